Source: an optimization exercise on an open RTL-to-GDS flow (aim: small area, a short achievable clock period and few clock cycles). Production flows keep margins and buffers that such runs may drop.
Only simulation tests tie the RTL to the original design; equivalence was not proved.
Runs are listed by start time; runs that overlapped did not see each other's results, and the first one shown may already differ from the original design.
The series may have gaps, and a smaller design here may also do less where the tests do not look.

==> constraint.sdc <==
create_clock -name core_clock -period 17.0 [get_ports {clock}]
set_input_delay 3.4000 -clock core_clock [delete_from_list [all_inputs] [get_ports {clock}]]
set_output_delay 3.4000 -clock core_clock [all_outputs]
set_load 0.01 [all_outputs]
==> atanLUTd.hex <==
2d000000
1a90a732
0e094740
07200112
03938aa6
01ca3795
00e52a1b
007296d8
00394ba5
001ca5da
000e52ee
00072977
000394bc
0001ca5e
0000e52f
00007297
0000394c
00001ca6
00000e53
00000729
00000395
000001ca
000000e5
00000073
00000039
0000001d
0000000e
00000007
00000004
00000002
00000001
00000000
00000000
00000000
00000000
00000000
00000000
00000000
00000000
00000000
00000000
00000000
00000000
00000000
00000000
00000000
00000000
00000000
00000000
00000000
00000000
00000000
00000000
00000000
00000000
00000000
00000000
00000000
00000000
00000000
00000000
00000000
00000000
00000000
==> run.sh <==
#!/bin/bash
# synth_recipe.tcl (not shown) runs the flow's synth.tcl, then flattens the netlist and writes it again
# the make line also repeats each setting of config.mk as NAME=value (left out here)
make -C /OpenROAD-flow-scripts/flow DESIGN_CONFIG=/design/flow/config.mk WORK_HOME=/design/flow/orfs CLKGATE_MAP_FILE= SYNTH_SCRIPT=/design/flow/synth_recipe.tcl finish
==> config.mk <==
export PLATFORM = sky130hd
export DESIGN_NAME = ALU
export DESIGN_NICKNAME = ALU
export VERILOG_FILES = /design/flow/design.v
export SDC_FILE = /design/flow/constraint.sdc
export NUM_CORES = 4
export LEC_CHECK = 0
export CAP_MARGIN = 20
export CORE_MARGIN = 2
export CORE_UTILIZATION = 40
export PLACE_DENSITY = 0.6
export SLEW_MARGIN = 20
==> design.v <==
module fulladder(
        input inA, 
		input inB, 
        input Cin,
		output add,
		output Co
 	); 
    assign add = inA ^ inB ^ Cin;
	assign Co = (inA & inB) | ((inA | inB) & Cin);
 endmodule
module rc_adder(
		 input signed [31:0] inA, 
		 input signed [31:0] inB,
		 input Cin, 
		 output signed [31:0] add,
		 output Co
 	); 
	wire [31:0] c;
	genvar i;
	assign c[0] =Cin;
	generate
		for(i = 0; i <= 30; i = i + 1) 
			begin    
				fulladder u(
					.inA(inA[i]), 
					.inB(inB[i]),
					.Cin(c[i]),
					.add(add[i]), 
					.Co(c[i+1])
				); 
			end 
	endgenerate
	fulladder u32(inA[31], inB[31], c[31], add[31], Co);
 endmodule
module mult(
         input signed [31:0] inA, 
		 input signed [31:0] inB, 
		 output signed [31:0] mult
 	);
    assign mult = inA * inB;   
endmodule
module ITERCOUNTER(
                 input clock,
				 input reset,
				 input start,
				 output reg [5:0] count
			   );
always @(posedge clock)
if ( reset )
begin
  count <= 6'd0;
end
else
begin
   if ( start )
    begin
	  count <= 6'd0;
    end
    else
	begin
	  count <= count + 1;
    end
end		
endmodule	
module MODSCALE(
                 input  [33:0] XF,
				 output [31:0] MODUL
			   );
parameter CORDIC_SCALE_FACTOR = 50'd159188;
assign MODUL = ( $signed( { {16{XF[33]}},XF} ) * $signed( CORDIC_SCALE_FACTOR ) ) >>> 18;
endmodule	
module ATAN_ROM(
                 input  [ 5:0] addr,
				 output [31:0] data
			   );
parameter ROMSIZE = 64;
parameter ATANLUT_FILENAME = "atanLUTd.hex";	
reg [31:0] atanLUT[ 0 : ROMSIZE-1 ];	
initial
begin
  $readmemh( "atanLUTd.hex", atanLUT );
end		
assign data = atanLUT[ addr ];  
endmodule	
module rec2pol( 
                input clock,
				input reset,
				input start,                
				input  signed [31:0] x,     
				input  signed [31:0] y,     
				output signed [31:0] mod,   
				output signed [31:0] angle  
			  );
wire [5:0] rom_addr;
wire signed [31:0] data_out_rom;
reg signed [33:0] xr;
reg signed [31:0] zr;
reg signed [33:0] yr;
ITERCOUNTER counter(clock, reset, start, rom_addr);
ATAN_ROM atan(rom_addr, data_out_rom);
MODSCALE scale(xr, mod);
assign angle = zr;
always @(posedge clock) 
	if (reset)
		zr <= 32'd0;
	else 
    begin
        if(start)
            zr <= 32'd0;
        else
            if(yr[33])
                zr <= zr - data_out_rom;
            else
                zr <= zr + data_out_rom;
    end
always @(posedge clock) 
	if (reset)
		yr <= 34'd0;
	else 
    begin
        if(start)
            yr <= y;
        else
            if(yr[33])
                yr <= yr + (xr >>> rom_addr);
            else
                yr <= yr - (xr >>> rom_addr);
    end
always @(posedge clock) 
	if (reset)
		xr <= 34'd0;
	else 
    begin
        if(start)
            xr <= x;
        else
            if(yr[33])
                xr <= xr - (yr >>> rom_addr);
            else
                xr <= xr + (yr >>> rom_addr);
    end
endmodule
module ALU(
		 input clock,  
		 input reset,  
		 input start, 
		 input [63:0] inA, 
		 input [63:0] inB,
		 input [ 4:0] opr, 
		 output reg signed [63:0] outAB, 
		 output done 
 );
 reg regdone;
 reg [4:0] count;
 reg sig;
 reg pend;  
 wire [63:0] add;
 wire [63:0] sub;
 wire [63:0] mult;
 wire [63:0] mult_im;
 wire signed [31:0] modA;
 wire signed [31:0] modB;
 wire signed [31:0] angleA;
 wire signed [31:0] angleB;
 wire Co1;
 wire Co2;
 wire Co3;
 wire Co4;
 wire Co5;
 rc_adder adder1(inA[31:0], inB[31:0],1'b0, add[31:0], Co1);
 rc_adder adder2(inA[63:32], inB[63:32],1'b0, add[63:32], Co2);
 rc_adder sub1(inA[31:0], -inB[31:0],1'b0, sub[31:0], Co3);
 rc_adder sub2(inA[63:32], -inB[63:32],1'b0, sub[63:32], Co4);
 mult mult1(inA[31:0], inB[31:0], mult[31:0]);
 mult mult2(inA[63:32], inB[63:32], mult[63:32]);
 mult mult3(inA[63:32], inB[31:0] , mult_im[31:0]);
 mult mult4(inA[31:0], inB[63:32], mult_im[63:32]);
 rec2pol rec2pol1(clock, reset , start, inA[63:32], inA[31:0], modA, angleA);
 rec2pol rec2pol2(clock, reset , start, inB[63:32], inB[31:0], modB, angleB);
 assign done = regdone;
 always @(posedge clock)
	if (reset)
		pend <= 1'b0;
	else if (start)
		pend <= (opr == 5'b01001) || (opr == 5'b01010);
	else if (sig)
		pend <= 1'b0;
 always @(posedge clock)
	if (reset)
			begin
				count <= 5'd0;
				sig <= 1'b0;
			end
		else 
		begin
			if(start)
				begin
					count <= 5'd0;
					sig <= 1'b0;
				end
			else
			begin
				if (count[4:0]==5'b11111)
					begin
						sig <= 1'b1;
						count <= 5'd0;
					end
				else
					begin
						count <= count + 1;
						sig <= 1'b0;
					end
			end
		end
 always @(posedge clock)
	if(reset)
		begin
			outAB <= 64'h0;
			regdone <= 1'b0;
		end
	else 
	if(regdone)
			regdone <= 1'b0;
	else 
	if(start || (sig && pend))
		begin
			case(opr)
			5'b00000:
				begin
					outAB <= inA;
					regdone <= 1'b1;
				end
			5'b00001:
				begin
					outAB <= inB;
					regdone <= 1'b1;
				end
			5'b00010:
				begin
					outAB <= add;
					regdone <= 1'b1;
				end
			5'b00011:
				begin
					outAB <= sub;
					regdone <= 1'b1;
				end
			5'b00100:
				begin
					outAB[63:32] <= mult[63:32] - mult[31:0]; 
					outAB[31:0] <= mult_im[63:32] + mult_im[31:0];
					regdone <= 1'b1;
				end
			5'b00110:
				begin
					outAB <= mult;
					regdone <= 1'b1;
				end
			5'b01000:
				begin
					outAB <= inA == inB;
					regdone <= 1'b1;
				end
			5'b01001:
				begin
					if(sig && !start)
						begin
							outAB <= {modA,angleA};
							regdone <= 1'b1;
						end
				end
			5'b01010:
				begin
					if(sig && !start)	
						begin
							outAB <= {modB,angleB};
							regdone <= 1'b1;
						end
				end
			endcase
		end
endmodule			
==> results of run 1 <==
synthesized netlist by cell type, types with 25 or more instances:
cell	number
sky130_fd_sc_hd__o2111ai_1	26
sky130_fd_sc_hd__nor4_1	76
sky130_fd_sc_hd__inv_1	3017
sky130_fd_sc_hd__and2_1	145
sky130_fd_sc_hd__and3_1	52
sky130_fd_sc_hd__a22oi_1	28
sky130_fd_sc_hd__fa_1	2337
sky130_fd_sc_hd__clkinv_1	40
sky130_fd_sc_hd__or3_1	35
sky130_fd_sc_hd__a21oi_1	589
sky130_fd_sc_hd__nand4_1	43
sky130_fd_sc_hd__a221o_1	42
sky130_fd_sc_hd__nor3b_1	25
sky130_fd_sc_hd__nor2_1	1258
sky130_fd_sc_hd__a221oi_1	75
sky130_fd_sc_hd__buf_1	211
sky130_fd_sc_hd__ha_1	1364
sky130_fd_sc_hd__o22ai_1	54
sky130_fd_sc_hd__buf_2	32
sky130_fd_sc_hd__a31oi_1	76
sky130_fd_sc_hd__nand3_1	146
sky130_fd_sc_hd__nor3_1	174
sky130_fd_sc_hd__mux2i_1	176
sky130_fd_sc_hd__mux4_2	151
sky130_fd_sc_hd__nand2b_1	77
sky130_fd_sc_hd__o31ai_1	31
sky130_fd_sc_hd__o21bai_1	50
sky130_fd_sc_hd__a211oi_1	95
sky130_fd_sc_hd__nor2b_1	57
sky130_fd_sc_hd__xor2_1	206
sky130_fd_sc_hd__mux2_2	84
sky130_fd_sc_hd__xnor2_1	565
sky130_fd_sc_hd__nand2_1	1933
sky130_fd_sc_hd__clkbuf_1	517
sky130_fd_sc_hd__o211ai_1	63
sky130_fd_sc_hd__o21a_1	80
sky130_fd_sc_hd__a21o_1	177
sky130_fd_sc_hd__o21ai_0	417
sky130_fd_sc_hd__dfxtp_1	344
state kept, by name, indices dropped and copies added, names as in the netlist:
| register | count |
|---|---|
| count | 5 |
| outAB | 64 |
| pend | 1 |
| rec2pol1.counter.count | 6 |
| rec2pol1.data_out_rom | 30 |
| rec2pol1.xr | 34 |
| rec2pol1.yr | 34 |
| rec2pol1.zr | 32 |
| rec2pol2.counter.count | 6 |
| rec2pol2.data_out_rom | 30 |
| rec2pol2.xr | 34 |
| rec2pol2.yr | 34 |
| rec2pol2.zr | 32 |
| regdone | 1 |
| sig | 1 |
per-stage QoR:
stage,cell area [um^2],hold WS (ns)
floorplan,129000,0.433
global placement,136000,0.443
detailed placement,136000,0.453
CTS,138000,0.462
global route,138000,0.483
finish,138000,0.461
worst max-delay path: cells and delay by family:
| kind | cells | cell delay (ns) |
|---|---|---|
| compound gates | 5 | 1.00 |
| buf+inv | 8 | 1.01 |
| fa+ha+maj | 30 | 11.39 |
| mux | 1 | 0.27 |
per-layer routing:
metal  track usage  up-vias
li1              -    47900
met1         0.443    56900
met2         0.501     7156
met3         0.101     1719
met4         0.211       36
met5             0        -
final cells by class:
cell class / count / area, um^2
antenna: 43 / 108
clock buffer: 55 / 1170
clock inverter: 21 / 349
fill: 32400 / 183000
inverter: 3060 / 11500
multi-input combinational: 11100 / 108000
sequential: 344 / 6910
tap: 4305 / 5390
timing repair buffer: 583 / 4530
what timing repair did:
item	CTS	global route
hold buffers	0	0
resized for setup	0	17
endpoints found under the setup margin	0	6
cells by family (layout without fill, tap and decap cells):
| kind of cell | Yosys count | count (layout) | share of synthesized area |
|---|---|---|---|
| fa+ha+maj | 3702 | 3702 | 0.494 |
| other cells | 0 | 43 | 0 |
| xor+xnor | 773 | 773 | 0.0526 |
| compound gates | 2068 | 2068 | 0.104 |
| mux | 411 | 411 | 0.0473 |
| simple gates | 4123 | 4123 | 0.136 |
| buf+inv | 3831 | 3719 | 0.112 |
| flops | 344 | 344 | 0.0533 |
final timing paths:
check / startpoint / endpoint / slack (ns) / cells past startpoint
setup / recovery: inB[1] / outAB[29]$_SDFFE_PP0P_ / 0.47 / 44
hold / removal: outAB[32]$_SDFFE_PP0P_ / outAB[32]$_SDFFE_PP0P_ / 0.46 / 2
setup reg to reg: rec2pol1.counter.count[0]$_SDFF_PP0_ / rec2pol1.yr[33]$_SDFF_PP0_ / 8.25 / 25
hold reg to reg: outAB[32]$_SDFFE_PP0P_ / outAB[32]$_SDFFE_PP0P_ / 0.46 / 2
==> summary.txt, run 1 <==
most frequent cells in the layout=sky130_fd_sc_hd__inv_1, sky130_fd_sc_hd__fa_1, sky130_fd_sc_hd__nand2_1; Hold Vio Cnt, Final=0; top-level I/O count=201; Critical-path top delay cell=sky130_fd_sc_hd__clkdlybuf4s50_1; total number of clock tree sinks=344; number of distinct standard cells referenced by the synthesized netlist=98; HP Class=flop to flop; number of max-cap violations=0; number of synthesized flops with an enable pin=0; RD Place Congestion=1.05; cell types with the largest area share after synthesis=sky130_fd_sc_hd__fa_1, sky130_fd_sc_hd__ha_1, sky130_fd_sc_hd__inv_1; drt pass-1 iters=7; sum of routed wire segments on met1=217 mm; post-route worst setup slack=0.474 ns; Final Core Density=0.429; kind of start point of the critical path=input port; most frequent standard cell in the layout excluding fill and tap cells=sky130_fd_sc_hd__inv_1; highest signal layer in the routed design=met5; synthesized area divided by synthesized cell count=8.47 um^2; wire length of the first global-routing pass=804 mm; setup repair after global routing missed its margin=no; Slew @ Worst Pin=1.33 ns; post-synthesis instance area=129,000 um^2; critical path fanouts, max=2; via count of the first global-routing pass=112,000; global-route usage over all layers=0.342; FFs w/ async S/R, synth=0; number of CTS-inserted buffers=41; cell occurring most often along the worst timing path=sky130_fd_sc_hd__fa_1; Top FF cell, synth=sky130_fd_sc_hd__dfxtp_1; maximum number of pins on one net before global-route repair=108; max-slew headroom at the worst pin=0.111; initial core utilization=0.402; CTS tree=built; buffers added on ports=200; critical path endpoint category=flop; Synthesis Warnings=4; Die Wd=572 um; sequential fraction of the synthesis area=0.0533; critical path data required time=17.56 ns; Post-CTS Repair Setup Buffers=0; period utilization=0.972; max-slew violations=0; Placed Instances=19,400; Worst EP arrival=17.09 ns; Max Fclk=60.5 MHz; post-placement worst setup slack=-0.454 ns; H-tree depth=2; number of register bits inferred by synthesis=344; clock input transition at the sequential cells of the worst setup and hold paths=0.07 ns; number of antenna violations at the first check in global routing=69; DRC viols=0; clock buffer depth=3; final setup vio count=0; max incr delay on CP=0.46 ns; height of the die=572 um; die area=328,000 um^2; CTS root buffer=sky130_fd_sc_hd__clkbuf_16; Final Skew=0.0785 ns; Vias/cell=5.83; total length of routed wires=564 mm; number of standard-cell rows in the floorplan=208; latest clock arrival within the worst-skew pair=0.70 ns; net total in the final layout=18,900; met3 routed WL=69.3 mm; routed wl met2=233 mm; non-filler instance count after layout=19,500; total nets after synthesis=19,100; total half-perimeter wirelength after legalization and detailed placement=442 mm; via count=114,000; Yosys top cell by area=sky130_fd_sc_hd__fa_1; area added between synthesis and finish=6.75%; Fin Setup TNS=0 ns; post-detailed-route wirelength per cell=28.9 um; run status=complete, no violations; standard cell core area=321,000 um^2; post-route ant nets=0; top-area cell type share of the netlist area=0.362; final worst path period need=16.53 ns; WS Path Type=input port to flop; share of final-layout standard cells stronger than drive strength 1=0.0585; overflow left after global routing=0; number of standard cells after synthesis=15,300; initial DRC count=13,200
Testbench counts, summed over its fixed seeds: cycles 73,288.
Power of run 1 is not shown: default switching activity piles up to over one toggle a cycle in this logic, so the estimate is an artifact.
==> run 2, diff against run 1 <==
==> design.v (replaced) <==
module FA(input a, input b, input c, output s, output co);
  assign s = a ^ b ^ c;
  assign co = (a & b) | (c & (a ^ b));
endmodule
module MTREE(input [31:0] a, input [31:0] b, input neg, input kf, input [31:0] fs, input [31:0] fc,
             output [31:0] s, output [31:0] c);
  wire [32:0] bb = {b, 1'b0};
  wire [32:0] aa = {a, 1'b0};
  wire one0 = kf ? 1'b1 : (bb[1] ^ bb[0]);
  wire two0 = kf ? 1'b0 : ((bb[2] & ~bb[1] & ~bb[0]) | (~bb[2] & bb[1] & bb[0]));
  wire ng0 = kf ? 1'b0 : (bb[2] ^ neg);
  wire p0_0 = ((one0 & aa[1]) | (two0 & aa[0])) ^ ng0;
  wire p0_1 = ((one0 & aa[2]) | (two0 & aa[1])) ^ ng0;
  wire p0_2 = ((one0 & aa[3]) | (two0 & aa[2])) ^ ng0;
  wire p0_3 = ((one0 & aa[4]) | (two0 & aa[3])) ^ ng0;
  wire p0_4 = ((one0 & aa[5]) | (two0 & aa[4])) ^ ng0;
  wire p0_5 = ((one0 & aa[6]) | (two0 & aa[5])) ^ ng0;
  wire p0_6 = ((one0 & aa[7]) | (two0 & aa[6])) ^ ng0;
  wire p0_7 = ((one0 & aa[8]) | (two0 & aa[7])) ^ ng0;
  wire p0_8 = ((one0 & aa[9]) | (two0 & aa[8])) ^ ng0;
  wire p0_9 = ((one0 & aa[10]) | (two0 & aa[9])) ^ ng0;
  wire p0_10 = ((one0 & aa[11]) | (two0 & aa[10])) ^ ng0;
  wire p0_11 = ((one0 & aa[12]) | (two0 & aa[11])) ^ ng0;
  wire p0_12 = ((one0 & aa[13]) | (two0 & aa[12])) ^ ng0;
  wire p0_13 = ((one0 & aa[14]) | (two0 & aa[13])) ^ ng0;
  wire p0_14 = ((one0 & aa[15]) | (two0 & aa[14])) ^ ng0;
  wire p0_15 = ((one0 & aa[16]) | (two0 & aa[15])) ^ ng0;
  wire p0_16 = ((one0 & aa[17]) | (two0 & aa[16])) ^ ng0;
  wire p0_17 = ((one0 & aa[18]) | (two0 & aa[17])) ^ ng0;
  wire p0_18 = ((one0 & aa[19]) | (two0 & aa[18])) ^ ng0;
  wire p0_19 = ((one0 & aa[20]) | (two0 & aa[19])) ^ ng0;
  wire p0_20 = ((one0 & aa[21]) | (two0 & aa[20])) ^ ng0;
  wire p0_21 = ((one0 & aa[22]) | (two0 & aa[21])) ^ ng0;
  wire p0_22 = ((one0 & aa[23]) | (two0 & aa[22])) ^ ng0;
  wire p0_23 = ((one0 & aa[24]) | (two0 & aa[23])) ^ ng0;
  wire p0_24 = ((one0 & aa[25]) | (two0 & aa[24])) ^ ng0;
  wire p0_25 = ((one0 & aa[26]) | (two0 & aa[25])) ^ ng0;
  wire p0_26 = ((one0 & aa[27]) | (two0 & aa[26])) ^ ng0;
  wire p0_27 = ((one0 & aa[28]) | (two0 & aa[27])) ^ ng0;
  wire p0_28 = ((one0 & aa[29]) | (two0 & aa[28])) ^ ng0;
  wire p0_29 = ((one0 & aa[30]) | (two0 & aa[29])) ^ ng0;
  wire p0_30 = ((one0 & aa[31]) | (two0 & aa[30])) ^ ng0;
  wire p0_31 = ((one0 & aa[32]) | (two0 & aa[31])) ^ ng0;
  wire one1 = kf ? 1'b1 : (bb[3] ^ bb[2]);
  wire two1 = kf ? 1'b0 : ((bb[4] & ~bb[3] & ~bb[2]) | (~bb[4] & bb[3] & bb[2]));
  wire ng1 = kf ? 1'b0 : (bb[4] ^ neg);
  wire p1_0 = ((one1 & aa[1]) | (two1 & aa[0])) ^ ng1;
  wire p1_1 = ((one1 & aa[2]) | (two1 & aa[1])) ^ ng1;
  wire p1_2 = ((one1 & aa[3]) | (two1 & aa[2])) ^ ng1;
  wire p1_3 = ((one1 & aa[4]) | (two1 & aa[3])) ^ ng1;
  wire p1_4 = ((one1 & aa[5]) | (two1 & aa[4])) ^ ng1;
  wire p1_5 = ((one1 & aa[6]) | (two1 & aa[5])) ^ ng1;
  wire p1_6 = ((one1 & aa[7]) | (two1 & aa[6])) ^ ng1;
  wire p1_7 = ((one1 & aa[8]) | (two1 & aa[7])) ^ ng1;
  wire p1_8 = ((one1 & aa[9]) | (two1 & aa[8])) ^ ng1;
  wire p1_9 = ((one1 & aa[10]) | (two1 & aa[9])) ^ ng1;
  wire p1_10 = ((one1 & aa[11]) | (two1 & aa[10])) ^ ng1;
  wire p1_11 = ((one1 & aa[12]) | (two1 & aa[11])) ^ ng1;
  wire p1_12 = ((one1 & aa[13]) | (two1 & aa[12])) ^ ng1;
  wire p1_13 = ((one1 & aa[14]) | (two1 & aa[13])) ^ ng1;
  wire p1_14 = ((one1 & aa[15]) | (two1 & aa[14])) ^ ng1;
  wire p1_15 = ((one1 & aa[16]) | (two1 & aa[15])) ^ ng1;
  wire p1_16 = ((one1 & aa[17]) | (two1 & aa[16])) ^ ng1;
  wire p1_17 = ((one1 & aa[18]) | (two1 & aa[17])) ^ ng1;
  wire p1_18 = ((one1 & aa[19]) | (two1 & aa[18])) ^ ng1;
  wire p1_19 = ((one1 & aa[20]) | (two1 & aa[19])) ^ ng1;
  wire p1_20 = ((one1 & aa[21]) | (two1 & aa[20])) ^ ng1;
  wire p1_21 = ((one1 & aa[22]) | (two1 & aa[21])) ^ ng1;
  wire p1_22 = ((one1 & aa[23]) | (two1 & aa[22])) ^ ng1;
  wire p1_23 = ((one1 & aa[24]) | (two1 & aa[23])) ^ ng1;
  wire p1_24 = ((one1 & aa[25]) | (two1 & aa[24])) ^ ng1;
  wire p1_25 = ((one1 & aa[26]) | (two1 & aa[25])) ^ ng1;
  wire p1_26 = ((one1 & aa[27]) | (two1 & aa[26])) ^ ng1;
  wire p1_27 = ((one1 & aa[28]) | (two1 & aa[27])) ^ ng1;
  wire p1_28 = ((one1 & aa[29]) | (two1 & aa[28])) ^ ng1;
  wire p1_29 = ((one1 & aa[30]) | (two1 & aa[29])) ^ ng1;
  wire one2 = kf ? 1'b1 : (bb[5] ^ bb[4]);
  wire two2 = kf ? 1'b0 : ((bb[6] & ~bb[5] & ~bb[4]) | (~bb[6] & bb[5] & bb[4]));
  wire ng2 = kf ? 1'b1 : (bb[6] ^ neg);
  wire p2_0 = ((one2 & aa[1]) | (two2 & aa[0])) ^ ng2;
  wire p2_1 = ((one2 & aa[2]) | (two2 & aa[1])) ^ ng2;
  wire p2_2 = ((one2 & aa[3]) | (two2 & aa[2])) ^ ng2;
  wire p2_3 = ((one2 & aa[4]) | (two2 & aa[3])) ^ ng2;
  wire p2_4 = ((one2 & aa[5]) | (two2 & aa[4])) ^ ng2;
  wire p2_5 = ((one2 & aa[6]) | (two2 & aa[5])) ^ ng2;
  wire p2_6 = ((one2 & aa[7]) | (two2 & aa[6])) ^ ng2;
  wire p2_7 = ((one2 & aa[8]) | (two2 & aa[7])) ^ ng2;
  wire p2_8 = ((one2 & aa[9]) | (two2 & aa[8])) ^ ng2;
  wire p2_9 = ((one2 & aa[10]) | (two2 & aa[9])) ^ ng2;
  wire p2_10 = ((one2 & aa[11]) | (two2 & aa[10])) ^ ng2;
  wire p2_11 = ((one2 & aa[12]) | (two2 & aa[11])) ^ ng2;
  wire p2_12 = ((one2 & aa[13]) | (two2 & aa[12])) ^ ng2;
  wire p2_13 = ((one2 & aa[14]) | (two2 & aa[13])) ^ ng2;
  wire p2_14 = ((one2 & aa[15]) | (two2 & aa[14])) ^ ng2;
  wire p2_15 = ((one2 & aa[16]) | (two2 & aa[15])) ^ ng2;
  wire p2_16 = ((one2 & aa[17]) | (two2 & aa[16])) ^ ng2;
  wire p2_17 = ((one2 & aa[18]) | (two2 & aa[17])) ^ ng2;
  wire p2_18 = ((one2 & aa[19]) | (two2 & aa[18])) ^ ng2;
  wire p2_19 = ((one2 & aa[20]) | (two2 & aa[19])) ^ ng2;
  wire p2_20 = ((one2 & aa[21]) | (two2 & aa[20])) ^ ng2;
  wire p2_21 = ((one2 & aa[22]) | (two2 & aa[21])) ^ ng2;
  wire p2_22 = ((one2 & aa[23]) | (two2 & aa[22])) ^ ng2;
  wire p2_23 = ((one2 & aa[24]) | (two2 & aa[23])) ^ ng2;
  wire p2_24 = ((one2 & aa[25]) | (two2 & aa[24])) ^ ng2;
  wire p2_25 = ((one2 & aa[26]) | (two2 & aa[25])) ^ ng2;
  wire p2_26 = ((one2 & aa[27]) | (two2 & aa[26])) ^ ng2;
  wire p2_27 = ((one2 & aa[28]) | (two2 & aa[27])) ^ ng2;
  wire one3 = kf ? 1'b0 : (bb[7] ^ bb[6]);
  wire two3 = kf ? 1'b1 : ((bb[8] & ~bb[7] & ~bb[6]) | (~bb[8] & bb[7] & bb[6]));
  wire ng3 = kf ? 1'b0 : (bb[8] ^ neg);
  wire p3_0 = ((one3 & aa[1]) | (two3 & aa[0])) ^ ng3;
  wire p3_1 = ((one3 & aa[2]) | (two3 & aa[1])) ^ ng3;
  wire p3_2 = ((one3 & aa[3]) | (two3 & aa[2])) ^ ng3;
  wire p3_3 = ((one3 & aa[4]) | (two3 & aa[3])) ^ ng3;
  wire p3_4 = ((one3 & aa[5]) | (two3 & aa[4])) ^ ng3;
  wire p3_5 = ((one3 & aa[6]) | (two3 & aa[5])) ^ ng3;
  wire p3_6 = ((one3 & aa[7]) | (two3 & aa[6])) ^ ng3;
  wire p3_7 = ((one3 & aa[8]) | (two3 & aa[7])) ^ ng3;
  wire p3_8 = ((one3 & aa[9]) | (two3 & aa[8])) ^ ng3;
  wire p3_9 = ((one3 & aa[10]) | (two3 & aa[9])) ^ ng3;
  wire p3_10 = ((one3 & aa[11]) | (two3 & aa[10])) ^ ng3;
  wire p3_11 = ((one3 & aa[12]) | (two3 & aa[11])) ^ ng3;
  wire p3_12 = ((one3 & aa[13]) | (two3 & aa[12])) ^ ng3;
  wire p3_13 = ((one3 & aa[14]) | (two3 & aa[13])) ^ ng3;
  wire p3_14 = ((one3 & aa[15]) | (two3 & aa[14])) ^ ng3;
  wire p3_15 = ((one3 & aa[16]) | (two3 & aa[15])) ^ ng3;
  wire p3_16 = ((one3 & aa[17]) | (two3 & aa[16])) ^ ng3;
  wire p3_17 = ((one3 & aa[18]) | (two3 & aa[17])) ^ ng3;
  wire p3_18 = ((one3 & aa[19]) | (two3 & aa[18])) ^ ng3;
  wire p3_19 = ((one3 & aa[20]) | (two3 & aa[19])) ^ ng3;
  wire p3_20 = ((one3 & aa[21]) | (two3 & aa[20])) ^ ng3;
  wire p3_21 = ((one3 & aa[22]) | (two3 & aa[21])) ^ ng3;
  wire p3_22 = ((one3 & aa[23]) | (two3 & aa[22])) ^ ng3;
  wire p3_23 = ((one3 & aa[24]) | (two3 & aa[23])) ^ ng3;
  wire p3_24 = ((one3 & aa[25]) | (two3 & aa[24])) ^ ng3;
  wire p3_25 = ((one3 & aa[26]) | (two3 & aa[25])) ^ ng3;
  wire one4 = kf ? 1'b1 : (bb[9] ^ bb[8]);
  wire two4 = kf ? 1'b0 : ((bb[10] & ~bb[9] & ~bb[8]) | (~bb[10] & bb[9] & bb[8]));
  wire ng4 = kf ? 1'b1 : (bb[10] ^ neg);
  wire p4_0 = ((one4 & aa[1]) | (two4 & aa[0])) ^ ng4;
  wire p4_1 = ((one4 & aa[2]) | (two4 & aa[1])) ^ ng4;
  wire p4_2 = ((one4 & aa[3]) | (two4 & aa[2])) ^ ng4;
  wire p4_3 = ((one4 & aa[4]) | (two4 & aa[3])) ^ ng4;
  wire p4_4 = ((one4 & aa[5]) | (two4 & aa[4])) ^ ng4;
  wire p4_5 = ((one4 & aa[6]) | (two4 & aa[5])) ^ ng4;
  wire p4_6 = ((one4 & aa[7]) | (two4 & aa[6])) ^ ng4;
  wire p4_7 = ((one4 & aa[8]) | (two4 & aa[7])) ^ ng4;
  wire p4_8 = ((one4 & aa[9]) | (two4 & aa[8])) ^ ng4;
  wire p4_9 = ((one4 & aa[10]) | (two4 & aa[9])) ^ ng4;
  wire p4_10 = ((one4 & aa[11]) | (two4 & aa[10])) ^ ng4;
  wire p4_11 = ((one4 & aa[12]) | (two4 & aa[11])) ^ ng4;
  wire p4_12 = ((one4 & aa[13]) | (two4 & aa[12])) ^ ng4;
  wire p4_13 = ((one4 & aa[14]) | (two4 & aa[13])) ^ ng4;
  wire p4_14 = ((one4 & aa[15]) | (two4 & aa[14])) ^ ng4;
  wire p4_15 = ((one4 & aa[16]) | (two4 & aa[15])) ^ ng4;
  wire p4_16 = ((one4 & aa[17]) | (two4 & aa[16])) ^ ng4;
  wire p4_17 = ((one4 & aa[18]) | (two4 & aa[17])) ^ ng4;
  wire p4_18 = ((one4 & aa[19]) | (two4 & aa[18])) ^ ng4;
  wire p4_19 = ((one4 & aa[20]) | (two4 & aa[19])) ^ ng4;
  wire p4_20 = ((one4 & aa[21]) | (two4 & aa[20])) ^ ng4;
  wire p4_21 = ((one4 & aa[22]) | (two4 & aa[21])) ^ ng4;
  wire p4_22 = ((one4 & aa[23]) | (two4 & aa[22])) ^ ng4;
  wire p4_23 = ((one4 & aa[24]) | (two4 & aa[23])) ^ ng4;
  wire one5 = kf ? 1'b1 : (bb[11] ^ bb[10]);
  wire two5 = kf ? 1'b0 : ((bb[12] & ~bb[11] & ~bb[10]) | (~bb[12] & bb[11] & bb[10]));
  wire ng5 = kf ? 1'b1 : (bb[12] ^ neg);
  wire p5_0 = ((one5 & aa[1]) | (two5 & aa[0])) ^ ng5;
  wire p5_1 = ((one5 & aa[2]) | (two5 & aa[1])) ^ ng5;
  wire p5_2 = ((one5 & aa[3]) | (two5 & aa[2])) ^ ng5;
  wire p5_3 = ((one5 & aa[4]) | (two5 & aa[3])) ^ ng5;
  wire p5_4 = ((one5 & aa[5]) | (two5 & aa[4])) ^ ng5;
  wire p5_5 = ((one5 & aa[6]) | (two5 & aa[5])) ^ ng5;
  wire p5_6 = ((one5 & aa[7]) | (two5 & aa[6])) ^ ng5;
  wire p5_7 = ((one5 & aa[8]) | (two5 & aa[7])) ^ ng5;
  wire p5_8 = ((one5 & aa[9]) | (two5 & aa[8])) ^ ng5;
  wire p5_9 = ((one5 & aa[10]) | (two5 & aa[9])) ^ ng5;
  wire p5_10 = ((one5 & aa[11]) | (two5 & aa[10])) ^ ng5;
  wire p5_11 = ((one5 & aa[12]) | (two5 & aa[11])) ^ ng5;
  wire p5_12 = ((one5 & aa[13]) | (two5 & aa[12])) ^ ng5;
  wire p5_13 = ((one5 & aa[14]) | (two5 & aa[13])) ^ ng5;
  wire p5_14 = ((one5 & aa[15]) | (two5 & aa[14])) ^ ng5;
  wire p5_15 = ((one5 & aa[16]) | (two5 & aa[15])) ^ ng5;
  wire p5_16 = ((one5 & aa[17]) | (two5 & aa[16])) ^ ng5;
  wire p5_17 = ((one5 & aa[18]) | (two5 & aa[17])) ^ ng5;
  wire p5_18 = ((one5 & aa[19]) | (two5 & aa[18])) ^ ng5;
  wire p5_19 = ((one5 & aa[20]) | (two5 & aa[19])) ^ ng5;
  wire p5_20 = ((one5 & aa[21]) | (two5 & aa[20])) ^ ng5;
  wire p5_21 = ((one5 & aa[22]) | (two5 & aa[21])) ^ ng5;
  wire one6 = kf ? 1'b0 : (bb[13] ^ bb[12]);
  wire two6 = kf ? 1'b1 : ((bb[14] & ~bb[13] & ~bb[12]) | (~bb[14] & bb[13] & bb[12]));
  wire ng6 = kf ? 1'b0 : (bb[14] ^ neg);
  wire p6_0 = ((one6 & aa[1]) | (two6 & aa[0])) ^ ng6;
  wire p6_1 = ((one6 & aa[2]) | (two6 & aa[1])) ^ ng6;
  wire p6_2 = ((one6 & aa[3]) | (two6 & aa[2])) ^ ng6;
  wire p6_3 = ((one6 & aa[4]) | (two6 & aa[3])) ^ ng6;
  wire p6_4 = ((one6 & aa[5]) | (two6 & aa[4])) ^ ng6;
  wire p6_5 = ((one6 & aa[6]) | (two6 & aa[5])) ^ ng6;
  wire p6_6 = ((one6 & aa[7]) | (two6 & aa[6])) ^ ng6;
  wire p6_7 = ((one6 & aa[8]) | (two6 & aa[7])) ^ ng6;
  wire p6_8 = ((one6 & aa[9]) | (two6 & aa[8])) ^ ng6;
  wire p6_9 = ((one6 & aa[10]) | (two6 & aa[9])) ^ ng6;
  wire p6_10 = ((one6 & aa[11]) | (two6 & aa[10])) ^ ng6;
  wire p6_11 = ((one6 & aa[12]) | (two6 & aa[11])) ^ ng6;
  wire p6_12 = ((one6 & aa[13]) | (two6 & aa[12])) ^ ng6;
  wire p6_13 = ((one6 & aa[14]) | (two6 & aa[13])) ^ ng6;
  wire p6_14 = ((one6 & aa[15]) | (two6 & aa[14])) ^ ng6;
  wire p6_15 = ((one6 & aa[16]) | (two6 & aa[15])) ^ ng6;
  wire p6_16 = ((one6 & aa[17]) | (two6 & aa[16])) ^ ng6;
  wire p6_17 = ((one6 & aa[18]) | (two6 & aa[17])) ^ ng6;
  wire p6_18 = ((one6 & aa[19]) | (two6 & aa[18])) ^ ng6;
  wire p6_19 = ((one6 & aa[20]) | (two6 & aa[19])) ^ ng6;
  wire one7 = kf ? 1'b0 : (bb[15] ^ bb[14]);
  wire two7 = kf ? 1'b1 : ((bb[16] & ~bb[15] & ~bb[14]) | (~bb[16] & bb[15] & bb[14]));
  wire ng7 = kf ? 1'b1 : (bb[16] ^ neg);
  wire p7_0 = ((one7 & aa[1]) | (two7 & aa[0])) ^ ng7;
  wire p7_1 = ((one7 & aa[2]) | (two7 & aa[1])) ^ ng7;
  wire p7_2 = ((one7 & aa[3]) | (two7 & aa[2])) ^ ng7;
  wire p7_3 = ((one7 & aa[4]) | (two7 & aa[3])) ^ ng7;
  wire p7_4 = ((one7 & aa[5]) | (two7 & aa[4])) ^ ng7;
  wire p7_5 = ((one7 & aa[6]) | (two7 & aa[5])) ^ ng7;
  wire p7_6 = ((one7 & aa[7]) | (two7 & aa[6])) ^ ng7;
  wire p7_7 = ((one7 & aa[8]) | (two7 & aa[7])) ^ ng7;
  wire p7_8 = ((one7 & aa[9]) | (two7 & aa[8])) ^ ng7;
  wire p7_9 = ((one7 & aa[10]) | (two7 & aa[9])) ^ ng7;
  wire p7_10 = ((one7 & aa[11]) | (two7 & aa[10])) ^ ng7;
  wire p7_11 = ((one7 & aa[12]) | (two7 & aa[11])) ^ ng7;
  wire p7_12 = ((one7 & aa[13]) | (two7 & aa[12])) ^ ng7;
  wire p7_13 = ((one7 & aa[14]) | (two7 & aa[13])) ^ ng7;
  wire p7_14 = ((one7 & aa[15]) | (two7 & aa[14])) ^ ng7;
  wire p7_15 = ((one7 & aa[16]) | (two7 & aa[15])) ^ ng7;
  wire p7_16 = ((one7 & aa[17]) | (two7 & aa[16])) ^ ng7;
  wire p7_17 = ((one7 & aa[18]) | (two7 & aa[17])) ^ ng7;
  wire one8 = kf ? 1'b1 : (bb[17] ^ bb[16]);
  wire two8 = kf ? 1'b0 : ((bb[18] & ~bb[17] & ~bb[16]) | (~bb[18] & bb[17] & bb[16]));
  wire ng8 = kf ? 1'b0 : (bb[18] ^ neg);
  wire p8_0 = ((one8 & aa[1]) | (two8 & aa[0])) ^ ng8;
  wire p8_1 = ((one8 & aa[2]) | (two8 & aa[1])) ^ ng8;
  wire p8_2 = ((one8 & aa[3]) | (two8 & aa[2])) ^ ng8;
  wire p8_3 = ((one8 & aa[4]) | (two8 & aa[3])) ^ ng8;
  wire p8_4 = ((one8 & aa[5]) | (two8 & aa[4])) ^ ng8;
  wire p8_5 = ((one8 & aa[6]) | (two8 & aa[5])) ^ ng8;
  wire p8_6 = ((one8 & aa[7]) | (two8 & aa[6])) ^ ng8;
  wire p8_7 = ((one8 & aa[8]) | (two8 & aa[7])) ^ ng8;
  wire p8_8 = ((one8 & aa[9]) | (two8 & aa[8])) ^ ng8;
  wire p8_9 = ((one8 & aa[10]) | (two8 & aa[9])) ^ ng8;
  wire p8_10 = ((one8 & aa[11]) | (two8 & aa[10])) ^ ng8;
  wire p8_11 = ((one8 & aa[12]) | (two8 & aa[11])) ^ ng8;
  wire p8_12 = ((one8 & aa[13]) | (two8 & aa[12])) ^ ng8;
  wire p8_13 = ((one8 & aa[14]) | (two8 & aa[13])) ^ ng8;
  wire p8_14 = ((one8 & aa[15]) | (two8 & aa[14])) ^ ng8;
  wire p8_15 = ((one8 & aa[16]) | (two8 & aa[15])) ^ ng8;
  wire one9 = kf ? 1'b0 : (bb[19] ^ bb[18]);
  wire two9 = kf ? 1'b0 : ((bb[20] & ~bb[19] & ~bb[18]) | (~bb[20] & bb[19] & bb[18]));
  wire ng9 = kf ? 1'b0 : (bb[20] ^ neg);
  wire p9_0 = ((one9 & aa[1]) | (two9 & aa[0])) ^ ng9;
  wire p9_1 = ((one9 & aa[2]) | (two9 & aa[1])) ^ ng9;
  wire p9_2 = ((one9 & aa[3]) | (two9 & aa[2])) ^ ng9;
  wire p9_3 = ((one9 & aa[4]) | (two9 & aa[3])) ^ ng9;
  wire p9_4 = ((one9 & aa[5]) | (two9 & aa[4])) ^ ng9;
  wire p9_5 = ((one9 & aa[6]) | (two9 & aa[5])) ^ ng9;
  wire p9_6 = ((one9 & aa[7]) | (two9 & aa[6])) ^ ng9;
  wire p9_7 = ((one9 & aa[8]) | (two9 & aa[7])) ^ ng9;
  wire p9_8 = ((one9 & aa[9]) | (two9 & aa[8])) ^ ng9;
  wire p9_9 = ((one9 & aa[10]) | (two9 & aa[9])) ^ ng9;
  wire p9_10 = ((one9 & aa[11]) | (two9 & aa[10])) ^ ng9;
  wire p9_11 = ((one9 & aa[12]) | (two9 & aa[11])) ^ ng9;
  wire p9_12 = ((one9 & aa[13]) | (two9 & aa[12])) ^ ng9;
  wire p9_13 = ((one9 & aa[14]) | (two9 & aa[13])) ^ ng9;
  wire one10 = kf ? 1'b0 : (bb[21] ^ bb[20]);
  wire two10 = kf ? 1'b0 : ((bb[22] & ~bb[21] & ~bb[20]) | (~bb[22] & bb[21] & bb[20]));
  wire ng10 = kf ? 1'b0 : (bb[22] ^ neg);
  wire p10_0 = ((one10 & aa[1]) | (two10 & aa[0])) ^ ng10;
  wire p10_1 = ((one10 & aa[2]) | (two10 & aa[1])) ^ ng10;
  wire p10_2 = ((one10 & aa[3]) | (two10 & aa[2])) ^ ng10;
  wire p10_3 = ((one10 & aa[4]) | (two10 & aa[3])) ^ ng10;
  wire p10_4 = ((one10 & aa[5]) | (two10 & aa[4])) ^ ng10;
  wire p10_5 = ((one10 & aa[6]) | (two10 & aa[5])) ^ ng10;
  wire p10_6 = ((one10 & aa[7]) | (two10 & aa[6])) ^ ng10;
  wire p10_7 = ((one10 & aa[8]) | (two10 & aa[7])) ^ ng10;
  wire p10_8 = ((one10 & aa[9]) | (two10 & aa[8])) ^ ng10;
  wire p10_9 = ((one10 & aa[10]) | (two10 & aa[9])) ^ ng10;
  wire p10_10 = ((one10 & aa[11]) | (two10 & aa[10])) ^ ng10;
  wire p10_11 = ((one10 & aa[12]) | (two10 & aa[11])) ^ ng10;
  wire one11 = kf ? 1'b0 : (bb[23] ^ bb[22]);
  wire two11 = kf ? 1'b0 : ((bb[24] & ~bb[23] & ~bb[22]) | (~bb[24] & bb[23] & bb[22]));
  wire ng11 = kf ? 1'b0 : (bb[24] ^ neg);
  wire p11_0 = ((one11 & aa[1]) | (two11 & aa[0])) ^ ng11;
  wire p11_1 = ((one11 & aa[2]) | (two11 & aa[1])) ^ ng11;
  wire p11_2 = ((one11 & aa[3]) | (two11 & aa[2])) ^ ng11;
  wire p11_3 = ((one11 & aa[4]) | (two11 & aa[3])) ^ ng11;
  wire p11_4 = ((one11 & aa[5]) | (two11 & aa[4])) ^ ng11;
  wire p11_5 = ((one11 & aa[6]) | (two11 & aa[5])) ^ ng11;
  wire p11_6 = ((one11 & aa[7]) | (two11 & aa[6])) ^ ng11;
  wire p11_7 = ((one11 & aa[8]) | (two11 & aa[7])) ^ ng11;
  wire p11_8 = ((one11 & aa[9]) | (two11 & aa[8])) ^ ng11;
  wire p11_9 = ((one11 & aa[10]) | (two11 & aa[9])) ^ ng11;
  wire one12 = kf ? 1'b0 : (bb[25] ^ bb[24]);
  wire two12 = kf ? 1'b0 : ((bb[26] & ~bb[25] & ~bb[24]) | (~bb[26] & bb[25] & bb[24]));
  wire ng12 = kf ? 1'b0 : (bb[26] ^ neg);
  wire p12_0 = ((one12 & aa[1]) | (two12 & aa[0])) ^ ng12;
  wire p12_1 = ((one12 & aa[2]) | (two12 & aa[1])) ^ ng12;
  wire p12_2 = ((one12 & aa[3]) | (two12 & aa[2])) ^ ng12;
  wire p12_3 = ((one12 & aa[4]) | (two12 & aa[3])) ^ ng12;
  wire p12_4 = ((one12 & aa[5]) | (two12 & aa[4])) ^ ng12;
  wire p12_5 = ((one12 & aa[6]) | (two12 & aa[5])) ^ ng12;
  wire p12_6 = ((one12 & aa[7]) | (two12 & aa[6])) ^ ng12;
  wire p12_7 = ((one12 & aa[8]) | (two12 & aa[7])) ^ ng12;
  wire one13 = kf ? 1'b0 : (bb[27] ^ bb[26]);
  wire two13 = kf ? 1'b0 : ((bb[28] & ~bb[27] & ~bb[26]) | (~bb[28] & bb[27] & bb[26]));
  wire ng13 = kf ? 1'b0 : (bb[28] ^ neg);
  wire p13_0 = ((one13 & aa[1]) | (two13 & aa[0])) ^ ng13;
  wire p13_1 = ((one13 & aa[2]) | (two13 & aa[1])) ^ ng13;
  wire p13_2 = ((one13 & aa[3]) | (two13 & aa[2])) ^ ng13;
  wire p13_3 = ((one13 & aa[4]) | (two13 & aa[3])) ^ ng13;
  wire p13_4 = ((one13 & aa[5]) | (two13 & aa[4])) ^ ng13;
  wire p13_5 = ((one13 & aa[6]) | (two13 & aa[5])) ^ ng13;
  wire one14 = kf ? 1'b0 : (bb[29] ^ bb[28]);
  wire two14 = kf ? 1'b0 : ((bb[30] & ~bb[29] & ~bb[28]) | (~bb[30] & bb[29] & bb[28]));
  wire ng14 = kf ? 1'b0 : (bb[30] ^ neg);
  wire p14_0 = ((one14 & aa[1]) | (two14 & aa[0])) ^ ng14;
  wire p14_1 = ((one14 & aa[2]) | (two14 & aa[1])) ^ ng14;
  wire p14_2 = ((one14 & aa[3]) | (two14 & aa[2])) ^ ng14;
  wire p14_3 = ((one14 & aa[4]) | (two14 & aa[3])) ^ ng14;
  wire one15 = kf ? 1'b0 : (bb[31] ^ bb[30]);
  wire two15 = kf ? 1'b0 : ((bb[32] & ~bb[31] & ~bb[30]) | (~bb[32] & bb[31] & bb[30]));
  wire ng15 = kf ? 1'b0 : (bb[32] ^ neg);
  wire p15_0 = ((one15 & aa[1]) | (two15 & aa[0])) ^ ng15;
  wire p15_1 = ((one15 & aa[2]) | (two15 & aa[1])) ^ ng15;
  assign w1 = fs[20] ^ fc[20];
  assign w2 = fs[20] & fc[20];
  assign w3 = fs[21] ^ fc[21];
  assign w4 = fs[21] & fc[21];
  FA u6(.a(fs[22]), .b(fc[22]), .c(ng11), .s(w5), .co(w6));
  assign w7 = p0_22 ^ p1_20;
  assign w8 = p0_22 & p1_20;
  FA u10(.a(fs[23]), .b(fc[23]), .c(p0_23), .s(w9), .co(w10));
  assign w11 = p1_21 ^ p2_19;
  assign w12 = p1_21 & p2_19;
  FA u14(.a(fs[24]), .b(fc[24]), .c(ng12), .s(w13), .co(w14));
  FA u16(.a(p0_24), .b(p1_22), .c(p2_20), .s(w15), .co(w16));
  assign w17 = p3_18 ^ p4_16;
  assign w18 = p3_18 & p4_16;
  FA u20(.a(fs[25]), .b(fc[25]), .c(p0_25), .s(w19), .co(w20));
  FA u22(.a(p1_23), .b(p2_21), .c(p3_19), .s(w21), .co(w22));
  assign w23 = p4_17 ^ p5_15;
  assign w24 = p4_17 & p5_15;
  FA u26(.a(fs[26]), .b(fc[26]), .c(ng13), .s(w25), .co(w26));
  FA u28(.a(p0_26), .b(p1_24), .c(p2_22), .s(w27), .co(w28));
  FA u30(.a(p3_20), .b(p4_18), .c(p5_16), .s(w29), .co(w30));
  assign w31 = p6_14 ^ p7_12;
  assign w32 = p6_14 & p7_12;
  FA u34(.a(fs[27]), .b(fc[27]), .c(p0_27), .s(w33), .co(w34));
  FA u36(.a(p1_25), .b(p2_23), .c(p3_21), .s(w35), .co(w36));
  FA u38(.a(p4_19), .b(p5_17), .c(p6_15), .s(w37), .co(w38));
  assign w39 = p7_13 ^ p8_11;
  assign w40 = p7_13 & p8_11;
  FA u42(.a(fs[28]), .b(fc[28]), .c(ng14), .s(w41), .co(w42));
  FA u44(.a(p0_28), .b(p1_26), .c(p2_24), .s(w43), .co(w44));
  FA u46(.a(p3_22), .b(p4_20), .c(p5_18), .s(w45), .co(w46));
  FA u48(.a(p6_16), .b(p7_14), .c(p8_12), .s(w47), .co(w48));
  assign w49 = p9_10 ^ p10_8;
  assign w50 = p9_10 & p10_8;
  FA u52(.a(fs[29]), .b(fc[29]), .c(p0_29), .s(w51), .co(w52));
  FA u54(.a(p1_27), .b(p2_25), .c(p3_23), .s(w53), .co(w54));
  FA u56(.a(p4_21), .b(p5_19), .c(p6_17), .s(w55), .co(w56));
  FA u58(.a(p7_15), .b(p8_13), .c(p9_11), .s(w57), .co(w58));
  assign w59 = p10_9 ^ p11_7;
  assign w60 = p10_9 & p11_7;
  FA u62(.a(fs[30]), .b(fc[30]), .c(ng15), .s(w61), .co(w62));
  FA u64(.a(p0_30), .b(p1_28), .c(p2_26), .s(w63), .co(w64));
  FA u66(.a(p3_24), .b(p4_22), .c(p5_20), .s(w65), .co(w66));
  FA u68(.a(p6_18), .b(p7_16), .c(p8_14), .s(w67), .co(w68));
  FA u70(.a(p9_12), .b(p10_10), .c(p11_8), .s(w69), .co(w70));
  assign w71 = p12_6 ^ p13_4;
  assign w72 = p12_6 & p13_4;
  FA u74(.a(fs[31]), .b(fc[31]), .c(p0_31), .s(w73), .co(w74));
  FA u76(.a(p1_29), .b(p2_27), .c(p3_25), .s(w75), .co(w76));
  FA u78(.a(p4_23), .b(p5_21), .c(p6_19), .s(w77), .co(w78));
  FA u80(.a(p7_17), .b(p8_15), .c(p9_13), .s(w79), .co(w80));
  FA u82(.a(p10_11), .b(p11_9), .c(p12_7), .s(w81), .co(w82));
  assign w83 = p13_5 ^ p14_3;
  assign w84 = p13_5 & p14_3;
  assign w85 = fs[12] ^ fc[12];
  assign w86 = fs[12] & fc[12];
  assign w87 = fs[13] ^ fc[13];
  assign w88 = fs[13] & fc[13];
  FA u90(.a(fs[14]), .b(fc[14]), .c(ng7), .s(w89), .co(w90));
  assign w91 = p0_14 ^ p1_12;
  assign w92 = p0_14 & p1_12;
  FA u94(.a(fs[15]), .b(fc[15]), .c(p0_15), .s(w93), .co(w94));
  assign w95 = p1_13 ^ p2_11;
  assign w96 = p1_13 & p2_11;
  FA u98(.a(fs[16]), .b(fc[16]), .c(ng8), .s(w97), .co(w98));
  FA u100(.a(p0_16), .b(p1_14), .c(p2_12), .s(w99), .co(w100));
  assign w101 = p3_10 ^ p4_8;
  assign w102 = p3_10 & p4_8;
  FA u104(.a(fs[17]), .b(fc[17]), .c(p0_17), .s(w103), .co(w104));
  FA u106(.a(p1_15), .b(p2_13), .c(p3_11), .s(w105), .co(w106));
  assign w107 = p4_9 ^ p5_7;
  assign w108 = p4_9 & p5_7;
  FA u110(.a(fs[18]), .b(fc[18]), .c(ng9), .s(w109), .co(w110));
  FA u112(.a(p0_18), .b(p1_16), .c(p2_14), .s(w111), .co(w112));
  FA u114(.a(p3_12), .b(p4_10), .c(p5_8), .s(w113), .co(w114));
  assign w115 = p6_6 ^ p7_4;
  assign w116 = p6_6 & p7_4;
  FA u118(.a(fs[19]), .b(fc[19]), .c(p0_19), .s(w117), .co(w118));
  FA u120(.a(p1_17), .b(p2_15), .c(p3_13), .s(w119), .co(w120));
  FA u122(.a(p4_11), .b(p5_9), .c(p6_7), .s(w121), .co(w122));
  assign w123 = p7_5 ^ p8_3;
  assign w124 = p7_5 & p8_3;
  FA u126(.a(w1), .b(ng10), .c(p0_20), .s(w125), .co(w126));
  FA u128(.a(p1_18), .b(p2_16), .c(p3_14), .s(w127), .co(w128));
  FA u130(.a(p4_12), .b(p5_10), .c(p6_8), .s(w129), .co(w130));
  FA u132(.a(p7_6), .b(p8_4), .c(p9_2), .s(w131), .co(w132));
  FA u134(.a(w2), .b(w3), .c(p0_21), .s(w133), .co(w134));
  FA u136(.a(p1_19), .b(p2_17), .c(p3_15), .s(w135), .co(w136));
  FA u138(.a(p4_13), .b(p5_11), .c(p6_9), .s(w137), .co(w138));
  FA u140(.a(p7_7), .b(p8_5), .c(p9_3), .s(w139), .co(w140));
  FA u142(.a(w4), .b(p2_18), .c(p3_16), .s(w141), .co(w142));
  FA u144(.a(p4_14), .b(p5_12), .c(p6_10), .s(w143), .co(w144));
  FA u146(.a(p7_8), .b(p8_6), .c(p9_4), .s(w145), .co(w146));
  FA u148(.a(p10_2), .b(p11_0), .c(w5), .s(w147), .co(w148));
  FA u150(.a(w6), .b(p3_17), .c(p4_15), .s(w149), .co(w150));
  FA u152(.a(p5_13), .b(p6_11), .c(p7_9), .s(w151), .co(w152));
  FA u154(.a(p8_7), .b(p9_5), .c(p10_3), .s(w153), .co(w154));
  FA u156(.a(p11_1), .b(w8), .c(w11), .s(w155), .co(w156));
  FA u158(.a(p5_14), .b(p6_12), .c(p7_10), .s(w157), .co(w158));
  FA u160(.a(p8_8), .b(p9_6), .c(p10_4), .s(w159), .co(w160));
  FA u162(.a(p11_2), .b(p12_0), .c(w13), .s(w161), .co(w162));
  FA u164(.a(w12), .b(w17), .c(w10), .s(w163), .co(w164));
  FA u166(.a(w14), .b(p6_13), .c(p7_11), .s(w165), .co(w166));
  FA u168(.a(p8_9), .b(p9_7), .c(p10_5), .s(w167), .co(w168));
  FA u170(.a(p11_3), .b(p12_1), .c(w18), .s(w169), .co(w170));
  FA u172(.a(w23), .b(w16), .c(w19), .s(w171), .co(w172));
  FA u174(.a(p8_10), .b(p9_8), .c(p10_6), .s(w173), .co(w174));
  FA u176(.a(p11_4), .b(p12_2), .c(p13_0), .s(w175), .co(w176));
  FA u178(.a(w25), .b(w24), .c(w31), .s(w177), .co(w178));
  FA u180(.a(w20), .b(w22), .c(w27), .s(w179), .co(w180));
  FA u182(.a(w26), .b(p9_9), .c(p10_7), .s(w181), .co(w182));
  FA u184(.a(p11_5), .b(p12_3), .c(p13_1), .s(w183), .co(w184));
  FA u186(.a(w32), .b(w39), .c(w28), .s(w185), .co(w186));
  FA u188(.a(w30), .b(w33), .c(w35), .s(w187), .co(w188));
  FA u190(.a(p11_6), .b(p12_4), .c(p13_2), .s(w189), .co(w190));
  FA u192(.a(p14_0), .b(w41), .c(w40), .s(w191), .co(w192));
  FA u194(.a(w49), .b(w34), .c(w36), .s(w193), .co(w194));
  FA u196(.a(w38), .b(w43), .c(w45), .s(w195), .co(w196));
  FA u198(.a(w42), .b(p12_5), .c(p13_3), .s(w197), .co(w198));
  FA u200(.a(p14_1), .b(w50), .c(w59), .s(w199), .co(w200));
  FA u202(.a(w44), .b(w46), .c(w48), .s(w201), .co(w202));
  FA u204(.a(w51), .b(w53), .c(w55), .s(w203), .co(w204));
  FA u206(.a(p14_2), .b(p15_0), .c(w61), .s(w205), .co(w206));
  FA u208(.a(w60), .b(w71), .c(w52), .s(w207), .co(w208));
  FA u210(.a(w54), .b(w56), .c(w58), .s(w209), .co(w210));
  FA u212(.a(w63), .b(w65), .c(w67), .s(w211), .co(w212));
  FA u214(.a(w62), .b(p15_1), .c(w72), .s(w213), .co(w214));
  FA u216(.a(w83), .b(w64), .c(w66), .s(w215), .co(w216));
  FA u218(.a(w68), .b(w70), .c(w73), .s(w217), .co(w218));
  FA u220(.a(w75), .b(w77), .c(w79), .s(w219), .co(w220));
  assign w221 = fs[6] ^ fc[6];
  assign w222 = fs[6] & fc[6];
  assign w223 = fs[7] ^ fc[7];
  assign w224 = fs[7] & fc[7];
  FA u226(.a(fs[8]), .b(fc[8]), .c(ng4), .s(w225), .co(w226));
  assign w227 = p0_8 ^ p1_6;
  assign w228 = p0_8 & p1_6;
  FA u230(.a(fs[9]), .b(fc[9]), .c(p0_9), .s(w229), .co(w230));
  assign w231 = p1_7 ^ p2_5;
  assign w232 = p1_7 & p2_5;
  FA u234(.a(fs[10]), .b(fc[10]), .c(ng5), .s(w233), .co(w234));
  FA u236(.a(p0_10), .b(p1_8), .c(p2_6), .s(w235), .co(w236));
  assign w237 = p3_4 ^ p4_2;
  assign w238 = p3_4 & p4_2;
  FA u240(.a(fs[11]), .b(fc[11]), .c(p0_11), .s(w239), .co(w240));
  FA u242(.a(p1_9), .b(p2_7), .c(p3_5), .s(w241), .co(w242));
  assign w243 = p4_3 ^ p5_1;
  assign w244 = p4_3 & p5_1;
  FA u246(.a(w85), .b(ng6), .c(p0_12), .s(w245), .co(w246));
  FA u248(.a(p1_10), .b(p2_8), .c(p3_6), .s(w247), .co(w248));
  FA u250(.a(p4_4), .b(p5_2), .c(p6_0), .s(w249), .co(w250));
  FA u252(.a(w86), .b(w87), .c(p0_13), .s(w251), .co(w252));
  FA u254(.a(p1_11), .b(p2_9), .c(p3_7), .s(w253), .co(w254));
  FA u256(.a(p4_5), .b(p5_3), .c(p6_1), .s(w255), .co(w256));
  FA u258(.a(w88), .b(p2_10), .c(p3_8), .s(w257), .co(w258));
  FA u260(.a(p4_6), .b(p5_4), .c(p6_2), .s(w259), .co(w260));
  FA u262(.a(p7_0), .b(w89), .c(w91), .s(w261), .co(w262));
  FA u264(.a(w90), .b(p3_9), .c(p4_7), .s(w263), .co(w264));
  FA u266(.a(p5_5), .b(p6_3), .c(p7_1), .s(w265), .co(w266));
  FA u268(.a(w92), .b(w95), .c(w93), .s(w267), .co(w268));
  FA u270(.a(p5_6), .b(p6_4), .c(p7_2), .s(w269), .co(w270));
  FA u272(.a(p8_0), .b(w97), .c(w96), .s(w271), .co(w272));
  FA u274(.a(w101), .b(w94), .c(w99), .s(w273), .co(w274));
  FA u276(.a(w98), .b(p6_5), .c(p7_3), .s(w275), .co(w276));
  FA u278(.a(p8_1), .b(w102), .c(w107), .s(w277), .co(w278));
  FA u280(.a(w100), .b(w103), .c(w105), .s(w279), .co(w280));
  FA u282(.a(p8_2), .b(p9_0), .c(w109), .s(w281), .co(w282));
  FA u284(.a(w108), .b(w115), .c(w104), .s(w283), .co(w284));
  FA u286(.a(w106), .b(w111), .c(w113), .s(w285), .co(w286));
  FA u288(.a(w110), .b(p9_1), .c(w116), .s(w287), .co(w288));
  FA u290(.a(w123), .b(w112), .c(w114), .s(w289), .co(w290));
  FA u292(.a(w117), .b(w119), .c(w121), .s(w291), .co(w292));
  FA u294(.a(p10_0), .b(w124), .c(w118), .s(w293), .co(w294));
  FA u296(.a(w120), .b(w122), .c(w125), .s(w295), .co(w296));
  FA u298(.a(w127), .b(w129), .c(w131), .s(w297), .co(w298));
  FA u300(.a(p10_1), .b(w126), .c(w128), .s(w299), .co(w300));
  FA u302(.a(w130), .b(w132), .c(w133), .s(w301), .co(w302));
  FA u304(.a(w135), .b(w137), .c(w139), .s(w303), .co(w304));
  FA u306(.a(w7), .b(w134), .c(w136), .s(w305), .co(w306));
  FA u308(.a(w138), .b(w140), .c(w141), .s(w307), .co(w308));
  FA u310(.a(w143), .b(w145), .c(w147), .s(w309), .co(w310));
  FA u312(.a(w142), .b(w144), .c(w146), .s(w311), .co(w312));
  FA u314(.a(w148), .b(w9), .c(w149), .s(w313), .co(w314));
  FA u316(.a(w151), .b(w153), .c(w155), .s(w315), .co(w316));
  FA u318(.a(w150), .b(w152), .c(w154), .s(w317), .co(w318));
  FA u320(.a(w15), .b(w157), .c(w159), .s(w319), .co(w320));
  FA u322(.a(w161), .b(w156), .c(w163), .s(w321), .co(w322));
  FA u324(.a(w158), .b(w160), .c(w162), .s(w323), .co(w324));
  FA u326(.a(w21), .b(w165), .c(w167), .s(w325), .co(w326));
  FA u328(.a(w169), .b(w164), .c(w171), .s(w327), .co(w328));
  FA u330(.a(w166), .b(w168), .c(w29), .s(w329), .co(w330));
  FA u332(.a(w173), .b(w175), .c(w170), .s(w331), .co(w332));
  FA u334(.a(w177), .b(w172), .c(w179), .s(w333), .co(w334));
  FA u336(.a(w174), .b(w176), .c(w37), .s(w335), .co(w336));
  FA u338(.a(w181), .b(w183), .c(w178), .s(w337), .co(w338));
  FA u340(.a(w180), .b(w185), .c(w187), .s(w339), .co(w340));
  FA u342(.a(w182), .b(w184), .c(w47), .s(w341), .co(w342));
  FA u344(.a(w189), .b(w191), .c(w186), .s(w343), .co(w344));
  FA u346(.a(w188), .b(w193), .c(w195), .s(w345), .co(w346));
  FA u348(.a(w190), .b(w57), .c(w197), .s(w347), .co(w348));
  FA u350(.a(w192), .b(w199), .c(w194), .s(w349), .co(w350));
  FA u352(.a(w196), .b(w201), .c(w203), .s(w351), .co(w352));
  FA u354(.a(w198), .b(w69), .c(w205), .s(w353), .co(w354));
  FA u356(.a(w200), .b(w202), .c(w204), .s(w355), .co(w356));
  FA u358(.a(w207), .b(w209), .c(w211), .s(w357), .co(w358));
  FA u360(.a(w206), .b(w81), .c(w213), .s(w359), .co(w360));
  FA u362(.a(w208), .b(w210), .c(w212), .s(w361), .co(w362));
  FA u364(.a(w215), .b(w217), .c(w219), .s(w363), .co(w364));
  assign w365 = fs[2] ^ fc[2];
  assign w366 = fs[2] & fc[2];
  assign w367 = fs[3] ^ fc[3];
  assign w368 = fs[3] & fc[3];
  FA u370(.a(fs[4]), .b(fc[4]), .c(ng2), .s(w369), .co(w370));
  assign w371 = p0_4 ^ p1_2;
  assign w372 = p0_4 & p1_2;
  FA u374(.a(fs[5]), .b(fc[5]), .c(p0_5), .s(w373), .co(w374));
  assign w375 = p1_3 ^ p2_1;
  assign w376 = p1_3 & p2_1;
  FA u378(.a(w221), .b(ng3), .c(p0_6), .s(w377), .co(w378));
  FA u380(.a(p1_4), .b(p2_2), .c(p3_0), .s(w379), .co(w380));
  FA u382(.a(w222), .b(w223), .c(p0_7), .s(w381), .co(w382));
  FA u384(.a(p1_5), .b(p2_3), .c(p3_1), .s(w383), .co(w384));
  FA u386(.a(w224), .b(p2_4), .c(p3_2), .s(w385), .co(w386));
  FA u388(.a(p4_0), .b(w225), .c(w227), .s(w387), .co(w388));
  FA u390(.a(w226), .b(p3_3), .c(p4_1), .s(w389), .co(w390));
  FA u392(.a(w228), .b(w231), .c(w229), .s(w391), .co(w392));
  FA u394(.a(p5_0), .b(w233), .c(w232), .s(w393), .co(w394));
  FA u396(.a(w237), .b(w230), .c(w235), .s(w395), .co(w396));
  FA u398(.a(w234), .b(w238), .c(w243), .s(w397), .co(w398));
  FA u400(.a(w236), .b(w239), .c(w241), .s(w399), .co(w400));
  FA u402(.a(w244), .b(w240), .c(w242), .s(w401), .co(w402));
  FA u404(.a(w245), .b(w247), .c(w249), .s(w403), .co(w404));
  FA u406(.a(w246), .b(w248), .c(w250), .s(w405), .co(w406));
  FA u408(.a(w251), .b(w253), .c(w255), .s(w407), .co(w408));
  FA u410(.a(w252), .b(w254), .c(w256), .s(w409), .co(w410));
  FA u412(.a(w257), .b(w259), .c(w261), .s(w411), .co(w412));
  FA u414(.a(w258), .b(w260), .c(w263), .s(w413), .co(w414));
  FA u416(.a(w265), .b(w262), .c(w267), .s(w415), .co(w416));
  FA u418(.a(w264), .b(w266), .c(w269), .s(w417), .co(w418));
  FA u420(.a(w271), .b(w268), .c(w273), .s(w419), .co(w420));
  FA u422(.a(w270), .b(w275), .c(w272), .s(w421), .co(w422));
  FA u424(.a(w277), .b(w274), .c(w279), .s(w423), .co(w424));
  FA u426(.a(w276), .b(w281), .c(w278), .s(w425), .co(w426));
  FA u428(.a(w280), .b(w283), .c(w285), .s(w427), .co(w428));
  FA u430(.a(w282), .b(w287), .c(w284), .s(w429), .co(w430));
  FA u432(.a(w286), .b(w289), .c(w291), .s(w431), .co(w432));
  FA u434(.a(w288), .b(w290), .c(w292), .s(w433), .co(w434));
  FA u436(.a(w293), .b(w295), .c(w297), .s(w435), .co(w436));
  FA u438(.a(w294), .b(w296), .c(w298), .s(w437), .co(w438));
  FA u440(.a(w299), .b(w301), .c(w303), .s(w439), .co(w440));
  FA u442(.a(w300), .b(w302), .c(w304), .s(w441), .co(w442));
  FA u444(.a(w305), .b(w307), .c(w309), .s(w443), .co(w444));
  FA u446(.a(w306), .b(w308), .c(w310), .s(w445), .co(w446));
  FA u448(.a(w311), .b(w313), .c(w315), .s(w447), .co(w448));
  FA u450(.a(w312), .b(w314), .c(w317), .s(w449), .co(w450));
  FA u452(.a(w319), .b(w316), .c(w321), .s(w451), .co(w452));
  FA u454(.a(w318), .b(w320), .c(w323), .s(w453), .co(w454));
  FA u456(.a(w325), .b(w322), .c(w327), .s(w455), .co(w456));
  FA u458(.a(w324), .b(w326), .c(w329), .s(w457), .co(w458));
  FA u460(.a(w331), .b(w328), .c(w333), .s(w459), .co(w460));
  FA u462(.a(w330), .b(w335), .c(w332), .s(w461), .co(w462));
  FA u464(.a(w337), .b(w334), .c(w339), .s(w463), .co(w464));
  FA u466(.a(w336), .b(w341), .c(w338), .s(w465), .co(w466));
  FA u468(.a(w343), .b(w340), .c(w345), .s(w467), .co(w468));
  FA u470(.a(w342), .b(w347), .c(w344), .s(w469), .co(w470));
  FA u472(.a(w349), .b(w346), .c(w351), .s(w471), .co(w472));
  FA u474(.a(w348), .b(w353), .c(w350), .s(w473), .co(w474));
  FA u476(.a(w352), .b(w355), .c(w357), .s(w475), .co(w476));
  FA u478(.a(w354), .b(w359), .c(w356), .s(w477), .co(w478));
  FA u480(.a(w358), .b(w361), .c(w363), .s(w479), .co(w480));
  assign w481 = fs[0] ^ fc[0];
  assign w482 = fs[0] & fc[0];
  assign w483 = fs[1] ^ fc[1];
  assign w484 = fs[1] & fc[1];
  FA u486(.a(w365), .b(ng1), .c(p0_2), .s(w485), .co(w486));
  FA u488(.a(w366), .b(w367), .c(p0_3), .s(w487), .co(w488));
  FA u490(.a(w368), .b(p2_0), .c(w369), .s(w489), .co(w490));
  FA u492(.a(w370), .b(w372), .c(w375), .s(w491), .co(w492));
  FA u494(.a(w376), .b(w374), .c(w377), .s(w493), .co(w494));
  FA u496(.a(w378), .b(w380), .c(w381), .s(w495), .co(w496));
  FA u498(.a(w382), .b(w384), .c(w385), .s(w497), .co(w498));
  FA u500(.a(w386), .b(w389), .c(w388), .s(w499), .co(w500));
  FA u502(.a(w390), .b(w393), .c(w392), .s(w501), .co(w502));
  FA u504(.a(w394), .b(w397), .c(w396), .s(w503), .co(w504));
  FA u506(.a(w398), .b(w400), .c(w401), .s(w505), .co(w506));
  FA u508(.a(w402), .b(w404), .c(w405), .s(w507), .co(w508));
  FA u510(.a(w406), .b(w408), .c(w409), .s(w509), .co(w510));
  FA u512(.a(w410), .b(w413), .c(w412), .s(w511), .co(w512));
  FA u514(.a(w414), .b(w417), .c(w416), .s(w513), .co(w514));
  FA u516(.a(w418), .b(w421), .c(w420), .s(w515), .co(w516));
  FA u518(.a(w422), .b(w425), .c(w424), .s(w517), .co(w518));
  FA u520(.a(w426), .b(w429), .c(w428), .s(w519), .co(w520));
  FA u522(.a(w430), .b(w432), .c(w433), .s(w521), .co(w522));
  FA u524(.a(w434), .b(w436), .c(w437), .s(w523), .co(w524));
  FA u526(.a(w438), .b(w440), .c(w441), .s(w525), .co(w526));
  FA u528(.a(w442), .b(w444), .c(w445), .s(w527), .co(w528));
  FA u530(.a(w446), .b(w449), .c(w448), .s(w529), .co(w530));
  FA u532(.a(w450), .b(w453), .c(w452), .s(w531), .co(w532));
  FA u534(.a(w454), .b(w457), .c(w456), .s(w533), .co(w534));
  FA u536(.a(w458), .b(w461), .c(w460), .s(w535), .co(w536));
  FA u538(.a(w462), .b(w465), .c(w464), .s(w537), .co(w538));
  FA u540(.a(w466), .b(w469), .c(w468), .s(w539), .co(w540));
  FA u542(.a(w470), .b(w473), .c(w472), .s(w541), .co(w542));
  FA u544(.a(w474), .b(w477), .c(w476), .s(w543), .co(w544));
  assign w545 = w481 ^ ng0;
  assign w546 = w481 & ng0;
  FA u548(.a(w482), .b(w483), .c(p0_1), .s(w547), .co(w548));
  FA u550(.a(w484), .b(p1_0), .c(w485), .s(w549), .co(w550));
  FA u552(.a(p1_1), .b(w486), .c(w487), .s(w551), .co(w552));
  FA u554(.a(w371), .b(w488), .c(w489), .s(w553), .co(w554));
  FA u556(.a(w490), .b(w373), .c(w491), .s(w555), .co(w556));
  FA u558(.a(w379), .b(w492), .c(w493), .s(w557), .co(w558));
  FA u560(.a(w383), .b(w494), .c(w495), .s(w559), .co(w560));
  FA u562(.a(w387), .b(w496), .c(w497), .s(w561), .co(w562));
  FA u564(.a(w498), .b(w391), .c(w499), .s(w563), .co(w564));
  FA u566(.a(w395), .b(w500), .c(w501), .s(w565), .co(w566));
  FA u568(.a(w399), .b(w502), .c(w503), .s(w567), .co(w568));
  FA u570(.a(w403), .b(w504), .c(w505), .s(w569), .co(w570));
  FA u572(.a(w407), .b(w506), .c(w507), .s(w571), .co(w572));
  FA u574(.a(w411), .b(w508), .c(w509), .s(w573), .co(w574));
  FA u576(.a(w510), .b(w415), .c(w511), .s(w575), .co(w576));
  FA u578(.a(w419), .b(w512), .c(w513), .s(w577), .co(w578));
  FA u580(.a(w423), .b(w514), .c(w515), .s(w579), .co(w580));
  FA u582(.a(w427), .b(w516), .c(w517), .s(w581), .co(w582));
  FA u584(.a(w431), .b(w518), .c(w519), .s(w583), .co(w584));
  FA u586(.a(w435), .b(w520), .c(w521), .s(w585), .co(w586));
  FA u588(.a(w439), .b(w522), .c(w523), .s(w587), .co(w588));
  FA u590(.a(w443), .b(w524), .c(w525), .s(w589), .co(w590));
  FA u592(.a(w447), .b(w526), .c(w527), .s(w591), .co(w592));
  FA u594(.a(w528), .b(w451), .c(w529), .s(w593), .co(w594));
  FA u596(.a(w455), .b(w530), .c(w531), .s(w595), .co(w596));
  FA u598(.a(w459), .b(w532), .c(w533), .s(w597), .co(w598));
  FA u600(.a(w463), .b(w534), .c(w535), .s(w599), .co(w600));
  FA u602(.a(w467), .b(w536), .c(w537), .s(w601), .co(w602));
  FA u604(.a(w471), .b(w538), .c(w539), .s(w603), .co(w604));
  FA u606(.a(w475), .b(w540), .c(w541), .s(w605), .co(w606));
  FA u608(.a(w479), .b(w542), .c(w543), .s(w607), .co(w608));
  assign s = {w606, w604, w602, w600, w598, w596, w594, w592, w590, w588, w586, w584, w582, w580, w578, w576, w574, w572, w570, w568, w566, w564, w562, w560, w558, w556, w554, w552, w550, w548, w546, p0_0};
  assign c = {w607, w605, w603, w601, w599, w597, w595, w593, w591, w589, w587, w585, w583, w581, w579, w577, w575, w573, w571, w569, w567, w565, w563, w561, w559, w557, w555, w553, w551, w549, w547, w545};
endmodule
module ALU(
    input clock,
    input reset,
    input start,
    input [63:0] inA,
    input [63:0] inB,
    input [ 4:0] opr,
    output signed [63:0] outAB,
    output done
);
  reg regdone;
  assign done = regdone;
  reg busy;             
  reg st_pol;           
  reg st_as;            
  reg sub;              
  reg op4;              
  reg [2:0] mstep;      
  reg [4:0] it;         
  reg tneg, tfb, amask, kf;   
  reg [2:0] mp;           
  reg [33:0] xr, yr;
  reg [31:0] zr;
  reg [31:0] cs_s, cs_c;
  assign outAB = {xr[31:0], zr};
  wire signed [33:0] xs = $signed(xr) >>> it;
  wire signed [33:0] ys = $signed(yr) >>> it;
  wire ysign = yr[33];
  wire xsub = st_as ? sub : ysign;         
  wire ysub = ~ysign;                       
  wire [34:0] xsum = {xr, 1'b1} + {(xsub ? ~ys : ys), xsub};
  wire [34:0] ysum = {yr, 1'b1} + {(ysub ? ~xs : xs), ysub};
  wire [33:0] xadd = xsum[34:1];
  wire [33:0] yadd = ysum[34:1];
  reg [31:0] atan;
  always @(*)
    case (it)
      5'd0:  atan = 32'h2d000000;
      5'd1:  atan = 32'h1a90a732;
      5'd2:  atan = 32'h0e094740;
      5'd3:  atan = 32'h07200112;
      5'd4:  atan = 32'h03938aa6;
      5'd5:  atan = 32'h01ca3795;
      5'd6:  atan = 32'h00e52a1b;
      5'd7:  atan = 32'h007296d8;
      5'd8:  atan = 32'h00394ba5;
      5'd9:  atan = 32'h001ca5da;
      5'd10: atan = 32'h000e52ee;
      5'd11: atan = 32'h00072977;
      5'd12: atan = 32'h000394bc;
      5'd13: atan = 32'h0001ca5e;
      5'd14: atan = 32'h0000e52f;
      5'd15: atan = 32'h00007297;
      5'd16: atan = 32'h0000394c;
      5'd17: atan = 32'h00001ca6;
      5'd18: atan = 32'h00000e53;
      5'd19: atan = 32'h00000729;
      5'd20: atan = 32'h00000395;
      5'd21: atan = 32'h000001ca;
      5'd22: atan = 32'h000000e5;
      5'd23: atan = 32'h00000073;
      5'd24: atan = 32'h00000039;
      5'd25: atan = 32'h0000001d;
      5'd26: atan = 32'h0000000e;
      5'd27: atan = 32'h00000007;
      5'd28: atan = 32'h00000004;
      5'd29: atan = 32'h00000002;
      5'd30: atan = 32'h00000001;
      default: atan = 32'h00000000;
    endcase
  wire [2:0] y31 = yr[33:31];
  wire [2:0] dlt = ysign ? (3'd0 - y31) : y31;
  reg [17:0] dk;
  always @(*)
    case (dlt)
      3'd1: dk = 18'd39797;
      3'd2: dk = 18'd79594;
      3'd3: dk = 18'd119391;
      3'd4: dk = 18'd159188;
      default: dk = 18'd0;
    endcase
  wire [31:0] ts, tc;
  MTREE mt(.a({xr[31:16] & {16{~amask}}, xr[15:0]}), .b(yr[31:0]), .neg(tneg), .kf(kf),
           .fs(tfb ? cs_s : {14'd0, dk & {18{amask}}}), .fc(cs_c & {32{tfb}}), .s(ts), .c(tc));
  wire uinv = st_pol ? ysign : (st_as & sub);
  wire [31:0] up = st_pol ? zr : cs_s;
  wire [31:0] uq = st_pol ? atan : cs_c;
  wire [32:0] usum = {up, 1'b1} + {(uinv ? ~uq : uq), uinv};
  wire [31:0] zadd = usum[32:1];
  wire [31:0] cpa = usum[32:1];
  wire done2 = opr[3] ? ~(opr[1] | opr[0]) : ~(opr[2] | opr[1]);    
  wire mlast = op4 ? (mstep == 3'd5) : (mstep == 3'd3);
  always @(posedge clock) begin
    if (reset) begin
      regdone <= 1'b0;
      busy <= 1'b0;
      st_pol <= 1'b0;
      st_as <= 1'b0;
      mstep <= 3'd0;
      mp <= 3'd0;
    end else begin
      regdone <= 1'b0;
      st_as <= 1'b0;
      if (start) begin
        busy <= ~done2;
        st_pol <= opr[3] & (opr[1] | opr[0]);
        st_as <= ~opr[3] & ~opr[2] & opr[1];
        mstep <= {2'd0, opr[2]};
        regdone <= done2;
      end else begin
        if (regdone)
          busy <= 1'b0;
        if (st_as)
          regdone <= 1'b1;
        if (st_pol && it == 5'd31) begin
          st_pol <= 1'b0;
          mp <= 3'd2;
        end
        if (mp != 3'd0) begin
          mp <= (mp == 3'd4) ? 3'd0 : mp + 3'd1;
          if (mp == 3'd4)
            regdone <= 1'b1;
        end
        if (mstep != 3'd0) begin
          mstep <= mlast ? 3'd0 : mstep + 3'd1;
          if (mlast)
            regdone <= 1'b1;
        end
      end
    end
  end
  wire selb_hi = opr[3] ? opr[1] : (opr[0] & ~opr[1]);    
  wire zero_hi = opr[3] & ~opr[1] & ~opr[0];             
  wire mul = ~opr[3] & opr[2];                           
  always @(posedge clock) begin
    if (!busy) begin
      it <= 5'd0;
      tneg <= 1'b0;
      tfb <= 1'b0;
      amask <= 1'b0;
      kf <= 1'b0;
      sub <= opr[0];
      op4 <= ~opr[1];
      xr <= zero_hi ? 34'd0 :
            mul ? {2'd0, inA[31:0]} :
            selb_hi ? {{2{inB[63]}}, inB[63:32]} : {{2{inA[63]}}, inA[63:32]};
      yr <= opr[3] ? (opr[1] ? {{2{inB[31]}}, inB[31:0]} : {{2{inA[31]}}, inA[31:0]})
                   : ((opr[2] & opr[1]) ? {2'd0, inB[31:0]} : {{2{inB[63]}}, inB[63:32]});
      zr <= opr[3] ? {31'd0, ~(opr[1] | opr[0]) & (inA == inB)} : (opr[0] ? inB[31:0] : inA[31:0]);
      cs_s <= inA[31:0];
      cs_c <= inB[31:0];
    end else begin
      tneg <= 1'b0;
      tfb <= 1'b0;
      amask <= 1'b0;
      cs_s <= ts;
      cs_c <= tc;
      if (st_pol) begin
        it <= it + 5'd1;
        xr <= xadd;
        yr <= yadd;
        zr <= zadd;
        if (it == 5'd30) begin
          amask <= 1'b1;
          kf <= 1'b1;
        end
        if (it == 5'd31) begin
          xr <= {{16{xr[33]}}, xr[33:16]};
          zr <= zr;
        end
      end
      case (mp)
        3'd2: begin
          cs_s <= {16'd0, cpa[31:16]};
          cs_c <= 32'd0;
          tfb <= 1'b1;
        end
        3'd4: xr[31:0] <= cpa;
        default: ;
      endcase
      if (st_as) begin
        xr <= xadd;
        zr <= cpa;
      end
      if (mstep != 3'd0) begin
        tneg <= op4 && mstep == 3'd3;
        tfb <= op4 && (mstep == 3'd1 || mstep == 3'd3);
        case (mstep)
          3'd1: begin
            xr[31:0] <= inA[63:32];
            yr[31:0] <= op4 ? inB[31:0] : inB[63:32];
          end
          3'd2: begin
            xr[31:0] <= inA[63:32]; yr[31:0] <= inB[63:32];
            if (!op4) zr <= cpa;
          end
          3'd3: begin
            xr[31:0] <= op4 ? inA[31:0] : cpa;
            yr[31:0] <= inB[31:0];
            if (op4) zr <= cpa;
          end
          3'd5: xr[31:0] <= cpa;
          default: ;
        endcase
      end
    end
  end
endmodule
==> flow/run.sh (new file) <==
#!/bin/bash
# The standard layout (standard.sh), with the setup repair asked to leave extra slack so
# that repair_timing sizes and buffers the design's real critical paths (the clock period and
# the constraints stay the design's own). make's full output goes to flow_make.log here.
set -euo pipefail
export SETUP_SLACK_MARGIN=11.5
bash standard.sh > flow_make.log 2>&1
==> standard.sh (new file) <==
#!/bin/bash
# synth_recipe.tcl (not shown) runs the flow's synth.tcl, then flattens the netlist and writes it again
# the make line also repeats each setting of config.mk as NAME=value (left out here)
make -C /OpenROAD-flow-scripts/flow DESIGN_CONFIG=/design/flow/config.mk WORK_HOME=/design/flow/orfs CLKGATE_MAP_FILE= SYNTH_SCRIPT=/design/flow/synth_recipe.tcl "${@:-finish}"
--- a/config.mk
+++ b/config.mk
@@ -5,8 +5,9 @@
 export SDC_FILE = /design/flow/constraint.sdc
 export NUM_CORES = 4
 export LEC_CHECK = 0
+export ABC_AREA = 1
 export CAP_MARGIN = 20
 export CORE_MARGIN = 2
-export CORE_UTILIZATION = 40
+export CORE_UTILIZATION = 45
 export PLACE_DENSITY = 0.6
 export SLEW_MARGIN = 20
removed: atanLUTd.hex
removed: run.sh
==> run 2 against run 1 <==
  * First-iteration DRC count is 43% lower
  * Flip-flop and latch count is 129 lower
  * Register-to-register slack better by 3.3 ns
  * Die area is 74% lower
  * Cell area is 70% lower
  * Clock-buffer cell count is 20 lower
  * Still clean on timing, DRC and antenna
  * Cell count is 65% lower
  * Synthesized cell count is 62% lower
  * Sequential share of layout area is 5.5 points higher
  * Synthesized area is 71% lower
==> summary.txt, run 2 <==
run status=complete, no violations; wire length of the first global-routing pass=310 mm (-62%); critical path endpoint category=output port; count of cell instances traversed by the critical path=1 (-98%); Worst EP arrival=2.18 ns (-14.91 ns); clock buffer depth=3 (unchanged); share of final-layout standard cells stronger than drive strength 1=0.0608 (+0.00236); number of antenna violations at the first check in global routing=10 (-86%); crit-path cells=clkdlybuf4s50_1; number of max-cap violations=0 (unchanged); slack of the worst reg-to-reg path=11.60 ns (+3.35 ns); Synthesis Warnings=609 (+605); total half-perimeter wirelength after legalization and detailed placement=172 mm (-61%); die area=86,500 um^2 (-74%); Hold Vio Cnt, Final=0 (unchanged); synthesized area divided by synthesized cell count=6.52 um^2 (-23%); fraction of the mapped netlist area in simple logic gates=0.206 (+0.0698); fraction of the mapped netlist area in compound gates=0.255 (+0.151); most frequent standard cell in the layout excluding fill and tap cells=sky130_fd_sc_hd__nand2_1; number of CTS-inserted buffers=27 (-34%); setup repair after global routing missed its margin=yes; final setup vio count=0 (unchanged); critical path fanouts, max=6 (+4); Fin Setup TNS=0 ns (unchanged); WS Path Type=flop to output port; Die Wd=294 um (-49%); drt pass-1 iters=7 (unchanged); number of buffers inserted by hold repair at cts=0 (unchanged); initial core utilization=0.453 (+0.0511); initial DRC count=7,548 (-43%); XOR/XNOR Fraction of Synth Area=0.107 (+0.0543); final worst path period need=5.58 ns (-10.94 ns); maximum number of pins on one net before global-route repair=92 (-15%); number of synthesized flops with an enable pin=6 (+6); net total in the final layout=6,309 (-67%); sequential fraction of the synthesis area=0.115 (+0.0619); height of the die=294 um (-49%); max-slew headroom at the worst pin=0.135 (+0.0241); Critical R2R Capture=xr[21]$_DFF_P_; number of distinct standard cells referenced by the synthesized netlist=68 (-31%); leading post-synthesis cells by instance count=sky130_fd_sc_hd__nand2_1, sky130_fd_sc_hd__inv_1, sky130_fd_sc_hd__o21ai_0; minimum hold slack=0.467 ns (+0.00539 ns); latest clock arrival within the worst-skew pair=0.62 ns (-0.08 ns); cell area reported after detailed placement=40,500 um^2 (-70%); Yosys top cell by area=sky130_fd_sc_hd__fa_1; number of standard-cell rows in the floorplan=106 (-49%); total nets after synthesis=6,354 (-67%); number of standard cells after synthesis=5,812 (-62%); family with the most delay on the worst path=flip-flops; DRC viols=0 (unchanged); most common cell in the synthesized netlist=sky130_fd_sc_hd__nand2_1; Max Fclk=179 MHz (+200%); Adder-Cell Fraction of Synth Area=0.185 (-0.309); buffers added on ports=199 (-0.50%); clock input transition at the sequential cells of the worst setup and hold paths=0.06 ns (about the same); global-route usage over all layers=0.501 (+0.158); start point of the critical path=xr[24]$_DFF_P_; standard cell core area=83,600 um^2 (-74%); FFs w/ async S/R, synth=0 (unchanged); share of synthesized area spent on multiplexers=0.0143 (-0.0330); H-tree depth=1 (-1); layout filler cell count=8,659 (-73%); most frequent cells in the layout=sky130_fd_sc_hd__nand2_1, sky130_fd_sc_hd__inv_1, sky130_fd_sc_hd__o21ai_0; CTS tree=built; post-route ant nets=0 (unchanged); overflow left after global routing=0 (unchanged); Critical-path top delay cell=sky130_fd_sc_hd__dfxtp_1; kind of start point of the critical path=flop; Top FF cell, synth=sky130_fd_sc_hd__dfxtp_1; RD Place Congestion=1.10 (+5.3%); crit path buf inv count=1 (-7); CTS root buffer=sky130_fd_sc_hd__clkbuf_16; critical path data required time=13.60 ns (-3.96 ns); registers with the most flip-flops=xr (34), yr (34); cell types with the largest area share after synthesis=sky130_fd_sc_hd__fa_1, sky130_fd_sc_hd__nand2_1, sky130_fd_sc_hd__dfxtp_1; max incr delay on CP=0.87 ns (+0.41 ns); area of the multi-input gates=29,300 um^2 (-73%); top-level I/O count=201 (unchanged); via count of the first global-routing pass=41,400 (-63%); cell area after layout=41,800 um^2 (-70%); HP Class=flop to flop; register area=4420 um^2 (-36%); Slew @ Worst Pin=1.29 ns (-0.0365 ns); max-slew violations=0 (unchanged); post-synthesis instance area=37,900 um^2 (-71%); top-area cell type share of the netlist area=0.135 (-0.227); post-detailed-route wirelength per cell=32.6 um (+13%); non-filler instance count after layout=6,875 (-65%); cells on worst reg2reg path=21 (-16%); Placed Instances=6,800 (-65%); reg2reg start=st_pol$_SDFFE_PP0P_; period utilization=0.328 (-0.644); Final Skew=0.0217 ns (-0.0568 ns); main combinational cell family by area after synthesis=compound AO/OA/AOI/OAI gates; worst setup path endpoint=outAB[56]; Vias/cell=6.61 (+13%); area added between synthesis and finish=10.5%; total length of routed wires=224 mm (-60%); via count=45,400 (-60%); total number of clock tree sinks=215 (-38%); number of register bits inferred by synthesis=215 (-38%)
## run 2: layout make-up
class	instances	share of cell area
Timing Repair Buffer	334	0.0732
Tap cell	1080	0.0323
Sequential cell	215	0.106
Inverter	716	0.0655
Multi-Input combinational cell	4473	0.701
Antenna cell	7	0.000419
Clock buffer	35	0.0186
Clock inverter	15	0.00374
## run 2: what timing repair did
action,4_1_cts,5_1_grt
setup buffers,3,14
gates resized for setup,23,72
gates cloned,0,1
endpoints found under the setup margin,56,54
pin swaps,0,2
## run 2: worst min-delay path by stage
stage | end | cells after the start | startpoint | slack [ns]
floorplan | mp[1]$_SDFFE_PP0P_ | 2 | mp[1]$_SDFFE_PP0P_ | 0.48
global placement | busy$_SDFFE_PP0P_ | 1 | regdone$_SDFF_PP0_ | 0.45
detailed placement | busy$_SDFFE_PP0P_ | 1 | regdone$_SDFF_PP0_ | 0.46
CTS | busy$_SDFFE_PP0P_ | 1 | regdone$_SDFF_PP0_ | 0.47
global route | busy$_SDFFE_PP0P_ | 1 | regdone$_SDFF_PP0_ | 0.49
finish | busy$_SDFFE_PP0P_ | 1 | regdone$_SDFF_PP0_ | 0.47
## run 2: kinds of logic after synthesis
| kind of cell | after synthesis |
|---|---|
| mux | 54 |
| compound gates | 1653 |
| buf+inv | 1125 |
| fa+ha+maj | 406 |
| simple gates | 1900 |
| xor+xnor | 459 |
| flops | 215 |
## run 2: routing by layer
layer | share of wire | GRT usage | vias to the layer above
met5 | 0.00054 | 0 | -
met4 | 0.082 | 0.323 | 14
met3 | 0.15 | 0.174 | 858
met2 | 0.38 | 0.687 | 3854
met1 | 0.38 | 0.660 | 21300
li1 | - | - | 19400
## run 2: stage by stage
step                utilization  worst slack (ns)
floorplan                     -             11.95
global placement          0.484             10.35
global route              0.500             11.29
detailed placement        0.484             10.41
finish                    0.501             11.42
CTS                       0.496             11.44
Testbench counts for the RTL of run 2, summed over its fixed seeds: cycles 85,665.
Power of run 2 is not shown: the default activity estimate is doubtful for this run.
==> run 3, diff against run 2 <==
==> flow/run.sh (replaced) <==
#!/bin/bash
# The standard layout (standard.sh) with two repair settings changed; the clock period and
# the constraints stay the design's own:
#  - the setup repair aims for extra slack, so that repair_timing sizes and buffers the
#    design's real critical paths;
#  - the resizer may swap a cell for one of another footprint (a stronger drive).
# make's full output goes to flow_make.log here.
set -euo pipefail
export SETUP_SLACK_MARGIN=12
sed 's#"\${@:-finish}"#MATCH_CELL_FOOTPRINT=0 "${@:-finish}"#' standard.sh > flow_std.sh
grep -q MATCH_CELL_FOOTPRINT=0 flow_std.sh
bash flow_std.sh > flow_make.log 2>&1
==> run 3 against run 2 <==
  * Still clean
  * Global-route usage shrank 0.45 points
  * Hold slack gained 0.00073 ns
  * Fmax grew 8.6%
  * Non-clock buffer count grew 117
==> summary.txt, run 3 <==
final worst path period need=5.14 ns (-0.440 ns); via count of the first global-routing pass=41,000 (-0.97%); cell types with the largest area share after synthesis=sky130_fd_sc_hd__fa_1, sky130_fd_sc_hd__nand2_1, sky130_fd_sc_hd__dfxtp_1; period utilization=0.303 (-0.0259); drt pass-1 iters=10 (+3); Hold Vio Cnt, Final=0 (unchanged); number of antenna violations at the first check in global routing=17 (+7); slack of the worst reg-to-reg path=11.98 ns (+0.38 ns); H-tree depth=1 (unchanged); WS Path Type=input port to flop; max-slew violations=0 (unchanged); post-placement worst setup slack=10.54 ns (+0.123 ns); global-route usage over all layers=0.496 (-0.00447); die area=86,500 um^2 (unchanged); clock buffer depth=3 (unchanged); DRC viols=0 (unchanged); Die Wd=294 um (unchanged); critical path endpoint category=flop; standard cell core area=83,600 um^2 (unchanged); top-level I/O count=201 (unchanged); number of CTS-inserted buffers=30 (+11%); area of the multi-input gates=29,700 um^2 (+1.2%); post-route worst setup slack=11.86 ns (+0.440 ns); total length of routed wires=224 mm (about the same); post-detailed-route wirelength per cell=32.0 um (-1.8%); run status=complete, no violations; Yosys top cell by area=sky130_fd_sc_hd__fa_1; synthesized area divided by synthesized cell count=6.52 um^2 (unchanged); CTS tree=built; post-synthesis instance area=37,900 um^2 (unchanged); FFs w/ async S/R, synth=0 (unchanged); share of final-layout standard cells stronger than drive strength 1=0.107 (+0.0459); reg2reg start=st_pol$_SDFFE_PP0P_; register area=4600 um^2 (+4.2%); RD Place Congestion=1.13 (+2.8%); number of standard-cell rows in the floorplan=106 (unchanged); start point of the critical path=opr[2]; total number of clock tree sinks=215 (unchanged); final setup vio count=0 (unchanged); Max Fclk=194 MHz (+8.6%); cells on worst reg2reg path=16 (-24%); number of buffers inserted by hold repair at cts=0 (unchanged); leading post-synthesis cells by instance count=sky130_fd_sc_hd__nand2_1, sky130_fd_sc_hd__inv_1, sky130_fd_sc_hd__o21ai_0; CTS root buffer=sky130_fd_sc_hd__clkbuf_16; critical path fanouts, max=14 (+8); Synthesis Warnings=609 (unchanged); sequential fraction of the synthesis area=0.115 (unchanged); initial DRC count=7,524 (-0.32%); most frequent cells in the layout=sky130_fd_sc_hd__nand2_1, sky130_fd_sc_hd__inv_1, sky130_fd_sc_hd__o21ai_0; number of max-cap violations=0 (unchanged); critical path data required time=17.48 ns (+3.88 ns); post-route ant nets=0 (unchanged); number of standard cells after synthesis=5,812 (unchanged); wire length of the first global-routing pass=306 mm (-1.0%); Slew @ Worst Pin=1.06 ns (-0.233 ns); total half-perimeter wirelength after legalization and detailed placement=167 mm (-2.6%); max-slew headroom at the worst pin=0.292 (+0.156); registers with the most flip-flops=xr (34), yr (34); Final Core Density=0.527 (+0.0262); Fin Setup TNS=0 ns (unchanged); worst setup path endpoint=yr[25]$_DFF_P_; latest clock arrival within the worst-skew pair=0.63 ns (about the same); top-area cell type share of the netlist area=0.135 (unchanged); maximum number of pins on one net before global-route repair=83 (-9.8%); number of register bits inferred by synthesis=215 (unchanged); layout filler cell count=8,598 (-0.70%); number of synthesized flops with an enable pin=6 (unchanged); Vias/cell=6.54 (-0.99%); most frequent standard cell in the layout excluding fill and tap cells=sky130_fd_sc_hd__nand2_1; Worst EP arrival=5.62 ns (+3.44 ns); height of the die=294 um (unchanged); buffers added on ports=199 (unchanged); setup repair after global routing missed its margin=yes; number of distinct standard cells referenced by the synthesized netlist=68 (unchanged); Final Skew=0.0396 ns (+0.0179 ns); via count=45,800 (+0.83%); HP Class=flop to flop; total nets after synthesis=6,354 (unchanged); initial core utilization=0.453 (unchanged); Critical R2R Capture=xr[31]$_DFF_P_; overflow left after global routing=0 (unchanged); most common cell in the synthesized netlist=sky130_fd_sc_hd__nand2_1; area added between synthesis and finish=16.2%; kind of start point of the critical path=input port; clock input transition at the sequential cells of the worst setup and hold paths=0.06 ns (about the same); net total in the final layout=6,432 (+1.9%); Top FF cell, synth=sky130_fd_sc_hd__dfxtp_1
-- run 3: cell counts after synthesis --
Identical to the previous run, type by type.
-- run 3: per-layer routing --
metal,up-vias,wire length (um),share of wire,track usage
met5,-,54,0.00024,0
met4,8,18200,0.081,0.294
met3,805,34800,0.16,0.160
met2,3836,86400,0.39,0.690
met1,21500,84900,0.38,0.665
li1,19700,-,-,-
-- run 3: worst min-delay path by stage --
stage                  startpoint            endpoint  cells past startpoint  slack, ns
2_1_floorplan  mp[1]$_SDFFE_PP0P_  mp[1]$_SDFFE_PP0P_                      2       0.48
3_3_place_gp   regdone$_SDFF_PP0_   busy$_SDFFE_PP0P_                      1       0.46
3_5_place_dp   regdone$_SDFF_PP0_   busy$_SDFFE_PP0P_                      1       0.47
4_1_cts        regdone$_SDFF_PP0_   busy$_SDFFE_PP0P_                      1       0.48
5_1_grt        regdone$_SDFF_PP0_   busy$_SDFFE_PP0P_                      1       0.49
6_report       regdone$_SDFF_PP0_   busy$_SDFFE_PP0P_                      1       0.47
-- run 3: cell type report --
class / count / share of cell area
Timing Repair Buffer: 451 / 0.102
Tap cell: 1080 / 0.0307
Multi-Input combinational cell: 4473 / 0.674
Clock buffer: 34 / 0.0183
Antenna cell: 9 / 0.000512
Sequential cell: 215 / 0.104
Inverter: 716 / 0.0646
Timing Repair inverter: 3 / 0.000398
Clock inverter: 21 / 0.00497
-- run 3: what timing repair did --
item,4_1_cts,5_1_grt
buffers inserted,61,68
gates resized for setup,254,211
setup endpoints to repair,183,83
pin swaps,10,37
gates cloned,5,10
-- run 3: cells by family after synthesis --
logic type / share of synthesized area
and+or+nand+nor: 0.206
AOI/OAI and AO/OA: 0.255
buffers and inverters: 0.117
xor gates and xnor gates: 0.107
adders and majority gates: 0.185
DFF: 0.115
muxes: 0.0143
-- run 3: stage by stage --
step / instances / instance area, um^2 / hold WS (ns)
after detailed placement: 6794 / 40400 / 0.473
after global routing: 6993 / 44000 / 0.492
after global placement: 6794 / 40400 / 0.462
final: 7002 / 44000 / 0.467
after floorplan: 5812 / 37900 / 0.482
after CTS: 6915 / 42700 / 0.481
-- run 3: critical path, stage by stage --
cell and delay, ns:
sky130_fd_sc_hd__clkdlybuf4s50_1 0.62, sky130_fd_sc_hd__nor2_1 0.07, sky130_fd_sc_hd__inv_1 0.10, sky130_fd_sc_hd__nand2_1 0.48, sky130_fd_sc_hd__o21ai_0 0.84, sky130_fd_sc_hd__nand2_1 0.10
Power of run 3 is not shown: the default activity estimate is doubtful for this run.
==> run 4, diff against run 3 <==
==> flow/run.sh (replaced) <==
#!/bin/bash
# The standard layout (standard.sh) with three layout settings changed; the clock period
# and the constraints stay the design's own:
#  - the setup repair aims for extra slack, so that repair_timing sizes and buffers the
#    design's real critical paths;
#  - the resizer may swap a cell for one of another footprint (a stronger drive);
#  - every input and output port still gets its own buffer, a sky130_fd_sc_hd__buf_4.
# make's full output goes to flow_make.log here.
set -euo pipefail
export SETUP_SLACK_MARGIN=12
sed 's#"\${@:-finish}"#MATCH_CELL_FOOTPRINT=0 "BUFFER_PORTS_ARGS=-buffer_cell sky130_fd_sc_hd__buf_4" "${@:-finish}"#' standard.sh > flow_std.sh
grep -q MATCH_CELL_FOOTPRINT=0 flow_std.sh
bash flow_std.sh > flow_make.log 2>&1
==> run 4 against run 3 <==
  * Still clean on timing, DRC and antenna
  * Non-clock buffer count decreased by 46
  * Cell count is 0.83% lower
  * Utilization shrank 1.6 points
  * Fmax up 2.8%
  * Critical endpoint is now yr[1]$_DFF_P_
  * Synthesized cell count unchanged
  * Register-to-register slack better by 0.05 ns
==> summary.txt, run 4 <==
number of distinct standard cells referenced by the synthesized netlist=68 (unchanged); FFs w/ async S/R, synth=0 (unchanged); CTS tree=built; drt pass-1 iters=7 (-3); Max Fclk=200 MHz (+2.8%); post-detailed-route wirelength per cell=32.1 um (+0.30%); H-tree depth=1 (unchanged); max incr delay on CP=0.99 ns (+0.15 ns); registers with the most flip-flops=xr (34), yr (34); sum of routed wire segments on met1=84.9 mm (about the same); cell types with the largest area share after synthesis=sky130_fd_sc_hd__fa_1, sky130_fd_sc_hd__nand2_1, sky130_fd_sc_hd__dfxtp_1; via count of the first global-routing pass=40,800 (-0.57%); cell depth of the worst min-delay path=1 (unchanged); Fin Setup TNS=0 ns (unchanged); buffers added on ports=199 (unchanged); number of register bits inferred by synthesis=215 (unchanged); DRC viols=0 (unchanged); most frequent standard cell in the layout excluding fill and tap cells=sky130_fd_sc_hd__nand2_1; top-area cell type share of the netlist area=0.135 (unchanged); wire length of the first global-routing pass=308 mm (+0.40%); Vias/cell=6.54 (about the same); critical path fanouts, max=36 (+22); period utilization=0.294 (-0.00816); number of antenna violations at the first check in global routing=9 (-8); setup repair after global routing missed its margin=yes; hold path startpoint=regdone$_SDFF_PP0_; max-slew headroom at the worst pin=0.150 (-0.142); total number of clock tree sinks=215 (unchanged); cells on worst reg2reg path=18 (+2); highest signal layer in the routed design=met5; clock buffer depth=3 (unchanged); post-synthesis instance area=37,900 um^2 (unchanged); standard cell core area=83,600 um^2 (unchanged); number of standard cells after synthesis=5,812 (unchanged); most frequent cells in the layout=sky130_fd_sc_hd__nand2_1, sky130_fd_sc_hd__inv_1, sky130_fd_sc_hd__o21ai_0; critical path endpoint category=flop; leading post-synthesis cells by instance count=sky130_fd_sc_hd__nand2_1, sky130_fd_sc_hd__inv_1, sky130_fd_sc_hd__o21ai_0; number of CTS-inserted buffers=28 (-6.7%); total length of routed wires=223 mm (-0.53%); initial DRC count=7,174 (-4.7%); CTS root buffer=sky130_fd_sc_hd__clkbuf_16; initial core utilization=0.453 (unchanged); slack of the worst reg-to-reg path=12.03 ns (+0.05 ns); Critical R2R Capture=cs_c[31]$_DFF_P_; RD Place Congestion=1.12 (-1.2%); number of synthesized flops with an enable pin=6 (unchanged); number of standard-cell rows in the floorplan=106 (unchanged); routed wl met2=86.3 mm (-0.11%); cell occurring most often along the worst timing path=sky130_fd_sc_hd__nand2_1; via count=45,400 (-0.90%); final setup vio count=0 (unchanged); Final Skew=0.0258 ns (-0.0137 ns); sequential fraction of the synthesis area=0.115 (unchanged); synthesized area divided by synthesized cell count=6.52 um^2 (unchanged); Slew @ Worst Pin=1.26 ns (+0.205 ns); overflow left after global routing=0 (unchanged); critical path data required time=17.44 ns (-0.04 ns); post-route ant nets=0 (unchanged); number of max-cap violations=0 (unchanged); Yosys top cell by area=sky130_fd_sc_hd__fa_1; most common cell in the synthesized netlist=sky130_fd_sc_hd__nand2_1; maximum number of pins on one net before global-route repair=76 (-8.4%); number of buffers inserted by hold repair at cts=0 (unchanged); area added between synthesis and finish=12.7%; clock input transition at the sequential cells of the worst setup and hold paths=0.06 ns (about the same); Worst EP arrival=5.44 ns (-0.18 ns); kind of start point of the critical path=input port; die area=86,500 um^2 (unchanged); final worst path period need=5.00 ns (-0.139 ns); run status=complete, no violations; crit-path cells=buf_6 > nand2_1 > o21ai_0 > nand2_1; met3 routed WL=34.2 mm (-1.6%); Synthesis Warnings=609 (unchanged); Hold Vio Cnt, Final=0 (unchanged); endpoint of the worst hold-timing path=busy$_SDFFE_PP0P_; global-route usage over all layers=0.498 (+0.00196); Die Wd=294 um (unchanged); Top FF cell, synth=sky130_fd_sc_hd__dfxtp_1; max-slew violations=0 (unchanged); total half-perimeter wirelength after legalization and detailed placement=170 mm (+1.5%); reg2reg start=xr[0]$_DFF_P_; HP Class=flop to flop; top-level I/O count=201 (unchanged); latest clock arrival within the worst-skew pair=0.63 ns (about the same); total nets after synthesis=6,354 (unchanged); net total in the final layout=6,384 (-0.75%); WS Path Type=input port to flop; share of final-layout standard cells stronger than drive strength 1=0.120 (+0.0137); height of the die=294 um (unchanged); Critical-path top delay cell=sky130_fd_sc_hd__o21ai_0
## run 4: cells by family after synthesis
kind of cell,after synthesis,share of synthesized area
XOR/XNOR,459,0.107
adder cells (fa/ha/maj),406,0.185
AND/OR/NAND/NOR,1900,0.206
multiplexers,54,0.0143
AO/OA/AOI/OAI,1653,0.255
buffers and inverters,1125,0.117
flip-flops,215,0.115
## run 4: how the worst max path moves through the flow
stage / startpoint / endpoint / slack, ns / cells after the start
after global routing: kf$_SDFFE_PN0P_ / cs_c[31]$_DFF_P_ / 11.82 / 23
final: opr[1] / yr[1]$_DFF_P_ / 12.00 / 4
after CTS: kf$_SDFFE_PN0P_ / cs_c[31]$_DFF_P_ / 11.81 / 23
after detailed placement: opr[0] / zr[0]$_DFF_P_ / 10.53 / 10
after global placement: opr[0] / zr[0]$_DFF_P_ / 10.56 / 10
after floorplan: tneg$_SDFF_PN0_ / cs_c[31]$_DFF_P_ / 12.02 / 24
## run 4: critical path, delay by kind of cell
kind            cells  cell delay, ns
simple gates        2            0.74
compound gates      1            0.99
buf+inv             1            0.29
## run 4: metal layers
metal  vias up  global-route usage
met1     21500               0.666
met2      3607               0.684
li1      19500                   -
met5         -                   0
met4        12               0.296
met3       746               0.173
## run 4: area by class of cell
class                           count  area, um^2
Timing Repair Buffer              405        3450
Clock inverter                     18         265
Tap cell                         1080        1350
Antenna cell                        1        2.50
Inverter                          716        2770
Multi-Input combinational cell   4473       29600
Clock buffer                       33         751
Timing Repair inverter              3        17.5
Fill cell                        8681       40900
Sequential cell                   215        4480
## run 4: what timing repair did
item | in CTS | in global routing
endpoints found under the setup margin | 98 | 83
resized for setup | 110 | 184
setup buffers | 23 | 63
pin swaps | 3 | 40
gates cloned | 4 | 6
## run 4: through the flow
| stage | setup slack (ns) | instances | area (um^2) | hold WS [ns] | utilization |
|---|---|---|---|---|---|
| finish | 12.00 | 6944 | 42700 | 0.458 | 0.511 |
| global placement | 10.56 | 6796 | 39900 | 0.442 | 0.478 |
| CTS | 11.81 | 6874 | 41500 | 0.460 | 0.497 |
| global route | 11.82 | 6943 | 42700 | 0.471 | 0.511 |
| detailed placement | 10.53 | 6796 | 39900 | 0.447 | 0.478 |
| floorplan | 12.02 | 5812 | 37900 | 0.482 | - |
Power of run 4 is not shown: the default activity estimate is doubtful for this run.
==> run 5, diff against run 4 <==
==> run.sh (new file) <==
#!/bin/bash
# synth_recipe.tcl (not shown) runs the flow's synth.tcl, then flattens the netlist and writes it again
# the make line also repeats each setting of config.mk as NAME=value (left out here)
make -C /OpenROAD-flow-scripts/flow DESIGN_CONFIG=/design/flow/config.mk WORK_HOME=/design/flow/orfs CLKGATE_MAP_FILE= SYNTH_SCRIPT=/design/flow/synth_recipe.tcl finish
removed: flow/run.sh
removed: standard.sh
==> run 5 against run 4 <==
  * Fmax down 19%
  * Synthesized cell count unchanged
  * Clock-buffer cell count grew 2
  * Critical path depth rose by 26
  * Largest cell class unchanged
  * Highest routed layer unchanged
==> summary.txt, run 5 <==
clock buffer depth=3 (unchanged); Post-CTS Repair Setup Buffers=0 (-100%); net total in the final layout=6,291 (-1.5%); top-level I/O count=201 (unchanged); minimum hold slack=0.466 ns (+0.00749 ns); via count=45,300 (-0.27%); global-route usage over all layers=0.500 (+0.00225); post-route worst setup slack=10.86 ns (-1.14 ns); critical path fanouts, max=23 (-36%); number of CTS-inserted buffers=27 (-3.6%); Synthesis Warnings=609 (unchanged); most frequent standard cell in the layout excluding fill and tap cells=sky130_fd_sc_hd__nand2_1; reg2reg start=yr[33]$_DFFE_PP_; max-slew violations=0 (unchanged); overflow left after global routing=0 (unchanged); met1 track demand over resource=0.663 (-0.00344); standard cell core area=83,600 um^2 (unchanged); max-slew headroom at the worst pin=0.141 (-0.00897); Yosys top cell by area=sky130_fd_sc_hd__fa_1; CTS root buffer=sky130_fd_sc_hd__clkbuf_16; Final Skew=0.0242 ns (-0.00167 ns); wire length of the first global-routing pass=309 mm (+0.57%); Vias/cell=6.60 (+0.97%); maximum number of pins on one net before global-route repair=92 (+21%); Fin Setup TNS=0 ns (unchanged); registers with the most flip-flops=xr (34), yr (34); latest clock arrival within the worst-skew pair=0.63 ns (about the same); drt pass-1 iters=8 (+1); CTS tree=built; final worst path period need=6.15 ns (+1.14 ns); buffers added on ports=199 (unchanged); DRC viols=0 (unchanged); FFs w/ async S/R, synth=0 (unchanged); total number of clock tree sinks=215 (unchanged); number of max-cap violations=0 (unchanged); clock input transition at the sequential cells of the worst setup and hold paths=0.07 ns (about the same); number of buffers inserted by hold repair at cts=0 (unchanged); post-placement worst setup slack=10.41 ns (-0.118 ns); number of standard cells after synthesis=5,812 (unchanged); final setup vio count=0 (unchanged); setup repair after global routing missed its margin=no; run status=complete, no violations; initial core utilization=0.453 (unchanged); hold path startpoint=regdone$_SDFF_PP0_; post-route ant nets=0 (unchanged); Max Fclk=163 MHz (-19%); total half-perimeter wirelength after legalization and detailed placement=172 mm (+1.2%); met3 usage=0.168 (-0.00544); most common cell in the synthesized netlist=sky130_fd_sc_hd__nand2_1; max incr delay on CP=0.98 ns (about the same); cell types with the largest area share after synthesis=sky130_fd_sc_hd__fa_1, sky130_fd_sc_hd__nand2_1, sky130_fd_sc_hd__dfxtp_1; start point of the critical path=yr[33]$_DFFE_PP_; HP Class=flop to flop; Slew @ Worst Pin=1.28 ns (+0.0116 ns); share of final-layout standard cells stronger than drive strength 1=0.0478 (-0.0726); height of the die=294 um (unchanged); top-area cell type share of the netlist area=0.135 (unchanged); number of standard-cell rows in the floorplan=106 (unchanged); die area=86,500 um^2 (unchanged); Hold Vio Cnt, Final=0 (unchanged); number of synthesized flops with an enable pin=6 (unchanged); initial DRC count=7,433 (+3.6%); number of antenna violations at the first check in global routing=9 (unchanged); via count of the first global-routing pass=41,300 (+1.2%); Die Wd=294 um (unchanged); kind of start point of the critical path=flop; critical path data required time=17.50 ns (+0.06 ns); Worst EP arrival=6.64 ns (+1.20 ns); sequential fraction of the synthesis area=0.115 (unchanged); Post-CTS Resized=0 (-100%); most frequent cells in the layout=sky130_fd_sc_hd__nand2_1, sky130_fd_sc_hd__inv_1, sky130_fd_sc_hd__o21ai_0; area added between synthesis and finish=9.40%; Final Core Density=0.496 (-0.0152); number of distinct standard cells referenced by the synthesized netlist=68 (unchanged); period utilization=0.361 (+0.0671); post-detailed-route wirelength per cell=32.6 um (+1.4%); RD Place Congestion=1.10 (-1.6%); Top FF cell, synth=sky130_fd_sc_hd__dfxtp_1; Critical-path top delay cell=sky130_fd_sc_hd__edfxtp_1; number of register bits inferred by synthesis=215 (unchanged); WS Path Type=flop to flop; total length of routed wires=223 mm (+0.17%); leading post-synthesis cells by instance count=sky130_fd_sc_hd__nand2_1, sky130_fd_sc_hd__inv_1, sky130_fd_sc_hd__o21ai_0; total nets after synthesis=6,354 (unchanged); H-tree depth=1 (unchanged); global routing's busiest layer=met2; global-route track usage on met2=0.686 (+0.00173); post-synthesis instance area=37,900 um^2 (unchanged); synthesized area divided by synthesized cell count=6.52 um^2 (unchanged); critical path endpoint category=flop; cell occurring most often along the worst timing path=sky130_fd_sc_hd__nand2_1
run 5: cell counts after synthesis:
Identical to the previous run, type by type.
run 5: area by class of cell:
cell class	instances	area, um^2
Fill cell	8701	42100
Multi-Input combinational cell	4472	29200
Sequential cell	215	4380
Timing Repair Buffer	317	2870
Inverter	716	2700
Tap cell	1080	1350
Clock buffer	35	778
Clock inverter	15	156
Antenna cell	9	22.5
run 5: cells by family (layout without fill, tap and decap cells):
kind of cell | Yosys count | count (layout) | synth area share
compound gates | 1653 | 1653 | 0.255
xor+xnor | 459 | 459 | 0.107
fa+ha+maj | 406 | 406 | 0.185
buf+inv | 1125 | 1083 | 0.117
flops | 215 | 215 | 0.115
mux | 54 | 54 | 0.0143
other cells | 0 | 9 | 0
simple gates | 1900 | 1900 | 0.206
run 5: critical path, delay by kind of cell (launching register included):
kind / cells / cell delay, ns
fa+ha+maj: 1 / 0.40
mux: 1 / 0.24
buf+inv: 7 / 1.09
simple gates: 11 / 0.98
compound gates: 9 / 2.22
xor+xnor: 1 / 0.12
flops: 1 / 0.98
run 5: routing by layer:
layer,vias to the layer above,part of all wire,wire length (um)
met3,786,0.15,34500
met2,3864,0.38,85500
li1,19400,-,-
met1,21200,0.38,84800
met4,8,0.083,18600
met5,-,0.00034,75
run 5: path summary, 6_finish.rpt:
check        depth (start not counted)  slack, ns                 to
max                                 30      10.86     xr[16]$_DFF_P_
min                                  1       0.47  busy$_SDFFE_PP0P_
max reg2reg                         30      10.86     xr[16]$_DFF_P_
min reg2reg                          1       0.47  busy$_SDFFE_PP0P_
run 5: stage by stage:
step / instance area, um^2 / cells
2_1_floorplan: 37900 / 5812
3_3_place_gp: 40500 / 6799
3_5_place_dp: 40500 / 6800
4_1_cts: 41400 / 6850
5_1_grt: 41400 / 6850
6_report: 41400 / 6859
Power of run 5 is not shown: the default activity estimate is doubtful for this run.
==> run 6, diff against run 5 <==
==> flow/run.sh (new file) <==
#!/bin/bash
# The standard layout (standard.sh) with three layout settings changed; the clock period
# and the constraints stay the design's own:
#  - the setup repair aims for extra slack, so that repair_timing sizes and buffers the
#    design's real critical paths;
#  - the resizer may swap a cell for one of another footprint (a stronger drive);
#  - every input and output port still gets its own buffer, a sky130_fd_sc_hd__buf_4.
# make's full output goes to flow_make.log here.
set -euo pipefail
export SETUP_SLACK_MARGIN=12
sed 's#"\${@:-finish}"#MATCH_CELL_FOOTPRINT=0 "BUFFER_PORTS_ARGS=-buffer_cell sky130_fd_sc_hd__buf_4" "${@:-finish}"#' standard.sh > flow_std.sh
grep -q MATCH_CELL_FOOTPRINT=0 flow_std.sh
bash flow_std.sh > flow_make.log 2>&1
==> standard.sh (new file) <==
#!/bin/bash
# synth_recipe.tcl (not shown) runs the flow's synth.tcl, then flattens the netlist and writes it again
# the make line also repeats each setting of config.mk as NAME=value (left out here)
make -C /OpenROAD-flow-scripts/flow DESIGN_CONFIG=/design/flow/config.mk WORK_HOME=/design/flow/orfs CLKGATE_MAP_FILE= SYNTH_SCRIPT=/design/flow/synth_recipe.tcl "${@:-finish}"
--- a/config.mk
+++ b/config.mk
@@ -11,3 +11,5 @@
 export CORE_UTILIZATION = 45
 export PLACE_DENSITY = 0.6
 export SLEW_MARGIN = 20
+export SYNTH_HIERARCHICAL = 1
+export SYNTH_MINIMUM_KEEP_SIZE = 0
removed: run.sh
==> run 6 against run 5 <==
  * Setup slack improved by 1.0 ns
  * Cell count increased by 5.7%
  * Die area increased by 3.3%
  * First-iteration DRC count decreased by 8.5%
  * Utilization decreased by 0.48 points
  * Cell area increased by 2.5%
  * Sequential share of layout area decreased by 0.12 points
  * Critical path type unchanged
  * Largest cell class unchanged
==> summary.txt, run 6 <==
run status=complete, no violations; final setup vio count=0 (unchanged); critical path fanouts, max=36 (+57%); critical path data required time=17.50 ns (about the same); height of the die=299 um (+1.6%); post-synthesis instance area=39,200 um^2 (+3.4%); top-area cell type share of the netlist area=0.153 (+0.0186); Hold Vio Cnt, Final=0 (unchanged); FFs w/ async S/R, synth=0 (unchanged); minimum hold slack=0.456 ns (-0.00922 ns); buffers added on ports=199 (unchanged); synthesized area divided by synthesized cell count=6.37 um^2 (-2.3%); post-route ant nets=0 (unchanged); via count of the first global-routing pass=42,500 (+3.0%); number of max-cap violations=0 (unchanged); number of register bits inferred by synthesis=215 (unchanged); clock buffer depth=3 (unchanged); CTS root buffer=sky130_fd_sc_hd__clkbuf_16; WS Path Type=flop to flop; wire length of the first global-routing pass=314 mm (+1.7%); Yosys top cell by area=sky130_fd_sc_hd__nand2_1; cell area reported after detailed placement=40,500 um^2 (about the same); number of standard-cell rows in the floorplan=108 (+1.9%); leading post-synthesis cells by instance count=sky130_fd_sc_hd__nand2_1, sky130_fd_sc_hd__o21ai_0, sky130_fd_sc_hd__inv_1; number of antenna violations at the first check in global routing=20 (+11); HP Class=flop to flop; post-detailed-route wirelength per cell=31.7 um (-2.8%); Worst EP arrival=5.61 ns (-1.03 ns); RD Place Congestion=1.12 (+1.7%); cell types with the largest area share after synthesis=sky130_fd_sc_hd__nand2_1, sky130_fd_sc_hd__fa_1, sky130_fd_sc_hd__dfxtp_1; number of standard cells after synthesis=6,149 (+5.8%); Final Skew=0.0400 ns (+0.0158 ns); max-slew violations=0 (unchanged); top-level I/O count=201 (unchanged); registers with the most flip-flops=xr (34), yr (34); Top FF cell, synth=sky130_fd_sc_hd__dfxtp_1; Slew @ Worst Pin=1.13 ns (-0.150 ns); total length of routed wires=230 mm (+2.7%); post-placement worst setup slack=10.81 ns (+0.401 ns); most frequent standard cell in the layout excluding fill and tap cells=sky130_fd_sc_hd__nand2_1; cell area after layout=42,500 um^2 (+2.5%); maximum number of pins on one net before global-route repair=93 (+1.1%); most common cell in the synthesized netlist=sky130_fd_sc_hd__nand2_1; latest clock arrival within the worst-skew pair=0.61 ns (-0.02 ns); setup repair after global routing missed its margin=yes; share of final-layout standard cells stronger than drive strength 1=0.0947 (+0.0469); Vias/cell=6.44 (-2.4%); final worst path period need=5.11 ns (-1.03 ns); Synthesis Warnings=615 (+0.99%); Fin Setup TNS=0 ns (unchanged); global-route usage over all layers=0.492 (-0.00821); Die Wd=299 um (+1.6%); clock input transition at the sequential cells of the worst setup and hold paths=0.07 ns (about the same); total nets after synthesis=6,710 (+5.6%); overflow left after global routing=0 (unchanged); H-tree depth=1 (unchanged); kind of start point of the critical path=flop; drt pass-1 iters=7 (-1); total number of clock tree sinks=215 (unchanged); post-route worst setup slack=11.89 ns (+1.03 ns); most frequent cells in the layout=sky130_fd_sc_hd__nand2_1, sky130_fd_sc_hd__o21ai_0, sky130_fd_sc_hd__inv_1; CTS tree=built; die area=89,400 um^2 (+3.3%); number of distinct standard cells referenced by the synthesized netlist=68 (unchanged); via count=46,700 (+3.2%); period utilization=0.301 (-0.0607); layout filler cell count=9,280 (+6.7%); initial DRC count=6,798 (-8.5%); Max Fclk=196 MHz (+20%); net total in the final layout=6,615 (+5.2%); standard cell core area=86,500 um^2 (+3.5%); critical path endpoint category=flop; initial core utilization=0.453 (-0.000574); max-slew headroom at the worst pin=0.246 (+0.105); total half-perimeter wirelength after legalization and detailed placement=175 mm (+2.2%); area added between synthesis and finish=8.48%; number of synthesized flops with an enable pin=6 (unchanged); DRC viols=0 (unchanged); number of CTS-inserted buffers=27 (unchanged); sequential fraction of the synthesis area=0.111 (-0.00376)
## run 6: cell types whose count changed after synthesis, moves of 102 or more
cell	change
sky130_fd_sc_hd__nand2_1	+388
sky130_fd_sc_hd__o22ai_1	-189
sky130_fd_sc_hd__o21ai_0	+148
sky130_fd_sc_hd__inv_1	-139
sky130_fd_sc_hd__o21ai_1	+102
## run 6: kinds of logic after synthesis
family          count (synthesis)  synth area share
compound gates               1688             0.242
xor+xnor                      385            0.0869
fa+ha+maj                     425             0.188
buf+inv                      1043             0.116
flops                         215             0.111
mux                            48            0.0123
simple gates                 2345             0.243
## run 6: modules after synthesis, one instance, submodules excluded
module	times used	cell area (um^2)
MTREE	1	7290
ALU	1	26400
FA	271	20.0
## run 6: final cells by class
type                            instances  area (um^2)  area share
Multi-Input combinational cell       4893        30600       0.720
Tap cell                             1155         1450      0.0340
Timing Repair Buffer                  338         2750      0.0647
Timing Repair inverter                  3         17.5    0.000412
Inverter                              576         2270      0.0536
Antenna cell                           21         52.6     0.00124
Clock inverter                         16          185     0.00436
Sequential cell                       215         4440       0.104
Clock buffer                           31          721      0.0170
## run 6: worst paths after layout
check                                    startpoint                end  slack, ns  depth (start not counted)
worst max-delay path            st_pol$_SDFFE_PP0P_     xr[27]$_DFF_P_      11.89                         17
worst max register to register  st_pol$_SDFFE_PP0P_     xr[27]$_DFF_P_      11.89                         17
worst min-delay path             regdone$_SDFF_PP0_  busy$_SDFFE_PP0P_       0.46                          1
worst min register to register   regdone$_SDFF_PP0_  busy$_SDFFE_PP0P_       0.46                          1
## run 6: metrics by stage
step,cells,utilization
4_1_cts,7198,0.484
6_report,7248,0.491
2_1_floorplan,6149,-
5_1_grt,7228,0.491
3_5_place_dp,7136,0.468
3_3_place_gp,7136,0.468
## run 6: routing by layer
metal,GRT usage,part of all wire
met2,0.704,0.40
met5,0,0.00057
met4,0.379,0.096
met3,0.150,0.13
met1,0.617,0.37
## run 6: critical path, cell delays in order (launching register included)
cell,delay (ns)
sky130_fd_sc_hd__dfxtp_4,0.55
sky130_fd_sc_hd__buf_4,0.55
sky130_fd_sc_hd__nand2_1,0.47
sky130_fd_sc_hd__nand2_1,0.18
sky130_fd_sc_hd__ha_1,0.35
sky130_fd_sc_hd__a21o_1,0.22
sky130_fd_sc_hd__a31oi_1,0.25
sky130_fd_sc_hd__o21ai_0,0.23
sky130_fd_sc_hd__a21oi_1,0.22
sky130_fd_sc_hd__nand3_1,0.18
sky130_fd_sc_hd__nand2_1,0.45
sky130_fd_sc_hd__inv_2,0.22
sky130_fd_sc_hd__nand2_1,0.31
sky130_fd_sc_hd__o21ai_1,0.21
sky130_fd_sc_hd__a21oi_1,0.34
sky130_fd_sc_hd__nor2_1,0.08
sky130_fd_sc_hd__nand2_1,0.10
sky130_fd_sc_hd__nand2_1,0.05
## run 6: timing repair
item,in CTS,in global routing
cloned,2,6
setup buffers,13,23
hold buffers,0,0
pin swaps,4,3
setup endpoints to repair,98,79
gates resized for setup,102,102
Power of run 6 is not shown: the default activity estimate is doubtful for this run.
==> run 7, diff against run 6 <==
--- a/flow/run.sh
+++ b/flow/run.sh
@@ -7,7 +7,7 @@
 #  - every input and output port still gets its own buffer, a sky130_fd_sc_hd__buf_4.
 # make's full output goes to flow_make.log here.
 set -euo pipefail
-export SETUP_SLACK_MARGIN=12
+export SETUP_SLACK_MARGIN=12.6
 sed 's#"\${@:-finish}"#MATCH_CELL_FOOTPRINT=0 "BUFFER_PORTS_ARGS=-buffer_cell sky130_fd_sc_hd__buf_4" "${@:-finish}"#' standard.sh > flow_std.sh
 grep -q MATCH_CELL_FOOTPRINT=0 flow_std.sh
 bash flow_std.sh > flow_make.log 2>&1
--- a/config.mk
+++ b/config.mk
@@ -11,5 +11,3 @@
 export CORE_UTILIZATION = 45
 export PLACE_DENSITY = 0.6
 export SLEW_MARGIN = 20
-export SYNTH_HIERARCHICAL = 1
-export SYNTH_MINIMUM_KEEP_SIZE = 0
==> run 7 against run 6 <==
  * Still clean
  * Sequential share of layout area shrank 0.69 points
  * Synthesized area shrank 3.3%
  * Via count grew 1.8%
  * Register-to-register slack gained 0.21 ns
  * Cell area grew 12%
  * Clock skew shrank 0.025 ns
  * Flip-flop and latch count is the same
  * Cell count shrank 1.0%
  * Setup slack gained 0.21 ns
  * Largest cell class unchanged
  * Highest routed layer unchanged
==> summary.txt, run 7 <==
final setup vio count=0 (unchanged); number of synthesized flops with an enable pin=6 (unchanged); Placed Instances=6,792 (-4.8%); clock input transition at the sequential cells of the worst setup and hold paths=0.07 ns (about the same); FFs w/ async S/R, synth=0 (unchanged); overflow left after global routing=0 (unchanged); post-route worst setup slack=12.10 ns (+0.214 ns); layout filler cell count=8,189 (-12%); registers with the most flip-flops=xr (34), yr (34); drt pass-1 iters=10 (+3); max-slew violations=0 (unchanged); Final Skew=0.0152 ns (-0.0247 ns); initial core utilization=0.453 (+0.000574); area added between synthesis and finish=25.9%; Synthesis Warnings=609 (-0.98%); max-slew headroom at the worst pin=0.300 (+0.0540); share of final-layout standard cells stronger than drive strength 1=0.224 (+0.129); standard cell core area=83,600 um^2 (-3.4%); top-level I/O count=201 (unchanged); non-filler instance count after layout=7,175 (-1.0%); Die Wd=294 um (-1.6%); total nets after synthesis=6,354 (-5.3%); global-route usage over all layers=0.524 (+0.0322); Top FF cell, synth=sky130_fd_sc_hd__dfxtp_1; total length of routed wires=236 mm (+2.7%); number of register bits inferred by synthesis=215 (unchanged); via count of the first global-routing pass=43,300 (+1.8%); Worst EP arrival=5.46 ns (-0.15 ns); critical path fanouts, max=6 (-83%); post-detailed-route wirelength per cell=32.9 um (+3.7%); wire length of the first global-routing pass=323 mm (+2.9%); Fin Setup TNS=0 ns (unchanged); most frequent standard cell in the layout excluding fill and tap cells=sky130_fd_sc_hd__nand2_1; Yosys top cell by area=sky130_fd_sc_hd__fa_1; Slew @ Worst Pin=1.05 ns (-0.0755 ns); via count=47,600 (+1.8%); RD Place Congestion=1.11 (-1.2%); H-tree depth=1 (unchanged); number of standard cells after synthesis=5,812 (-5.5%); number of antenna violations at the first check in global routing=17 (-15%); critical path endpoint category=flop; Vias/cell=6.63 (+2.9%); top-area cell type share of the netlist area=0.135 (-0.0186); post-placement worst setup slack=10.83 ns (+0.0138 ns); number of CTS-inserted buffers=29 (+7.4%); leading post-synthesis cells by instance count=sky130_fd_sc_hd__nand2_1, sky130_fd_sc_hd__inv_1, sky130_fd_sc_hd__o21ai_0; run status=complete, no violations; critical path data required time=17.56 ns (+0.06 ns); number of max-cap violations=0 (unchanged); DRC viols=0 (unchanged); sequential fraction of the synthesis area=0.115 (+0.00376); setup repair after global routing missed its margin=yes; total half-perimeter wirelength after legalization and detailed placement=169 mm (-3.7%); CTS tree=built; total number of clock tree sinks=215 (unchanged); number of standard-cell rows in the floorplan=106 (-1.9%); synthesized area divided by synthesized cell count=6.52 um^2 (+2.3%); CTS root buffer=sky130_fd_sc_hd__clkbuf_16; post-synthesis instance area=37,900 um^2 (-3.3%); clock buffer depth=3 (unchanged); most common cell in the synthesized netlist=sky130_fd_sc_hd__nand2_1; number of buffers inserted by hold repair at cts=0 (unchanged); WS Path Type=flop to flop; Hold Vio Cnt, Final=0 (unchanged); die area=86,500 um^2 (-3.2%); final worst path period need=4.90 ns (-0.214 ns); post-route ant nets=0 (unchanged); buffers added on ports=199 (unchanged); maximum number of pins on one net before global-route repair=75 (-19%); HP Class=flop to flop; cell types with the largest area share after synthesis=sky130_fd_sc_hd__fa_1, sky130_fd_sc_hd__nand2_1, sky130_fd_sc_hd__dfxtp_1; kind of start point of the critical path=flop; most frequent cells in the layout=sky130_fd_sc_hd__nand2_1, sky130_fd_sc_hd__inv_1, sky130_fd_sc_hd__o21ai_0; period utilization=0.288 (-0.0126); height of the die=294 um (-1.6%); Max Fclk=204 MHz (+4.4%); net total in the final layout=6,604 (-0.17%); initial DRC count=7,565 (+11%); number of distinct standard cells referenced by the synthesized netlist=68 (unchanged); latest clock arrival within the worst-skew pair=0.62 ns (about the same)
-- run 7: cell types whose count changed after synthesis, sizes merged, moves of 45 or more --
cell / delta
buf: -103
clkbuf: +45
inv: +136
nand2: -384
o21ai: -247
o22ai: +189
xnor2: +79
-- run 7: cell type report --
cell class / count / area [um^2] / area share
multi-input combinational: 4474 / 31500 / 0.660
timing repair buffer: 620 / 6140 / 0.129
sequential: 215 / 4650 / 0.0976
inverter: 716 / 2940 / 0.0616
tap: 1080 / 1350 / 0.0283
clock buffer: 36 / 835 / 0.0175
clock inverter: 18 / 215 / 0.00451
timing repair inverter: 6 / 46.3 / 0.000971
antenna: 10 / 25.0 / 0.000525
-- run 7: metrics by stage --
step | instance area, um^2 | hold WS, ns | utilization
2_1_floorplan | 38200 | 0.482 | -
3_3_place_gp | 40000 | 0.509 | 0.479
3_5_place_dp | 40000 | 0.505 | 0.479
4_1_cts | 45300 | 0.487 | 0.542
5_1_grt | 47700 | 0.499 | 0.570
6_report | 47700 | 0.492 | 0.571
-- run 7: path summary, 6_finish.rpt --
kind | startpoint | end | slack, ns | cells after the start
max | yr[16]$_DFF_P_ | cs_c[31]$_DFF_P_ | 12.10 | 16
min | regdone$_SDFF_PP0_ | busy$_SDFFE_PP0P_ | 0.49 | 1
max reg2reg | yr[16]$_DFF_P_ | cs_c[31]$_DFF_P_ | 12.10 | 16
min reg2reg | regdone$_SDFF_PP0_ | busy$_SDFFE_PP0P_ | 0.49 | 1
-- run 7: cell families after synthesis --
kind of cell / synth area share
XOR/XNOR: 0.107
flip-flops: 0.115
AO/OA/AOI/OAI: 0.255
multiplexers: 0.0143
buffers and inverters: 0.117
AND/OR/NAND/NOR: 0.206
adder cells (fa/ha/maj): 0.185
-- run 7: critical path, stage by stage (launching register included) --
cell and delay [ns]:
sky130_fd_sc_hd__dfxtp_2 0.56, sky130_fd_sc_hd__inv_1 0.17, sky130_fd_sc_hd__a21oi_4 0.21, sky130_fd_sc_hd__o21a_4 0.22, sky130_fd_sc_hd__o22ai_1 0.10, sky130_fd_sc_hd__xor2_1 0.19
sky130_fd_sc_hd__fa_1 0.54, sky130_fd_sc_hd__fa_1 0.52, sky130_fd_sc_hd__fa_1 0.52, sky130_fd_sc_hd__fa_1 0.49, sky130_fd_sc_hd__xnor2_1 0.20, sky130_fd_sc_hd__xor2_1 0.19
sky130_fd_sc_hd__xor2_1 0.25, sky130_fd_sc_hd__xor2_2 0.29, sky130_fd_sc_hd__nand3b_1 0.17, sky130_fd_sc_hd__nand3_2 0.13, sky130_fd_sc_hd__nand2_1 0.08
-- run 7: what timing repair did --
action / 4_1_cts / 5_1_grt
cloned: 25 / 6
setup endpoints to repair: 220 / 177
pin swaps: 115 / 152
resized for setup: 724 / 422
setup buffers: 188 / 100
-- run 7: per-layer routing --
metal	share of wire	routed length (um)	track usage
met5	0.00079	186	0
met4	0.088	20700	0.352
met3	0.16	36600	0.194
met2	0.39	91700	0.727
met1	0.37	86600	0.673
Power of run 7 is not shown: the default activity estimate is doubtful for this run.
==> run 8, diff against run 7 <==
--- a/flow/run.sh
+++ b/flow/run.sh
@@ -7,7 +7,7 @@
 #  - every input and output port still gets its own buffer, a sky130_fd_sc_hd__buf_4.
 # make's full output goes to flow_make.log here.
 set -euo pipefail
-export SETUP_SLACK_MARGIN=12.6
+export SETUP_SLACK_MARGIN=12
 sed 's#"\${@:-finish}"#MATCH_CELL_FOOTPRINT=0 "BUFFER_PORTS_ARGS=-buffer_cell sky130_fd_sc_hd__buf_4" "${@:-finish}"#' standard.sh > flow_std.sh
 grep -q MATCH_CELL_FOOTPRINT=0 flow_std.sh
 bash flow_std.sh > flow_make.log 2>&1
--- a/config.mk
+++ b/config.mk
@@ -9,5 +9,5 @@
 export CAP_MARGIN = 20
 export CORE_MARGIN = 2
 export CORE_UTILIZATION = 45
-export PLACE_DENSITY = 0.6
+export PLACE_DENSITY = 0.7
 export SLEW_MARGIN = 20
==> run 8 against run 7 <==
  * First-iteration DRC count up 7.6%
  * Highest routed layer unchanged
  * Via count down 4.0%
  * Clock skew up 0.00060 ns
  * Fmax down 6.5%
  * Cell count down 3.0%
  * Still clean on timing, DRC and antenna
==> summary.txt, run 8 <==
overflow left after global routing=0 (unchanged); Die Wd=294 um (unchanged); number of register bits inferred by synthesis=215 (unchanged); via count of the first global-routing pass=41,300 (-4.6%); WS Path Type=input port to flop; Slew @ Worst Pin=1.15 ns (+0.103 ns); total length of routed wires=221 mm (-6.2%); FFs w/ async S/R, synth=0 (unchanged); total number of clock tree sinks=215 (unchanged); Synthesis Warnings=609 (unchanged); final worst path period need=5.24 ns (+0.338 ns); post-route worst setup slack=11.76 ns (-0.338 ns); drt pass-1 iters=7 (-3); maximum number of pins on one net before global-route repair=86 (+15%); number of CTS-inserted buffers=29 (unchanged); buffers added on ports=199 (unchanged); max-slew violations=0 (unchanged); synthesized area divided by synthesized cell count=6.52 um^2 (unchanged); Worst EP arrival=5.70 ns (+0.24 ns); post-route ant nets=0 (unchanged); global-route usage over all layers=0.487 (-0.0370); post-synthesis instance area=37,900 um^2 (unchanged); Top FF cell, synth=sky130_fd_sc_hd__dfxtp_1; number of antenna violations at the first check in global routing=11 (-6); Yosys top cell by area=sky130_fd_sc_hd__fa_1; net total in the final layout=6,394 (-3.2%); clock buffer depth=3 (unchanged); cell occurring most often along the worst timing path=sky130_fd_sc_hd__nand2_1; DRC viols=0 (unchanged); critical path endpoint category=flop; global routing's busiest layer=met2; max incr delay on CP=1.10 ns (+0.54 ns); initial core utilization=0.453 (unchanged); RD Place Congestion=1.15 (+4.0%); Fin Setup TNS=0 ns (unchanged); cell types with the largest area share after synthesis=sky130_fd_sc_hd__fa_1, sky130_fd_sc_hd__nand2_1, sky130_fd_sc_hd__dfxtp_1; setup repair after global routing missed its margin=yes; post-detailed-route wirelength per cell=31.8 um (-3.3%); crit path buf inv count=1 (unchanged); run status=complete, no violations; height of the die=294 um (unchanged); sequential fraction of the synthesis area=0.115 (unchanged); leading post-synthesis cells by instance count=sky130_fd_sc_hd__nand2_1, sky130_fd_sc_hd__inv_1, sky130_fd_sc_hd__o21ai_0; final setup vio count=0 (unchanged); registers with the most flip-flops=xr (34), yr (34); latest clock arrival within the worst-skew pair=0.62 ns (about the same); max-slew headroom at the worst pin=0.229 (-0.0715); area added between synthesis and finish=13.3%; number of synthesized flops with an enable pin=6 (unchanged); global-route track usage on met2=0.675 (-0.0521); critical path fanouts, max=36 (+30); top-area cell type share of the netlist area=0.135 (unchanged); most common cell in the synthesized netlist=sky130_fd_sc_hd__nand2_1; via count=45,700 (-4.0%); post-placement worst setup slack=10.58 ns (-0.249 ns); critical path data required time=17.46 ns (-0.10 ns); share of final-layout standard cells stronger than drive strength 1=0.126 (-0.0974); initial DRC count=8,138 (+7.6%); wire length of the first global-routing pass=303 mm (-6.4%); Final Core Density=0.514 (-0.0571); most frequent cells in the layout=sky130_fd_sc_hd__nand2_1, sky130_fd_sc_hd__inv_1, sky130_fd_sc_hd__o21ai_0; H-tree depth=1 (unchanged); standard cell core area=83,600 um^2 (unchanged); number of standard-cell rows in the floorplan=106 (unchanged); clock input transition at the sequential cells of the worst setup and hold paths=0.06 ns (about the same); total nets after synthesis=6,354 (unchanged); Hold Vio Cnt, Final=0 (unchanged); CTS root buffer=sky130_fd_sc_hd__clkbuf_16; kind of start point of the critical path=input port; number of standard cells after synthesis=5,812 (unchanged); family with the most delay on the worst path=compound AO/OA/AOI/OAI gates; Vias/cell=6.56 (-1.0%); crit-path cells=buf_4 > nand2_1 > o21ai_0 > nand2_1; Critical-path top delay cell=sky130_fd_sc_hd__o21ai_0; die area=86,500 um^2 (unchanged); HP Class=flop to flop; most frequent standard cell in the layout excluding fill and tap cells=sky130_fd_sc_hd__nand2_1; met1 track demand over resource=0.633 (-0.0407); top-level I/O count=201 (unchanged); total half-perimeter wirelength after legalization and detailed placement=165 mm (-2.0%); period utilization=0.308 (+0.0199); Max Fclk=191 MHz (-6.5%); met3 usage=0.180 (-0.0145); CTS tree=built; number of max-cap violations=0 (unchanged); number of buffers inserted by hold repair at cts=0 (unchanged); number of distinct standard cells referenced by the synthesized netlist=68 (unchanged); Final Skew=0.0158 ns (+0.000595 ns)
[run 8: cell counts after synthesis]
No cell type changed its count.
[run 8: final timing paths]
kind	startpoint	to	slack (ns)	depth (start not counted)
max reg2reg	kf$_SDFFE_PN0P_	cs_c[31]$_DFF_P_	12.03	22
min reg2reg	regdone$_SDFF_PP0_	busy$_SDFFE_PP0P_	0.46	1
min	regdone$_SDFF_PP0_	busy$_SDFFE_PP0P_	0.46	1
max	opr[1]	yr[1]$_DFF_P_	11.76	4
[run 8: repair_timing]
item                                    4_1_cts  5_1_grt
pin swaps                                     2       37
cloned                                        2       15
resized for setup                           116      210
endpoints found under the setup margin      117       74
setup buffers                                25       80
[run 8: cell type report]
cell class	instances	area, um^2
clock inverter	15	164
timing repair inverter	6	35.0
antenna	5	12.5
sequential	215	4490
clock buffer	39	855
fill	8516	40600
timing repair buffer	410	3530
inverter	716	2790
multi-input combinational	4474	29700
tap	1080	1350
[run 8: per-layer routing]
layer,vias to the layer above,share of wire
met5,-,0.00082
met4,18,0.086
met3,852,0.16
met2,3830,0.39
met1,21400,0.37
li1,19600,-
[run 8: per-stage QoR]
| stage | cells | cell area, um^2 | hold slack, ns |
|---|---|---|---|
| CTS | 6860 | 41400 | 0.468 |
| finish | 6960 | 42900 | 0.460 |
| global placement | 6779 | 39800 | 0.441 |
| global route | 6955 | 42900 | 0.472 |
| floorplan | 5812 | 37900 | 0.482 |
| detailed placement | 6779 | 39800 | 0.452 |
[run 8: logic make-up after synthesis]
group,count (synthesis),synth area share
AND/OR/NAND/NOR,1900,0.206
AO/OA/AOI/OAI,1653,0.255
buffers and inverters,1125,0.117
XOR/XNOR,459,0.107
adder cells (fa/ha/maj),406,0.185
flip-flops,215,0.115
multiplexers,54,0.0143
[run 8: worst register-to-register path, stage by stage (launching register included)]
cell,delay [ns]
sky130_fd_sc_hd__dfxtp_4,0.38
sky130_fd_sc_hd__buf_12,0.16
sky130_fd_sc_hd__a21oi_1,0.19
sky130_fd_sc_hd__o211ai_1,0.19
sky130_fd_sc_hd__buf_6,0.20
sky130_fd_sc_hd__o22ai_1,0.17
sky130_fd_sc_hd__xnor2_1,0.13
sky130_fd_sc_hd__fa_1,0.52
sky130_fd_sc_hd__fa_1,0.51
sky130_fd_sc_hd__fa_1,0.52
sky130_fd_sc_hd__inv_2,0.05
sky130_fd_sc_hd__fa_2,0.39
sky130_fd_sc_hd__inv_2,0.07
sky130_fd_sc_hd__fa_2,0.21
sky130_fd_sc_hd__xnor2_2,0.11
sky130_fd_sc_hd__xor2_1,0.25
sky130_fd_sc_hd__xor2_1,0.28
sky130_fd_sc_hd__xor2_1,0.18
sky130_fd_sc_hd__nand2_1,0.09
sky130_fd_sc_hd__nand2_1,0.08
sky130_fd_sc_hd__nand2_1,0.06
sky130_fd_sc_hd__nand3_2,0.10
sky130_fd_sc_hd__nand2_1,0.06
Power of run 8 is not shown: the default activity estimate is doubtful for this run.
==> run 9, diff against run 8 <==
--- a/config.mk
+++ b/config.mk
@@ -8,6 +8,6 @@
 export ABC_AREA = 1
 export CAP_MARGIN = 20
 export CORE_MARGIN = 2
-export CORE_UTILIZATION = 45
-export PLACE_DENSITY = 0.7
+export CORE_UTILIZATION = 50
+export PLACE_DENSITY = 0.65
 export SLEW_MARGIN = 20
==> run 9 against run 8 <==
  * Wire length is 3.7% lower
  * Flip-flop and latch count did not move
  * Highest routed layer unchanged
  * Still clean
  * Via count hardly changed
  * Clock skew is 0.0081 ns higher
  * Clock-buffer cell count shrank 4
  * Cell count down 2.1%
  * Critical endpoint is now yr[28]$_DFF_P_
  * Critical path depth unchanged
  * Synthesized area is the same
  * Hold slack gained 0.00078 ns
  * First-iteration DRC count shrank 0.84%
  * Synthesized cell count did not move
==> summary.txt, run 9 <==
clock buffer depth=3 (unchanged); number of CTS-inserted buffers=29 (unchanged); Top FF cell, synth=sky130_fd_sc_hd__dfxtp_1; maximum number of pins on one net before global-route repair=106 (+23%); clock input transition at the sequential cells of the worst setup and hold paths=0.06 ns (about the same); most common cell in the synthesized netlist=sky130_fd_sc_hd__nand2_1; max-slew headroom at the worst pin=0.163 (-0.0654); via count=45,600 (-0.028%); critical path data required time=17.43 ns (-0.03 ns); Slew @ Worst Pin=1.25 ns (+0.0934 ns); period utilization=0.299 (-0.00857); wire length of the first global-routing pass=295 mm (-2.7%); total half-perimeter wirelength after legalization and detailed placement=161 mm (-2.9%); critical path fanouts, max=36 (unchanged); WS Path Type=input port to flop; Yosys top cell by area=sky130_fd_sc_hd__fa_1; Vias/cell=6.70 (+2.1%); height of the die=279 um (-5.1%); Critical-path top delay cell=sky130_fd_sc_hd__o21ai_0; CTS tree=built; critical path endpoint category=flop; total nets after synthesis=6,354 (unchanged); initial core utilization=0.507 (+0.0538); top-level I/O count=201 (unchanged); crit-path cells=buf_6 > nand2_1 > o21ai_0 > nand2_1; cell types with the largest area share after synthesis=sky130_fd_sc_hd__fa_1, sky130_fd_sc_hd__nand2_1, sky130_fd_sc_hd__dfxtp_1; minimum hold slack=0.460 ns (+0.000775 ns); FFs w/ async S/R, synth=0 (unchanged); final setup vio count=0 (unchanged); post-detailed-route wirelength per cell=31.3 um (-1.6%); number of standard cells after synthesis=5,812 (unchanged); most frequent standard cell in the layout excluding fill and tap cells=sky130_fd_sc_hd__nand2_1; post-synthesis instance area=37,900 um^2 (unchanged); run status=complete, no violations; cell occurring most often along the worst timing path=sky130_fd_sc_hd__nand2_1; initial DRC count=8,070 (-0.84%); CTS root buffer=sky130_fd_sc_hd__clkbuf_16; Hold Vio Cnt, Final=0 (unchanged); latest clock arrival within the worst-skew pair=0.62 ns (about the same); max incr delay on CP=0.94 ns (-0.16 ns); number of antenna violations at the first check in global routing=14 (+3); post-route worst setup slack=11.91 ns (+0.146 ns); number of register bits inferred by synthesis=215 (unchanged); top-area cell type share of the netlist area=0.135 (unchanged); drt pass-1 iters=7 (unchanged); post-placement worst setup slack=10.69 ns (+0.114 ns); net total in the final layout=6,356 (-0.59%); kind of start point of the critical path=input port; H-tree depth=1 (unchanged); registers with the most flip-flops=xr (34), yr (34); Max Fclk=196 MHz (+2.9%); synthesized area divided by synthesized cell count=6.52 um^2 (unchanged); total number of clock tree sinks=215 (unchanged); number of distinct standard cells referenced by the synthesized netlist=68 (unchanged); post-route ant nets=0 (unchanged); via count of the first global-routing pass=40,800 (-1.1%); most frequent cells in the layout=sky130_fd_sc_hd__nand2_1, sky130_fd_sc_hd__inv_1, sky130_fd_sc_hd__o21ai_0; family with the most delay on the worst path=compound AO/OA/AOI/OAI gates; sequential fraction of the synthesis area=0.115 (unchanged); cell area reported after detailed placement=39,700 um^2 (-0.25%); share of final-layout standard cells stronger than drive strength 1=0.114 (-0.0122); max-slew violations=0 (unchanged); total length of routed wires=213 mm (-3.7%); cell area after layout=41,900 um^2 (-2.3%); Worst EP arrival=5.52 ns (-0.18 ns); Die Wd=279 um (-5.1%); number of buffers inserted by hold repair at cts=0 (unchanged); Fin Setup TNS=0 ns (unchanged); area added between synthesis and finish=10.7%; DRC viols=0 (unchanged); overflow left after global routing=0 (unchanged); global-route usage over all layers=0.524 (+0.0363); RD Place Congestion=1.14 (-1.2%); leading post-synthesis cells by instance count=sky130_fd_sc_hd__nand2_1, sky130_fd_sc_hd__inv_1, sky130_fd_sc_hd__o21ai_0; number of synthesized flops with an enable pin=6 (unchanged); die area=78,000 um^2 (-9.9%); number of standard-cell rows in the floorplan=100 (-5.7%); setup repair after global routing missed its margin=yes; final worst path period need=5.09 ns (-0.146 ns); HP Class=flop to flop; standard cell core area=74,700 um^2 (-11%); crit path buf inv count=1 (unchanged); buffers added on ports=199 (unchanged); number of max-cap violations=0 (unchanged); Synthesis Warnings=609 (unchanged); Final Skew=0.0239 ns (+0.00805 ns)
run 9: logic make-up (layout without fill, tap and decap cells):
group           count (synthesis)  in the layout  share of synthesized area
compound gates               1653           1653                      0.255
xor+xnor                      459            459                      0.107
fa+ha+maj                     406            406                      0.185
buf+inv                      1125           1149                      0.117
flops                         215            215                      0.115
mux                            54             54                     0.0143
other cells                     0              8                          0
simple gates                 1900           1901                      0.206
run 9: per-stage QoR:
stage / utilization / instances
floorplan: - / 5812
global placement: 0.532 / 6675
detailed placement: 0.532 / 6675
CTS: 0.549 / 6747
global route: 0.561 / 6806
finish: 0.562 / 6814
run 9: worst register-to-register path: stages (launching register included):
cell and delay, ns:
sky130_fd_sc_hd__dfxtp_2 0.41, sky130_fd_sc_hd__inv_2 0.12, sky130_fd_sc_hd__a21oi_1 0.18, sky130_fd_sc_hd__o21ai_1 0.16, sky130_fd_sc_hd__inv_2 0.19, sky130_fd_sc_hd__buf_4 0.30, sky130_fd_sc_hd__o22ai_1 0.14, sky130_fd_sc_hd__xor2_1 0.17
sky130_fd_sc_hd__fa_1 0.55, sky130_fd_sc_hd__fa_1 0.46, sky130_fd_sc_hd__fa_1 0.53, sky130_fd_sc_hd__fa_1 0.49, sky130_fd_sc_hd__xnor2_1 0.19, sky130_fd_sc_hd__xor2_1 0.18, sky130_fd_sc_hd__xor2_1 0.19, sky130_fd_sc_hd__xor2_1 0.33
sky130_fd_sc_hd__nand3b_1 0.19, sky130_fd_sc_hd__nand3_2 0.11, sky130_fd_sc_hd__nand2_1 0.08
run 9: routing by layer:
| layer | up-vias | track usage | routed length, um |
|---|---|---|---|
| met5 | - | 0 | 146 |
| li1 | 19500 | - | - |
| met2 | 4034 | 0.699 | 79500 |
| met4 | 14 | 0.373 | 20000 |
| met1 | 21200 | 0.687 | 77700 |
| met3 | 929 | 0.195 | 35700 |
run 9: what timing repair did:
item / 4_1_cts / 5_1_grt
hold endpoints to repair: 0 / 0
cloned: 3 / 10
pin swaps: 5 / 37
setup endpoints to repair: 94 / 75
buffers inserted: 15 / 49
gates resized for setup: 86 / 142
run 9: layout make-up:
cell class	count	area [um^2]
sequential	215	4470
antenna	8	20.0
clock buffer	35	800
inverter	716	2770
timing repair buffer	372	3040
tap	969	1210
multi-input combinational	4473	29500
fill	7525	32800
timing repair inverter	7	37.5
clock inverter	19	131
run 9: worst paths after layout:
kind                                     endpoint  cells past startpoint          startpoint  slack [ns]
worst max-delay path               yr[28]$_DFF_P_                      4              opr[1]       11.91
worst min-delay path            busy$_SDFFE_PP0P_                      1  regdone$_SDFF_PP0_        0.46
worst max register to register   cs_c[31]$_DFF_P_                     18       yr[1]$_DFF_P_       11.96
worst min register to register  busy$_SDFFE_PP0P_                      1  regdone$_SDFF_PP0_        0.46
Power of run 9 is not shown: the default activity estimate is doubtful for this run.
==> run 10, diff against run 9 <==
--- a/config.mk
+++ b/config.mk
@@ -11,3 +11,5 @@
 export CORE_UTILIZATION = 50
 export PLACE_DENSITY = 0.65
 export SLEW_MARGIN = 20
+export SYNTH_HIERARCHICAL = 1
+export SYNTH_MINIMUM_KEEP_SIZE = 0
==> run 10 against run 9 <==
  * Cell count rose by 4.8%
  * Hold slack better by 0.0048 ns
  * Fmax grew 0.31%
  * Sequential share of layout area fell by 0.20 points
  * Non-clock buffer count decreased by 26
  * Clock-buffer cell count is 4 lower
  * Flip-flop and latch count is the same
  * Cell area up 1.4%
  * Wire length up 3.9%
  * Clock skew increased by 0.020 ns
  * Critical path depth is 4 higher
==> summary.txt, run 10 <==
critical path data required time=17.55 ns (+0.12 ns); reg2reg start=xr[25]$_DFF_P_; cells on worst reg2reg path=13 (-5); final setup vio count=0 (unchanged); top-level I/O count=201 (unchanged); fraction of the mapped netlist area in compound gates=0.242 (-0.0129); overflow left after global routing=0 (unchanged); Yosys top cell by area=sky130_fd_sc_hd__nand2_1; clock buffer depth=3 (unchanged); buffers added on ports=199 (unchanged); Adder-Cell Fraction of Synth Area=0.188 (+0.00311); via count of the first global-routing pass=42,800 (+4.8%); final worst path period need=5.08 ns (-0.0157 ns); area added between synthesis and finish=8.66%; Final Skew=0.0436 ns (+0.0197 ns); number of antenna violations at the first check in global routing=23 (+9); sequential fraction of the synthesis area=0.111 (-0.00376); Die Wd=284 um (+1.6%); registers with the most flip-flops=xr (34), yr (34); number of CTS-inserted buffers=26 (-10%); Vias/cell=6.65 (-0.79%); via count=47,500 (+4.0%); endpoint of the worst hold-timing path=busy$_SDFFE_PP0P_; fraction of the mapped netlist area in simple logic gates=0.243 (+0.0365); cell occurring most often along the worst timing path=sky130_fd_sc_hd__nor4_1; most frequent standard cell in the layout excluding fill and tap cells=sky130_fd_sc_hd__nand2_1; initial DRC count=7,387 (-8.5%); CTS root buffer=sky130_fd_sc_hd__clkbuf_16; HP Class=flop to flop; critical path fanouts, max=4 (-89%); latest clock arrival within the worst-skew pair=0.61 ns (about the same); kind of start point of the critical path=input port; most common cell in the synthesized netlist=sky130_fd_sc_hd__nand2_1; number of distinct standard cells referenced by the synthesized netlist=68 (unchanged); crit-path cells=buf_4 > inv_1 > o22ai_1 > nor4_1 > nand4_1 > nor4_1 > nand2_1 > nand3_1; FFs w/ async S/R, synth=0 (unchanged); Top FF cell, synth=sky130_fd_sc_hd__dfxtp_1; die area=80,600 um^2 (+3.3%); wire length of the first global-routing pass=305 mm (+3.4%); post-detailed-route wirelength per cell=31.0 um (-0.90%); global-route usage over all layers=0.523 (-0.00105); cell depth of the worst min-delay path=1 (unchanged); clock input transition at the sequential cells of the worst setup and hold paths=0.07 ns (about the same); Max Fclk=197 MHz (+0.31%); hold path startpoint=regdone$_SDFF_PP0_; run status=complete, no violations; post-synthesis instance area=39,200 um^2 (+3.4%); number of synthesized flops with an enable pin=6 (unchanged); post-route ant nets=0 (unchanged); share of synthesized area spent on multiplexers=0.0123 (-0.00200); layout filler cell count=8,102 (+7.7%); maximum number of pins on one net before global-route repair=171 (+61%); Slew @ Worst Pin=1.30 ns (+0.0556 ns); total length of routed wires=221 mm (+3.9%); max incr delay on CP=0.51 ns (-0.43 ns); Critical-path top delay cell=sky130_fd_sc_hd__nor4_1; share of final-layout standard cells stronger than drive strength 1=0.0964 (-0.0177); RD Place Congestion=1.14 (-0.14%); leading post-synthesis cells by instance count=sky130_fd_sc_hd__nand2_1, sky130_fd_sc_hd__o21ai_0, sky130_fd_sc_hd__inv_1; WS Path Type=input port to flop; most frequent cells in the layout=sky130_fd_sc_hd__nand2_1, sky130_fd_sc_hd__o21ai_0, sky130_fd_sc_hd__inv_1; period utilization=0.299 (-0.000924); post-route worst setup slack=11.92 ns (+0.0157 ns); H-tree depth=1 (unchanged); critical path endpoint category=flop; Critical R2R Capture=cs_c[31]$_DFF_P_; max-slew violations=0 (unchanged); main combinational cell family by area after synthesis=simple AND/OR/NAND/NOR gates; register area=4450 um^2 (-0.50%); total number of clock tree sinks=215 (unchanged); synthesized area divided by synthesized cell count=6.37 um^2 (-2.3%); Hold Vio Cnt, Final=0 (unchanged); drt pass-1 iters=9 (+2); cell types with the largest area share after synthesis=sky130_fd_sc_hd__nand2_1, sky130_fd_sc_hd__fa_1, sky130_fd_sc_hd__dfxtp_1; Fin Setup TNS=0 ns (unchanged); net total in the final layout=6,621 (+4.2%); top-area cell type share of the netlist area=0.153 (+0.0186); total half-perimeter wirelength after legalization and detailed placement=167 mm (+4.1%); post-placement worst setup slack=11.02 ns (+0.329 ns); number of standard-cell rows in the floorplan=102 (+2.0%); DRC viols=0 (unchanged); number of buffers inserted by hold repair at cts=0 (unchanged); Worst EP arrival=5.62 ns (+0.10 ns); Synthesis Warnings=615 (+0.99%); XOR/XNOR Fraction of Synth Area=0.0869 (-0.0200); total nets after synthesis=6,710 (+5.6%); number of standard cells after synthesis=6,149 (+5.8%); setup repair after global routing missed its margin=yes; area of the multi-input gates=30,600 um^2 (+3.7%); height of the die=284 um (+1.6%); max-slew headroom at the worst pin=0.126 (-0.0373); initial core utilization=0.505 (-0.00164); slack of the worst reg-to-reg path=11.97 ns (about the same); CTS tree=built; standard cell core area=77,500 um^2 (+3.7%); number of register bits inferred by synthesis=215 (unchanged); number of max-cap violations=0 (unchanged)
==> run 10: cell types whose count changed in the layout (fill, tap and decap cells not counted), moves of 25 or more <==
cell | before | now
sky130_fd_sc_hd__o21ai_1 | 30 | 133
sky130_fd_sc_hd__o21ai_0 | 597 | 745
sky130_fd_sc_hd__nand3_1 | 284 | 321
sky130_fd_sc_hd__nor2_1 | 264 | 291
sky130_fd_sc_hd__inv_1 | 667 | 528
sky130_fd_sc_hd__o22ai_1 | 331 | 152
sky130_fd_sc_hd__fa_1 | 246 | 271
sky130_fd_sc_hd__xnor2_1 | 114 | 34
sky130_fd_sc_hd__nand2_1 | 1193 | 1583
sky130_fd_sc_hd__o221ai_1 | 62 | 26
==> run 10: modules after synthesis (local to each module, per instance) <==
module / flops+latches / cell area, um^2 / copies in the design / cells inside
ALU: 215 / 26400 / 1 / 4601
MTREE: 0 / 7290 / 1 / 1277
FA: 0 / 20.0 / 271 / 1
==> run 10: repair_timing <==
item	in CTS	in global routing
gates resized for setup	90	138
endpoints found under the setup margin	100	79
pin swaps	4	10
cloned	1	6
setup buffers	21	32
==> run 10: cell families (layout without fill, tap and decap cells) <==
logic type / after synthesis / count (layout)
buffers and inverters: 1043 / 972
muxes: 48 / 48
adders and majority gates: 425 / 425
other: 0 / 21
AOI/OAI and AO/OA: 1688 / 1689
xor gates and xnor gates: 385 / 385
and+or+nand+nor: 2345 / 2346
DFF: 215 / 215
==> run 10: metal layers <==
layer / track usage / up-vias / routed length (um) / part of all wire
met5: 0 / - / 156 / 0.00070
met4: 0.416 / 18 / 22200 / 0.10
met3: 0.205 / 1175 / 32600 / 0.15
met2: 0.736 / 3976 / 87900 / 0.40
met1: 0.630 / 22100 / 78500 / 0.35
li1: - / 20200 / - / -
==> run 10: worst max-delay path by stage <==
stage | from | endpoint | cells after the start
finish | inB[23] | zr[0]$_DFF_P_ | 8
global route | yr[2]$_DFF_P_ | cs_c[31]$_DFF_P_ | 13
CTS | xr[4]$_DFF_P_ | cs_c[31]$_DFF_P_ | 14
detailed placement | opr[0] | xr[30]$_DFF_P_ | 8
global placement | opr[0] | xr[30]$_DFF_P_ | 8
floorplan | opr[1] | xr[28]$_DFF_P_ | 8
==> run 10: area by class of cell <==
| cell class | instances | area share |
|---|---|---|
| diodes | 21 | 0.00124 |
| clock buffers | 31 | 0.0169 |
| clock inverters | 17 | 0.00553 |
| inverters | 576 | 0.0540 |
| multi-input cells | 4893 | 0.719 |
| flip-flops and latches | 215 | 0.105 |
| well taps | 1040 | 0.0306 |
| repair buffers | 346 | 0.0682 |
| repair inverters | 2 | 0.000235 |
==> run 10: worst max-delay path, delay by kind of cell <==
family                 cells  cell delay, ns
AO/OA/AOI/OAI              1            0.27
buffers and inverters      2            0.64
AND/OR/NAND/NOR            5            1.29
==> run 10: through the flow <==
step	hold WS [ns]	instances	instance area (um^2)	util
2_1_floorplan	0.489	6149	39200	-
3_3_place_gp	0.437	7011	40300	0.520
3_5_place_dp	0.443	7011	40300	0.520
4_1_cts	0.460	7081	41700	0.539
5_1_grt	0.480	7121	42500	0.549
6_report	0.465	7141	42500	0.549
Power of run 10 is not shown: the default activity estimate is doubtful for this run.
==> run 11, diff against run 10 <==
--- a/flow/run.sh
+++ b/flow/run.sh
@@ -7,7 +7,7 @@
 #  - every input and output port still gets its own buffer, a sky130_fd_sc_hd__buf_4.
 # make's full output goes to flow_make.log here.
 set -euo pipefail
-export SETUP_SLACK_MARGIN=12
+export SETUP_SLACK_MARGIN=11.8
 sed 's#"\${@:-finish}"#MATCH_CELL_FOOTPRINT=0 "BUFFER_PORTS_ARGS=-buffer_cell sky130_fd_sc_hd__buf_4" "${@:-finish}"#' standard.sh > flow_std.sh
 grep -q MATCH_CELL_FOOTPRINT=0 flow_std.sh
 bash flow_std.sh > flow_make.log 2>&1
--- a/config.mk
+++ b/config.mk
@@ -11,5 +11,3 @@
 export CORE_UTILIZATION = 50
 export PLACE_DENSITY = 0.65
 export SLEW_MARGIN = 20
-export SYNTH_HIERARCHICAL = 1
-export SYNTH_MINIMUM_KEEP_SIZE = 0
==> run 11 against run 10 <==
  * Still clean
  * Utilization increased by 1.0 points
  * Fmax fell by 1.5%
  * Critical path type unchanged
  * Critical endpoint is now yr[23]$_DFF_P_
  * Flip-flop and latch count stayed put
  * Clock-buffer cell count unchanged
  * Die area fell by 3.2%
  * First-iteration DRC count up 14%
==> summary.txt, run 11 <==
run status=complete, no violations; standard cell core area=74,700 um^2 (-3.6%); number of distinct standard cells referenced by the synthesized netlist=68 (unchanged); Final Skew=0.0223 ns (-0.0213 ns); share of final-layout standard cells stronger than drive strength 1=0.107 (+0.0107); post-synthesis instance area=37,900 um^2 (-3.3%); Top FF cell, synth=sky130_fd_sc_hd__dfxtp_1; kind of start point of the critical path=input port; FFs w/ async S/R, synth=0 (unchanged); total nets after synthesis=6,354 (-5.3%); CTS tree=built; Max Fclk=194 MHz (-1.5%); latest clock arrival within the worst-skew pair=0.62 ns (about the same); DRC viols=0 (unchanged); number of CTS-inserted buffers=28 (+7.7%); number of max-cap violations=0 (unchanged); total half-perimeter wirelength after legalization and detailed placement=164 mm (-2.0%); final worst path period need=5.15 ns (+0.0754 ns); period utilization=0.303 (+0.00444); clock input transition at the sequential cells of the worst setup and hold paths=0.07 ns (about the same); Synthesis Warnings=609 (-0.98%); registers with the most flip-flops=xr (34), yr (34); most frequent cells in the layout=sky130_fd_sc_hd__nand2_1, sky130_fd_sc_hd__inv_1, sky130_fd_sc_hd__o21ai_0; die area=78,000 um^2 (-3.2%); H-tree depth=1 (unchanged); number of antenna violations at the first check in global routing=9 (-61%); overflow left after global routing=0 (unchanged); Hold Vio Cnt, Final=0 (unchanged); maximum number of pins on one net before global-route repair=99 (-42%); worst setup path endpoint=yr[23]$_DFF_P_; minimum hold slack=0.447 ns (-0.0179 ns); Slew @ Worst Pin=1.17 ns (-0.133 ns); Fin Setup TNS=0 ns (unchanged); HP Class=flop to flop; number of buffers inserted by hold repair at cts=0 (unchanged); most common cell in the synthesized netlist=sky130_fd_sc_hd__nand2_1; height of the die=279 um (-1.6%); post-detailed-route wirelength per cell=31.7 um (+2.4%); cells on worst reg2reg path=16 (+3); number of standard-cell rows in the floorplan=100 (-2.0%); WS Path Type=input port to flop; net total in the final layout=6,331 (-4.4%); Yosys top cell by area=sky130_fd_sc_hd__fa_1; Die Wd=279 um (-1.6%); wire length of the first global-routing pass=298 mm (-2.3%); via count of the first global-routing pass=41,100 (-4.0%); sequential fraction of the synthesis area=0.115 (+0.00376); buffers added on ports=199 (unchanged); post-route ant nets=0 (unchanged); top-area cell type share of the netlist area=0.135 (-0.0186); setup repair after global routing missed its margin=yes; max-slew violations=0 (unchanged); leading post-synthesis cells by instance count=sky130_fd_sc_hd__nand2_1, sky130_fd_sc_hd__inv_1, sky130_fd_sc_hd__o21ai_0; drt pass-1 iters=7 (-2); area added between synthesis and finish=10.4%; reg2reg start=xr[2]$_DFF_P_; critical path data required time=17.50 ns (-0.05 ns); global-route usage over all layers=0.530 (+0.00681); cell types with the largest area share after synthesis=sky130_fd_sc_hd__fa_1, sky130_fd_sc_hd__nand2_1, sky130_fd_sc_hd__dfxtp_1; synthesized area divided by synthesized cell count=6.52 um^2 (+2.3%); number of synthesized flops with an enable pin=6 (unchanged); Worst EP arrival=5.65 ns (+0.03 ns); number of standard cells after synthesis=5,812 (-5.5%); total number of clock tree sinks=215 (unchanged); via count=45,600 (-3.8%); RD Place Congestion=1.12 (-1.4%); Vias/cell=6.73 (+1.2%); clock buffer depth=3 (unchanged); most frequent standard cell in the layout excluding fill and tap cells=sky130_fd_sc_hd__nand2_1; max-slew headroom at the worst pin=0.212 (+0.0864); number of register bits inferred by synthesis=215 (unchanged); critical path endpoint category=flop; initial DRC count=8,416 (+14%); initial core utilization=0.507 (+0.00164); layout filler cell count=7,493 (-7.5%); total length of routed wires=215 mm (-2.7%); top-level I/O count=201 (unchanged); critical path fanouts, max=36 (+32); CTS root buffer=sky130_fd_sc_hd__clkbuf_16; start point of the critical path=opr[1]; slack of the worst reg-to-reg path=11.89 ns (-0.08 ns); final setup vio count=0 (unchanged); Critical R2R Capture=cs_c[31]$_DFF_P_
[run 11: cell types whose count changed after synthesis, moves of 102 or more]
| cell | previous run | this run |
|---|---|---|
| sky130_fd_sc_hd__nand2_1 | 1600 | 1212 |
| sky130_fd_sc_hd__o22ai_1 | 153 | 342 |
| sky130_fd_sc_hd__o21ai_0 | 767 | 619 |
| sky130_fd_sc_hd__inv_1 | 547 | 686 |
| sky130_fd_sc_hd__o21ai_1 | 119 | 17 |
[run 11: cells by family after synthesis]
group	synth area share
compound gates	0.255
simple gates	0.206
flops	0.115
mux	0.0143
fa+ha+maj	0.185
buf+inv	0.117
xor+xnor	0.107
[run 11: cell type report]
cell class	count	area [um^2]	share of cell area
multi-input cells	4473	29400	0.704
flip-flops and latches	215	4490	0.107
repair buffers	351	2890	0.0691
inverters	716	2760	0.0661
well taps	969	1210	0.0290
clock buffers	31	733	0.0175
clock inverters	21	253	0.00605
repair inverters	4	20.0	0.000479
diodes	7	17.5	0.000419
[run 11: worst min path at each step]
stage                             startpoint                 end  slack (ns)  cells after the start
after global routing      regdone$_SDFF_PP0_   busy$_SDFFE_PP0P_        0.46                      1
after floorplan           mp[1]$_SDFFE_PP0P_  mp[1]$_SDFFE_PP0P_        0.48                      2
after global placement    regdone$_SDFF_PP0_   busy$_SDFFE_PP0P_        0.44                      1
after CTS                 regdone$_SDFF_PP0_   busy$_SDFFE_PP0P_        0.46                      1
after detailed placement  regdone$_SDFF_PP0_   busy$_SDFFE_PP0P_        0.45                      1
final                     regdone$_SDFF_PP0_   busy$_SDFFE_PP0P_        0.45                      1
[run 11: what timing repair did]
item / in CTS / in global routing
buffers inserted: 13 / 30
gates cloned: 2 / 8
gates resized for setup: 75 / 139
setup endpoints to repair: 70 / 62
pin swaps: 2 / 9
[run 11: metrics by stage]
stage	instances	utilization	cell area, um^2	setup WS, ns
2_1_floorplan	5812	-	37900	11.95
3_3_place_gp	6675	0.532	39700	10.52
3_5_place_dp	6675	0.532	39700	10.64
4_1_cts	6742	0.550	41000	11.74
5_1_grt	6780	0.559	41800	11.64
6_report	6787	0.560	41800	11.85
[run 11: worst max-delay path, stage by stage]
cell	delay [ns]
sky130_fd_sc_hd__buf_4	0.26
sky130_fd_sc_hd__nand2_1	0.12
sky130_fd_sc_hd__buf_4	0.44
sky130_fd_sc_hd__clkinvlp_4	0.54
sky130_fd_sc_hd__nor2_1	0.27
sky130_fd_sc_hd__o21ai_0	0.36
sky130_fd_sc_hd__inv_1	0.14
sky130_fd_sc_hd__nand2_1	0.06
[run 11: per-layer routing]
layer / wire (um) / global-route usage / vias up
li1: - / - / 19400
met1: 77900 / 0.685 / 21200
met2: 82700 / 0.730 / 3994
met3: 35700 / 0.198 / 952
met4: 18900 / 0.347 / 14
met5: 206 / 0.0106 / -
Power of run 11 is not shown: the default activity estimate is doubtful for this run.

afterwards: timing with drivers on the ports:
In the flow no input, the clock included, has a driving cell. The finished layouts below were timed again as built, in two steps. Step 1, drivers: a clkbuf_16 drives clock and a buf_2 each remaining input, both assumed. Step 2 also shifts input and output timing later by t, the mid clock arrival at the registers, as if the neighbouring blocks saw the same clock. Three values: no drivers, after step 1, after step 2; two values: the first two.
run | shift t [ns] | setup WS [ns] | hold WS [ns] | worst setup path after step 2
run 1 | 0.740 | 0.474 / 0.244 / -0.496 | 0.461 / 0.461 / 0.461 | input to register
run 2 | 0.681 | 11.417 / 11.349 / 10.837 | 0.467 / 0.467 / 0.467 | input to register
run 3 | 0.676 | 11.857 / 11.893 / 11.216 | 0.467 / 0.467 / 0.467 | input to register
run 4 | 0.679 | 11.996 / 12.017 / 11.338 | 0.458 / 0.458 / 0.458 | input to register
run 5 | 0.684 | 10.855 / 10.855 / 10.220 | 0.466 / 0.466 / 0.466 | input to register
run 6 | 0.667 | 11.886 / 11.859 / 11.335 | 0.456 / 0.456 / 0.456 | input to register
run 7 | 0.677 | 12.101 / 12.101 / 11.672 | 0.492 / 0.492 / 0.492 | input to register
run 8 | 0.687 | 11.763 / 11.803 / 11.116 | 0.460 / 0.460 / 0.460 | input to register
run 9 | 0.680 | 11.909 / 11.858 / 11.264 | 0.460 / 0.460 / 0.460 | input to register
run 10 | 0.660 | 11.925 / 11.855 / 11.312 | 0.465 / 0.465 / 0.465 | input to register
run 11 | 0.680 | 11.849 / 11.837 / 11.213 | 0.447 / 0.447 / 0.447 | input to register
With both steps, setup timing fails in run 1, where it was met with ideal ports. The setup slack of run 1, which loses most, moves by -0.230 ns with the drivers and by -0.970 ns with both steps.
